Background: an optimization exercise with open tools, aiming at small area. Do not read the settings as production practice. RTL that was checked went through simulation tests only; none was proved equivalent to the original. Order is by start time. A run may have started before the one above it ended, and the first run may already hold edits. Some runs may be left out. An edit can pass the tests and still lose a function that they never use. No functional check of the RTL was part of runs 19, 20 and 22 to 25.

--- design/flow/run.sh ---
#!/bin/bash
# synth_recipe.tcl (not shown) runs the flow's synth.tcl, then flattens the netlist and writes it again
# the make line also repeats each setting of config.mk as NAME=value (left out here)
make -C /OpenROAD-flow-scripts/flow DESIGN_CONFIG=/design/flow/config.mk WORK_HOME=/design/flow/orfs CLKGATE_MAP_FILE= SYNTH_SCRIPT=/design/flow/synth_recipe.tcl finish
--- design/flow/config.mk ---
export PLATFORM = sky130hd
export DESIGN_NAME = uart_copro_top
export DESIGN_NICKNAME = uart_copro_top
export VERILOG_FILES = /design/flow/design.v
export SDC_FILE = /design/flow/constraint.sdc
export NUM_CORES = 4
export LEC_CHECK = 0
export CAP_MARGIN = 20
export CORE_MARGIN = 2
export CORE_UTILIZATION = 40
export SLEW_MARGIN = 20
--- design/flow/constraint.sdc ---
create_clock -name core_clock -period 10.0 [get_ports {clk}]
set_input_delay 2.0000 -clock core_clock [delete_from_list [all_inputs] [get_ports {clk}]]
set_output_delay 2.0000 -clock core_clock [all_outputs]
set_load 0.01 [all_outputs]
--- design/flow/design.v ---
`timescale 1ns / 1ps
module baud_rate_generator
    #(               
        parameter   N = 10,      
                    M = 651      
    )
    (
        input clk_100MHz,        
        input reset,             
        output tick              
    );
    reg [N-1:0] counter;         
    wire [N-1:0] next;           
    always @(posedge clk_100MHz)
        if(reset)
            counter <= 0;
        else
            counter <= next;
    assign next = (counter >= (M-1)) ? 0 : counter + 1;
    assign tick = (counter >= (M-1)) ? 1'b1 : 1'b0;
endmodule
`timescale 1ns / 1ps
module uart_receiver
    #(
        parameter   DBITS = 8,           
                    SB_TICK = 16         
    )
    (
        input clk_100MHz,                
        input reset,                     
        input rx,                        
        input sample_tick,               
        output reg data_ready,           
        output [DBITS-1:0] data_out      
    );
    localparam [1:0] idle  = 2'b00,
                     start = 2'b01,
                     data  = 2'b10,
                     stop  = 2'b11;
    reg [1:0] state, next_state;         
    reg [3:0] tick_reg, tick_next;       
    reg [2:0] nbits_reg, nbits_next;     
    reg [7:0] data_reg, data_next;       
    always @(posedge clk_100MHz)
        if(reset) begin
            state <= idle;
            tick_reg <= 0;
            nbits_reg <= 0;
            data_reg <= 0;
        end
        else begin
            state <= next_state;
            tick_reg <= tick_next;
            nbits_reg <= nbits_next;
            data_reg <= data_next;
        end        
    always @* begin
        next_state = state;
        data_ready = 1'b0;
        tick_next = tick_reg;
        nbits_next = nbits_reg;
        data_next = data_reg;
        case(state)
            idle:
                if(~rx) begin                
                    next_state = start;
                    tick_next = 0;
                end
            start:
                if(sample_tick)
                    if(tick_reg == 7) begin
                        next_state = data;
                        tick_next = 0;
                        nbits_next = 0;
                    end
                    else
                        tick_next = tick_reg + 1;
            data:
                if(sample_tick)
                    if(tick_reg == 15) begin
                        tick_next = 0;
                        data_next = {rx, data_reg[7:1]};
                        if(nbits_reg == (DBITS-1))
                            next_state = stop;
                        else
                            nbits_next = nbits_reg + 1;
                    end
                    else
                        tick_next = tick_reg + 1;
            stop:
                if(sample_tick)
                    if(tick_reg == (SB_TICK-1)) begin
                        next_state = idle;
                        data_ready = 1'b1;
                    end
                    else
                        tick_next = tick_reg + 1;
        endcase                    
    end
    assign data_out = data_reg;
endmodule
`timescale 1ns / 1ps
module uart_transmitter
    #(
        parameter   DBITS = 8,           
                    SB_TICK = 16         
    )
    (
        input clk_100MHz,                
        input reset,                     
        input tx_start,                  
        input sample_tick,               
        input [DBITS-1:0] data_in,       
        output reg tx_done,              
        output tx,                        
        output [1:0] state_out
    );
    localparam [1:0]    idle  = 2'b00,
                        start = 2'b01,
                        data  = 2'b10,
                        stop  = 2'b11;
    reg [1:0] state, next_state;             
    reg [3:0] tick_reg, tick_next;           
    reg [2:0] nbits_reg, nbits_next;         
    reg [DBITS-1:0] data_reg, data_next;     
    reg tx_reg, tx_next;                     
    always @(posedge clk_100MHz)
        if(reset) begin
            state <= idle;
            tick_reg <= 0;
            nbits_reg <= 0;
            data_reg <= 0;
            tx_reg <= 1'b0;
        end
        else begin
            state <= next_state;
            tick_reg <= tick_next;
            nbits_reg <= nbits_next;
            data_reg <= data_next;
            tx_reg <= tx_next;
        end
    always @* begin
        next_state = state;
        tx_done = 1'b0;
        tick_next = tick_reg;
        nbits_next = nbits_reg;
        data_next = data_reg;
        tx_next = tx_reg;
        case(state)
            idle: begin                      
                tx_next = 1'b1;              
                if(tx_start) begin           
                    next_state = start;
                    tick_next = 0;
                    data_next = data_in;
                end
            end
            start: begin
                tx_next = 1'b0;              
                if(sample_tick)
                    if(tick_reg == 15) begin
                        next_state = data;
                        tick_next = 0;
                        nbits_next = 0;
                    end
                    else
                        tick_next = tick_reg + 1;
            end
            data: begin
                tx_next = data_reg[0];
                if(sample_tick)
                    if(tick_reg == 15) begin
                        tick_next = 0;
                        data_next = data_reg >> 1;
                        if(nbits_reg == (DBITS-1))
                            next_state = stop;
                        else
                            nbits_next = nbits_reg + 1;
                    end
                    else
                        tick_next = tick_reg + 1;
            end
            stop: begin
                tx_next = 1'b1;          
                if(sample_tick)
                    if(tick_reg == (SB_TICK-1)) begin
                        next_state = idle;
                        tx_done = 1'b1;
                    end
                    else
                        tick_next = tick_reg + 1;
            end
        endcase    
    end
    assign tx = tx_next;  
    assign state_out = state;
endmodule
`timescale 1ns /1ps
 module fifo_shift
	#(
	   parameter	DATA_SIZE  = 8,	        
				    ADDR_SPACE = 4	            
	)
	(
	   input clk,                               
	   input reset,                             
       input write_to_fifo,                     
	   input [DATA_SIZE-1:0] write_data_in,     
       input write_batch_to_fifo,               
       input [(DATA_SIZE * ADDR_SPACE)-1:0] write_batch_data_in,        
       input shift,
	   output [DATA_SIZE-1:0] read_data_out,    
       output [DATA_SIZE-1:0] read_data_out_last,    
	   output [(DATA_SIZE * ADDR_SPACE)-1:0] read_all_data_out,
	   output reg tick
);
	reg [(DATA_SIZE * ADDR_SPACE)-1:0] memory;		 
	reg fifo_full, fifo_empty, full_buff, empty_buff;
    wire [(DATA_SIZE * ADDR_SPACE)-1:0]shifted_memory = memory << DATA_SIZE;  
    reg past_shift;
	always @(posedge clk) begin
	    tick <= 1'b0;
        if(write_batch_to_fifo) begin
            memory <= write_batch_data_in;
			tick <= 1'b1;
		end
		if(write_to_fifo || (shift != past_shift && shift == 1)) begin  
		    memory <= shifted_memory | write_data_in ;   
			tick <= 1'b1;
		end 
        past_shift <= shift;
        if (reset) past_shift <= 1'b0;
    end
	assign read_data_out = memory[DATA_SIZE-1:0];
	assign read_data_out_last = memory[(DATA_SIZE * ADDR_SPACE)-1:(DATA_SIZE * (ADDR_SPACE-1))];
	assign read_all_data_out = memory;
endmodule
`timescale 1ns / 1ps
module uart_top
    #(
        parameter   
            DBITS = 8,           
            SB_TICK = 16,        
            BR_LIMIT = 14,      
            BR_BITS = 4,        
            FIFO_IN_SIZE = 4,        
            FIFO_OUT_SIZE = 4, 
            FIFO_OUT_SIZE_EXP = 32
    )
    (
        input clk_100MHz,                
        input reset,                     
        input [DBITS-1:0] write_data,    
        input rx,                
        output tx,               
        output rx_char_received, 
        output rx_full,                  
        output rx_empty,                 
        output [DBITS*FIFO_IN_SIZE - 1:0] rx_out,
        output [DBITS*FIFO_OUT_SIZE - 1:0] tx_fifo_out,
        input tx_trigger,
        input [DBITS*FIFO_OUT_SIZE -1 :0] tx_in  
    );
    wire tick;                           
    baud_rate_generator 
        #(
            .M(BR_LIMIT), 
            .N(BR_BITS)
         ) 
        BAUD_RATE_GEN   
        (
            .clk_100MHz(clk_100MHz), 
            .reset(reset),
            .tick(tick)
         );
    wire rx_done_tick;                   
    wire [DBITS-1:0] rx_data_out;        
    uart_receiver
        #(
            .DBITS(DBITS),
            .SB_TICK(SB_TICK)
         )
         UART_RX_UNIT
         (
            .clk_100MHz(clk_100MHz),
            .reset(reset),
            .rx(rx),
            .sample_tick(tick),
            .data_ready(rx_done_tick),
            .data_out(rx_data_out)
         );
    assign rx_char_received = rx_done_tick;
    reg  [(DBITS * FIFO_IN_SIZE)-1:0] memory;
    wire [(DBITS * FIFO_IN_SIZE)-1:0] shifted_memory = memory << DBITS; 
    always @ (posedge clk_100MHz) begin
        if (reset) begin
            memory <= 0;
        end else if (rx_done_tick) begin
            memory <= shifted_memory | rx_data_out;
        end
    end
    assign rx_out = memory;
    wire tx_done_tick;                   
    wire read_tick;
    wire tx_empty;                       
    wire tx_fifo_not_empty;              
    fifo_shift
        #(
            .DATA_SIZE(DBITS),
            .ADDR_SPACE(FIFO_OUT_SIZE)
         )
         FIFO_TX_UNIT
         (
             .clk(clk_100MHz),
             .reset(reset),
             .write_to_fifo(1'b0),
             .write_data_in({DBITS{1'b0}}),
             .write_batch_to_fifo(tx_trigger),
             .write_batch_data_in(tx_in),
             .shift(tx_done_tick),
             .read_data_out_last(tx_fifo_out),
             .tick(read_tick)  
           );
    reg [FIFO_OUT_SIZE_EXP-1:0] count;
    reg tx_done_tick_latch;
    wire tx_send = count != 0 & ~tx_trigger;
    uart_transmitter
        #(
            .DBITS(DBITS),
            .SB_TICK(SB_TICK)
         )
         UART_TX_UNIT
         (
            .clk_100MHz(clk_100MHz),
            .reset(reset),
            .tx(tx),
            .sample_tick(tick),
            .tx_start(tx_send),
            .data_in(tx_fifo_out),
            .tx_done(tx_done_tick)
         );
    always @(posedge clk_100MHz) begin
        if (reset) begin
            count <= 0;
        end else if (tx_trigger) begin
            count <= FIFO_OUT_SIZE;  
        end else if (tx_done_tick != tx_done_tick_latch && tx_done_tick && count != 0) begin
            count <= count - 1;
        end
        tx_done_tick_latch <= reset ? 1'b0 : tx_done_tick;
    end
endmodule
module coprocessor #(
    parameter WIDTH_DIN  = 18*8,
    parameter WIDTH_DOUT = 18*8
)(
    input clk, 
    input rst, 
    input [WIDTH_DIN-1:0] din,
    input din_valid,
    output [WIDTH_DOUT-1:0] dout,
    output dout_valid, 
    input [1:0] control
);  
    reg send;
    always @ (posedge clk) begin
        if (rst) send <= 1'b0;
        else     send <= din_valid;
    end
    reg [WIDTH_DIN-1:0] prev_din_2;
    reg [WIDTH_DIN-1:0] prev_din;
    always @ (posedge clk) begin
        if (rst) begin
            prev_din_2 <= 0;
            prev_din   <= 0;
        end else if (din_valid) begin
            prev_din_2[WIDTH_DIN-1:0] <= prev_din[WIDTH_DIN-1:0];
            prev_din  [WIDTH_DIN-1:0] <= din[WIDTH_DIN-1:0];
        end
    end
    wire [WIDTH_DIN-1:0] out = (
        control[0] ? din :
        control[1] ? prev_din_2 :
                     (prev_din + din)
    );
    assign dout = out;  
    assign dout_valid = send;
endmodule
module uart_copro_top(
    input  clk,
    input  reset,
    input  rx,
    output tx,
    input  [1:0] mode
);
    parameter DBITS = 8;
    parameter UART_FRAME_SIZE = 16;
    wire [UART_FRAME_SIZE*DBITS-1:0] uart_rx_out;
    wire [UART_FRAME_SIZE*DBITS-1:0] uart_tx_out;
    wire                             uart_tx_controller_send;
    wire                             uart_rx_received;
    wire rx_full, rx_empty;
    uart_top 
        #(
            .FIFO_IN_SIZE(UART_FRAME_SIZE),
            .FIFO_OUT_SIZE(UART_FRAME_SIZE),
            .FIFO_OUT_SIZE_EXP(32)
        ) 
        UART_UNIT
        (
            .clk_100MHz  (clk),
            .reset       (reset),
            .write_data  ({DBITS{1'b0}}),
            .rx          (rx),
            .tx          (tx),
            .rx_char_received (uart_rx_received),
            .rx_full     (rx_full),
            .rx_empty    (rx_empty),
            .rx_out      (uart_rx_out),
            .tx_trigger  (uart_tx_controller_send),
            .tx_in       (uart_tx_out) 
        );
    reg [7:0] rx_char_count;
    reg din_valid;
    reg [UART_FRAME_SIZE*DBITS-1:0] din_dly;
    always @ (posedge clk) begin
        if (reset) begin
            rx_char_count <= 0; 
            din_valid     <= 0;
            din_dly       <= 0;
        end else if (uart_rx_received) begin
            if (rx_char_count >= 15) begin
                rx_char_count <= 0;
                din_valid     <= 1;  
            end else begin
                rx_char_count <= rx_char_count + 1;
                din_valid     <= 0;
            end
        end else if (rx_char_count == 0) begin
            din_valid     <= 0;
            din_dly       <= uart_rx_out;
        end
    end
    coprocessor #(
        .WIDTH_DIN    (UART_FRAME_SIZE*DBITS),
        .WIDTH_DOUT   (UART_FRAME_SIZE*DBITS)
    ) u_coprocessor (
        .clk (clk),
        .rst (reset),
        .din         (din_dly),
        .din_valid   (din_valid),
        .dout        (uart_tx_out),
        .dout_valid  (uart_tx_controller_send), 
        .control     (mode)
    );
endmodule
==> flow_summary.yaml, run 1 <==
clock_tree:
  cts-resized-gates: 0
  clk-insertion-delay-late_ns: 0.66
  post-cts-setup-buffers: 0
  cts.path.max_buffers: 3
  cts_num_sinks: 721
  holdBufCountCts: 0
  cts_tree: "done"
  root_buffer: "clkbuf_16"
  ctsHtreeMaxLevel: 3
  numCtsBuffers: 82
  cts.clk_slew.worst_paths_ns: 0.06
logic_synthesis:
  synth_top_family_by_area: "compound AO/OA/AOI/OAI gates"
  synth_seq_cells: 721
  synth.cell_area_sq_mm: 0.03749
  synth-compound-area-share_pct: 20.00
  avgSynthCellArea_sq_um: 8.155
  ys_types: 92
  ys_seq_area_share_pct: 41.70
  synth-main-ff-cell: "dfxtp_1"
  synth_edf_count: 120
  synthAdderAreaFrac_pct: 5.026
  synth_warnings: 9
  yosys.area_share.simple_pct: 18.00
  synth_cells: 4597
  syn_nets: 4752
  synthArstFlopShare_pct: 0
  synthXorXnorAreaFrac_pct: 3.528
  synthMuxAreaShare_pct: 7.860
detailed_routing:
  postRouteWirelength_mm: 108.5
  firstDrtPassIters: 6
  post_drt_via_cell_ratio: 5.527
  drc: 0
  antenna_left: 0
  vias: 31738
  drtIter0Drc: 2352
  wire_per_inst_um: 18.89
die:
  die_width_um: 310.1
  die_height_um: 310.1
  rows: 112
  dieArea_sq_mm: 0.09619
  core_sq_mm: 0.09305
  initial_core_util_pct: 40.29
  ios: 6
global_routing:
  antenna_found_initial: 1
  grt_pass1_vias: 30163
  grt_max_degree: 198
  overflow: 0
  track_usage_pct: 22.30
  grt_pass1_wl_mm: 172.0
placement:
  place_hpwl_mm: 72.78
  gp_congestion: 0.9508
  io_buffers: 5
  place_inst: 5588
worst_hold_path:
  holdCritStartpoint: "UART_UNIT.memory[121]"
  worstHoldPathType: "reg -> reg"
timing:
  period_minus_slack_ns: 4.764
  fmax_ghz: 0.2099
  finalHoldViolCount: 0
  finClkSkew_ns: 0.02183
  maxSlewHeadroom_pct: 25.43
  worstMarginPinSlew_ns: 1.118
  finalSetupTns_ns: 0
  setup_viol: 0
  slew_violations: 0
  finalCritPeriodShare_pct: 47.64
  rsz0062_at_grt: "false"
final_layout:
  drive_gt1_share_pct: 4.924
  antenna_cells: 0
  syn2layout_area_growth_pct: 9.365
  fill_cells: 9449
  final_cell_mix: "nand2_1 (898), dfxtp_1 (599), a21oi_1 (542), nor2_1 (515), o21ai_0 (295)"
  final_cells: 5742
  num-nets-final: 4573
  final_common_cell: "nand2_1"
critical_path:
  crit_arrival_ns: 5.16
  worstSetupPathType: "reg -> reg"
  critPathMostFrequentCell: "a31oi_1"
  critical_path_required_ns: 10.39
  critPathTopFamily: "compound AO/OA/AOI/OAI gates"
  crit_slowest_cell: "o21ai_0"
  endpoint_kind: "register"
  crit_start: "din_dly[0]"
  r2r-start: "din_dly[0]"
  slowest_delay_ns: 0.54
  cp-start-kind: "register"
  cp_num_buf_inv: 1
  critPathMaxFanout: 4
  crit_chain: "ha_1 -> fa_1 -> a211oi_1 -> o21ai_1 -> a31oi_1 -> nand2_1 -> a31oi_1 -> o31ai_1 -> buf_4 -> o31a_1 -> o21ai_0 -> a22oi_1 -> a31oi_1 -> xor2_1 -> o22ai_1"
run:
  drv_cap: 0
status:
  status: "no timing/DRC/antenna violations"
-- cells by family after synthesis --
| group | count (synthesis) |
|---|---|
| and+or+nand+nor | 1651 |
| AOI/OAI and AO/OA | 1264 |
| DFF | 721 |
| buffers and inverters | 366 |
| muxes | 294 |
| xor gates and xnor gates | 151 |
| adders and majority gates | 150 |
-- final cells by class --
| cell class | count | area (sq um) | area share, % |
|---|---|---|---|
| Timing Repair Buffer | 39 | 325.3 | 0.7934 |
| Inverter | 64 | 242.7 | 0.5920 |
| Sequential cell | 721 | 15640 | 38.15 |
| Clock buffer | 108 | 2283 | 5.569 |
| Tap cell | 1254 | 1569 | 3.827 |
| Clock inverter | 46 | 490.5 | 1.196 |
| Multi-Input combinational cell | 3510 | 20450 | 49.88 |
-- worst reg2reg max path: stages (launching register included) --
cell      delay (ns)
dfxtp_1         0.33
ha_1            0.24
fa_1            0.45
a211oi_1        0.37
o21ai_1         0.15
a31oi_1         0.34
nand2_1         0.20
a31oi_1         0.38
o31ai_1         0.13
buf_4           0.17
o31a_1          0.37
o21ai_0         0.54
a22oi_1         0.30
a31oi_1         0.26
xor2_1          0.17
o22ai_1         0.10
-- metal layers --
| metal | vias to the layer above | part of all wire [%] | track usage, % |
|---|---|---|---|
| met1 | 15163 | 48 | 31.71 |
| li1 | 15709 | - | - |
| met2 | 711 | 45 | 35.98 |
| met4 | 2 | 2.1 | 5.089 |
| met3 | 153 | 4.6 | 2.779 |
| met5 | - | 0.012 | 0 |
-- path summary, 6_finish.rpt --
check	cells after the start	slack, ns	endpoint
max	15	5.24	UART_UNIT.FIFO_TX_UNIT.memory[124]
min	2	0.45	din_dly[121]
max reg2reg	15	5.24	UART_UNIT.FIFO_TX_UNIT.memory[124]
min reg2reg	2	0.45	din_dly[121]
-- through the flow --
step	worst slack, ns	util [%]	instance area, sq um	hold WS (ns)
after global routing	4.960	44.06	41000	0.4746
after floorplan	5.411	-	37490	0.4315
after detailed placement	5.373	41.08	38220	0.4452
final	5.236	44.06	41000	0.4547
after CTS	5.328	44.06	41000	0.4540
after global placement	5.537	41.08	38220	0.4411
-- cells in the mapped netlist, types with 4 or more instances --
cell type | count | area, sq um
a21o_1 | 86 | 645.6
buf_1 | 38 | 142.6
o21a_1 | 23 | 172.7
inv_1 | 64 | 240.2
and2_1 | 5 | 31.28
a21oi_2 | 4 | 35.03
clkbuf_1 | 241 | 904.6
o21ai_1 | 14 | 70.07
o21bai_1 | 56 | 420.4
edfxtp_1 | 120 | 3603
o2111ai_1 | 4 | 35.03
a221oi_1 | 7 | 61.31
and3_1 | 21 | 131.4
nand4_1 | 57 | 356.6
dfxtp_1 | 601 | 12030
a21boi_0 | 7 | 52.55
o22ai_1 | 47 | 294.0
xnor2_1 | 98 | 858.3
ha_1 | 149 | 1864
nor4_1 | 20 | 125.1
nor2b_1 | 9 | 56.30
a221o_1 | 10 | 100.1
a21oi_1 | 542 | 2713
a211oi_1 | 22 | 165.2
buf_2 | 12 | 60.06
or4_1 | 7 | 52.55
o211ai_1 | 48 | 360.4
nand3_1 | 33 | 165.2
xor2_1 | 53 | 464.2
or2_2 | 6 | 37.54
or3_1 | 9 | 56.30
o31ai_1 | 6 | 45.04
nand2b_1 | 10 | 62.56
a22o_1 | 5 | 43.79
a31oi_1 | 29 | 181.4
o221ai_1 | 7 | 61.31
nand3b_1 | 5 | 37.54
o21ai_0 | 295 | 1476
nor2_1 | 518 | 1944
nand2_1 | 899 | 3374
mux2i_1 | 291 | 2913
buf_6 | 6 | 67.56
nor3_1 | 36 | 180.2
Power of run 1 is not shown: the default activity estimate is doubtful for this run.
==> run 2: changes to the inputs <==
==> design/flow/design.v (replaced) <==
module baud_rate_generator(
    input  clk,
    input  reset,
    output tick,
    output bc1
);
    reg [3:0] counter;
    assign bc1  = (counter == 4'd1);
    assign tick = counter[3] & counter[2] & counter[0];    
    always @(posedge clk)
        if (reset | tick) counter <= 4'd0;
        else              counter <= counter + 4'd1;
endmodule
module uart_copro_top(
    input  clk,
    input  reset,
    input  rx,
    output tx,
    input  [1:0] mode
);
    localparam [1:0] IDLE = 2'd0, START = 2'd1, DATA = 2'd2, STOP = 2'd3;
    wire tick, bc1;
    baud_rate_generator BAUD (.clk(clk), .reset(reset), .tick(tick), .bc1(bc1));
    reg [5:0] ph;
    always @(posedge clk) ph <= ph + 6'd1;
    wire ph63 = &ph;
    reg [1:0] rs;
    reg [3:0] rt;
    reg [6:0] w;         
    reg       rxb;       
    reg       rpend;
    wire rt15 = &rt;
    wire rsample    = (rs == DATA) & tick & rt15;
    wire data_ready = (rs == STOP) & tick & rt15;
    wire [5:0] welem = w[6:1] ^ 6'h3C;    
    wire rwr = rpend & (ph == welem);
    always @(posedge clk) begin
        case (rs)
            IDLE:  if (~rx) begin rs <= START; rt <= 4'd0; end
            START: if (tick) begin
                       if (rt == 4'd7) begin rs <= DATA; rt <= 4'd0; end
                       else rt <= rt + 4'd1;
                   end
            DATA:  if (tick) begin
                       if (rt15) begin
                           rt <= 4'd0;
                           if (&w[2:0]) rs <= STOP;
                       end else rt <= rt + 4'd1;
                   end
            STOP:  if (tick) begin
                       if (rt15) rs <= IDLE;
                       else rt <= rt + 4'd1;
                   end
        endcase
        if (rsample) rxb <= rx;
        if (reset) begin
            rs    <= IDLE;
            w     <= 7'd0;
            rpend <= 1'b0;
        end else if (rsample) begin
            rpend <= 1'b1;
        end else if (rwr) begin
            rpend <= 1'b0;
            w     <= w + 7'd1;
        end
    end
    reg cflag;
    wire trig = cflag & bc1;
    always @(posedge clk)
        cflag <= ~reset & ((data_ready & (w == 7'd0)) | (cflag & ~bc1));
    reg [63:0] A0, A1, B0, B1, C0, C1, R0, R1;
    reg cpend, act, cy, fv1, fv2;
    reg [1:0] mL;
    wire a0 = A0[0], a1 = A1[0];
    wire b0 = B0[0] & fv1, b1 = B1[0] & fv1;
    wire c0 = C0[0] & fv2, c1 = C1[0] & fv2;
    wire s0 = a0 ^ b0 ^ cy;
    wire k0 = (a0 & b0) | (cy & (a0 ^ b0));
    wire s1 = a1 ^ b1 ^ k0;
    wire k1 = (a1 & b1) | (k0 & (a1 ^ b1));
    wire r0 = mL[0] ? a0 : mL[1] ? c0 : s0;
    wire r1 = mL[0] ? a1 : mL[1] ? c1 : s1;
    always @(posedge clk) begin
        A0 <= {(rwr & ~w[0]) ? rxb : A0[0], A0[63:1]};
        A1 <= {(rwr &  w[0]) ? rxb : A1[0], A1[63:1]};
        B0 <= {act ? A0[0] : B0[0], B0[63:1]};
        B1 <= {act ? A1[0] : B1[0], B1[63:1]};
        C0 <= {act ? B0[0] : C0[0], C0[63:1]};
        C1 <= {act ? B1[0] : C1[0], C1[63:1]};
        R0 <= {act ? r0 : R0[0], R0[63:1]};
        R1 <= {act ? r1 : R1[0], R1[63:1]};
        cy <= act & k1;
        if (trig) mL <= mode;
        cpend <= ~reset & (trig | (cpend & ~ph63));
        act   <= ~reset & ((act & ~ph63) | (cpend & ph63));
        if (reset) begin
            fv1 <= 1'b0;
            fv2 <= 1'b0;
        end else if (act & ph63) begin
            fv1 <= 1'b1;
            fv2 <= fv1;
        end
    end
    reg [4:0] p;
    reg [1:0] ts;
    reg [3:0] tt;
    reg [2:0] nb;
    reg [7:0] dr;
    wire tt15 = &tt;
    wire tx_done  = (ts == STOP) & tick & tt15;
    wire tx_start = (ts == IDLE) & ~p[4] & ~trig;
    wire fetch = (ts == START) & ~cpend & ~act & (ph[5:2] == ~p[3:0]);
    always @(posedge clk) begin
        if (reset) p[4] <= 1'b1;
        else if (trig) p <= 5'd0;
        else if (tx_done) p <= p + 5'd1;
        if (fetch) begin
            dr[{ph[1:0], 1'b0}] <= R0[0];
            dr[{ph[1:0], 1'b1}] <= R1[0];
        end
        case (ts)
            IDLE:  if (tx_start) begin ts <= START; tt <= 4'd0; end
            START: if (tick) begin
                       if (tt15) begin ts <= DATA; tt <= 4'd0; nb <= 3'd0; end
                       else tt <= tt + 4'd1;
                   end
            DATA:  if (tick) begin
                       if (tt15) begin
                           tt <= 4'd0;
                           if (&nb) ts <= STOP; else nb <= nb + 3'd1;
                       end else tt <= tt + 4'd1;
                   end
            STOP:  if (tick) begin
                       if (tt15) ts <= IDLE;
                       else tt <= tt + 4'd1;
                   end
        endcase
        if (reset) ts <= IDLE;
    end
    assign tx = (ts == DATA) ? dr[nb] : (ts != START);
endmodule
==> flow_summary.yaml, run 2 <==
global_routing:
  grt_pass1_wl_mm: 26.11
  grt_pass1_vias: 5230
  track_usage_pct: 9.045
  grt_max_degree: 27
  overflow: 0
  antenna_found_initial: 0
timing:
  finalSetupTns_ns: 0
  rsz0062_at_grt: "false"
  worstMarginPinSlew_ns: 0.9764
  finClkSkew_ns: 0.01159
  maxSlewHeadroom_pct: 34.70
  period_minus_slack_ns: 4.195
  finalCritPeriodShare_pct: 41.95
  setup_viol: 0
  finalHoldViolCount: 0
  fmax_ghz: 0.2384
  slew_violations: 0
final_layout:
  num-nets-final: 881
  antenna_cells: 0
  fin_area_sq_mm: 0.01551
  multiInputGateArea_sq_mm: 0.001582
  final_cell_mix: "dfxtp_1 (541), clkbuf_16 (53), nor2_1 (30), edfxtp_1 (26), ha_1 (22)"
  drive_gt1_share_pct: 11.04
  syn2layout_area_growth_pct: 16.62
  fill_cells: 2755
  final_cells: 1330
  regArea_sq_mm: 0.01161
  final_common_cell: "dfxtp_1"
logic_synthesis:
  syn_nets: 832
  yosysTopAreaCellShare_pct: 81.41
  synth_cells: 803
  synth_warnings: 2
  ys_seq_area_share_pct: 87.28
  synth_edf_count: 26
  synth_most_common_cell: "dfxtp_1"
  synth-main-ff-cell: "dfxtp_1"
  synth_seq_cells: 567
  netlist_top_cells_count: "dfxtp_1 (541), nor2_1 (30), edfxtp_1 (26), ha_1 (22)"
  avgSynthCellArea_sq_um: 16.57
  ys_types: 51
  synth.cell_area_sq_mm: 0.01330
  ys_top_cells_by_area: "dfxtp_1 (81%), edfxtp_1 (5.9%), ha_1 (2.1%)"
  synthArstFlopShare_pct: 0
  synth_top_cell_by_area: "dfxtp_1"
die:
  core_sq_mm: 0.03262
  initial_core_util_pct: 40.78
  dieArea_sq_mm: 0.03473
  die_height_um: 186.4
  ios: 6
  die_width_um: 186.4
  rows: 66
critical_path:
  crit_arrival_ns: 2.20
  critPathTopFamily: "multiplexers"
  critPathMostFrequentCell: "mux2i_1"
  cp-start-kind: "register"
  worstSetupPathType: "reg -> out"
  cp_num_buf_inv: 1
  critPathMaxFanout: 3
  critical_path_required_ns: 8.00
  endpoint_kind: "primary output"
  crit_chain: "mux4_2 -> mux2i_1 -> mux2i_1 -> clkdlybuf4s50_1"
  crit_slowest_cell: "mux4_2"
  slowest_delay_ns: 0.52
clock_tree:
  numCtsBuffers: 50
  clk-insertion-delay-late_ns: 0.55
  cts_tree: "done"
  cts_num_sinks: 567
  cts.path.max_buffers: 3
  holdBufCountCts: 0
  cts.clk_slew.worst_paths_ns: 0.06
  root_buffer: "clkbuf_16"
  ctsHtreeMaxLevel: 2
  cts-resized-gates: 0
  post-cts-setup-buffers: 0
placement:
  place_hpwl_mm: 7.767
  place_inst: 1242
  place_area_sq_mm: 0.01386
  io_buffers: 5
  gp_congestion: 0.7239
detailed_routing:
  wire_per_inst_um: 11.36
  top_layer: "met4"
  route.met3.wl_um: 709
  drt-met1-wl_mm: 8.316
  drtIter0Drc: 293
  firstDrtPassIters: 4
  drc: 0
  postRouteWirelength_mm: 15.11
  vias: 5346
  post_drt_via_cell_ratio: 4.020
  wl_met2_mm: 5.715
  antenna_left: 0
status:
  status: "no timing/DRC/antenna violations"
worst_hold_path:
  worstHoldPathType: "reg -> reg"
run:
  drv_cap: 0
==> run 2: changes by cell type after synthesis, moves of 60 or more <==
cell / delta
a21oi_1: -532
nand2_1: -887
a21o_1: -85
xnor2_1: -85
edfxtp_1: -94
mux2i_1: -284
ha_1: -127
o21ai_0: -289
nor2_1: -488
dfxtp_1: -60
clkbuf_1: -236
==> run 2: per-stage QoR <==
step	hold slack, ns	setup slack (ns)	util, %
global route	0.3242	5.639	47.56
CTS	0.3101	5.747	47.56
floorplan	0.3096	6.864	-
global placement	0.3097	6.266	42.50
finish	0.3153	5.805	47.56
detailed placement	0.3121	6.181	42.50
==> run 2: per-layer routing <==
metal  global-route usage, %  vias to the layer above
met5                       0                        -
met4                   4.000                        0
met3                   2.784                       31
met2                   11.84                       76
met1                   13.56                     2521
li1                        -                     2718
==> run 2: cell type report <==
class	count	share of cell area [%]
clock inverter	10	0.5162
multi-input combinational	211	10.19
tap	442	3.565
clock buffer	78	10.12
sequential	567	74.84
timing repair buffer	6	0.3710
inverter	16	0.3871
==> run 2: cells by family (layout without fill, tap and decap cells) <==
group | count (synthesis) | after routing | synth area share, %
AND/OR/NAND/NOR | 107 | 107 | 4.289
buffers and inverters | 25 | 110 | 0.8276
multiplexers | 21 | 21 | 1.881
AO/OA/AOI/OAI | 36 | 36 | 1.834
flip-flops | 567 | 567 | 87.28
XOR/XNOR | 23 | 23 | 1.514
adder cells (fa/ha/maj) | 24 | 24 | 2.370
==> run 2: path summary, 6_finish.rpt <==
check                            start      to  slack, ns  cells after the start
worst min register to register  R1[61]  R1[60]       0.32                      0
worst max register to register   rs[0]   rs[1]       7.91                      6
worst min-delay path            R1[61]  R1[60]       0.32                      0
worst max-delay path             nb[1]      tx       5.80                      4
Power of run 2 is not shown: the default activity estimate is doubtful for this run.
==> run 3: changes to the inputs <==
--- a/design/flow/design.v
+++ b/design/flow/design.v
@@ -68,7 +68,8 @@
     wire trig = cflag & bc1;
     always @(posedge clk)
         cflag <= ~reset & ((data_ready & (w == 7'd0)) | (cflag & ~bc1));
-    reg [63:0] A0, A1, B0, B1, C0, C1, R0, R1;
+    reg [63:0] A0, A1, B0, B1, C0, C1;
+    reg [3:0]  X0, X1;
     reg cpend, act, cy, fv1, fv2;
     reg [1:0] mL;
     wire a0 = A0[0], a1 = A1[0];
@@ -80,15 +81,18 @@
     wire k1 = (a1 & b1) | (k0 & (a1 ^ b1));
     wire r0 = mL[0] ? a0 : mL[1] ? c0 : s0;
     wire r1 = mL[0] ? a1 : mL[1] ? c1 : s1;
+    wire slot0 = (ph[5:2] == 4'd0);
+    wire wra = act & ~slot0;     
+    wire wrx = act & slot0;      
     always @(posedge clk) begin
-        A0 <= {(rwr & ~w[0]) ? rxb : A0[0], A0[63:1]};
-        A1 <= {(rwr &  w[0]) ? rxb : A1[0], A1[63:1]};
+        A0 <= {(rwr & ~w[0]) ? rxb : A0[0], A0[63:61], wra ? r0 : A0[60], A0[59:1]};
+        A1 <= {(rwr &  w[0]) ? rxb : A1[0], A1[63:61], wra ? r1 : A1[60], A1[59:1]};
+        X0 <= {wrx ? r0 : X0[0], X0[3:1]};
+        X1 <= {wrx ? r1 : X1[0], X1[3:1]};
         B0 <= {act ? A0[0] : B0[0], B0[63:1]};
         B1 <= {act ? A1[0] : B1[0], B1[63:1]};
         C0 <= {act ? B0[0] : C0[0], C0[63:1]};
         C1 <= {act ? B1[0] : C1[0], C1[63:1]};
-        R0 <= {act ? r0 : R0[0], R0[63:1]};
-        R1 <= {act ? r1 : R1[0], R1[63:1]};
         cy <= act & k1;
         if (trig) mL <= mode;
         cpend <= ~reset & (trig | (cpend & ~ph63));
@@ -101,22 +105,22 @@
             fv2 <= fv1;
         end
     end
-    reg [4:0] p;
+    reg [4:0] pd;
     reg [1:0] ts;
     reg [3:0] tt;
     reg [2:0] nb;
     reg [7:0] dr;
     wire tt15 = &tt;
     wire tx_done  = (ts == STOP) & tick & tt15;
-    wire tx_start = (ts == IDLE) & ~p[4] & ~trig;
-    wire fetch = (ts == START) & ~cpend & ~act & (ph[5:2] == ~p[3:0]);
+    wire tx_start = (ts == IDLE) & ~(pd[4] & ~pd[0]) & ~trig;
+    wire fetch = (ts == START) & (pd[4] | (ph[5:2] == pd[3:0]));
     always @(posedge clk) begin
-        if (reset) p[4] <= 1'b1;
-        else if (trig) p <= 5'd0;
-        else if (tx_done) p <= p + 5'd1;
+        if (reset) begin pd[4] <= 1'b1; pd[0] <= 1'b0; end
+        else if (trig) pd <= 5'd14;
+        else if (tx_done) pd <= pd - 5'd1;
         if (fetch) begin
-            dr[{ph[1:0], 1'b0}] <= R0[0];
-            dr[{ph[1:0], 1'b1}] <= R1[0];
+            dr[{ph[1:0], 1'b0}] <= pd[4] ? X0[0] : A0[0];
+            dr[{ph[1:0], 1'b1}] <= pd[4] ? X1[0] : A1[0];
         end
         case (ts)
             IDLE:  if (tx_start) begin ts <= START; tt <= 4'd0; end
==> flow_summary.yaml, run 3 <==
logic_synthesis:
  ys_top_cells_by_area: "dfxtp_1 (77%), edfxtp_1 (6.8%), ha_1 (2.5%)"
  yosysTopAreaCellShare_pct: 76.61
  synth_most_common_cell: "dfxtp_1"
  avgSynthCellArea_sq_um: 15.78
  netlist_top_cells_count: "dfxtp_1 (422), edfxtp_1 (25), nor2_1 (25), ha_1 (22), nand2_1 (22)"
  synthArstFlopShare_pct: 0
  synth_seq_cells: 447
  synth_edf_count: 25
  synth_top_cell_by_area: "dfxtp_1"
  synth.cell_area_sq_mm: 0.01103
  syn_nets: 728
  ys_types: 61
  synth-main-ff-cell: "dfxtp_1"
  ys_seq_area_share_pct: 83.42
  synth_cells: 699
  synth_warnings: 2
clock_tree:
  ctsHtreeMaxLevel: 2
  post-cts-setup-buffers: 0
  holdBufCountCts: 0
  cts-resized-gates: 0
  cts_num_sinks: 447
  root_buffer: "clkbuf_16"
  numCtsBuffers: 39
  cts.path.max_buffers: 3
  cts_tree: "done"
  cts.clk_slew.worst_paths_ns: 0.06
  clk-insertion-delay-late_ns: 0.53
timing:
  worstMarginPinSlew_ns: 0.8340
  period_minus_slack_ns: 4.242
  finalCritPeriodShare_pct: 42.42
  fmax_ghz: 0.2357
  rsz0062_at_grt: "false"
  slew_violations: 0
  finalHoldViolCount: 0
  finalSetupTns_ns: 0
  finClkSkew_ns: 0.01851
  setup_viol: 0
  maxSlewHeadroom_pct: 44.23
global_routing:
  overflow: 0
  track_usage_pct: 9.539
  grt_pass1_vias: 4610
  antenna_found_initial: 0
  grt_pass1_wl_mm: 22.53
  grt_max_degree: 23
final_layout:
  num-nets-final: 765
  drive_gt1_share_pct: 11.11
  antenna_cells: 0
  syn2layout_area_growth_pct: 16.39
  final_cell_mix: "dfxtp_1 (422), clkbuf_16 (39), nor2_1 (25), edfxtp_1 (25)"
  final_common_cell: "dfxtp_1"
critical_path:
  cp-start-kind: "register"
  worstSetupPathType: "reg -> out"
  critPathMaxFanout: 3
  critical_path_required_ns: 8.00
  endpoint_kind: "primary output"
  reg2reg_depth: 7
  crit_arrival_ns: 2.24
detailed_routing:
  vias: 4571
  antenna_left: 0
  post_drt_via_cell_ratio: 4.133
  drc: 0
  postRouteWirelength_mm: 13.16
  firstDrtPassIters: 4
  drtIter0Drc: 208
  wire_per_inst_um: 11.90
run:
  drv_cap: 0
die:
  initial_core_util_pct: 40.80
  dieArea_sq_mm: 0.02891
  rows: 60
  die_width_um: 170.0
  core_sq_mm: 0.02703
  die_height_um: 170.0
  ios: 6
worst_hold_path:
  min_path_cells: 0
  worstHoldPathType: "reg -> reg"
placement:
  place_hpwl_mm: 7.257
  io_buffers: 5
  gp_congestion: 0.7545
status:
  status: "no timing/DRC/antenna violations"
run 3: cell count changes after synthesis, sizes merged, moves of 4 or more:
cell    previous run  this run
nor2              30        26
nor2b             10         5
nor3              10        16
inv               16        22
o32ai              0         4
nand2             12        23
nand2b             0         4
xnor2             13        19
dfxtp            541       422
run 3: per-layer routing:
layer,global-route usage [%],vias up,wire [um]
li1,-,2376,-
met1,14.01,2112,7262
met2,13.15,51,5031
met3,2.791,32,523
met4,3.753,0,346
met5,0,-,0
run 3: critical path, stage by stage, from the launching register on:
cell and delay (ns):
edfxtp_1 0.44, mux4_2 0.53, mux2i_1 0.16, mux2i_1 0.11, clkdlybuf4s50_1 0.49
run 3: final timing paths:
kind	start	end	slack, ns
min	C0[23]	C0[22]	0.31
max	nb[1]	tx	5.76
min reg2reg	C0[23]	C0[22]	0.31
max reg2reg	B0[0]	A1[59]	7.79
run 3: final cells by class:
class | count | area (sq um)
Fill cell | 2302 | 14190
Sequential cell | 447 | 9199
Multi-Input combinational cell | 221 | 1700
Clock buffer | 52 | 1115
Tap cell | 341 | 426.7
Clock inverter | 18 | 260.3
Inverter | 22 | 82.58
Timing Repair Buffer | 5 | 50.05
run 3: cells by family (layout without fill, tap and decap cells):
family,count (synthesis),after routing,share of synthesized area (%)
adder cells (fa/ha/maj),24,24,2.859
XOR/XNOR,26,26,2.133
buffers and inverters,31,97,1.157
AO/OA/AOI/OAI,37,37,2.360
flip-flops,447,447,83.42
AND/OR/NAND/NOR,112,112,5.685
multiplexers,22,22,2.383
run 3: metrics by stage:
stage	util, %	cell area [sq um]	std cells	hold WS [ns]	setup WS, ns
2_1_floorplan	-	11030	699	0.3096	6.864
3_3_place_gp	42.40	11460	1036	0.3109	6.156
3_5_place_dp	42.40	11460	1036	0.3121	6.093
4_1_cts	47.49	12830	1106	0.3139	5.732
5_1_grt	47.49	12830	1106	0.3157	5.688
6_report	47.49	12830	1106	0.3118	5.758
Power of run 3 is not shown: the default activity estimate is doubtful for this run.
==> run 4: changes to the inputs <==
--- a/design/flow/config.mk
+++ b/design/flow/config.mk
@@ -8,4 +8,5 @@
 export CAP_MARGIN = 20
 export CORE_MARGIN = 2
 export CORE_UTILIZATION = 40
+export CTS_BUF_LIST = sky130_fd_sc_hd__clkbuf_4
 export SLEW_MARGIN = 20
==> flow_summary.yaml, run 4 <==
detailed_routing:
  vias: 4944
  drc: 0
  post_drt_via_cell_ratio: 4.103
  drtIter0Drc: 191
  wire_per_inst_um: 11.28
  firstDrtPassIters: 4
  antenna_left: 0
  postRouteWirelength_mm: 13.59
final_layout:
  num-nets-final: 824
  final_cell_mix: "dfxtp_1 (422), clkbuf_4 (153), nor2_1 (25), edfxtp_1 (25)"
  fin_area_sq_mm: 0.01270
  fill_cells: 2410
  final_util_pct: 46.99
  syn2layout_area_growth_pct: 15.16
  drive_gt1_share_pct: 20.83
  final_common_cell: "dfxtp_1"
  antenna_cells: 0
critical_path:
  crit_chain: "mux4_2 -> mux2i_1 -> mux2i_1 -> clkdlybuf4s50_1"
  endpoint_kind: "primary output"
  cp_num_buf_inv: 1
  slowest_delay_ns: 0.53
  r2r-start: "fv1"
  critPathMaxFanout: 3
  critical_path_required_ns: 8.00
  critPathMostFrequentCell: "mux2i_1"
  cp-start-kind: "register"
  crit_slowest_cell: "mux4_2"
  crit_arrival_ns: 2.42
  worstSetupPathType: "reg -> out"
  critPathTopFamily: "multiplexers"
  crit_start: "nb[1]"
placement:
  gp_congestion: 0.7545
  io_buffers: 5
  pre_cts_slack_ns: 6.093
  place_area_sq_mm: 0.01146
  place_hpwl_mm: 7.257
clock_tree:
  cts.clk_slew.worst_paths_ns: 0.07
  cts_num_sinks: 447
  cts-resized-gates: 0
  post-cts-setup-buffers: 0
  numCtsBuffers: 98
  ctsHtreeMaxLevel: 3
  holdBufCountCts: 0
  root_buffer: "clkbuf_4"
  cts.path.max_buffers: 3
  cts_tree: "done"
  clk-insertion-delay-late_ns: 0.70
logic_synthesis:
  synth_most_common_cell: "dfxtp_1"
  yosysTopAreaCellShare_pct: 76.61
  synth_warnings: 2
  avgSynthCellArea_sq_um: 15.78
  syn_nets: 728
  ys_types: 61
  synth_edf_count: 25
  ys_top_cells_by_area: "dfxtp_1 (77%), edfxtp_1 (6.8%), ha_1 (2.5%)"
  synth_seq_cells: 447
  netlist_top_cells_count: "dfxtp_1 (422), edfxtp_1 (25), nor2_1 (25), ha_1 (22), nand2_1 (22)"
  synth_top_cell_by_area: "dfxtp_1"
  synthArstFlopShare_pct: 0
  synth-main-ff-cell: "dfxtp_1"
  synth.cell_area_sq_mm: 0.01103
  synth_cells: 699
  ys_seq_area_share_pct: 83.42
die:
  rows: 60
  die_height_um: 170.0
  die_width_um: 170.0
  dieArea_sq_mm: 0.02891
  initial_core_util_pct: 40.80
  core_sq_mm: 0.02703
  ios: 6
global_routing:
  overflow: 0
  grt_max_degree: 23
  grt_pass1_wl_mm: 23.76
  grt_pass1_vias: 5115
  track_usage_pct: 10.20
  antenna_found_initial: 0
timing:
  finalHoldViolCount: 0
  setup_viol: 0
  maxSlewHeadroom_pct: 44.01
  slew_violations: 0
  period_minus_slack_ns: 4.424
  rsz0062_at_grt: "false"
  finalSetupTns_ns: 0
  finalCritPeriodShare_pct: 44.24
  fmax_ghz: 0.2260
  worstMarginPinSlew_ns: 0.8372
  setup_ws_ns: 5.576
  finClkSkew_ns: 0.04768
worst_hold_path:
  worstHoldPathType: "reg -> reg"
  holdCritStartpoint: "C1[55]"
run:
  drv_cap: 0
status:
  status: "no timing/DRC/antenna violations"
run 4: cell counts after synthesis:
Identical to the previous run, type by type.
run 4: layout make-up:
cell class,count,area (sq um),share of cell area [%]
inverters,22,82.58,0.6503
repair buffers,5,50.05,0.3941
clock buffers,153,1149,9.045
well taps,341,426.7,3.360
multi-input cells,221,1700,13.39
flip-flops and latches,447,9199,72.44
clock inverters,16,91.34,0.7193
run 4: worst reg2reg max path, delay by kind of cell (launching register included):
family                     cells  cell delay [ns]
AOI/OAI and AO/OA              2             0.28
adders and majority gates      2             0.81
DFF                            1             0.34
muxes                          1             0.34
and+or+nand+nor                2             0.29
run 4: final timing paths:
| path | end | slack, ns | cells past startpoint |
|---|---|---|---|
| hold reg to reg | C1[54] | 0.29 | 0 |
| hold / removal | C1[54] | 0.29 | 0 |
| setup / recovery | tx | 5.58 | 4 |
| setup reg to reg | A1[59] | 7.78 | 7 |
run 4: per-layer routing:
layer	global-route usage, %	routed length [um]	vias to the layer above
met1	14.02	7289	2284
li1	-	-	2555
met2	13.36	5397	78
met4	5.946	236	0
met3	4.186	668	27
met5	0	0	-
run 4: kinds of logic (layout without fill, tap and decap cells):
kind of cell               count (synthesis)  after routing  synth area share [%]
adders and majority gates                 24             24                 2.859
xor gates and xnor gates                  26             26                 2.133
AOI/OAI and AO/OA                         37             37                 2.360
muxes                                     22             22                 2.383
DFF                                      447            447                 83.42
and+or+nand+nor                          112            112                 5.685
buffers and inverters                     31            196                 1.157
run 4: per-stage QoR:
step | hold slack (ns) | cells
after floorplan | 0.3096 | 699
after global placement | 0.3109 | 1036
after detailed placement | 0.3121 | 1036
after CTS | 0.2678 | 1205
after global routing | 0.2775 | 1205
final | 0.2932 | 1205
Power of run 4 is not shown: the default activity estimate is doubtful for this run.
==> run 5: changes to the inputs <==
--- a/design/flow/config.mk
+++ b/design/flow/config.mk
@@ -8,5 +8,7 @@
 export CAP_MARGIN = 20
 export CORE_MARGIN = 2
 export CORE_UTILIZATION = 40
-export CTS_BUF_LIST = sky130_fd_sc_hd__clkbuf_4
+export CTS_BUF_LIST = sky130_fd_sc_hd__clkbuf_8
+export CTS_CLUSTER_DIAMETER = 80
+export CTS_CLUSTER_SIZE = 20
 export SLEW_MARGIN = 20
==> flow_summary.yaml, run 5 <==
status:
  status: "no timing/DRC/antenna violations"
global_routing:
  track_usage_pct: 9.124
  grt_pass1_wl_mm: 21.70
  grt_max_degree: 23
  antenna_found_initial: 0
  overflow: 0
  grt_pass1_vias: 4360
clock_tree:
  cts.path.max_buffers: 3
  cts_num_sinks: 447
  clk-insertion-delay-late_ns: 0.57
  numCtsBuffers: 26
  root_buffer: "clkbuf_8"
  ctsHtreeMaxLevel: 1
  cts.clk_slew.worst_paths_ns: 0.13
  cts-resized-gates: 0
  cts_tree: "done"
  post-cts-setup-buffers: 0
  holdBufCountCts: 0
critical_path:
  reg2reg_to: "A1[59]"
  crit_arrival_ns: 2.34
  critPathMaxFanout: 3
  r2r-start: "fv1"
  r2r_setup_slack_ns: 7.79
  critical_path_required_ns: 8.00
  worstSetupPathType: "reg -> out"
  cp-start-kind: "register"
  reg2reg_depth: 7
  endpoint_kind: "primary output"
detailed_routing:
  drtIter0Drc: 231
  wire_per_inst_um: 11.88
  vias: 4409
  firstDrtPassIters: 4
  postRouteWirelength_mm: 12.71
  drc: 0
  post_drt_via_cell_ratio: 4.121
  antenna_left: 0
placement:
  place_hpwl_mm: 7.257
  gp_congestion: 0.7545
  io_buffers: 5
final_layout:
  num-nets-final: 752
  drive_gt1_share_pct: 6.584
  final_common_cell: "dfxtp_1"
  final_cell_mix: "dfxtp_1 (422), inv_1 (27), clkbuf_8 (26), nor2_1 (25), edfxtp_1 (25)"
  antenna_cells: 0
  syn2layout_area_growth_pct: 7.591
logic_synthesis:
  synth.cell_area_sq_mm: 0.01103
  synth_warnings: 2
  synth_top_cell_by_area: "dfxtp_1"
  yosys.area_share.simple_pct: 5.685
  syn_nets: 728
  synthMuxAreaShare_pct: 2.383
  synth_most_common_cell: "dfxtp_1"
  synth_cells: 699
  synthArstFlopShare_pct: 0
  synth_edf_count: 25
  synthXorXnorAreaFrac_pct: 2.133
  yosysTopAreaCellShare_pct: 76.61
  ys_seq_area_share_pct: 83.42
  ys_types: 61
  synthAdderAreaFrac_pct: 2.859
  synth-compound-area-share_pct: 2.360
  synth-main-ff-cell: "dfxtp_1"
  avgSynthCellArea_sq_um: 15.78
  synth_seq_cells: 447
  ys_top_cells_by_area: "dfxtp_1 (77%), edfxtp_1 (6.8%), ha_1 (2.5%)"
  synth_top_family_by_area: "simple AND/OR/NAND/NOR gates"
  netlist_top_cells_count: "dfxtp_1 (422), edfxtp_1 (25), nor2_1 (25), ha_1 (22), nand2_1 (22)"
timing:
  worstMarginPinSlew_ns: 0.8436
  finalSetupTns_ns: 0
  setup_viol: 0
  finClkSkew_ns: 0.02582
  period_minus_slack_ns: 4.335
  finalHoldViolCount: 0
  maxSlewHeadroom_pct: 43.58
  rsz0062_at_grt: "false"
  slew_violations: 0
  fmax_ghz: 0.2307
  finalCritPeriodShare_pct: 43.35
die:
  core_sq_mm: 0.02703
  initial_core_util_pct: 40.80
  dieArea_sq_mm: 0.02891
  die_width_um: 170.0
  rows: 60
  ios: 6
  die_height_um: 170.0
worst_hold_path:
  holdCritStartpoint: "A1[29]"
  hold_end: "A1[28]"
  min_path_cells: 0
  worstHoldPathType: "reg -> reg"
run:
  drv_cap: 0
run 5: kinds of logic after synthesis:
| group | after synthesis |
|---|---|
| fa+ha+maj | 24 |
| mux | 22 |
| compound gates | 37 |
| xor+xnor | 26 |
| flops | 447 |
| buf+inv | 31 |
| simple gates | 112 |
run 5: how the worst max path moves through the flow:
stage	from	endpoint	cells after the start
after floorplan	nb[1]	tx	3
after global placement	reset	w[6]	5
after detailed placement	reset	w[5]	5
after CTS	nb[1]	tx	4
after global routing	nb[1]	tx	4
final	nb[1]	tx	4
run 5: final cells by class:
type / count / area, sq um
Clock inverter: 8 / 47.55
Clock buffer: 26 / 357.8
Timing Repair Buffer: 5 / 50.05
Multi-Input combinational cell: 221 / 1700
Fill cell: 2393 / 15160
Inverter: 22 / 82.58
Tap cell: 341 / 426.7
Sequential cell: 447 / 9199
run 5: critical path, stage by stage, from the launching register on:
cell and delay [ns]:
edfxtp_1 0.46, mux4_2 0.53, mux2i_1 0.16, mux2i_1 0.11
clkdlybuf4s50_1 0.49
run 5: per-layer routing:
layer	global-route usage [%]	up-vias	wire, um
li1	-	2317	-
met1	14.07	2029	7189
met2	12.56	37	4778
met3	2.186	26	412
met4	2.750	0	333
met5	0	-	0
run 5: metrics by stage:
step	util [%]	instance area, sq um	std cells	hold slack, ns	worst slack (ns)
finish	43.90	11860	1070	0.3130	5.665
global route	43.90	11860	1070	0.3156	5.564
CTS	43.90	11860	1070	0.3140	5.604
detailed placement	42.40	11460	1036	0.3121	6.093
global placement	42.40	11460	1036	0.3109	6.156
floorplan	-	11030	699	0.3096	6.864
Power of run 5 is not shown: the default activity estimate is doubtful for this run.
==> run 6: changes to the inputs <==
--- a/design/flow/config.mk
+++ b/design/flow/config.mk
@@ -9,6 +9,6 @@
 export CORE_MARGIN = 2
 export CORE_UTILIZATION = 40
 export CTS_BUF_LIST = sky130_fd_sc_hd__clkbuf_8
-export CTS_CLUSTER_DIAMETER = 80
-export CTS_CLUSTER_SIZE = 20
+export CTS_CLUSTER_DIAMETER = 60
+export CTS_CLUSTER_SIZE = 16
 export SLEW_MARGIN = 20
==> flow_summary.yaml, run 6 <==
placement:
  pre_cts_slack_ns: 6.093
  gp_congestion: 0.7545
  place_area_sq_mm: 0.01146
  io_buffers: 5
  place_hpwl_mm: 7.257
die:
  die_width_um: 170.0
  die_height_um: 170.0
  dieArea_sq_mm: 0.02891
  core_sq_mm: 0.02703
  rows: 60
  ios: 6
  initial_core_util_pct: 40.80
logic_synthesis:
  synth_warnings: 2
  synth_top_cell_by_area: "dfxtp_1"
  synth-main-ff-cell: "dfxtp_1"
  syn_nets: 728
  synth_seq_cells: 447
  ys_seq_area_share_pct: 83.42
  netlist_top_cells_count: "dfxtp_1 (422), edfxtp_1 (25), nor2_1 (25), ha_1 (22), nand2_1 (22)"
  synth.cell_area_sq_mm: 0.01103
  synth_edf_count: 25
  synth_cells: 699
  synth_most_common_cell: "dfxtp_1"
  ys_top_cells_by_area: "dfxtp_1 (77%), edfxtp_1 (6.8%), ha_1 (2.5%)"
  synthArstFlopShare_pct: 0
  ys_types: 61
  yosysTopAreaCellShare_pct: 76.61
  avgSynthCellArea_sq_um: 15.78
detailed_routing:
  vias: 4476
  post_drt_via_cell_ratio: 4.144
  firstDrtPassIters: 4
  postRouteWirelength_mm: 12.89
  drtIter0Drc: 270
  antenna_left: 0
  wire_per_inst_um: 11.93
  drc: 0
critical_path:
  critical_path_required_ns: 8.00
  critPathMaxFanout: 3
  slowest_delay_ns: 0.53
  crit_chain: "mux4_2 -> mux2i_1 -> mux2i_1 -> clkdlybuf4s50_1"
  critPathMostFrequentCell: "mux2i_1"
  critPathTopFamily: "multiplexers"
  worstSetupPathType: "reg -> out"
  crit_arrival_ns: 2.27
  crit_slowest_cell: "mux4_2"
  endpoint_kind: "primary output"
  cp_num_buf_inv: 1
  cp-start-kind: "register"
  crit_start: "nb[1]"
  r2r-start: "B0[0]"
worst_hold_path:
  holdCritStartpoint: "A1[40]"
  worstHoldPathType: "reg -> reg"
timing:
  maxSlewHeadroom_pct: 44.17
  finClkSkew_ns: 0.02003
  setup_viol: 0
  worstMarginPinSlew_ns: 0.8348
  finalSetupTns_ns: 0
  finalCritPeriodShare_pct: 42.72
  finalHoldViolCount: 0
  slew_violations: 0
  period_minus_slack_ns: 4.272
  fmax_ghz: 0.2341
  rsz0062_at_grt: "false"
  setup_ws_ns: 5.728
global_routing:
  grt_max_degree: 23
  track_usage_pct: 9.366
  antenna_found_initial: 0
  grt_pass1_vias: 4509
  grt_pass1_wl_mm: 22.09
  overflow: 0
final_layout:
  num-nets-final: 760
  antenna_cells: 0
  fill_cells: 2372
  final_common_cell: "dfxtp_1"
  drive_gt1_share_pct: 7.984
  final_cell_mix: "dfxtp_1 (422), clkbuf_8 (36), inv_1 (26), nor2_1 (25), edfxtp_1 (25)"
  syn2layout_area_growth_pct: 8.896
  fin_area_sq_mm: 0.01201
clock_tree:
  holdBufCountCts: 0
  clk-insertion-delay-late_ns: 0.53
  cts_num_sinks: 447
  post-cts-setup-buffers: 0
  root_buffer: "clkbuf_8"
  cts.clk_slew.worst_paths_ns: 0.10
  cts_tree: "done"
  numCtsBuffers: 34
  cts.path.max_buffers: 3
  cts-resized-gates: 0
  ctsHtreeMaxLevel: 2
status:
  status: "no timing/DRC/antenna violations"
run:
  drv_cap: 0
==> run 6: cell counts after synthesis <==
Identical to the previous run, type by type.
==> run 6: routing by layer <==
layer,part of all wire (%),up-vias,GRT usage [%]
met5,0,-,0
met4,2.5,0,3.530
met3,4.0,30,2.628
met2,38,43,12.60
met1,56,2064,14.15
li1,-,2339,-
==> run 6: worst paths after layout <==
check / slack, ns / depth (start not counted) / endpoint
setup / recovery: 5.73 / 4 / tx
hold / removal: 0.31 / 0 / A1[39]
setup reg to reg: 7.80 / 7 / A1[59]
hold reg to reg: 0.31 / 0 / A1[39]
==> run 6: logic make-up after synthesis <==
kind of cell | share of synthesized area [%]
AND/OR/NAND/NOR | 5.685
flip-flops | 83.42
XOR/XNOR | 2.133
multiplexers | 2.383
buffers and inverters | 1.157
adder cells (fa/ha/maj) | 2.859
AO/OA/AOI/OAI | 2.360
==> run 6: stage by stage <==
stage                     util (%)  hold slack [ns]  std cells
after global routing         44.43           0.3128       1080
after detailed placement     42.40           0.3121       1036
after global placement       42.40           0.3109       1036
after CTS                    44.43           0.3131       1080
final                        44.43           0.3141       1080
after floorplan                  -           0.3096        699
==> run 6: area by class of cell <==
cell class                 count  area, sq um  area share (%)
tap                          341        426.7           3.553
multi-input combinational    221         1700           14.16
sequential                   447         9199           76.61
clock buffer                  36        495.5           4.126
timing repair buffer           5        50.05          0.4168
clock inverter                 8        53.80          0.4481
inverter                      22        82.58          0.6877
Power of run 6 is not shown: the default activity estimate is doubtful for this run.
==> run 7: changes to the inputs <==
--- a/design/flow/config.mk
+++ b/design/flow/config.mk
@@ -7,8 +7,8 @@
 export LEC_CHECK = 0
 export CAP_MARGIN = 20
 export CORE_MARGIN = 2
-export CORE_UTILIZATION = 40
+export CORE_UTILIZATION = 65
 export CTS_BUF_LIST = sky130_fd_sc_hd__clkbuf_8
 export CTS_CLUSTER_DIAMETER = 60
-export CTS_CLUSTER_SIZE = 16
+export CTS_CLUSTER_SIZE = 20
 export SLEW_MARGIN = 20
==> flow_summary.yaml, run 7 <==
status:
  status: "no timing/DRC/antenna violations"
global_routing:
  grt_max_degree: 23
  met2_usage_pct: 23.38
  grtUsageMet1_pct: 23.95
  grtUsageMet3_pct: 2.608
  track_usage_pct: 15.74
  overflow: 0
  grt_pass1_wl_mm: 22.83
  grt_pass1_vias: 4543
  busiest_layer: "met1"
  antenna_found_initial: 0
final_layout:
  final_cell_mix: "dfxtp_1 (422), inv_1 (29), clkbuf_8 (26), nor2_1 (25), edfxtp_1 (25)"
  drive_gt1_share_pct: 6.694
  final_common_cell: "dfxtp_1"
  syn2layout_area_growth_pct: 6.274
  multiInputGateArea_sq_mm: 0.001700
  fill_cells: 1109
  antenna_cells: 0
  regArea_sq_mm: 0.009199
  num-nets-final: 752
logic_synthesis:
  synth_top_cell_by_area: "dfxtp_1"
  yosysTopAreaCellShare_pct: 76.61
  synth-main-ff-cell: "dfxtp_1"
  ys_types: 61
  ys_top_cells_by_area: "dfxtp_1 (77%), edfxtp_1 (6.8%), ha_1 (2.5%)"
  syn_nets: 728
  synth_cells: 699
  synthArstFlopShare_pct: 0
  synth_most_common_cell: "dfxtp_1"
  netlist_top_cells_count: "dfxtp_1 (422), edfxtp_1 (25), nor2_1 (25), ha_1 (22), nand2_1 (22)"
  ys_seq_area_share_pct: 83.42
  synth_warnings: 2
  avgSynthCellArea_sq_um: 15.78
  synth_edf_count: 25
  synth_seq_cells: 447
  synth.cell_area_sq_mm: 0.01103
critical_path:
  crit_slowest_cell: "mux4_2"
  endpoint_kind: "primary output"
  cp-start-kind: "register"
  critPathMostFrequentCell: "mux2i_1"
  slowest_delay_ns: 0.53
  critical_path_required_ns: 8.00
  crit_chain: "mux4_2 -> mux2i_1 -> mux2i_1 -> clkdlybuf4s50_1"
  critPathMaxFanout: 3
  worstSetupPathType: "reg -> out"
  crit_arrival_ns: 2.30
detailed_routing:
  vias: 4584
  post_drt_via_cell_ratio: 4.815
  postRouteWirelength_mm: 13.46
  drc: 0
  wire_per_inst_um: 14.14
  antenna_left: 0
  drtIter0Drc: 231
  firstDrtPassIters: 4
clock_tree:
  cts-resized-gates: 0
  cts_tree: "done"
  cts_num_sinks: 447
  holdBufCountCts: 0
  root_buffer: "clkbuf_8"
  clk-insertion-delay-late_ns: 0.58
  cts.clk_slew.worst_paths_ns: 0.12
  cts.path.max_buffers: 3
  numCtsBuffers: 26
  ctsHtreeMaxLevel: 1
  post-cts-setup-buffers: 0
die:
  initial_core_util_pct: 66.49
  die_width_um: 134.2
  rows: 47
  die_height_um: 134.2
  ios: 6
  dieArea_sq_mm: 0.01802
  core_sq_mm: 0.01658
timing:
  fmax_ghz: 0.2327
  period_minus_slack_ns: 4.298
  finClkSkew_ns: 0.01743
  finalSetupTns_ns: 0
  worstMarginPinSlew_ns: 0.8681
  finalHoldViolCount: 0
  finalCritPeriodShare_pct: 42.98
  setup_viol: 0
  slew_violations: 0
  rsz0062_at_grt: "false"
  maxSlewHeadroom_pct: 41.95
placement:
  io_buffers: 5
  gp_congestion: 0.7384
  place_hpwl_mm: 8.421
worst_hold_path:
  worstHoldPathType: "reg -> reg"
run:
  drv_cap: 0
run 7: area by class of cell:
| class | instances | area share [%] |
|---|---|---|
| inverters | 22 | 0.7047 |
| repair buffers | 5 | 0.4271 |
| well taps | 220 | 2.349 |
| clock buffers | 26 | 3.054 |
| flip-flops and latches | 447 | 78.50 |
| clock inverters | 11 | 0.4591 |
| multi-input cells | 221 | 14.51 |
run 7: routing by layer:
metal | vias up | routed length (um)
met5 | - | 0
met4 | 0 | 331
met3 | 25 | 298
met2 | 47 | 5861
met1 | 2193 | 6971
li1 | 2319 | -
run 7: critical path, delay by kind of cell, from the launching register on:
family	cells	cell delay [ns]
mux	3	0.80
flops	1	0.45
buf+inv	1	0.48
run 7: path summary, 6_finish.rpt:
| path | start | end | slack, ns | cells after the start |
|---|---|---|---|---|
| worst max-delay path | nb[1] | tx | 5.70 | 4 |
| worst min-delay path | A0[30] | A0[29] | 0.32 | 0 |
| worst max register to register | B0[0] | A1[59] | 7.79 | 7 |
| worst min register to register | A0[30] | A0[29] | 0.32 | 0 |
run 7: cell families (layout without fill, tap and decap cells):
family	Yosys count	after routing	share of synthesized area (%)
buf+inv	31	64	1.157
xor+xnor	26	26	2.133
simple gates	112	112	5.685
fa+ha+maj	24	24	2.859
flops	447	447	83.42
mux	22	22	2.383
compound gates	37	37	2.360
run 7: stage by stage:
stage	hold slack [ns]	util, %	worst slack [ns]	instance area (sq um)	std cells
2_1_floorplan	0.3096	-	6.864	11030	699
3_3_place_gp	0.3095	68.18	6.191	11310	915
3_5_place_dp	0.3121	68.18	6.176	11310	915
4_1_cts	0.3276	70.67	5.643	11720	952
5_1_grt	0.3325	70.67	5.576	11720	952
6_report	0.3230	70.67	5.702	11720	952
Power of run 7 is not shown: the default activity estimate is doubtful for this run.
==> run 8: changes to the inputs <==
--- a/design/flow/config.mk
+++ b/design/flow/config.mk
@@ -5,10 +5,11 @@
 export SDC_FILE = /design/flow/constraint.sdc
 export NUM_CORES = 4
 export LEC_CHECK = 0
+export ABC_AREA = 1
 export CAP_MARGIN = 20
 export CORE_MARGIN = 2
-export CORE_UTILIZATION = 65
+export CORE_UTILIZATION = 50
 export CTS_BUF_LIST = sky130_fd_sc_hd__clkbuf_8
 export CTS_CLUSTER_DIAMETER = 60
-export CTS_CLUSTER_SIZE = 20
+export CTS_CLUSTER_SIZE = 18
 export SLEW_MARGIN = 20
==> flow_summary.yaml, run 8 <==
logic_synthesis:
  synth_most_common_cell: "dfxtp_1"
  ys_top_cells_by_area: "dfxtp_1 (76%), edfxtp_1 (6.7%), nand2_1 (3.0%)"
  syn_nets: 828
  ys_seq_area_share_pct: 82.66
  synth_seq_cells: 447
  avgSynthCellArea_sq_um: 13.93
  synth_warnings: 2
  synth_cells: 799
  netlist_top_cells_count: "dfxtp_1 (422), nand2_1 (90), inv_1 (60), nor2_1 (34), edfxtp_1 (25)"
  synth.cell_area_sq_mm: 0.01113
  ys_types: 38
  synth_edf_count: 25
  synth-main-ff-cell: "dfxtp_1"
  yosysTopAreaCellShare_pct: 75.92
  synth_top_cell_by_area: "dfxtp_1"
  synthArstFlopShare_pct: 0
detailed_routing:
  vias: 4986
  wire_per_inst_um: 12.38
  drc: 0
  post_drt_via_cell_ratio: 4.460
  antenna_left: 0
  drtIter0Drc: 213
  postRouteWirelength_mm: 13.84
  firstDrtPassIters: 6
clock_tree:
  cts-resized-gates: 0
  holdBufCountCts: 0
  numCtsBuffers: 31
  post-cts-setup-buffers: 0
  root_buffer: "clkbuf_8"
  cts.path.max_buffers: 3
  ctsHtreeMaxLevel: 1
  clk-insertion-delay-late_ns: 0.60
  cts_tree: "done"
  cts_num_sinks: 447
  cts.clk_slew.worst_paths_ns: 0.10
critical_path:
  critical_path_required_ns: 8.00
  crit_arrival_ns: 2.24
  critPathMaxFanout: 10
  worstSetupPathType: "reg -> out"
  endpoint_kind: "primary output"
  cp-start-kind: "register"
die:
  core_sq_mm: 0.02182
  dieArea_sq_mm: 0.02347
  die_width_um: 153.2
  rows: 54
  ios: 6
  die_height_um: 153.2
  initial_core_util_pct: 50.99
timing:
  maxSlewHeadroom_pct: 49.29
  finalCritPeriodShare_pct: 42.39
  period_minus_slack_ns: 4.239
  rsz0062_at_grt: "false"
  worstMarginPinSlew_ns: 0.7607
  fmax_ghz: 0.2359
  finalSetupTns_ns: 0
  slew_violations: 0
  setup_ws_ns: 5.761
  setup_viol: 0
  finalHoldViolCount: 0
  finClkSkew_ns: 0.02142
final_layout:
  syn2layout_area_growth_pct: 7.860
  final_cell_mix: "dfxtp_1 (422), nand2_1 (90), inv_1 (61), nor2_1 (34), clkbuf_8 (31)"
  antenna_cells: 0
  num-nets-final: 861
  final_common_cell: "dfxtp_1"
  drive_gt1_share_pct: 7.637
global_routing:
  grt_max_degree: 20
  antenna_found_initial: 0
  track_usage_pct: 12.42
  grt_pass1_vias: 5031
  overflow: 0
  grt_pass1_wl_mm: 24.44
placement:
  pre_cts_slack_ns: 6.403
  io_buffers: 5
  place_hpwl_mm: 8.319
  gp_congestion: 0.7737
worst_hold_path:
  worstHoldPathType: "reg -> reg"
run:
  drv_cap: 0
status:
  status: "no timing/DRC/antenna violations"
## run 8: changes by cell type after synthesis, moves of 11 or more
cell / delta
nand2_1: +68
inv_1: +39
o21ai_0: +21
xnor2_1: -14
nand4_1: +11
## run 8: metrics by stage
step	cells	utilization [%]	cell area, sq um	hold WS [ns]
after floorplan	799	-	11130	0.3096
after global placement	1079	52.64	11490	0.3107
after detailed placement	1079	52.64	11490	0.3121
after CTS	1118	55.00	12000	0.3211
after global routing	1118	55.00	12000	0.3208
final	1118	55.00	12000	0.3229
## run 8: logic make-up (layout without fill, tap and decap cells)
logic type,after synthesis,in the layout,synth area share [%]
xor+xnor,13,13,1.023
compound gates,64,64,3.204
fa+ha+maj,24,24,2.833
buf+inv,73,112,2.665
simple gates,178,178,7.612
flops,447,447,82.66
## run 8: cell type report
class	count	area (sq um)
clock buffers	31	426.7
clock inverters	8	87.58
fillers	1744	9821
inverters	68	256.5
multi-input cells	279	1633
flip-flops and latches	447	9199
well taps	280	350.3
repair buffers	5	50.05
## run 8: final timing paths
kind              cells past startpoint    from  slack, ns      to
hold reg to reg                       0  A0[62]       0.32  A0[61]
setup / recovery                      6   nb[0]       5.76      tx
setup reg to reg                      6   rs[0]       7.92   rt[0]
hold / removal                        0  A0[62]       0.32  A0[61]
## run 8: layer usage
metal	track usage (%)	up-vias	part of all wire, %
met5	0	-	0
met4	4.145	0	2.8
met3	2.920	30	3.8
met2	18.26	61	42
met1	18.19	2305	52
li1	-	2590	-
## run 8: worst max-delay path, cell delays in order, from the launching register on
cell,delay (ns)
edfxtp_1,0.53
a21oi_1,0.18
o21ai_0,0.10
nand2_1,0.08
o211ai_1,0.09
o21ai_0,0.11
clkdlybuf4s50_1,0.56
Power of run 8 is not shown: the default activity estimate is doubtful for this run.
==> run 9: changes to the inputs <==
--- a/design/flow/config.mk
+++ b/design/flow/config.mk
@@ -11,5 +11,5 @@
 export CORE_UTILIZATION = 50
 export CTS_BUF_LIST = sky130_fd_sc_hd__clkbuf_8
 export CTS_CLUSTER_DIAMETER = 60
-export CTS_CLUSTER_SIZE = 18
+export CTS_CLUSTER_SIZE = 16
 export SLEW_MARGIN = 20
==> flow_summary.yaml, run 9 <==
clock_tree:
  holdBufCountCts: 0
  cts-resized-gates: 0
  numCtsBuffers: 35
  clk-insertion-delay-late_ns: 0.55
  cts.clk_slew.worst_paths_ns: 0.09
  post-cts-setup-buffers: 0
  cts_num_sinks: 447
  ctsHtreeMaxLevel: 2
  cts_tree: "done"
  root_buffer: "clkbuf_8"
  cts.path.max_buffers: 3
critical_path:
  r2r-start: "rs[0]"
  critPathMaxFanout: 10
  worstSetupEndpoint: "tx"
  cp-start-kind: "register"
  crit_arrival_ns: 2.17
  critical_path_required_ns: 8.00
  reg2reg_to: "rt[0]"
  worstSetupPathType: "reg -> out"
  endpoint_kind: "primary output"
  crit_start: "nb[0]"
  reg2reg_depth: 6
  r2r_setup_slack_ns: 7.91
timing:
  finClkSkew_ns: 0.01957
  finalCritPeriodShare_pct: 41.71
  slew_violations: 0
  period_minus_slack_ns: 4.171
  setup_viol: 0
  maxSlewHeadroom_pct: 48.17
  fmax_ghz: 0.2398
  finalHoldViolCount: 0
  rsz0062_at_grt: "false"
  finalSetupTns_ns: 0
  worstMarginPinSlew_ns: 0.7775
die:
  die_height_um: 153.2
  die_width_um: 153.2
  rows: 54
  core_sq_mm: 0.02182
  ios: 6
  dieArea_sq_mm: 0.02347
  initial_core_util_pct: 50.99
run:
  drv_cap: 0
logic_synthesis:
  ys_seq_area_share_pct: 82.66
  synth_cells: 799
  syn_nets: 828
  synth-main-ff-cell: "dfxtp_1"
  synth_edf_count: 25
  netlist_top_cells_count: "dfxtp_1 (422), nand2_1 (90), inv_1 (60), nor2_1 (34), edfxtp_1 (25)"
  synth_seq_cells: 447
  ys_top_cells_by_area: "dfxtp_1 (76%), edfxtp_1 (6.7%), nand2_1 (3.0%)"
  synth_most_common_cell: "dfxtp_1"
  synth_warnings: 2
  synthArstFlopShare_pct: 0
  synth_top_cell_by_area: "dfxtp_1"
  ys_types: 38
  avgSynthCellArea_sq_um: 13.93
  synth.cell_area_sq_mm: 0.01113
  yosysTopAreaCellShare_pct: 75.92
detailed_routing:
  antenna_left: 0
  postRouteWirelength_mm: 13.79
  post_drt_via_cell_ratio: 4.481
  vias: 5032
  drtIter0Drc: 212
  firstDrtPassIters: 4
  wire_per_inst_um: 12.28
  drc: 0
worst_hold_path:
  min_path_cells: 0
  worstHoldPathType: "reg -> reg"
final_layout:
  fill_cells: 1756
  drive_gt1_share_pct: 8.185
  syn2layout_area_growth_pct: 8.286
  final_common_cell: "dfxtp_1"
  antenna_cells: 0
  final_cell_mix: "dfxtp_1 (422), nand2_1 (90), inv_1 (61), clkbuf_8 (36), nor2_1 (34)"
  num-nets-final: 865
global_routing:
  grt_pass1_wl_mm: 24.43
  grt_max_degree: 18
  track_usage_pct: 12.54
  overflow: 0
  grt_pass1_vias: 5070
  antenna_found_initial: 0
status:
  status: "no timing/DRC/antenna violations"
placement:
  gp_congestion: 0.7737
  io_buffers: 5
  place_hpwl_mm: 8.319
## run 9: how the worst min path moves through the flow
stage | from | slack [ns] | endpoint
finish | B1[12] | 0.32 | B1[11]
global route | A0[58] | 0.32 | A0[57]
CTS | B1[12] | 0.32 | B1[11]
detailed placement | B1[60] | 0.31 | B1[59]
global placement | A1[59] | 0.31 | A1[58]
floorplan | A0[1] | 0.31 | A0[0]
## run 9: worst max-delay path, stage by stage (launching register included)
cell             delay [ns]
edfxtp_1               0.53
a21oi_1                0.18
o21ai_0                0.09
nand3_1                0.08
o211ai_1               0.09
o21ai_0                0.10
clkdlybuf4s50_1        0.56
## run 9: layout make-up
cell class	count	area, sq um	share of cell area (%)
Sequential cell	447	9199	76.34
Multi-Input combinational cell	279	1633	13.55
Clock buffer	36	495.5	4.112
Tap cell	280	350.3	2.907
Inverter	68	256.5	2.129
Clock inverter	8	66.31	0.5503
Timing Repair Buffer	5	50.05	0.4153
## run 9: per-layer routing
metal	part of all wire, %	GRT usage (%)
met5	0	0
met4	2.6	5.159
met3	4.1	3.204
met2	42	18.28
met1	51	17.94
## run 9: cell families after synthesis
group	after synthesis	share of synthesized area, %
xor+xnor	13	1.023
buf+inv	73	2.665
flops	447	82.66
compound gates	64	3.204
simple gates	178	7.612
fa+ha+maj	24	2.833
## run 9: through the flow
| stage | instance area (sq um) | hold slack [ns] | cells | util, % | setup WS [ns] |
|---|---|---|---|---|---|
| after floorplan | 11130 | 0.3096 | 799 | - | 6.928 |
| after detailed placement | 11490 | 0.3121 | 1079 | 52.64 | 6.403 |
| after global placement | 11490 | 0.3107 | 1079 | 52.64 | 6.412 |
| after CTS | 12050 | 0.3170 | 1123 | 55.22 | 5.789 |
| after global routing | 12050 | 0.3236 | 1123 | 55.22 | 5.711 |
| final | 12050 | 0.3222 | 1123 | 55.22 | 5.829 |
Power of run 9 is not shown: the default activity estimate is doubtful for this run.
==> run 10: changes to the inputs <==
--- a/design/flow/design.v
+++ b/design/flow/design.v
@@ -28,12 +28,11 @@
     reg [3:0] rt;
     reg [6:0] w;         
     reg       rxb;       
-    reg       rpend;
     wire rt15 = &rt;
     wire rsample    = (rs == DATA) & tick & rt15;
     wire data_ready = (rs == STOP) & tick & rt15;
     wire [5:0] welem = w[6:1] ^ 6'h3C;    
-    wire rwr = rpend & (ph == welem);
+    wire rwr = ((rs == STOP) | ((rs == DATA) & ~&w[2:0])) & (ph == welem);
     always @(posedge clk) begin
         case (rs)
             IDLE:  if (~rx) begin rs <= START; rt <= 4'd0; end
@@ -44,7 +43,7 @@
             DATA:  if (tick) begin
                        if (rt15) begin
                            rt <= 4'd0;
-                           if (&w[2:0]) rs <= STOP;
+                           if (w[2:0] == 3'd6) rs <= STOP;
                        end else rt <= rt + 4'd1;
                    end
             STOP:  if (tick) begin
@@ -54,20 +53,16 @@
         endcase
         if (rsample) rxb <= rx;
         if (reset) begin
-            rs    <= IDLE;
-            w     <= 7'd0;
-            rpend <= 1'b0;
+            rs <= IDLE;
+            w  <= 7'h7F;
         end else if (rsample) begin
-            rpend <= 1'b1;
-        end else if (rwr) begin
-            rpend <= 1'b0;
-            w     <= w + 7'd1;
+            w  <= w + 7'd1;
         end
     end
     reg cflag;
     wire trig = cflag & bc1;
     always @(posedge clk)
-        cflag <= ~reset & ((data_ready & (w == 7'd0)) | (cflag & ~bc1));
+        cflag <= ~reset & ((data_ready & (&w)) | (cflag & ~bc1));
     reg [63:0] A0, A1, B0, B1, C0, C1;
     reg [3:0]  X0, X1;
     reg cpend, act, cy, fv1, fv2;
@@ -109,7 +104,7 @@
     reg [1:0] ts;
     reg [3:0] tt;
     reg [2:0] nb;
-    reg [7:0] dr;
+    reg [3:0] D0, D1;    
     wire tt15 = &tt;
     wire tx_done  = (ts == STOP) & tick & tt15;
     wire tx_start = (ts == IDLE) & ~(pd[4] & ~pd[0]) & ~trig;
@@ -118,10 +113,8 @@
         if (reset) begin pd[4] <= 1'b1; pd[0] <= 1'b0; end
         else if (trig) pd <= 5'd14;
         else if (tx_done) pd <= pd - 5'd1;
-        if (fetch) begin
-            dr[{ph[1:0], 1'b0}] <= pd[4] ? X0[0] : A0[0];
-            dr[{ph[1:0], 1'b1}] <= pd[4] ? X1[0] : A1[0];
-        end
+        D0 <= {fetch ? (pd[4] ? X0[0] : A0[0]) : D0[0], D0[3:1]};
+        D1 <= {fetch ? (pd[4] ? X1[0] : A1[0]) : D1[0], D1[3:1]};
         case (ts)
             IDLE:  if (tx_start) begin ts <= START; tt <= 4'd0; end
             START: if (tick) begin
@@ -141,5 +134,7 @@
         endcase
         if (reset) ts <= IDLE;
     end
-    assign tx = (ts == DATA) ? dr[nb] : (ts != START);
+    wire [1:0] dst = nb[2:1] - ph[1:0];
+    wire [3:0] dsel = nb[0] ? D1 : D0;
+    assign tx = (ts == DATA) ? dsel[dst] : (ts != START);
 endmodule
==> design/flow/config.mk (replaced) <==
export PLATFORM = sky130hd
export DESIGN_NAME = uart_copro_top
export DESIGN_NICKNAME = uart_copro_top
export VERILOG_FILES = /design/flow/design.v
export SDC_FILE = /design/flow/constraint.sdc
export NUM_CORES = 4
export LEC_CHECK = 0
export CAP_MARGIN = 20
export CORE_MARGIN = 2
export CORE_UTILIZATION = 65
export CTS_BUF_LIST = sky130_fd_sc_hd__clkbuf_16
export CTS_CLUSTER_DIAMETER = 50
export CTS_CLUSTER_SIZE = 30
export SLEW_MARGIN = 20
==> flow_summary.yaml, run 10 <==
status:
  status: "no timing/DRC/antenna violations"
timing:
  rsz0062_at_grt: "false"
  worstMarginPinSlew_ns: 0.6767
  period_minus_slack_ns: 4.315
  whs_ns: 0.3215
  fmax_ghz: 0.2317
  maxSlewHeadroom_pct: 54.89
  slew_violations: 0
  setup_viol: 0
  finalSetupTns_ns: 0
  finalHoldViolCount: 0
  finalCritPeriodShare_pct: 43.15
  finClkSkew_ns: 0.01752
detailed_routing:
  vias: 4448
  drc: 0
  drtIter0Drc: 184
  antenna_left: 0
  postRouteWirelength_mm: 13.77
  wire_per_inst_um: 14.67
  firstDrtPassIters: 4
  post_drt_via_cell_ratio: 4.742
placement:
  gp_congestion: 0.7787
  io_buffers: 5
  place_hpwl_mm: 7.495
  place_inst: 890
final_layout:
  antenna_cells: 0
  multiInputGateArea_sq_mm: 0.001499
  fill_cells: 973
  final_cell_mix: "dfxtp_1 (429), clkbuf_16 (27), nand2_1 (25), xnor2_1 (20), ha_1 (20)"
  syn2layout_area_growth_pct: 12.18
  num-nets-final: 729
  drive_gt1_share_pct: 8.310
  regArea_sq_mm: 0.009099
  final_common_cell: "dfxtp_1"
  final_cells: 938
critical_path:
  worstSetupPathType: "reg -> out"
  crit_arrival_ns: 2.32
  worstSetupEndpoint: "tx"
  critPathMaxFanout: 6
  slowest_delay_ns: 0.55
  cp_num_buf_inv: 1
  cp-start-kind: "register"
  critical_path_required_ns: 8.00
  crit_chain: "ha_1 -> xor2_1 -> xnor2_1 -> mux2i_1 -> mux2i_1 -> clkdlybuf4s50_1"
  reg2reg_to: "rt[3]"
  critPathMostFrequentCell: "mux2i_1"
  endpoint_kind: "primary output"
  r2r-start: "rs[0]"
  cp.depth: 6
  reg2reg_depth: 6
  r2r_setup_slack_ns: 7.80
  crit_start: "ph[0]"
  critPathTopFamily: "buffers and inverters"
  crit_slowest_cell: "clkdlybuf4s50_1"
die:
  initial_core_util_pct: 66.77
  ios: 6
  die_width_um: 132.2
  rows: 46
  dieArea_sq_mm: 0.01748
  core_sq_mm: 0.01600
  die_height_um: 132.2
logic_synthesis:
  synthAdderAreaFrac_pct: 2.717
  synthMuxAreaShare_pct: 2.167
  synthArstFlopShare_pct: 0
  synthXorXnorAreaFrac_pct: 2.213
  ys_top_cells_by_area: "dfxtp_1 (80%), edfxtp_1 (4.8%), ha_1 (2.3%)"
  netlist_top_cells_count: "dfxtp_1 (429), nand2_1 (25), ha_1 (20), xnor2_1 (20)"
  synth_top_family_by_area: "simple AND/OR/NAND/NOR gates"
  ys_seq_area_share_pct: 85.16
  synth_edf_count: 17
  synth_seq_cells: 446
  synth_most_common_cell: "dfxtp_1"
  synth-compound-area-share_pct: 1.956
  synth_top_cell_by_area: "dfxtp_1"
  yosysTopAreaCellShare_pct: 80.38
  synth_warnings: 2
  syn_nets: 702
  yosys.area_share.simple_pct: 4.977
  synth_cells: 675
  avgSynthCellArea_sq_um: 15.83
  synth-main-ff-cell: "dfxtp_1"
  ys_types: 44
  synth.cell_area_sq_mm: 0.01068
global_routing:
  overflow: 0
  grt_max_degree: 31
  antenna_found_initial: 0
  track_usage_pct: 16.76
  grt_pass1_vias: 4709
  grt_pass1_wl_mm: 23.61
clock_tree:
  cts_num_sinks: 446
  cts.clk_slew.worst_paths_ns: 0.10
  clk-insertion-delay-late_ns: 0.55
  cts-resized-gates: 0
  ctsHtreeMaxLevel: 1
  cts.path.max_buffers: 3
  root_buffer: "clkbuf_16"
  holdBufCountCts: 0
  numCtsBuffers: 26
  cts_tree: "done"
  post-cts-setup-buffers: 0
run:
  drv_cap: 0
worst_hold_path:
  worstHoldPathType: "reg -> reg"
## run 10: area by class of cell
type	count	area share, %
tap	216	2.255
clock inverter	21	2.798
multi-input combinational	208	12.51
inverter	15	0.4698
sequential	446	75.92
clock buffer	27	5.637
timing repair buffer	5	0.4176
## run 10: cell families (layout without fill, tap and decap cells)
logic type	Yosys count	count (layout)
muxes	19	19
AOI/OAI and AO/OA	35	35
DFF	446	446
buffers and inverters	21	68
adders and majority gates	22	22
and+or+nand+nor	105	105
xor gates and xnor gates	27	27
## run 10: how the worst min path moves through the flow
stage | slack, ns | startpoint | cells past startpoint | end
2_1_floorplan | 0.31 | A0[1] | 0 | A0[0]
3_5_place_dp | 0.31 | B0[18] | 0 | B0[17]
5_1_grt | 0.34 | B0[8] | 0 | B0[7]
4_1_cts | 0.33 | B1[45] | 0 | B1[44]
3_3_place_gp | 0.31 | X0[3] | 0 | X0[2]
6_report | 0.32 | B1[45] | 0 | B1[44]
## run 10: through the flow
stage,instance area [sq um],utilization [%],setup WS (ns)
2_1_floorplan,10680,-,6.795
6_report,11990,74.91,5.685
3_3_place_gp,10970,68.59,6.268
4_1_cts,11990,74.91,5.638
3_5_place_dp,10970,68.59,6.250
5_1_grt,11990,74.91,5.515
## run 10: per-layer routing
layer,vias to the layer above,global-route usage (%),routed length (um)
met3,36,3.383,497
met1,2101,23.14,6635
met4,0,5.496,354
met2,59,26.97,6276
met5,-,0,0
li1,2252,-,-
Power of run 10 is not shown: the default activity estimate is doubtful for this run.
==> run 11: changes to the inputs <==
--- a/design/flow/config.mk
+++ b/design/flow/config.mk
@@ -8,7 +8,7 @@
 export CAP_MARGIN = 20
 export CORE_MARGIN = 2
 export CORE_UTILIZATION = 65
-export CTS_BUF_LIST = sky130_fd_sc_hd__clkbuf_16
-export CTS_CLUSTER_DIAMETER = 50
-export CTS_CLUSTER_SIZE = 30
+export CTS_BUF_LIST = sky130_fd_sc_hd__clkbuf_8
+export CTS_CLUSTER_DIAMETER = 60
+export CTS_CLUSTER_SIZE = 16
 export SLEW_MARGIN = 20
==> flow_summary.yaml, run 11 <==
status:
  status: "no timing/DRC/antenna violations"
logic_synthesis:
  syn_nets: 702
  netlist_top_cells_count: "dfxtp_1 (429), nand2_1 (25), ha_1 (20), xnor2_1 (20)"
  synth_seq_cells: 446
  ys_types: 44
  synth_edf_count: 17
  synthArstFlopShare_pct: 0
  ys_seq_area_share_pct: 85.16
  synth_most_common_cell: "dfxtp_1"
  yosysTopAreaCellShare_pct: 80.38
  avgSynthCellArea_sq_um: 15.83
  synth_warnings: 2
  synth-main-ff-cell: "dfxtp_1"
  synth.cell_area_sq_mm: 0.01068
  ys_top_cells_by_area: "dfxtp_1 (80%), edfxtp_1 (4.8%), ha_1 (2.3%)"
  synth_cells: 675
  synth_top_cell_by_area: "dfxtp_1"
detailed_routing:
  postRouteWirelength_mm: 12.44
  vias: 4360
  post_drt_via_cell_ratio: 4.693
  drc: 0
  firstDrtPassIters: 4
  wire_per_inst_um: 13.39
  antenna_left: 0
  drtIter0Drc: 147
worst_hold_path:
  holdCritStartpoint: "B0[55]"
  hold_end: "B0[54]"
  min_path_cells: 0
  worstHoldPathType: "reg -> reg"
critical_path:
  reg2reg_to: "tt[0]"
  reg2reg_depth: 5
  crit_chain: "ha_1 -> xor2_1 -> xnor2_1 -> mux2i_1 -> mux2i_1 -> clkdlybuf4s50_1"
  crit_start: "ph[0]"
  r2r-start: "BAUD.counter[0]"
  r2r_setup_slack_ns: 7.82
  critPathMostFrequentCell: "mux2i_1"
  critPathMaxFanout: 6
  cp-start-kind: "register"
  endpoint_kind: "primary output"
  crit_arrival_ns: 2.36
  crit_slowest_cell: "clkdlybuf4s50_1"
  slowest_delay_ns: 0.55
  worstSetupPathType: "reg -> out"
  critical_path_required_ns: 8.00
placement:
  io_buffers: 5
  gp_congestion: 0.7787
  place_hpwl_mm: 7.495
  place_inst: 890
run:
  drv_cap: 0
global_routing:
  antenna_found_initial: 0
  grt_max_degree: 18
  grt_pass1_wl_mm: 21.43
  overflow: 0
  grt_pass1_vias: 4502
  track_usage_pct: 15.00
timing:
  finalCritPeriodShare_pct: 43.61
  finalSetupTns_ns: 0
  worstMarginPinSlew_ns: 0.6513
  setup_viol: 0
  period_minus_slack_ns: 4.361
  finClkSkew_ns: 0.01708
  rsz0062_at_grt: "false"
  fmax_ghz: 0.2293
  slew_violations: 0
  maxSlewHeadroom_pct: 56.58
  finalHoldViolCount: 0
clock_tree:
  root_buffer: "clkbuf_8"
  cts-resized-gates: 0
  numCtsBuffers: 31
  holdBufCountCts: 0
  cts.clk_slew.worst_paths_ns: 0.11
  cts.path.max_buffers: 3
  cts_tree: "done"
  ctsHtreeMaxLevel: 1
  cts_num_sinks: 446
  clk-insertion-delay-late_ns: 0.59
  post-cts-setup-buffers: 0
final_layout:
  fill_cells: 1083
  regArea_sq_mm: 0.009099
  drive_gt1_share_pct: 6.311
  multiInputGateArea_sq_mm: 0.001499
  syn2layout_area_growth_pct: 7.062
  antenna_cells: 0
  final_cell_mix: "dfxtp_1 (429), clkbuf_8 (31), nand2_1 (25), inv_1 (21)"
  num-nets-final: 734
  final_cells: 929
  final_common_cell: "dfxtp_1"
die:
  die_height_um: 132.2
  core_sq_mm: 0.01600
  initial_core_util_pct: 66.77
  dieArea_sq_mm: 0.01748
  die_width_um: 132.2
  ios: 6
  rows: 46
==> run 11: changes by cell type in the layout (fill, tap and decap cells not counted), sizes merged <==
cell and delta:
bufinv -1, clkbuf +4, clkinvlp -3, clkinv -7, inv -2
==> run 11: cells by family (layout without fill, tap and decap cells) <==
family          count (synthesis)  count (layout)  synth area share, %
fa+ha+maj                      22              22                2.717
buf+inv                        21              59               0.8079
xor+xnor                       27              27                2.213
flops                         446             446                85.16
mux                            19              19                2.167
compound gates                 35              35                1.956
simple gates                  105             105                4.977
==> run 11: how the worst max path moves through the flow <==
stage	endpoint	cells past startpoint
3_3_place_gp	tx	6
5_1_grt	tx	6
2_1_floorplan	tx	5
4_1_cts	tx	6
3_5_place_dp	tx	6
6_report	tx	6
==> run 11: critical path, delay by kind of cell (launching register included) <==
family	cells	cell delay, ns
xor gates and xnor gates	2	0.34
muxes	2	0.23
adders and majority gates	1	0.20
buffers and inverters	1	0.55
DFF	1	0.47
==> run 11: routing by layer <==
layer	wire, um	global-route usage, %	up-vias
met1	6515	21.89	2045
met4	342	4.898	0
met3	413	3.230	24
li1	-	-	2239
met5	0	0	-
met2	5172	22.69	52
==> run 11: layout make-up <==
type,instances,share of cell area (%)
Timing Repair Buffer,5,0.4375
Clock buffer,31,3.730
Sequential cell,446,79.54
Clock inverter,8,0.3282
Inverter,15,0.4922
Tap cell,216,2.363
Multi-Input combinational cell,208,13.10
==> run 11: metrics by stage <==
stage	utilization (%)	hold WS, ns	setup slack (ns)	instance area, sq um
6_report	71.49	0.3139	5.639	11440
5_1_grt	71.49	0.3241	5.500	11440
4_1_cts	71.49	0.3193	5.585	11440
3_5_place_dp	68.59	0.3121	6.250	10970
3_3_place_gp	68.59	0.3100	6.268	10970
2_1_floorplan	-	0.3096	6.795	10680
Power of run 11 is not shown: the default activity estimate is doubtful for this run.
==> run 12: changes to the inputs <==
--- a/design/flow/config.mk
+++ b/design/flow/config.mk
@@ -7,8 +7,8 @@
 export LEC_CHECK = 0
 export CAP_MARGIN = 20
 export CORE_MARGIN = 2
-export CORE_UTILIZATION = 65
+export CORE_UTILIZATION = 80
 export CTS_BUF_LIST = sky130_fd_sc_hd__clkbuf_8
-export CTS_CLUSTER_DIAMETER = 60
-export CTS_CLUSTER_SIZE = 16
+export CTS_CLUSTER_DIAMETER = 50
+export CTS_CLUSTER_SIZE = 18
 export SLEW_MARGIN = 20
==> flow_summary.yaml, run 12 <==
logic_synthesis:
  synth_warnings: 2
  synthArstFlopShare_pct: 0
  synth.cell_area_sq_mm: 0.01068
  synth_top_cell_by_area: "dfxtp_1"
  synth_edf_count: 17
  synth_cells: 675
  synth_most_common_cell: "dfxtp_1"
  synth-main-ff-cell: "dfxtp_1"
  ys_seq_area_share_pct: 85.16
  yosysTopAreaCellShare_pct: 80.38
  ys_types: 44
  syn_nets: 702
  synth_seq_cells: 446
  ys_top_cells_by_area: "dfxtp_1 (80%), edfxtp_1 (4.8%), ha_1 (2.3%)"
  netlist_top_cells_count: "dfxtp_1 (429), nand2_1 (25), ha_1 (20), xnor2_1 (20)"
  avgSynthCellArea_sq_um: 15.83
detailed_routing:
  postRouteWirelength_mm: 18.86
  post_drt_via_cell_ratio: 5.506
  antenna_left: 0
  firstDrtPassIters: 5
  drtIter0Drc: 510
  wire_per_inst_um: 21.24
  drc: 0
  vias: 4889
global_routing:
  antenna_found_initial: 0
  overflow: 0
  grt_pass1_vias: 5249
  grt_pass1_wl_mm: 29.78
  grt_max_degree: 20
  track_usage_pct: 27.85
timing:
  fmax_ghz: 0.2169
  slew_violations: 0
  finClkSkew_ns: 0.02476
  finalSetupTns_ns: 0
  rsz0062_at_grt: "false"
  finalHoldViolCount: 0
  finalCritPeriodShare_pct: 46.10
  setup_viol: 0
  maxSlewHeadroom_pct: 52.22
  worstMarginPinSlew_ns: 0.7167
  period_minus_slack_ns: 4.610
critical_path:
  r2r-start: "B0[0]"
  crit_slowest_cell: "clkdlybuf4s50_1"
  critPathMaxFanout: 2
  cp-start-kind: "register"
  critical_path_required_ns: 8.00
  r2r_setup_slack_ns: 7.68
  slowest_delay_ns: 0.59
  worstSetupPathType: "reg -> out"
  reg2reg_depth: 7
  critPathMostFrequentCell: "mux2i_1"
  crit_arrival_ns: 2.61
  crit_chain: "inv_1 -> ha_1 -> xor2_1 -> xnor2_1 -> mux2i_1 -> mux2i_1 -> clkdlybuf4s50_1"
  reg2reg_to: "X1[3]"
  endpoint_kind: "primary output"
clock_tree:
  root_buffer: "clkbuf_8"
  holdBufCountCts: 0
  cts_tree: "done"
  cts.clk_slew.worst_paths_ns: 0.11
  ctsHtreeMaxLevel: 1
  post-cts-setup-buffers: 0
  clk-insertion-delay-late_ns: 0.59
  cts.path.max_buffers: 3
  cts_num_sinks: 446
  cts-resized-gates: 0
  numCtsBuffers: 29
final_layout:
  num-nets-final: 732
  final_common_cell: "dfxtp_1"
  antenna_cells: 0
  final_cell_mix: "dfxtp_1 (429), clkbuf_8 (30), nand2_1 (25), xnor2_1 (20), ha_1 (20)"
  final_util_pct: 86.66
  drive_gt1_share_pct: 6.601
  syn2layout_area_growth_pct: 6.558
status:
  status: "no timing/DRC/antenna violations"
worst_hold_path:
  holdCritStartpoint: "C0[61]"
  hold_end: "C0[60]"
  min_path_cells: 0
  worstHoldPathType: "reg -> reg"
die:
  die_height_um: 119.6
  initial_core_util_pct: 81.32
  die_width_um: 119.6
  core_sq_mm: 0.01314
  dieArea_sq_mm: 0.01430
  rows: 42
  ios: 6
run:
  drv_cap: 0
placement:
  place_hpwl_mm: 10.68
  gp_congestion: 0.8363
  io_buffers: 5
run 12: worst max-delay path by stage:
stage	start	slack (ns)	endpoint
floorplan	ph[0]	6.80	tx
global placement	ph[0]	6.28	tx
detailed placement	ph[0]	6.07	tx
CTS	nb[1]	5.35	tx
global route	nb[1]	5.33	tx
finish	nb[1]	5.39	tx
run 12: worst max-delay path, delay by kind of cell (launching register included):
family                     cells  cell delay (ns)
xor gates and xnor gates       2             0.44
adders and majority gates      1             0.15
buffers and inverters          2             0.69
DFF                            1             0.46
muxes                          2             0.28
run 12: cell families after synthesis:
group	count (synthesis)	share of synthesized area, %
compound gates	35	1.956
xor+xnor	27	2.213
fa+ha+maj	22	2.717
buf+inv	21	0.8079
flops	446	85.16
mux	19	2.167
simple gates	105	4.977
run 12: routing by layer:
metal / part of all wire [%] / vias up / GRT usage (%)
li1: - / 2240 / -
met1: 38 / 2369 / 33.33
met2: 52 / 209 / 49.57
met3: 5.3 / 71 / 4.468
met4: 4.9 / 0 / 12.87
met5: 0 / - / 0
run 12: final cells by class:
cell class,instances,area (sq um)
clock buffers,30,412.9
clock inverters,8,47.55
fillers,505,1753
inverters,15,56.30
multi-input cells,208,1499
flip-flops and latches,446,9099
well taps,176,220.2
repair buffers,5,50.05
run 12: stage by stage:
| stage | instances | worst slack, ns | hold WS [ns] | cell area, sq um |
|---|---|---|---|---|
| CTS | 888 | 5.355 | 0.3288 | 11380 |
| detailed placement | 850 | 6.073 | 0.3121 | 10920 |
| global placement | 850 | 6.276 | 0.3105 | 10920 |
| global route | 888 | 5.331 | 0.3275 | 11380 |
| floorplan | 675 | 6.795 | 0.3096 | 10680 |
| finish | 888 | 5.390 | 0.3192 | 11380 |
Power of run 12 is not shown: the default activity estimate is doubtful for this run.
==> run 13: changes to the inputs <==
==> design/flow/config.mk (replaced) <==
export PLATFORM = sky130hd
export DESIGN_NAME = uart_copro_top
export DESIGN_NICKNAME = uart_copro_top
export VERILOG_FILES = /design/flow/design.v
export SDC_FILE = /design/flow/constraint.sdc
export NUM_CORES = 4
export LEC_CHECK = 0
export CAP_MARGIN = 20
export CORE_MARGIN = 2
export CORE_UTILIZATION = 65
export CTS_BUF_LIST = sky130_fd_sc_hd__clkbuf_4 sky130_fd_sc_hd__clkbuf_8
export CTS_CLUSTER_DIAMETER = 60
export CTS_CLUSTER_SIZE = 16
export SLEW_MARGIN = 20
==> flow_summary.yaml, run 13 <==
global_routing:
  track_usage_pct: 14.98
  grt_pass1_wl_mm: 21.41
  grt_pass1_vias: 4498
  grt_max_degree: 18
  overflow: 0
  antenna_found_initial: 0
final_layout:
  drive_gt1_share_pct: 7.293
  final_cell_mix: "dfxtp_1 (429), clkbuf_8 (31), nand2_1 (25), xnor2_1 (20), ha_1 (20)"
  num-nets-final: 734
  final_common_cell: "dfxtp_1"
  antenna_cells: 0
  final_util_pct: 71.65
  final_cells: 929
  fill_cells: 1080
  syn2layout_area_growth_pct: 7.307
clock_tree:
  post-cts-setup-buffers: 0
  numCtsBuffers: 31
  cts.clk_slew.worst_paths_ns: 0.11
  clk-insertion-delay-late_ns: 0.59
  cts.path.max_buffers: 3
  cts_num_sinks: 446
  cts_tree: "done"
  cts-resized-gates: 0
  ctsHtreeMaxLevel: 1
  root_buffer: "clkbuf_8"
  holdBufCountCts: 0
detailed_routing:
  post_drt_via_cell_ratio: 4.700
  drtIter0Drc: 144
  drc: 0
  wire_per_inst_um: 13.37
  antenna_left: 0
  postRouteWirelength_mm: 12.42
  firstDrtPassIters: 4
  vias: 4366
critical_path:
  r2r_setup_slack_ns: 7.82
  endpoint_kind: "primary output"
  crit_chain: "ha_1 -> xor2_1 -> xnor2_1 -> mux2i_1 -> mux2i_1 -> clkdlybuf4s50_1"
  crit_slowest_cell: "clkdlybuf4s50_1"
  cp-start-kind: "register"
  worstSetupPathType: "reg -> out"
  slowest_delay_ns: 0.55
  crit_arrival_ns: 2.36
  critPathMostFrequentCell: "mux2i_1"
  critical_path_required_ns: 8.00
  critPathMaxFanout: 6
timing:
  finalCritPeriodShare_pct: 43.62
  worstMarginPinSlew_ns: 0.6514
  maxSlewHeadroom_pct: 56.58
  finalHoldViolCount: 0
  period_minus_slack_ns: 4.362
  slew_violations: 0
  finClkSkew_ns: 0.01687
  rsz0062_at_grt: "false"
  setup_viol: 0
  finalSetupTns_ns: 0
  fmax_ghz: 0.2293
logic_synthesis:
  syn_nets: 702
  synth_top_cell_by_area: "dfxtp_1"
  synth_most_common_cell: "dfxtp_1"
  ys_top_cells_by_area: "dfxtp_1 (80%), edfxtp_1 (4.8%), ha_1 (2.3%)"
  yosysTopAreaCellShare_pct: 80.38
  synth.cell_area_sq_mm: 0.01068
  synth-main-ff-cell: "dfxtp_1"
  synth_warnings: 2
  synthArstFlopShare_pct: 0
  synth_seq_cells: 446
  netlist_top_cells_count: "dfxtp_1 (429), nand2_1 (25), ha_1 (20), xnor2_1 (20)"
  synth_cells: 675
  ys_types: 44
  avgSynthCellArea_sq_um: 15.83
  ys_seq_area_share_pct: 85.16
  synth_edf_count: 17
placement:
  gp_congestion: 0.7787
  place_inst: 890
  place_hpwl_mm: 7.495
  io_buffers: 5
die:
  initial_core_util_pct: 66.77
  rows: 46
  die_height_um: 132.2
  core_sq_mm: 0.01600
  dieArea_sq_mm: 0.01748
  ios: 6
  die_width_um: 132.2
status:
  status: "no timing/DRC/antenna violations"
run:
  drv_cap: 0
worst_hold_path:
  worstHoldPathType: "reg -> reg"
==> run 13: cell count changes in the layout (fill, tap and decap cells not counted), sizes merged <==
| cell | delta |
|---|---|
| clkbuf | +8 |
| clkinv | -1 |
| clkinvlp | -1 |
| inv | -5 |
==> run 13: metrics by stage <==
step	instance area (sq um)	worst slack [ns]	hold WS (ns)
2_1_floorplan	10680	6.795	0.3096
3_3_place_gp	10970	6.268	0.3100
3_5_place_dp	10970	6.250	0.3121
4_1_cts	11460	5.585	0.3195
5_1_grt	11460	5.500	0.3243
6_report	11460	5.638	0.3144
==> run 13: worst paths after layout <==
kind              startpoint      to  cells after the start
setup / recovery       ph[0]      tx                      6
hold / removal        B0[55]  B0[54]                      0
setup reg to reg       rs[0]   rt[3]                      6
hold reg to reg       B0[55]  B0[54]                      0
==> run 13: worst max-delay path: cells and delay by family (launching register included) <==
| family | cells | cell delay, ns |
|---|---|---|
| buffers and inverters | 1 | 0.55 |
| DFF | 1 | 0.47 |
| xor gates and xnor gates | 2 | 0.34 |
| muxes | 2 | 0.23 |
| adders and majority gates | 1 | 0.20 |
==> run 13: area by class of cell <==
class	count	area, sq um	area share, %
Clock inverter	1	11.26	0.09822
Multi-Input combinational cell	208	1499	13.07
Inverter	15	56.30	0.4911
Tap cell	216	270.3	2.357
Timing Repair Buffer	5	50.05	0.4365
Sequential cell	446	9099	79.36
Clock buffer	38	479.2	4.180
==> run 13: cells by family (layout without fill, tap and decap cells) <==
group                      Yosys count  in the layout  synth area share, %
buffers and inverters               21             59               0.8079
xor gates and xnor gates            27             27                2.213
AOI/OAI and AO/OA                   35             35                1.956
adders and majority gates           22             22                2.717
and+or+nand+nor                    105            105                4.977
DFF                                446            446                85.16
muxes                               19             19                2.167
==> run 13: routing by layer <==
layer	track usage [%]	wire, um
met2	22.69	5184
met5	0	0
met1	21.84	6494
met4	4.898	340
met3	3.230	399
Power of run 13 is not shown: the default activity estimate is doubtful for this run.
==> run 14: changes to the inputs <==
==> design/flow/flow/run.sh (new file) <==
#!/bin/bash
# Probe: run the standard flow unchanged, logging its output.
bash standard.sh > standard.log 2>&1
==> design/flow/standard.sh (new file) <==
#!/bin/bash
# synth_recipe.tcl (not shown) runs the flow's synth.tcl, then flattens the netlist and writes it again
# the make line also repeats each setting of config.mk as NAME=value (left out here)
make -C /OpenROAD-flow-scripts/flow DESIGN_CONFIG=/design/flow/config.mk WORK_HOME=/design/flow/orfs CLKGATE_MAP_FILE= SYNTH_SCRIPT=/design/flow/synth_recipe.tcl "${@:-finish}"
--- a/design/flow/config.mk
+++ b/design/flow/config.mk
@@ -8,7 +8,7 @@
 export CAP_MARGIN = 20
 export CORE_MARGIN = 2
 export CORE_UTILIZATION = 65
-export CTS_BUF_LIST = sky130_fd_sc_hd__clkbuf_4 sky130_fd_sc_hd__clkbuf_8
+export CTS_BUF_LIST = sky130_fd_sc_hd__clkbuf_8
 export CTS_CLUSTER_DIAMETER = 60
 export CTS_CLUSTER_SIZE = 16
 export SLEW_MARGIN = 20
removed: design/flow/run.sh
==> flow_summary.yaml, run 14 <==
timing:
  period_minus_slack_ns: 4.361
  finalCritPeriodShare_pct: 43.61
  setup_viol: 0
  finClkSkew_ns: 0.01708
  finalHoldViolCount: 0
  maxSlewHeadroom_pct: 56.58
  slew_violations: 0
  finalSetupTns_ns: 0
  whs_ns: 0.3139
  worstMarginPinSlew_ns: 0.6513
  rsz0062_at_grt: "false"
  fmax_ghz: 0.2293
detailed_routing:
  vias: 4360
  firstDrtPassIters: 4
  wire_per_inst_um: 13.39
  postRouteWirelength_mm: 12.44
  drtIter0Drc: 147
  drc: 0
  post_drt_via_cell_ratio: 4.693
  antenna_left: 0
clock_tree:
  holdBufCountCts: 0
  cts_num_sinks: 446
  cts_tree: "done"
  clk-insertion-delay-late_ns: 0.59
  numCtsBuffers: 31
  cts-resized-gates: 0
  ctsHtreeMaxLevel: 1
  cts.path.max_buffers: 3
  cts.clk_slew.worst_paths_ns: 0.11
  root_buffer: "clkbuf_8"
  post-cts-setup-buffers: 0
die:
  rows: 46
  die_height_um: 132.2
  ios: 6
  core_sq_mm: 0.01600
  dieArea_sq_mm: 0.01748
  initial_core_util_pct: 66.77
  die_width_um: 132.2
logic_synthesis:
  synth_warnings: 2
  synth-main-ff-cell: "dfxtp_1"
  yosys.area_share.simple_pct: 4.977
  yosysTopAreaCellShare_pct: 80.38
  synth_top_cell_by_area: "dfxtp_1"
  synth_seq_cells: 446
  synth-compound-area-share_pct: 1.956
  synth_edf_count: 17
  synth_most_common_cell: "dfxtp_1"
  ys_top_cells_by_area: "dfxtp_1 (80%), edfxtp_1 (4.8%), ha_1 (2.3%)"
  syn_nets: 702
  avgSynthCellArea_sq_um: 15.83
  synthArstFlopShare_pct: 0
  ys_types: 44
  synthMuxAreaShare_pct: 2.167
  netlist_top_cells_count: "dfxtp_1 (429), nand2_1 (25), ha_1 (20), xnor2_1 (20)"
  synth.cell_area_sq_mm: 0.01068
  synthXorXnorAreaFrac_pct: 2.213
  synthAdderAreaFrac_pct: 2.717
  ys_seq_area_share_pct: 85.16
  synth_cells: 675
  synth_top_family_by_area: "simple AND/OR/NAND/NOR gates"
critical_path:
  crit_arrival_ns: 2.36
  critical_path_required_ns: 8.00
  reg2reg_depth: 5
  cp-start-kind: "register"
  reg2reg_to: "tt[0]"
  r2r_setup_slack_ns: 7.82
  critPathMaxFanout: 6
  endpoint_kind: "primary output"
  r2r-start: "BAUD.counter[0]"
  worstSetupPathType: "reg -> out"
worst_hold_path:
  worstHoldPathType: "reg -> reg"
  holdCritStartpoint: "B0[55]"
  hold_end: "B0[54]"
  min_path_cells: 0
placement:
  place_inst: 890
  gp_congestion: 0.7787
  place_hpwl_mm: 7.495
  io_buffers: 5
global_routing:
  track_usage_pct: 15.00
  grt_pass1_wl_mm: 21.43
  antenna_found_initial: 0
  grt_max_degree: 18
  grt_pass1_vias: 4502
  overflow: 0
final_layout:
  final_cells: 929
  syn2layout_area_growth_pct: 7.062
  final_common_cell: "dfxtp_1"
  drive_gt1_share_pct: 6.311
  final_cell_mix: "dfxtp_1 (429), clkbuf_8 (31), nand2_1 (25), inv_1 (21)"
  num-nets-final: 734
  antenna_cells: 0
status:
  status: "no timing/DRC/antenna violations"
run:
  drv_cap: 0
[run 14: cell count changes in the layout (fill, tap and decap cells not counted)]
cell / before / now
clkbuf_4: 7 / 0
inv_1: 14 / 21
[run 14: cell families (layout without fill, tap and decap cells)]
kind of cell	after synthesis	after routing
compound gates	35	35
flops	446	446
mux	19	19
buf+inv	21	59
xor+xnor	27	27
simple gates	105	105
fa+ha+maj	22	22
[run 14: cell type report]
cell class	instances	area (sq um)
flip-flops and latches	446	9099
fillers	1083	4562
multi-input cells	208	1499
clock buffers	31	426.7
well taps	216	270.3
inverters	15	56.30
repair buffers	5	50.05
clock inverters	8	37.54
[run 14: how the worst max path moves through the flow]
stage	startpoint	endpoint	cells after the start
6_report	ph[0]	tx	6
5_1_grt	ph[0]	tx	6
4_1_cts	ph[0]	tx	6
3_5_place_dp	ph[0]	tx	6
3_3_place_gp	ph[0]	tx	6
2_1_floorplan	ph[0]	tx	5
[run 14: layer usage]
layer	GRT usage [%]	routed length, um
met1	21.89	6515
met2	22.69	5172
met3	3.230	413
met4	4.898	342
met5	0	0
[run 14: per-stage QoR]
step	cell area, sq um	worst slack, ns	util (%)
global placement	10970	6.268	68.59
floorplan	10680	6.795	-
detailed placement	10970	6.250	68.59
finish	11440	5.639	71.49
global route	11440	5.500	71.49
CTS	11440	5.585	71.49
[run 14: critical path, stage by stage, from the launching register on]
cell	delay, ns
dfxtp_1	0.47
ha_1	0.20
xor2_1	0.18
xnor2_1	0.16
mux2i_1	0.09
mux2i_1	0.14
clkdlybuf4s50_1	0.55
Power of run 14 is not shown: the default activity estimate is doubtful for this run.
==> run 15: changes to the inputs <==
==> design/flow/run.sh (new file) <==
#!/bin/bash
# synth_recipe.tcl (not shown) runs the flow's synth.tcl, then flattens the netlist and writes it again
# the make line also repeats each setting of config.mk as NAME=value (left out here)
make -C /OpenROAD-flow-scripts/flow DESIGN_CONFIG=/design/flow/config.mk WORK_HOME=/design/flow/orfs CLKGATE_MAP_FILE= SYNTH_SCRIPT=/design/flow/synth_recipe.tcl finish
--- a/design/flow/config.mk
+++ b/design/flow/config.mk
@@ -7,8 +7,8 @@
 export LEC_CHECK = 0
 export CAP_MARGIN = 20
 export CORE_MARGIN = 2
-export CORE_UTILIZATION = 65
+export CORE_UTILIZATION = 70
 export CTS_BUF_LIST = sky130_fd_sc_hd__clkbuf_8
-export CTS_CLUSTER_DIAMETER = 60
-export CTS_CLUSTER_SIZE = 16
+export CTS_CLUSTER_DIAMETER = 30
+export CTS_CLUSTER_SIZE = 20
 export SLEW_MARGIN = 20
removed: design/flow/flow/run.sh
removed: design/flow/standard.sh
==> flow_summary.yaml, run 15 <==
placement:
  gp_congestion: 0.7549
  place_hpwl_mm: 7.873
  io_buffers: 5
clock_tree:
  holdBufCountCts: 0
  numCtsBuffers: 48
  post-cts-setup-buffers: 0
  cts_tree: "done"
  cts.path.max_buffers: 3
  clk-insertion-delay-late_ns: 0.56
  cts_num_sinks: 446
  ctsHtreeMaxLevel: 2
  cts-resized-gates: 0
  cts.clk_slew.worst_paths_ns: 0.09
  root_buffer: "clkbuf_8"
logic_synthesis:
  ys_types: 44
  synthArstFlopShare_pct: 0
  synth.cell_area_sq_mm: 0.01068
  synth_seq_cells: 446
  netlist_top_cells_count: "dfxtp_1 (429), nand2_1 (25), ha_1 (20), xnor2_1 (20)"
  syn_nets: 702
  synth_cells: 675
  synth_top_cell_by_area: "dfxtp_1"
  ys_seq_area_share_pct: 85.16
  synth_most_common_cell: "dfxtp_1"
  yosysTopAreaCellShare_pct: 80.38
  synth-main-ff-cell: "dfxtp_1"
  avgSynthCellArea_sq_um: 15.83
  synth_edf_count: 17
  synth_warnings: 2
  ys_top_cells_by_area: "dfxtp_1 (80%), edfxtp_1 (4.8%), ha_1 (2.3%)"
die:
  initial_core_util_pct: 71.07
  die_width_um: 127.5
  core_sq_mm: 0.01503
  dieArea_sq_mm: 0.01627
  rows: 45
  die_height_um: 127.5
  ios: 6
worst_hold_path:
  worstHoldPathType: "reg -> reg"
timing:
  finClkSkew_ns: 0.01433
  finalCritPeriodShare_pct: 44.14
  finalHoldViolCount: 0
  setup_viol: 0
  maxSlewHeadroom_pct: 55.77
  worstMarginPinSlew_ns: 0.6613
  finalSetupTns_ns: 0
  rsz0062_at_grt: "false"
  slew_violations: 0
  fmax_ghz: 0.2265
  period_minus_slack_ns: 4.414
final_layout:
  syn2layout_area_growth_pct: 13.49
  num-nets-final: 751
  regArea_sq_mm: 0.009099
  antenna_cells: 0
  multiInputGateArea_sq_mm: 0.001499
  drive_gt1_share_pct: 13.22
  final_common_cell: "dfxtp_1"
  fill_cells: 743
  final_cell_mix: "dfxtp_1 (429), clkbuf_8 (50), nand2_1 (25), xnor2_1 (20), ha_1 (20)"
critical_path:
  crit_chain: "ha_1 -> xor2_1 -> xnor2_1 -> mux2i_1 -> mux2i_1 -> clkdlybuf4s50_1"
  r2r_setup_slack_ns: 7.83
  reg2reg_depth: 6
  critical_path_required_ns: 8.00
  crit_arrival_ns: 2.41
  crit_start: "ph[0]"
  crit_slowest_cell: "clkdlybuf4s50_1"
  r2r-start: "rs[0]"
  slowest_delay_ns: 0.49
  critPathMostFrequentCell: "mux2i_1"
  endpoint_kind: "primary output"
  cp-start-kind: "register"
  reg2reg_to: "rt[0]"
  worstSetupEndpoint: "tx"
  worstSetupPathType: "reg -> out"
  critPathMaxFanout: 6
detailed_routing:
  wire_per_inst_um: 14.89
  post_drt_via_cell_ratio: 4.798
  drtIter0Drc: 187
  drc: 0
  antenna_left: 0
  postRouteWirelength_mm: 14.18
  firstDrtPassIters: 4
  vias: 4568
global_routing:
  track_usage_pct: 18.94
  grt_max_degree: 18
  antenna_found_initial: 0
  grt_pass1_vias: 4881
  overflow: 0
  grt_pass1_wl_mm: 24.25
status:
  status: "no timing/DRC/antenna violations"
run:
  drv_cap: 0
run 15: cell counts after synthesis:
No cell type changed its count.
run 15: cell families after synthesis:
family	Yosys count	share of synthesized area [%]
and+or+nand+nor	105	4.977
buffers and inverters	21	0.8079
adders and majority gates	22	2.717
DFF	446	85.16
AOI/OAI and AO/OA	35	1.956
muxes	19	2.167
xor gates and xnor gates	27	2.213
run 15: how the worst min path moves through the flow:
stage | startpoint | end | cells past startpoint
3_5_place_dp | A1[18] | A1[17] | 0
6_report | X0[1] | X0[0] | 0
4_1_cts | X0[1] | X0[0] | 0
3_3_place_gp | X0[3] | X0[2] | 0
5_1_grt | C1[37] | C1[36] | 0
2_1_floorplan | A0[1] | A0[0] | 0
run 15: worst max-delay path, delay by kind of cell, from the launching register on:
kind,cells,cell delay [ns]
flip-flops,1,0.45
multiplexers,2,0.37
XOR/XNOR,2,0.35
buffers and inverters,1,0.49
adder cells (fa/ha/maj),1,0.20
run 15: cell type report:
type / instances / share of cell area, %
sequential: 446 / 75.04
multi-input combinational: 208 / 12.36
clock buffer: 50 / 5.675
clock inverter: 40 / 4.107
tap: 188 / 1.940
inverter: 15 / 0.4643
timing repair buffer: 5 / 0.4128
run 15: per-layer routing:
metal  global-route usage, %  vias up  part of all wire [%]
met1                   25.50     2169                    48
met5                       0        -                     0
met2                   29.95       58                    47
li1                        -     2313                     -
met4                   7.692        0                   2.2
met3                   4.606       28                   3.3
run 15: through the flow:
step / hold slack, ns / instance area (sq um) / worst slack [ns] / instances / utilization, %
4_1_cts: 0.3205 / 12130 / 5.546 / 952 / 80.66
3_5_place_dp: 0.3121 / 10940 / 6.240 / 862 / 72.77
5_1_grt: 0.3279 / 12130 / 5.423 / 952 / 80.66
2_1_floorplan: 0.3096 / 10680 / 6.795 / 675 / -
6_report: 0.3180 / 12130 / 5.586 / 952 / 80.66
3_3_place_gp: 0.3108 / 10940 / 6.269 / 862 / 72.77
Power of run 15 is not shown: the default activity estimate is doubtful for this run.
==> run 16: changes to the inputs <==
--- a/design/flow/config.mk
+++ b/design/flow/config.mk
@@ -9,6 +9,6 @@
 export CORE_MARGIN = 2
 export CORE_UTILIZATION = 70
 export CTS_BUF_LIST = sky130_fd_sc_hd__clkbuf_8
-export CTS_CLUSTER_DIAMETER = 30
-export CTS_CLUSTER_SIZE = 20
+export CTS_CLUSTER_DIAMETER = 35
+export CTS_CLUSTER_SIZE = 18
 export SLEW_MARGIN = 20
==> flow_summary.yaml, run 16 <==
logic_synthesis:
  ys_types: 44
  synth_warnings: 2
  ys_seq_area_share_pct: 85.16
  synth_top_cell_by_area: "dfxtp_1"
  ys_top_cells_by_area: "dfxtp_1 (80%), edfxtp_1 (4.8%), ha_1 (2.3%)"
  synthArstFlopShare_pct: 0
  synth_edf_count: 17
  yosysTopAreaCellShare_pct: 80.38
  synth_seq_cells: 446
  syn_nets: 702
  synth_most_common_cell: "dfxtp_1"
  avgSynthCellArea_sq_um: 15.83
  synth.cell_area_sq_mm: 0.01068
  synth-main-ff-cell: "dfxtp_1"
  synth_cells: 675
  netlist_top_cells_count: "dfxtp_1 (429), nand2_1 (25), ha_1 (20), xnor2_1 (20)"
critical_path:
  cp-start-kind: "register"
  worstSetupPathType: "reg -> out"
  reg2reg_depth: 6
  endpoint_kind: "primary output"
  critical_path_required_ns: 8.00
  critPathMaxFanout: 6
  reg2reg_to: "rt[0]"
  crit_arrival_ns: 2.31
  r2r_setup_slack_ns: 7.82
  crit_start: "ph[0]"
  worstSetupEndpoint: "tx"
  r2r-start: "rs[0]"
worst_hold_path:
  worstHoldPathType: "reg -> reg"
final_layout:
  drive_gt1_share_pct: 10.51
  final_common_cell: "dfxtp_1"
  fill_cells: 804
  final_cell_mix: "dfxtp_1 (429), clkbuf_8 (44), nand2_1 (25), xnor2_1 (20), ha_1 (20)"
  final_cells: 930
  num-nets-final: 743
  antenna_cells: 0
  syn2layout_area_growth_pct: 10.19
detailed_routing:
  postRouteWirelength_mm: 14.11
  drc: 0
  firstDrtPassIters: 4
  antenna_left: 0
  drtIter0Drc: 183
  wire_per_inst_um: 15.18
  post_drt_via_cell_ratio: 4.843
  vias: 4504
clock_tree:
  cts.clk_slew.worst_paths_ns: 0.10
  root_buffer: "clkbuf_8"
  cts_num_sinks: 446
  clk-insertion-delay-late_ns: 0.55
  holdBufCountCts: 0
  cts.path.max_buffers: 3
  ctsHtreeMaxLevel: 2
  numCtsBuffers: 40
  post-cts-setup-buffers: 0
  cts-resized-gates: 0
  cts_tree: "done"
timing:
  setup_viol: 0
  finalSetupTns_ns: 0
  finalHoldViolCount: 0
  whs_ns: 0.3165
  finClkSkew_ns: 0.03207
  rsz0062_at_grt: "false"
  slew_violations: 0
  finalCritPeriodShare_pct: 43.10
  period_minus_slack_ns: 4.310
  fmax_ghz: 0.2320
  maxSlewHeadroom_pct: 56.23
  worstMarginPinSlew_ns: 0.6545
global_routing:
  grt_max_degree: 20
  grt_pass1_wl_mm: 23.57
  grt_pass1_vias: 4678
  track_usage_pct: 18.59
  overflow: 0
  antenna_found_initial: 0
die:
  dieArea_sq_mm: 0.01627
  die_height_um: 127.5
  die_width_um: 127.5
  ios: 6
  core_sq_mm: 0.01503
  initial_core_util_pct: 71.07
  rows: 45
run:
  drv_cap: 0
status:
  status: "no timing/DRC/antenna violations"
placement:
  gp_congestion: 0.7549
  place_inst: 862
  io_buffers: 5
  place_hpwl_mm: 7.873
==> run 16: cell counts after synthesis <==
Identical to the previous run, type by type.
==> run 16: layout make-up <==
class,count,area (sq um),area share [%]
clock buffers,44,605.6,5.144
clock inverters,24,227.7,1.934
inverters,15,56.30,0.4783
multi-input cells,208,1499,12.73
flip-flops and latches,446,9099,77.29
well taps,188,235.2,1.998
repair buffers,5,50.05,0.4251
==> run 16: logic make-up after synthesis <==
logic type               count (synthesis)  synth area share (%)
AO/OA/AOI/OAI                           35                 1.956
XOR/XNOR                                27                 2.213
adder cells (fa/ha/maj)                 22                 2.717
buffers and inverters                   21                0.8079
flip-flops                             446                 85.16
multiplexers                            19                 2.167
AND/OR/NAND/NOR                        105                 4.977
==> run 16: through the flow <==
step                      util (%)  instance area (sq um)  setup slack (ns)
after floorplan                  -                  10680             6.795
after global placement       72.77                  10940             6.269
after detailed placement     72.77                  10940             6.240
after CTS                    78.31                  11770             5.657
after global routing         78.31                  11770             5.574
final                        78.31                  11770             5.690
==> run 16: metal layers <==
layer	vias up	GRT usage, %	part of all wire (%)
met5	-	0	0
met4	0	8.080	2.8
met3	30	4.188	3.6
met2	80	29.13	45
met1	2115	25.24	48
li1	2279	-	-
==> run 16: worst max-delay path, cell delays in order, from the launching register on <==
cell and delay, ns:
dfxtp_1 0.45, ha_1 0.20, xor2_1 0.17, xnor2_1 0.16
mux2i_1 0.23, mux2i_1 0.10, clkdlybuf4s50_1 0.48
==> run 16: worst min-delay path by stage <==
stage	start	slack, ns	to	cells past startpoint
floorplan	A0[1]	0.31	A0[0]	0
global placement	X0[3]	0.31	X0[2]	0
detailed placement	A1[18]	0.31	A1[17]	0
CTS	A1[51]	0.32	A1[50]	0
global route	B0[37]	0.32	B0[36]	0
finish	A1[51]	0.32	A1[50]	0
Power of run 16 is not shown: the default activity estimate is doubtful for this run.
==> run 17: changes to the inputs <==
--- a/design/flow/config.mk
+++ b/design/flow/config.mk
@@ -7,8 +7,8 @@
 export LEC_CHECK = 0
 export CAP_MARGIN = 20
 export CORE_MARGIN = 2
-export CORE_UTILIZATION = 70
+export CORE_UTILIZATION = 65
 export CTS_BUF_LIST = sky130_fd_sc_hd__clkbuf_8
-export CTS_CLUSTER_DIAMETER = 35
-export CTS_CLUSTER_SIZE = 18
+export CTS_CLUSTER_DIAMETER = 80
+export CTS_CLUSTER_SIZE = 17
 export SLEW_MARGIN = 20
==> flow_summary.yaml, run 17 <==
timing:
  finClkSkew_ns: 0.01988
  setup_viol: 0
  worstMarginPinSlew_ns: 0.6671
  maxSlewHeadroom_pct: 55.53
  period_minus_slack_ns: 4.358
  slew_violations: 0
  rsz0062_at_grt: "false"
  fmax_ghz: 0.2295
  finalHoldViolCount: 0
  finalCritPeriodShare_pct: 43.58
  finalSetupTns_ns: 0
worst_hold_path:
  holdCritStartpoint: "C0[25]"
  worstHoldPathType: "reg -> reg"
  min_path_cells: 0
clock_tree:
  cts_num_sinks: 446
  clk-insertion-delay-late_ns: 0.58
  cts-resized-gates: 0
  holdBufCountCts: 0
  cts.path.max_buffers: 3
  numCtsBuffers: 30
  root_buffer: "clkbuf_8"
  post-cts-setup-buffers: 0
  cts.clk_slew.worst_paths_ns: 0.11
  ctsHtreeMaxLevel: 1
  cts_tree: "done"
placement:
  io_buffers: 5
  place_hpwl_mm: 7.495
  gp_congestion: 0.7787
critical_path:
  endpoint_kind: "primary output"
  critPathMaxFanout: 6
  crit_start: "ph[0]"
  r2r-start: "rs[0]"
  worstSetupPathType: "reg -> out"
  reg2reg_depth: 6
  critical_path_required_ns: 8.00
  crit_arrival_ns: 2.36
  cp-start-kind: "register"
detailed_routing:
  antenna_left: 0
  firstDrtPassIters: 4
  drc: 0
  vias: 4371
  wire_per_inst_um: 13.44
  postRouteWirelength_mm: 12.48
  drtIter0Drc: 143
  post_drt_via_cell_ratio: 4.710
logic_synthesis:
  synth_cells: 675
  synth_top_cell_by_area: "dfxtp_1"
  ys_seq_area_share_pct: 85.16
  netlist_top_cells_count: "dfxtp_1 (429), nand2_1 (25), ha_1 (20), xnor2_1 (20)"
  ys_top_cells_by_area: "dfxtp_1 (80%), edfxtp_1 (4.8%), ha_1 (2.3%)"
  synth_edf_count: 17
  synth-main-ff-cell: "dfxtp_1"
  synth_most_common_cell: "dfxtp_1"
  ys_types: 44
  avgSynthCellArea_sq_um: 15.83
  synth.cell_area_sq_mm: 0.01068
  synthArstFlopShare_pct: 0
  yosysTopAreaCellShare_pct: 80.38
  synth_warnings: 2
  syn_nets: 702
  synth_seq_cells: 446
die:
  core_sq_mm: 0.01600
  die_width_um: 132.2
  die_height_um: 132.2
  rows: 46
  ios: 6
  initial_core_util_pct: 66.77
  dieArea_sq_mm: 0.01748
global_routing:
  antenna_found_initial: 0
  overflow: 0
  track_usage_pct: 15.04
  grt_pass1_wl_mm: 21.51
  grt_max_degree: 19
  grt_pass1_vias: 4531
run:
  drv_cap: 0
status:
  status: "no timing/DRC/antenna violations"
final_layout:
  drive_gt1_share_pct: 6.320
  fill_cells: 1075
  multiInputGateArea_sq_mm: 0.001499
  syn2layout_area_growth_pct: 7.026
  antenna_cells: 0
  final_common_cell: "dfxtp_1"
  num-nets-final: 733
  final_cell_mix: "dfxtp_1 (429), clkbuf_8 (30), nand2_1 (25)"
  regArea_sq_mm: 0.009099
-- run 17: cell count changes in the layout (fill, tap and decap cells not counted), sizes merged --
cell and change:
clkinv -11, bufinv -2, inv -3, clkbuf -14
-- run 17: final cells by class --
class	instances	area share, %
well taps	216	2.363
repair buffers	5	0.4377
flip-flops and latches	446	79.57
clock buffers	30	3.611
clock inverters	8	0.4158
multi-input cells	208	13.11
inverters	15	0.4924
-- run 17: routing by layer --
metal / vias up / routed length (um) / track usage, %
li1: 2245 / - / -
met1: 2044 / 6542 / 21.92
met2: 52 / 5207 / 22.54
met3: 30 / 377 / 3.076
met4: 0 / 347 / 5.615
met5: - / 0 / 0
-- run 17: metrics by stage --
step / hold WS (ns) / setup slack (ns) / instances / instance area [sq um] / utilization (%)
5_1_grt: 0.3324 / 5.506 / 928 / 11430 / 71.47
6_report: 0.3250 / 5.642 / 928 / 11430 / 71.47
4_1_cts: 0.3213 / 5.592 / 928 / 11430 / 71.47
3_5_place_dp: 0.3121 / 6.250 / 890 / 10970 / 68.59
2_1_floorplan: 0.3096 / 6.795 / 675 / 10680 / -
3_3_place_gp: 0.3100 / 6.268 / 890 / 10970 / 68.59
-- run 17: cell families after synthesis --
| family | after synthesis | synth area share (%) |
|---|---|---|
| flops | 446 | 85.16 |
| compound gates | 35 | 1.956 |
| simple gates | 105 | 4.977 |
| mux | 19 | 2.167 |
| fa+ha+maj | 22 | 2.717 |
| xor+xnor | 27 | 2.213 |
| buf+inv | 21 | 0.8079 |
-- run 17: worst paths after layout --
path         endpoint  slack, ns
min            C0[24]       0.32
min reg2reg    C0[24]       0.32
max reg2reg     rt[2]       7.81
max                tx       5.64
-- run 17: worst max-delay path: stages, from the launching register on --
cell and delay (ns):
dfxtp_1 0.47, ha_1 0.20, xor2_1 0.18, xnor2_1 0.16
mux2i_1 0.09, mux2i_1 0.14, clkdlybuf4s50_1 0.55
Power of run 17 is not shown: the default activity estimate is doubtful for this run.
==> run 18: changes to the inputs <==
--- a/design/flow/config.mk
+++ b/design/flow/config.mk
@@ -9,6 +9,6 @@
 export CORE_MARGIN = 2
 export CORE_UTILIZATION = 65
 export CTS_BUF_LIST = sky130_fd_sc_hd__clkbuf_8
-export CTS_CLUSTER_DIAMETER = 80
-export CTS_CLUSTER_SIZE = 17
+export CTS_CLUSTER_DIAMETER = 100
+export CTS_CLUSTER_SIZE = 16
 export SLEW_MARGIN = 20
==> flow_summary.yaml, run 18 <==
logic_synthesis:
  ys_types: 44
  yosysTopAreaCellShare_pct: 80.38
  synth_top_family_by_area: "simple AND/OR/NAND/NOR gates"
  synth.cell_area_sq_mm: 0.01068
  synth_edf_count: 17
  synth_cells: 675
  syn_nets: 702
  synth-compound-area-share_pct: 1.956
  synthArstFlopShare_pct: 0
  synthAdderAreaFrac_pct: 2.717
  synth_top_cell_by_area: "dfxtp_1"
  netlist_top_cells_count: "dfxtp_1 (429), nand2_1 (25), ha_1 (20), xnor2_1 (20)"
  synthXorXnorAreaFrac_pct: 2.213
  synth_most_common_cell: "dfxtp_1"
  yosys.area_share.simple_pct: 4.977
  ys_seq_area_share_pct: 85.16
  synth_warnings: 2
  synth_seq_cells: 446
  synthMuxAreaShare_pct: 2.167
  ys_top_cells_by_area: "dfxtp_1 (80%), edfxtp_1 (4.8%), ha_1 (2.3%)"
  avgSynthCellArea_sq_um: 15.83
  synth-main-ff-cell: "dfxtp_1"
die:
  rows: 46
  die_width_um: 132.2
  dieArea_sq_mm: 0.01748
  ios: 6
  initial_core_util_pct: 66.77
  die_height_um: 132.2
  core_sq_mm: 0.01600
critical_path:
  crit_arrival_ns: 2.37
  critPathMostFrequentCell: "mux2i_1"
  critPathTopFamily: "buffers and inverters"
  critPathMaxFanout: 6
  crit_slowest_cell: "clkdlybuf4s50_1"
  slowest_delay_ns: 0.55
  worstSetupPathType: "reg -> out"
  endpoint_kind: "primary output"
  critical_path_required_ns: 8.00
  cp-start-kind: "register"
  cp_num_buf_inv: 1
  crit_chain: "ha_1 -> xor2_1 -> xnor2_1 -> mux2i_1 -> mux2i_1 -> clkdlybuf4s50_1"
timing:
  fmax_ghz: 0.2289
  whs_ns: 0.3052
  maxSlewHeadroom_pct: 56.37
  finalHoldViolCount: 0
  slew_violations: 0
  rsz0062_at_grt: "false"
  finClkSkew_ns: 0.03516
  finalSetupTns_ns: 0
  period_minus_slack_ns: 4.369
  finalCritPeriodShare_pct: 43.69
  worstMarginPinSlew_ns: 0.6544
  setup_viol: 0
final_layout:
  antenna_cells: 0
  syn2layout_area_growth_pct: 7.190
  fill_cells: 1080
  num-nets-final: 734
  drive_gt1_share_pct: 6.443
  final_util_pct: 71.57
  final_cell_mix: "dfxtp_1 (429), clkbuf_8 (32), nand2_1 (25), inv_1 (21)"
  final_common_cell: "dfxtp_1"
  fin_area_sq_mm: 0.01145
clock_tree:
  cts-resized-gates: 0
  cts.clk_slew.worst_paths_ns: 0.10
  root_buffer: "clkbuf_8"
  cts_tree: "done"
  ctsHtreeMaxLevel: 1
  numCtsBuffers: 31
  post-cts-setup-buffers: 0
  cts.path.max_buffers: 3
  holdBufCountCts: 0
  clk-insertion-delay-late_ns: 0.60
  cts_num_sinks: 446
global_routing:
  overflow: 0
  grt_pass1_vias: 4520
  grt_max_degree: 18
  track_usage_pct: 15.23
  antenna_found_initial: 0
  grt_pass1_wl_mm: 21.68
detailed_routing:
  drc: 0
  firstDrtPassIters: 4
  wire_per_inst_um: 13.54
  route.met3.wl_um: 407
  antenna_left: 0
  drtIter0Drc: 163
  post_drt_via_cell_ratio: 4.745
  drt-met1-wl_mm: 6.428
  vias: 4413
  postRouteWirelength_mm: 12.59
  top_layer: "met4"
  wl_met2_mm: 5.303
placement:
  place_area_sq_mm: 0.01097
  io_buffers: 5
  gp_congestion: 0.7787
  place_hpwl_mm: 7.495
worst_hold_path:
  worstHoldPathType: "reg -> reg"
run:
  drv_cap: 0
status:
  status: "no timing/DRC/antenna violations"
run 18: cell counts after synthesis:
Identical to the previous run, type by type.
run 18: per-layer routing:
layer / track usage (%) / vias up
met5: 0 / -
met4: 6.332 / 0
met3: 3.153 / 34
met2: 22.74 / 61
met1: 21.99 / 2076
li1: - / 2242
run 18: final timing paths:
path	startpoint	to	slack, ns	cells after the start
max	ph[0]	tx	5.63	6
min	C1[5]	C1[4]	0.31	0
max reg2reg	rs[0]	rt[3]	7.82	6
min reg2reg	C1[5]	C1[4]	0.31	0
run 18: worst reg2reg max path, delay by kind of cell (launching register included):
kind / cells / cell delay (ns)
DFF: 1 / 0.38
and+or+nand+nor: 2 / 0.52
buffers and inverters: 1 / 0.09
AOI/OAI and AO/OA: 2 / 0.58
adders and majority gates: 1 / 0.28
run 18: cell families (layout without fill, tap and decap cells):
group / after synthesis / count (layout)
simple gates: 105 / 105
mux: 19 / 19
compound gates: 35 / 35
xor+xnor: 27 / 27
fa+ha+maj: 22 / 22
buf+inv: 21 / 60
flops: 446 / 446
run 18: layout make-up:
class | instances | area, sq um | share of cell area [%]
clock buffers | 32 | 440.4 | 3.846
multi-input cells | 208 | 1499 | 13.09
well taps | 216 | 270.3 | 2.360
flip-flops and latches | 446 | 9099 | 79.45
repair buffers | 5 | 50.05 | 0.4370
inverters | 15 | 56.30 | 0.4916
clock inverters | 8 | 37.54 | 0.3278
run 18: through the flow:
step                      std cells  setup slack [ns]
after global placement          890             6.268
final                           930             5.631
after global routing            930             5.494
after CTS                       930             5.574
after floorplan                 675             6.795
after detailed placement        890             6.250
Power of run 18 is not shown: the default activity estimate is doubtful for this run.
==> run 19: changes to the inputs <==
--- a/design/flow/design.v
+++ b/design/flow/design.v
@@ -59,13 +59,18 @@
             w  <= w + 7'd1;
         end
     end
-    reg cflag;
-    wire trig = cflag & bc1;
-    always @(posedge clk)
-        cflag <= ~reset & ((data_ready & (&w)) | (cflag & ~bc1));
+    reg [1:0] sq;
+    wire trig  = (sq == 2'd1) & bc1;
+    wire cpend = (sq == 2'd3);
+    wire act   = (sq == 2'd2);
+    wire compl = data_ready & (&w);
+    always @(posedge clk) begin
+        sq[0] <= ~reset & ((~sq[1] & (sq[0] | compl)) | (sq[1] & sq[0] & ~ph63));
+        sq[1] <= ~reset & ((sq[0] & (sq[1] | bc1)) | (sq[1] & ~sq[0] & ~ph63));
+    end
     reg [63:0] A0, A1, B0, B1, C0, C1;
     reg [3:0]  X0, X1;
-    reg cpend, act, cy, fv1, fv2;
+    reg cy, fv1, fv2;
     reg [1:0] mL;
     wire a0 = A0[0], a1 = A1[0];
     wire b0 = B0[0] & fv1, b1 = B1[0] & fv1;
@@ -90,8 +95,6 @@
         C1 <= {act ? B1[0] : C1[0], C1[63:1]};
         cy <= act & k1;
         if (trig) mL <= mode;
-        cpend <= ~reset & (trig | (cpend & ~ph63));
-        act   <= ~reset & ((act & ~ph63) | (cpend & ph63));
         if (reset) begin
             fv1 <= 1'b0;
             fv2 <= 1'b0;
--- a/design/flow/config.mk
+++ b/design/flow/config.mk
@@ -9,6 +9,6 @@
 export CORE_MARGIN = 2
 export CORE_UTILIZATION = 65
 export CTS_BUF_LIST = sky130_fd_sc_hd__clkbuf_8
-export CTS_CLUSTER_DIAMETER = 100
+export CTS_CLUSTER_DIAMETER = 60
 export CTS_CLUSTER_SIZE = 16
 export SLEW_MARGIN = 20
==> flow_summary.yaml, run 19 <==
logic_synthesis:
  avgSynthCellArea_sq_um: 15.97
  netlist_top_cells_count: "dfxtp_1 (428), ha_1 (21), xnor2_1 (19), edfxtp_1 (17), inv_1 (17)"
  synth_edf_count: 17
  syn_nets: 702
  ys_seq_area_share_pct: 84.33
  ys_types: 49
  synth.cell_area_sq_mm: 0.01077
  synth_most_common_cell: "dfxtp_1"
  synth_cells: 674
  synth_top_cell_by_area: "dfxtp_1"
  yosysTopAreaCellShare_pct: 79.59
  synth-main-ff-cell: "dfxtp_1"
  synthArstFlopShare_pct: 0
  synth_warnings: 2
  ys_top_cells_by_area: "dfxtp_1 (80%), edfxtp_1 (4.7%), ha_1 (2.4%)"
  synth_seq_cells: 445
timing:
  rsz0062_at_grt: "false"
  whs_ns: 0.3231
  slew_violations: 0
  maxSlewHeadroom_pct: 39.57
  period_minus_slack_ns: 4.393
  finalSetupTns_ns: 0
  finalCritPeriodShare_pct: 43.93
  setup_ws_ns: 5.607
  finClkSkew_ns: 0.01477
  fmax_ghz: 0.2276
  worstMarginPinSlew_ns: 0.9035
  setup_viol: 0
  finalHoldViolCount: 0
global_routing:
  grt_max_degree: 29
  grtUsageMet1_pct: 22.70
  grt_pass1_vias: 4439
  track_usage_pct: 15.31
  grt_pass1_wl_mm: 21.82
  busiest_layer: "met2"
  met2_usage_pct: 22.86
  overflow: 0
  antenna_found_initial: 0
  grtUsageMet3_pct: 3.410
worst_hold_path:
  holdCritStartpoint: "A0[63]"
  min_path_cells: 0
  hold_end: "A0[62]"
  worstHoldPathType: "reg -> reg"
final_layout:
  final_cell_mix: "dfxtp_1 (428), clkbuf_8 (31), ha_1 (21), inv_1 (20), xnor2_1 (19)"
  final_common_cell: "dfxtp_1"
  fill_cells: 1092
  syn2layout_area_growth_pct: 6.660
  regArea_sq_mm: 0.009079
  antenna_cells: 0
  drive_gt1_share_pct: 7.255
  multiInputGateArea_sq_mm: 0.001564
  num-nets-final: 728
clock_tree:
  cts_num_sinks: 445
  root_buffer: "clkbuf_8"
  cts.path.max_buffers: 3
  cts.clk_slew.worst_paths_ns: 0.10
  post-cts-setup-buffers: 0
  ctsHtreeMaxLevel: 1
  cts_tree: "done"
  numCtsBuffers: 31
  cts-resized-gates: 0
  clk-insertion-delay-late_ns: 0.58
  holdBufCountCts: 0
placement:
  gp_congestion: 0.8457
  place_hpwl_mm: 7.842
  io_buffers: 5
  pre_cts_slack_ns: 6.189
critical_path:
  reg2reg_to: "rs[0]"
  cp-start-kind: "register"
  r2r_setup_slack_ns: 7.88
  crit_arrival_ns: 2.39
  endpoint_kind: "primary output"
  reg2reg_depth: 6
  r2r-start: "rs[0]"
  critPathMaxFanout: 6
  worstSetupPathType: "reg -> out"
  critical_path_required_ns: 8.00
  crit_start: "ph[0]"
die:
  dieArea_sq_mm: 0.01761
  ios: 6
  core_sq_mm: 0.01641
  die_width_um: 132.7
  initial_core_util_pct: 65.61
  rows: 47
  die_height_um: 132.7
detailed_routing:
  postRouteWirelength_mm: 12.80
  drtIter0Drc: 154
  post_drt_via_cell_ratio: 4.793
  firstDrtPassIters: 4
  wire_per_inst_um: 13.87
  vias: 4424
  drc: 0
  antenna_left: 0
status:
  status: "no timing/DRC/antenna violations"
run:
  drv_cap: 0
run 19: worst max path at each step:
stage / to / slack [ns] / cells after the start
6_report: tx / 5.61 / 6
5_1_grt: tx / 5.39 / 6
4_1_cts: tx / 5.53 / 6
3_5_place_dp: tx / 6.19 / 6
3_3_place_gp: tx / 6.26 / 6
2_1_floorplan: tx / 6.80 / 5
run 19: metrics by stage:
stage	std cells	cell area, sq um	util (%)
global placement	887	11030	67.24
detailed placement	887	11030	67.24
global route	923	11480	69.98
finish	923	11480	69.98
floorplan	674	10770	-
CTS	923	11480	69.98
run 19: layout make-up:
class | count | area share, %
clock inverters | 5 | 0.2070
inverters | 17 | 0.5557
flip-flops and latches | 445 | 79.07
multi-input cells | 200 | 13.62
well taps | 220 | 2.397
repair buffers | 5 | 0.4359
clock buffers | 31 | 3.716
run 19: critical path, stage by stage (launching register included):
cell and delay, ns:
dfxtp_1 0.45, ha_1 0.20, xor2_1 0.19, xnor2_1 0.17
mux2i_1 0.11, mux2i_1 0.14, clkdlybuf4s50_1 0.55
run 19: kinds of logic (layout without fill, tap and decap cells):
group           Yosys count  count (layout)  share of synthesized area [%]
mux                      23              23                          2.534
flops                   445             445                          84.33
xor+xnor                 28              28                          2.278
simple gates             93              93                          4.800
fa+ha+maj                23              23                          2.813
compound gates           33              33                          2.104
buf+inv                  29              58                          1.139
run 19: per-layer routing:
metal	wire length (um)	part of all wire, %
met3	421	3.3
met2	5409	42
met4	334	2.6
met1	6632	52
met5	0	0
Power of run 19 is not shown: the default activity estimate is doubtful for this run.
==> run 20: changes to the inputs <==
--- a/design/flow/design.v
+++ b/design/flow/design.v
@@ -35,9 +35,9 @@
     wire rwr = ((rs == STOP) | ((rs == DATA) & ~&w[2:0])) & (ph == welem);
     always @(posedge clk) begin
         case (rs)
-            IDLE:  if (~rx) begin rs <= START; rt <= 4'd0; end
+            IDLE:  if (~rx) begin rs <= START; rt <= 4'd8; end
             START: if (tick) begin
-                       if (rt == 4'd7) begin rs <= DATA; rt <= 4'd0; end
+                       if (rt15) begin rs <= DATA; rt <= 4'd0; end
                        else rt <= rt + 4'd1;
                    end
             DATA:  if (tick) begin
==> flow_summary.yaml, run 20 <==
logic_synthesis:
  ys_top_cells_by_area: "dfxtp_1 (80%), edfxtp_1 (4.8%), ha_1 (2.4%)"
  netlist_top_cells_count: "dfxtp_1 (428), nand2_1 (34), ha_1 (21), edfxtp_1 (17), xnor2_1 (17)"
  ys_types: 46
  synth_warnings: 2
  synth.cell_area_sq_mm: 0.01074
  ys_seq_area_share_pct: 84.53
  yosysTopAreaCellShare_pct: 79.78
  synth-main-ff-cell: "dfxtp_1"
  syn_nets: 710
  synth_cells: 682
  synth_seq_cells: 445
  synthArstFlopShare_pct: 0
  synth_most_common_cell: "dfxtp_1"
  synth_top_cell_by_area: "dfxtp_1"
  synth_edf_count: 17
  avgSynthCellArea_sq_um: 15.75
timing:
  period_minus_slack_ns: 4.339
  rsz0062_at_grt: "false"
  setup_viol: 0
  finalHoldViolCount: 0
  fmax_ghz: 0.2305
  slew_violations: 0
  finalCritPeriodShare_pct: 43.39
  finClkSkew_ns: 0.02600
  finalSetupTns_ns: 0
  maxSlewHeadroom_pct: 66.47
  worstMarginPinSlew_ns: 0.5013
clock_tree:
  post-cts-setup-buffers: 0
  ctsHtreeMaxLevel: 2
  cts_tree: "done"
  cts.clk_slew.worst_paths_ns: 0.10
  cts-resized-gates: 0
  numCtsBuffers: 34
  root_buffer: "clkbuf_8"
  cts.path.max_buffers: 3
  cts_num_sinks: 445
  clk-insertion-delay-late_ns: 0.55
  holdBufCountCts: 0
detailed_routing:
  route.met3.wl_um: 515
  drt-met1-wl_mm: 6.823
  drtIter0Drc: 316
  antenna_left: 0
  post_drt_via_cell_ratio: 4.760
  drc: 0
  wl_met2_mm: 5.432
  firstDrtPassIters: 5
  postRouteWirelength_mm: 13.07
  vias: 4455
  wire_per_inst_um: 13.96
  top_layer: "met4"
global_routing:
  antenna_found_initial: 0
  grt_max_degree: 18
  grt_pass1_wl_mm: 22.32
  track_usage_pct: 15.83
  overflow: 0
  grt_pass1_vias: 4529
die:
  rows: 46
  dieArea_sq_mm: 0.01757
  die_width_um: 132.5
  core_sq_mm: 0.01600
  die_height_um: 132.5
  initial_core_util_pct: 67.13
  ios: 6
final_layout:
  antenna_cells: 0
  num-nets-final: 741
  fin_area_sq_mm: 0.01153
  syn2layout_area_growth_pct: 7.340
  final_common_cell: "dfxtp_1"
  drive_gt1_share_pct: 7.639
  fill_cells: 1061
  final_cell_mix: "dfxtp_1 (428), nand2_1 (34), clkbuf_8 (34), ha_1 (21), inv_1 (20)"
critical_path:
  reg2reg_to: "A1[59]"
  crit_arrival_ns: 2.34
  critPathMostFrequentCell: "mux2i_1"
  endpoint_kind: "primary output"
  worstSetupPathType: "reg -> out"
  critPathTopFamily: "buffers and inverters"
  reg2reg_depth: 7
  cp_num_buf_inv: 1
  critPathMaxFanout: 6
  slowest_delay_ns: 0.56
  critical_path_required_ns: 8.00
  cp-start-kind: "register"
  crit_slowest_cell: "clkdlybuf4s50_1"
  crit_chain: "ha_1 -> xor2_1 -> xnor2_1 -> mux2i_1 -> mux2i_1 -> clkdlybuf4s50_1"
  r2r_setup_slack_ns: 7.92
  r2r-start: "fv1"
run:
  drv_cap: 0
worst_hold_path:
  holdCritStartpoint: "B1[58]"
  worstHoldPathType: "reg -> reg"
  min_path_cells: 0
  hold_end: "B1[57]"
placement:
  place_area_sq_mm: 0.01100
  gp_congestion: 0.8169
  io_buffers: 5
  place_hpwl_mm: 7.822
status:
  status: "no timing/DRC/antenna violations"
==> run 20: per-layer routing <==
layer / global-route usage, % / vias to the layer above
li1: - / 2272
met1: 23.31 / 2089
met2: 22.54 / 66
met3: 3.870 / 28
met4: 6.750 / 0
met5: 0 / -
==> run 20: cells by family after synthesis <==
logic type                 count (synthesis)  synth area share [%]
AOI/OAI and AO/OA                         37                 2.225
xor gates and xnor gates                  27                 2.202
adders and majority gates                 23                 2.819
buffers and inverters                     26                 1.153
DFF                                      445                 84.53
muxes                                     17                 1.934
and+or+nand+nor                          107                 5.138
==> run 20: worst max-delay path by stage <==
stage	from	to	slack (ns)	cells after the start
6_report	ph[0]	tx	5.66	6
5_1_grt	ph[0]	tx	5.49	5
4_1_cts	ph[0]	tx	5.62	5
3_5_place_dp	ph[0]	tx	6.22	6
3_3_place_gp	ph[0]	tx	6.22	6
2_1_floorplan	ph[0]	tx	6.80	5
==> run 20: final cells by class <==
type                            instances  area, sq um  share of cell area (%)
Clock buffer                           34        467.9                   4.059
Clock inverter                          9        63.81                  0.5535
Inverter                               16        60.06                  0.5209
Multi-Input combinational cell        211         1538                   13.34
Sequential cell                       445         9079                   78.75
Tap cell                              216        270.3                   2.344
Timing Repair Buffer                    5        50.05                  0.4341
==> run 20: per-stage QoR <==
stage	utilization, %	hold WS [ns]	setup slack [ns]	instances
2_1_floorplan	-	0.3096	6.797	682
3_3_place_gp	68.73	0.3097	6.225	893
3_5_place_dp	68.73	0.3121	6.219	893
4_1_cts	72.05	0.3257	5.616	936
5_1_grt	72.05	0.3316	5.495	936
6_report	72.05	0.3203	5.661	936
Power of run 20 is not shown: the default activity estimate is doubtful for this run.
==> run 21: changes to the inputs <==
--- a/design/flow/design.v
+++ b/design/flow/design.v
@@ -35,9 +35,9 @@
     wire rwr = ((rs == STOP) | ((rs == DATA) & ~&w[2:0])) & (ph == welem);
     always @(posedge clk) begin
         case (rs)
-            IDLE:  if (~rx) begin rs <= START; rt <= 4'd8; end
+            IDLE:  if (~rx) begin rs <= START; rt <= 4'd0; end
             START: if (tick) begin
-                       if (rt15) begin rs <= DATA; rt <= 4'd0; end
+                       if (rt == 4'd7) begin rs <= DATA; rt <= 4'd0; end
                        else rt <= rt + 4'd1;
                    end
             DATA:  if (tick) begin
@@ -59,18 +59,13 @@
             w  <= w + 7'd1;
         end
     end
-    reg [1:0] sq;
-    wire trig  = (sq == 2'd1) & bc1;
-    wire cpend = (sq == 2'd3);
-    wire act   = (sq == 2'd2);
-    wire compl = data_ready & (&w);
-    always @(posedge clk) begin
-        sq[0] <= ~reset & ((~sq[1] & (sq[0] | compl)) | (sq[1] & sq[0] & ~ph63));
-        sq[1] <= ~reset & ((sq[0] & (sq[1] | bc1)) | (sq[1] & ~sq[0] & ~ph63));
-    end
+    reg cflag;
+    wire trig = cflag & bc1;
+    always @(posedge clk)
+        cflag <= ~reset & ((data_ready & (&w)) | (cflag & ~bc1));
     reg [63:0] A0, A1, B0, B1, C0, C1;
     reg [3:0]  X0, X1;
-    reg cy, fv1, fv2;
+    reg cpend, act, cy, fv1, fv2;
     reg [1:0] mL;
     wire a0 = A0[0], a1 = A1[0];
     wire b0 = B0[0] & fv1, b1 = B1[0] & fv1;
@@ -95,6 +90,8 @@
         C1 <= {act ? B1[0] : C1[0], C1[63:1]};
         cy <= act & k1;
         if (trig) mL <= mode;
+        cpend <= ~reset & (trig | (cpend & ~ph63));
+        act   <= ~reset & ((act & ~ph63) | (cpend & ph63));
         if (reset) begin
             fv1 <= 1'b0;
             fv2 <= 1'b0;
==> design/flow/flow/run.sh (new file) <==
#!/bin/bash
# Standard layout, except that synthesis maps the logic with an area-oriented
# ABC script (flow/area.abc) instead of ORFS's speed script.  Everything else
# in synthesis is the standard flow's own script (synth_recipe.tcl), so the registers are
# the standard synthesis's.
set -euo pipefail
HERE=$(pwd)
{
  cat <<TCL
proc abc {args} {
  set i [lsearch -exact \$args -script]
  if {\$i >= 0} { lset args [expr {\$i + 1}] $HERE/flow/area.abc }
  yosys abc {*}\$args
}
TCL
  cat synth_recipe.tcl
} > area_synth.tcl
bash standard.sh SYNTH_SCRIPT=$HERE/area_synth.tcl finish > standard.log 2>&1
==> design/flow/flow/area.abc (new file) <==
strash
ifraig
scorr
dc2
strash
dch -f
amap -m
==> design/flow/standard.sh (new file) <==
#!/bin/bash
# synth_recipe.tcl (not shown) runs the flow's synth.tcl, then flattens the netlist and writes it again
# the make line also repeats each setting of config.mk as NAME=value (left out here)
make -C /OpenROAD-flow-scripts/flow DESIGN_CONFIG=/design/flow/config.mk WORK_HOME=/design/flow/orfs CLKGATE_MAP_FILE= SYNTH_SCRIPT=/design/flow/synth_recipe.tcl "${@:-finish}"
removed: design/flow/run.sh
==> flow_summary.yaml, run 21 <==
status:
  status: "no timing/DRC/antenna violations"
clock_tree:
  holdBufCountCts: 0
  clk-insertion-delay-late_ns: 0.53
  cts.clk_slew.worst_paths_ns: 0.09
  numCtsBuffers: 34
  post-cts-setup-buffers: 0
  cts-resized-gates: 0
  root_buffer: "clkbuf_8"
  cts.path.max_buffers: 3
  ctsHtreeMaxLevel: 2
  cts_num_sinks: 446
  cts_tree: "done"
timing:
  rsz0062_at_grt: "false"
  setup_viol: 0
  finalHoldViolCount: 0
  slew_violations: 0
  setup_ws_ns: 5.540
  fmax_ghz: 0.2242
  period_minus_slack_ns: 4.460
  maxSlewHeadroom_pct: 24.43
  finalCritPeriodShare_pct: 44.60
  worstMarginPinSlew_ns: 1.105
  finClkSkew_ns: 0.01911
  finalSetupTns_ns: 0
detailed_routing:
  drtIter0Drc: 222
  vias: 4639
  drc: 0
  antenna_left: 0
  firstDrtPassIters: 5
  wire_per_inst_um: 13.33
  postRouteWirelength_mm: 12.88
  post_drt_via_cell_ratio: 4.802
die:
  ios: 6
  core_sq_mm: 0.01589
  dieArea_sq_mm: 0.01729
  initial_core_util_pct: 66.52
  die_height_um: 131.5
  rows: 46
  die_width_um: 131.5
placement:
  place_hpwl_mm: 7.744
  gp_congestion: 0.8097
  place_inst: 925
  pre_cts_slack_ns: 6.089
  io_buffers: 5
logic_synthesis:
  synth.cell_area_sq_mm: 0.01057
  avgSynthCellArea_sq_um: 15.01
  synth_warnings: 2
  synth_most_common_cell: "dfxtp_1"
  synth-main-ff-cell: "dfxtp_1"
  synth_seq_cells: 446
  ys_seq_area_share_pct: 86.10
  netlist_top_cells_count: "dfxtp_1 (429), clkinv_1 (50), nor2_1 (45), a21oi_1 (24), o21ai_0 (21)"
  ys_types: 31
  synth_top_cell_by_area: "dfxtp_1"
  synth_edf_count: 17
  syn_nets: 731
  synthArstFlopShare_pct: 0
  yosysTopAreaCellShare_pct: 81.27
  synth_cells: 704
  ys_top_cells_by_area: "dfxtp_1 (81%), edfxtp_1 (4.8%), ha_1 (2.4%)"
final_layout:
  syn2layout_area_growth_pct: 7.945
  num-nets-final: 772
  drive_gt1_share_pct: 5.200
  antenna_cells: 0
  final_cell_mix: "dfxtp_1 (429), clkinv_1 (50), nor2_1 (45), clkbuf_8 (35), a21oi_1 (24)"
  final_cells: 966
  final_util_pct: 71.81
  final_common_cell: "dfxtp_1"
worst_hold_path:
  worstHoldPathType: "reg -> reg"
global_routing:
  antenna_found_initial: 0
  grt_max_degree: 18
  overflow: 0
  grt_pass1_wl_mm: 21.79
  grt_pass1_vias: 4536
  track_usage_pct: 15.61
critical_path:
  critPathTopFamily: "buffers and inverters"
  cp_num_buf_inv: 2
  crit_arrival_ns: 2.46
  critPathMaxFanout: 4
  crit_chain: "clkinv_1 -> ha_1 -> a221oi_1 -> a21oi_1 -> or2_0 -> a31o_1 -> clkdlybuf4s50_1"
  slowest_delay_ns: 0.47
  critical_path_required_ns: 8.00
  cp-start-kind: "register"
  crit_slowest_cell: "clkdlybuf4s50_1"
  endpoint_kind: "primary output"
  worstSetupPathType: "reg -> out"
run:
  drv_cap: 0
==> run 21: changes by cell type in the layout (fill, tap and decap cells not counted), moves of 9 or more <==
cell      change
mux2_2       -10
nand2_1      -19
o21ai_0      +15
a21oi_1      +13
xnor2_1      -17
nand3_1       -9
xor2_1       -10
nor2_1       +35
clkinv_1     +50
o22ai_1      +12
inv_1        -18
==> run 21: per-stage QoR <==
| stage | cell area, sq um | hold slack, ns |
|---|---|---|
| after floorplan | 10570 | 0.3096 |
| after global placement | 10890 | 0.3099 |
| after detailed placement | 10890 | 0.3121 |
| after CTS | 11410 | 0.3282 |
| after global routing | 11410 | 0.3291 |
| final | 11410 | 0.3242 |
==> run 21: kinds of logic (layout without fill, tap and decap cells) <==
logic type / after synthesis / after routing / synth area share, %
flops: 446 / 446 / 86.10
compound gates: 93 / 93 / 5.506
simple gates: 93 / 93 / 3.872
buf+inv: 50 / 96 / 1.776
fa+ha+maj: 22 / 22 / 2.747
==> run 21: final timing paths <==
path | end | start | slack [ns] | cells after the start
worst max register to register | w[5] | rt[0] | 7.27 | 11
worst min register to register | C1[40] | C1[41] | 0.32 | 0
worst max-delay path | tx | nb[1] | 5.54 | 7
worst min-delay path | C1[40] | C1[41] | 0.32 | 0
==> run 21: cell type report <==
| class | instances | area (sq um) |
|---|---|---|
| Clock buffer | 35 | 481.7 |
| Clock inverter | 6 | 37.54 |
| Fill cell | 1051 | 4478 |
| Inverter | 50 | 187.7 |
| Multi-Input combinational cell | 208 | 1281 |
| Sequential cell | 446 | 9099 |
| Tap cell | 216 | 270.3 |
| Timing Repair Buffer | 5 | 50.05 |
==> run 21: layer usage <==
metal	vias up	part of all wire (%)	track usage [%]
met5	-	0	0
li1	2391	-	-
met2	77	41	21.61
met4	0	2.8	7.065
met3	34	3.8	3.704
met1	2137	53	23.43
Power of run 21 is not shown: the default activity estimate is doubtful for this run.
==> run 22: changes to the inputs <==
--- a/design/flow/design.v
+++ b/design/flow/design.v
@@ -59,13 +59,18 @@
             w  <= w + 7'd1;
         end
     end
-    reg cflag;
-    wire trig = cflag & bc1;
-    always @(posedge clk)
-        cflag <= ~reset & ((data_ready & (&w)) | (cflag & ~bc1));
+    reg [1:0] sq;
+    wire trig  = (sq == 2'd1) & bc1;
+    wire cpend = (sq == 2'd3);
+    wire act   = (sq == 2'd2);
+    wire compl = data_ready & (&w);
+    always @(posedge clk) begin
+        sq[0] <= ~reset & ((~sq[1] & (sq[0] | compl)) | (sq[1] & sq[0] & ~ph63));
+        sq[1] <= ~reset & ((sq[0] & (sq[1] | bc1)) | (sq[1] & ~sq[0] & ~ph63));
+    end
     reg [63:0] A0, A1, B0, B1, C0, C1;
     reg [3:0]  X0, X1;
-    reg cpend, act, cy, fv1, fv2;
+    reg cy, fv1, fv2;
     reg [1:0] mL;
     wire a0 = A0[0], a1 = A1[0];
     wire b0 = B0[0] & fv1, b1 = B1[0] & fv1;
@@ -90,8 +95,6 @@
         C1 <= {act ? B1[0] : C1[0], C1[63:1]};
         cy <= act & k1;
         if (trig) mL <= mode;
-        cpend <= ~reset & (trig | (cpend & ~ph63));
-        act   <= ~reset & ((act & ~ph63) | (cpend & ph63));
         if (reset) begin
             fv1 <= 1'b0;
             fv2 <= 1'b0;
==> flow_summary.yaml, run 22 <==
status:
  status: "no timing/DRC/antenna violations"
critical_path:
  reg2reg_depth: 11
  cp-start-kind: "register"
  worstSetupPathType: "reg -> out"
  crit_arrival_ns: 2.46
  critPathMaxFanout: 4
  endpoint_kind: "primary output"
  critical_path_required_ns: 8.00
timing:
  rsz0062_at_grt: "false"
  slew_violations: 0
  finalSetupTns_ns: 0
  finalHoldViolCount: 0
  setup_ws_ns: 5.536
  finalCritPeriodShare_pct: 44.64
  maxSlewHeadroom_pct: 35.96
  period_minus_slack_ns: 4.464
  worstMarginPinSlew_ns: 0.9582
  fmax_ghz: 0.2240
  finClkSkew_ns: 0.03321
  setup_viol: 0
logic_synthesis:
  synth-main-ff-cell: "dfxtp_1"
  synthArstFlopShare_pct: 0
  ys_top_cells_by_area: "dfxtp_1 (81%), edfxtp_1 (4.8%), ha_1 (2.5%)"
  synth_warnings: 2
  ys_types: 29
  synth_cells: 712
  synth_top_cell_by_area: "dfxtp_1"
  ys_seq_area_share_pct: 85.83
  avgSynthCellArea_sq_um: 14.86
  yosysTopAreaCellShare_pct: 81.00
  synth_most_common_cell: "dfxtp_1"
  netlist_top_cells_count: "dfxtp_1 (428), clkinv_1 (51), nor2_1 (51), a21oi_1 (26), o21ai_0 (24)"
  synth_seq_cells: 445
  synth.cell_area_sq_mm: 0.01058
  synth_edf_count: 17
  syn_nets: 740
final_layout:
  final_common_cell: "dfxtp_1"
  syn2layout_area_growth_pct: 8.126
  antenna_cells: 0
  num-nets-final: 781
  drive_gt1_share_pct: 5.263
  fill_cells: 1044
  final_cell_mix: "dfxtp_1 (428), clkinv_1 (51), nor2_1 (51), clkbuf_8 (35), a21oi_1 (26)"
worst_hold_path:
  worstHoldPathType: "reg -> reg"
  min_path_cells: 0
die:
  core_sq_mm: 0.01589
  initial_core_util_pct: 66.59
  rows: 46
  die_height_um: 131.6
  die_width_um: 131.6
  ios: 6
  dieArea_sq_mm: 0.01731
placement:
  gp_congestion: 0.8403
  pre_cts_slack_ns: 6.093
  io_buffers: 5
  place_hpwl_mm: 7.797
clock_tree:
  cts_num_sinks: 445
  cts.clk_slew.worst_paths_ns: 0.09
  holdBufCountCts: 0
  clk-insertion-delay-late_ns: 0.53
  ctsHtreeMaxLevel: 2
  post-cts-setup-buffers: 0
  cts.path.max_buffers: 3
  cts_tree: "done"
  numCtsBuffers: 34
  root_buffer: "clkbuf_8"
  cts-resized-gates: 0
global_routing:
  antenna_found_initial: 0
  grt_max_degree: 18
  track_usage_pct: 15.90
  grt_pass1_vias: 4654
  overflow: 0
  grt_pass1_wl_mm: 22.32
detailed_routing:
  vias: 4675
  drc: 0
  antenna_left: 0
  wire_per_inst_um: 13.44
  post_drt_via_cell_ratio: 4.790
  drtIter0Drc: 235
  postRouteWirelength_mm: 13.11
  firstDrtPassIters: 4
run:
  drv_cap: 0
-- run 22: routing by layer --
metal	track usage, %	vias to the layer above	part of all wire [%]	wire length [um]
met4	6.461	0	2.3	297
met2	22.45	70	41	5319
met3	3.511	29	3.3	429
met5	0	-	0	0
li1	-	2412	-	-
met1	23.94	2164	54	7068
-- run 22: worst paths after layout --
check / from / endpoint / slack [ns]
setup / recovery: nb[1] / tx / 5.54
hold / removal: B0[4] / B0[3] / 0.32
setup reg to reg: rt[0] / w[5] / 7.29
hold reg to reg: B0[4] / B0[3] / 0.32
-- run 22: per-stage QoR --
stage / hold slack (ns) / area [sq um] / cells / util, %
global placement: 0.3101 / 10900 / 933 / 68.60
global route: 0.3271 / 11440 / 976 / 72.00
finish: 0.3192 / 11440 / 976 / 72.00
floorplan: 0.3096 / 10580 / 712 / -
detailed placement: 0.3121 / 10900 / 933 / 68.61
CTS: 0.3198 / 11440 / 976 / 72.00
-- run 22: cell type report --
type / count / area (sq um) / share of cell area, %
sequential: 445 / 9079 / 79.38
multi-input combinational: 216 / 1309 / 11.44
clock buffer: 35 / 481.7 / 4.212
tap: 216 / 270.3 / 2.363
inverter: 51 / 191.4 / 1.674
clock inverter: 8 / 56.30 / 0.4923
timing repair buffer: 5 / 50.05 / 0.4376
-- run 22: worst max-delay path: stages, from the launching register on --
cell and delay (ns):
edfxtp_1 0.37, clkinv_1 0.07, ha_1 0.32, a221oi_1 0.22, a21oi_1 0.07, or2_0 0.20
a31o_1 0.21, clkdlybuf4s50_1 0.47
-- run 22: cells by family after synthesis --
logic type	synth area share, %
flip-flops	85.83
adder cells (fa/ha/maj)	2.863
AND/OR/NAND/NOR	4.069
AO/OA/AOI/OAI	5.429
buffers and inverters	1.810
Power of run 22 is not shown: the default activity estimate is doubtful for this run.
==> run 23: changes to the inputs <==
--- a/design/flow/design.v
+++ b/design/flow/design.v
@@ -35,9 +35,9 @@
     wire rwr = ((rs == STOP) | ((rs == DATA) & ~&w[2:0])) & (ph == welem);
     always @(posedge clk) begin
         case (rs)
-            IDLE:  if (~rx) begin rs <= START; rt <= 4'd0; end
+            IDLE:  if (~rx) begin rs <= START; rt <= 4'd8; end
             START: if (tick) begin
-                       if (rt == 4'd7) begin rs <= DATA; rt <= 4'd0; end
+                       if (rt15) begin rs <= DATA; rt <= 4'd0; end
                        else rt <= rt + 4'd1;
                    end
             DATA:  if (tick) begin
--- a/design/flow/config.mk
+++ b/design/flow/config.mk
@@ -10,5 +10,5 @@
 export CORE_UTILIZATION = 65
 export CTS_BUF_LIST = sky130_fd_sc_hd__clkbuf_8
 export CTS_CLUSTER_DIAMETER = 60
-export CTS_CLUSTER_SIZE = 16
+export CTS_CLUSTER_SIZE = 20
 export SLEW_MARGIN = 20
==> flow_summary.yaml, run 23 <==
die:
  ios: 6
  dieArea_sq_mm: 0.01727
  initial_core_util_pct: 66.41
  core_sq_mm: 0.01589
  rows: 46
  die_width_um: 131.4
  die_height_um: 131.4
worst_hold_path:
  worstHoldPathType: "reg -> reg"
  hold_end: "B0[42]"
  holdCritStartpoint: "B0[43]"
  min_path_cells: 0
logic_synthesis:
  synth_edf_count: 17
  synth-main-ff-cell: "dfxtp_1"
  synthArstFlopShare_pct: 0
  syn_nets: 731
  ys_top_cells_by_area: "dfxtp_1 (81%), edfxtp_1 (4.8%), ha_1 (2.5%)"
  synth_seq_cells: 445
  yosysTopAreaCellShare_pct: 81.21
  synth_top_cell_by_area: "dfxtp_1"
  ys_seq_area_share_pct: 86.05
  synth_cells: 703
  avgSynthCellArea_sq_um: 15.01
  netlist_top_cells_count: "dfxtp_1 (428), nor2_1 (53), clkinv_1 (45), a21oi_1 (27), ha_1 (21)"
  synth_warnings: 2
  ys_types: 32
  synth.cell_area_sq_mm: 0.01055
  synth_most_common_cell: "dfxtp_1"
clock_tree:
  cts.path.max_buffers: 3
  cts-resized-gates: 0
  post-cts-setup-buffers: 0
  cts.clk_slew.worst_paths_ns: 0.11
  ctsHtreeMaxLevel: 1
  root_buffer: "clkbuf_8"
  cts_tree: "done"
  clk-insertion-delay-late_ns: 0.58
  holdBufCountCts: 0
  cts_num_sinks: 445
  numCtsBuffers: 26
critical_path:
  endpoint_kind: "primary output"
  critPathMaxFanout: 5
  r2r_setup_slack_ns: 7.66
  r2r-start: "BAUD.counter[0]"
  crit_arrival_ns: 2.42
  reg2reg_depth: 9
  cp-start-kind: "register"
  reg2reg_to: "w[5]"
  worstSetupPathType: "reg -> out"
  critical_path_required_ns: 8.00
global_routing:
  track_usage_pct: 15.33
  grt_pass1_wl_mm: 21.85
  antenna_found_initial: 0
  overflow: 0
  grt_max_degree: 22
  grt_pass1_vias: 4545
detailed_routing:
  antenna_left: 0
  wire_per_inst_um: 13.30
  post_drt_via_cell_ratio: 4.816
  vias: 4614
  drc: 0
  firstDrtPassIters: 4
  postRouteWirelength_mm: 12.74
  drtIter0Drc: 269
final_layout:
  final_util_pct: 71.01
  final_cell_mix: "dfxtp_1 (428), nor2_1 (53), clkinv_1 (45), a21oi_1 (27), clkbuf_8 (26)"
  drive_gt1_share_pct: 4.043
  final_common_cell: "dfxtp_1"
  num-nets-final: 765
  antenna_cells: 0
  syn2layout_area_growth_pct: 6.914
timing:
  worstMarginPinSlew_ns: 0.5746
  finalHoldViolCount: 0
  whs_ns: 0.3295
  finalCritPeriodShare_pct: 44.16
  setup_viol: 0
  maxSlewHeadroom_pct: 61.57
  rsz0062_at_grt: "false"
  slew_violations: 0
  finClkSkew_ns: 0.01545
  fmax_ghz: 0.2265
  period_minus_slack_ns: 4.416
  finalSetupTns_ns: 0
placement:
  gp_congestion: 0.7732
  io_buffers: 5
  place_hpwl_mm: 7.620
run:
  drv_cap: 0
status:
  status: "no timing/DRC/antenna violations"
run 23: cell count changes after synthesis, sizes merged, moves of 3 or more:
| cell | previous run | this run |
|---|---|---|
| nor3 | 12 | 9 |
| o21ai | 24 | 20 |
| clkinv | 51 | 45 |
| o22ai | 14 | 9 |
run 23: critical path: stages, from the launching register on:
cell,delay (ns)
dfxtp_1,0.44
ha_1,0.20
nor2_1,0.04
a21oi_1,0.15
nand2_1,0.07
o21ai_0,0.10
o311ai_0,0.16
o211ai_1,0.10
o21ai_0,0.10
clkdlybuf4s50_1,0.48
run 23: metrics by stage:
step | setup slack, ns | instances | cell area, sq um
final | 5.584 | 958 | 11280
after global placement | 6.209 | 925 | 10880
after global routing | 5.347 | 958 | 11280
after floorplan | 6.728 | 703 | 10550
after detailed placement | 6.193 | 925 | 10880
after CTS | 5.536 | 958 | 11280
run 23: area by class of cell:
| type | instances | area [sq um] |
|---|---|---|
| fillers | 1072 | 4606 |
| repair buffers | 6 | 57.56 |
| clock buffers | 26 | 357.8 |
| clock inverters | 7 | 43.79 |
| well taps | 216 | 270.3 |
| multi-input cells | 213 | 1303 |
| inverters | 45 | 168.9 |
| flip-flops and latches | 445 | 9079 |
run 23: worst max path at each step:
stage | from | to | slack, ns | depth (start not counted)
floorplan | nb[1] | tx | 6.73 | 9
global route | ph[0] | tx | 5.35 | 9
global placement | nb[1] | tx | 6.21 | 9
finish | ph[0] | tx | 5.58 | 9
CTS | ph[0] | tx | 5.54 | 9
detailed placement | nb[1] | tx | 6.19 | 6
run 23: routing by layer:
metal	global-route usage, %	up-vias	share of wire (%)	wire length (um)
met1	23.17	2150	53	6761
li1	-	2362	-	-
met2	22.37	68	40	5130
met4	4.952	0	2.8	363
met5	0	-	0	0
met3	3.164	34	3.8	483
run 23: logic make-up after synthesis:
group / synth area share [%]
AO/OA/AOI/OAI: 5.242
adder cells (fa/ha/maj): 2.870
buffers and inverters: 1.601
flip-flops: 86.05
AND/OR/NAND/NOR: 4.234
Power of run 23 is not shown: the default activity estimate is doubtful for this run.
==> run 24: changes to the inputs <==
--- a/design/flow/config.mk
+++ b/design/flow/config.mk
@@ -10,5 +10,5 @@
 export CORE_UTILIZATION = 65
 export CTS_BUF_LIST = sky130_fd_sc_hd__clkbuf_8
 export CTS_CLUSTER_DIAMETER = 60
-export CTS_CLUSTER_SIZE = 20
+export CTS_CLUSTER_SIZE = 18
 export SLEW_MARGIN = 20
==> flow_summary.yaml, run 24 <==
clock_tree:
  holdBufCountCts: 0
  post-cts-setup-buffers: 0
  numCtsBuffers: 29
  ctsHtreeMaxLevel: 1
  cts_tree: "done"
  cts_num_sinks: 445
  clk-insertion-delay-late_ns: 0.59
  cts-resized-gates: 0
  cts.path.max_buffers: 3
  cts.clk_slew.worst_paths_ns: 0.11
  root_buffer: "clkbuf_8"
global_routing:
  grt_pass1_wl_mm: 21.80
  grt_max_degree: 20
  grt_pass1_vias: 4547
  track_usage_pct: 15.25
  antenna_found_initial: 0
  overflow: 0
logic_synthesis:
  ys_top_cells_by_area: "dfxtp_1 (81%), edfxtp_1 (4.8%), ha_1 (2.5%)"
  avgSynthCellArea_sq_um: 15.01
  netlist_top_cells_count: "dfxtp_1 (428), nor2_1 (53), clkinv_1 (45), a21oi_1 (27), ha_1 (21)"
  ys_types: 32
  synth_warnings: 2
  syn_nets: 731
  synthArstFlopShare_pct: 0
  synth_seq_cells: 445
  synth.cell_area_sq_mm: 0.01055
  synth-main-ff-cell: "dfxtp_1"
  yosysTopAreaCellShare_pct: 81.21
  synth_most_common_cell: "dfxtp_1"
  synth_top_cell_by_area: "dfxtp_1"
  synth_cells: 703
  synth_edf_count: 17
  ys_seq_area_share_pct: 86.05
timing:
  period_minus_slack_ns: 4.421
  maxSlewHeadroom_pct: 60.85
  fmax_ghz: 0.2262
  finalCritPeriodShare_pct: 44.21
  finalSetupTns_ns: 0
  slew_violations: 0
  rsz0062_at_grt: "false"
  finClkSkew_ns: 0.02798
  worstMarginPinSlew_ns: 0.5854
  setup_viol: 0
  finalHoldViolCount: 0
die:
  initial_core_util_pct: 66.41
  die_height_um: 131.4
  dieArea_sq_mm: 0.01727
  ios: 6
  rows: 46
  core_sq_mm: 0.01589
  die_width_um: 131.4
final_layout:
  num-nets-final: 768
  syn2layout_area_growth_pct: 7.365
  antenna_cells: 0
  final_common_cell: "dfxtp_1"
  final_cell_mix: "dfxtp_1 (428), nor2_1 (53), clkinv_1 (45), clkbuf_8 (29), a21oi_1 (27)"
  drive_gt1_share_pct: 4.564
detailed_routing:
  postRouteWirelength_mm: 12.78
  drc: 0
  drtIter0Drc: 259
  antenna_left: 0
  firstDrtPassIters: 4
  post_drt_via_cell_ratio: 4.846
  vias: 4657
  wire_per_inst_um: 13.30
critical_path:
  worstSetupPathType: "reg -> out"
  r2r_setup_slack_ns: 7.63
  cp-start-kind: "register"
  crit_arrival_ns: 2.42
  critical_path_required_ns: 8.00
  endpoint_kind: "primary output"
  critPathMaxFanout: 5
run:
  drv_cap: 0
status:
  status: "no timing/DRC/antenna violations"
placement:
  io_buffers: 5
  place_hpwl_mm: 7.620
  gp_congestion: 0.7732
worst_hold_path:
  worstHoldPathType: "reg -> reg"
==> run 24: cell count changes in the layout (fill, tap and decap cells not counted) <==
| cell | before | now |
|---|---|---|
| clkbuf_8 | 26 | 29 |
| clkinv_4 | 1 | 0 |
| inv_1 | 4 | 3 |
| inv_6 | 1 | 0 |
| clkinv_2 | 0 | 1 |
| inv_12 | 0 | 1 |
| inv_4 | 0 | 1 |
==> run 24: metrics by stage <==
stage	cell area [sq um]	instances	util [%]	worst slack, ns	hold WS [ns]
2_1_floorplan	10550	703	-	6.728	0.3096
3_3_place_gp	10880	925	68.48	6.209	0.3102
3_5_place_dp	10880	925	68.48	6.193	0.3121
4_1_cts	11330	961	71.31	5.530	0.3132
5_1_grt	11330	961	71.31	5.353	0.3259
6_report	11330	961	71.31	5.579	0.3276
==> run 24: path summary, 6_finish.rpt <==
kind,from,endpoint,cells past startpoint
worst min-delay path,A0[4],A0[3],0
worst max-delay path,ph[0],tx,9
worst max register to register,BAUD.counter[0],w[5],9
worst min register to register,A0[4],A0[3],0
==> run 24: critical path, cell delays in order (launching register included) <==
cell and delay (ns):
dfxtp_1 0.44, ha_1 0.20, nor2_1 0.04, a21oi_1 0.15, nand2_1 0.07, o21ai_0 0.10, o311ai_0 0.16, o211ai_1 0.10
o21ai_0 0.10, clkdlybuf4s50_1 0.48
==> run 24: area by class of cell <==
type / instances / area, sq um
timing repair buffer: 6 / 57.56
inverter: 45 / 168.9
multi-input combinational: 213 / 1303
sequential: 445 / 9079
fill: 1052 / 4558
tap: 216 / 270.3
clock buffer: 29 / 399.1
clock inverter: 7 / 50.05
==> run 24: cell families (layout without fill, tap and decap cells) <==
family          after synthesis  after routing  synth area share (%)
flops                       445            445                 86.05
compound gates               89             89                 5.242
buf+inv                      45             87                 1.601
simple gates                101            101                 4.234
fa+ha+maj                    23             23                 2.870
==> run 24: routing by layer <==
layer | GRT usage [%] | vias up | routed length (um)
li1 | - | 2367 | -
met5 | 0 | - | 0
met1 | 23.22 | 2194 | 6742
met3 | 3.279 | 26 | 481
met2 | 21.93 | 70 | 5261
met4 | 5.012 | 0 | 296
Power of run 24 is not shown: the default activity estimate is doubtful for this run.
==> run 25: changes to the inputs <==
==> design/flow/design.v (replaced) <==
module baud_rate_generator(
    input  clk,
    input  reset,
    output tick,
    output bc1
);
    reg [3:0] counter;
    assign bc1  = (counter == 4'd1);
    assign tick = counter[3] & counter[2] & counter[0];    
    always @(posedge clk)
        if (reset | tick) counter <= 4'd0;
        else              counter <= counter + 4'd1;
endmodule
module uart_copro_top(
    input  clk,
    input  reset,
    input  rx,
    output tx,
    input  [1:0] mode
);
    localparam [1:0] IDLE = 2'd0, START = 2'd1, DATA = 2'd2, STOP = 2'd3;
    wire tick, bc1;
    baud_rate_generator BAUD (.clk(clk), .reset(reset), .tick(tick), .bc1(bc1));
    reg [5:0] ph;
    always @(posedge clk) ph <= ph + 6'd1;
    wire ph63 = &ph;
    reg [7:0] q;
    reg [3:0] cc;        
    reg       rxb;       
    wire rsample    = tick & (&q[3:0]) & (q[7] ? ~&q[6:4] : &q[6:4]);
    wire data_ready = tick & (&q);
    wire [5:0] welem = {~cc, q[6:5]};    
    wire rwr = q[7] & (ph == welem);
    always @(posedge clk) begin
        if (reset) q <= 8'd0;
        else if (q == 8'd0) begin if (~rx) q <= 8'd104; end
        else if (tick) q <= q + 8'd1;
        if (rsample) rxb <= rx;
        if (reset) cc <= 4'd0;
        else if (data_ready) cc <= cc + 4'd1;
    end
    reg [1:0] sq;
    wire trig  = (sq == 2'd1) & bc1;
    wire cpend = (sq == 2'd3);
    wire act   = (sq == 2'd2);
    wire compl = data_ready & (&cc);
    always @(posedge clk) begin
        sq[0] <= ~reset & ((~sq[1] & (sq[0] | compl)) | (sq[1] & sq[0] & ~ph63));
        sq[1] <= ~reset & ((sq[0] & (sq[1] | bc1)) | (sq[1] & ~sq[0] & ~ph63));
    end
    reg [63:0] A0, A1, B0, B1, C0, C1;
    reg [3:0]  X0, X1;
    reg cy, fv1, fv2;
    reg [1:0] mL;
    wire a0 = A0[0], a1 = A1[0];
    wire b0 = B0[0] & fv1, b1 = B1[0] & fv1;
    wire c0 = C0[0] & fv2, c1 = C1[0] & fv2;
    wire s0 = a0 ^ b0 ^ cy;
    wire k0 = (a0 & b0) | (cy & (a0 ^ b0));
    wire s1 = a1 ^ b1 ^ k0;
    wire k1 = (a1 & b1) | (k0 & (a1 ^ b1));
    wire r0 = mL[0] ? a0 : mL[1] ? c0 : s0;
    wire r1 = mL[0] ? a1 : mL[1] ? c1 : s1;
    wire slot0 = (ph[5:2] == 4'd0);
    wire wra = act & ~slot0;     
    wire wrx = act & slot0;      
    always @(posedge clk) begin
        A0 <= {(rwr & ~q[4]) ? rxb : A0[0], A0[63:61], wra ? r0 : A0[60], A0[59:1]};
        A1 <= {(rwr &  q[4]) ? rxb : A1[0], A1[63:61], wra ? r1 : A1[60], A1[59:1]};
        X0 <= {wrx ? r0 : X0[0], X0[3:1]};
        X1 <= {wrx ? r1 : X1[0], X1[3:1]};
        B0 <= {act ? A0[0] : B0[0], B0[63:1]};
        B1 <= {act ? A1[0] : B1[0], B1[63:1]};
        C0 <= {act ? B0[0] : C0[0], C0[63:1]};
        C1 <= {act ? B1[0] : C1[0], C1[63:1]};
        cy <= act & k1;
        if (trig) mL <= mode;
        if (reset) begin
            fv1 <= 1'b0;
            fv2 <= 1'b0;
        end else if (act & ph63) begin
            fv1 <= 1'b1;
            fv2 <= fv1;
        end
    end
    reg [4:0] pd;
    reg [8:0] u;
    reg [3:0] D0, D1;    
    wire tidle    = (u[8:4] == 5'd0);
    wire tstart   = ~u[8] & (u[7:4] == 4'd7);
    wire tdata    = ~u[8] & u[7];
    wire tx_done  = tick & u[8] & (&u[3:0]);
    wire tx_start = tidle & ~(pd[4] & ~pd[0]) & ~trig;
    wire fetch = tstart & (pd[4] | (ph[5:2] == pd[3:0]));
    always @(posedge clk) begin
        if (reset) begin pd[4] <= 1'b1; pd[0] <= 1'b0; end
        else if (trig) pd <= 5'd14;
        else if (tx_done) pd <= pd - 5'd1;
        D0 <= {fetch ? (pd[4] ? X0[0] : A0[0]) : D0[0], D0[3:1]};
        D1 <= {fetch ? (pd[4] ? X1[0] : A1[0]) : D1[0], D1[3:1]};
        if (reset | tx_done) u <= 9'd0;
        else if (tidle) begin if (tx_start) u <= 9'h070; end
        else if (tick) u <= u + 9'd1;
    end
    wire [1:0] dst = u[6:5] - ph[1:0];
    wire [3:0] dsel = u[4] ? D1 : D0;
    assign tx = tdata ? dsel[dst] : ~tstart;
endmodule
==> flow_summary.yaml, run 25 <==
placement:
  gp_congestion: 0.7665
  io_buffers: 5
  pre_cts_slack_ns: 5.510
  place_hpwl_mm: 7.750
  place_area_sq_mm: 0.01060
  place_inst: 908
critical_path:
  worstSetupPathType: "reg -> out"
  critPathMostFrequentCell: "nor2_1"
  critPathMaxFanout: 4
  r2r_setup_slack_ns: 6.85
  crit_chain: "clkinv_1 -> ha_1 -> a21oi_1 -> nor2_1 -> a21oi_1 -> nor2_1 -> a31oi_1 -> nor3b_1 -> nor2_1 -> clkdlybuf4s50_1"
  crit_arrival_ns: 2.56
  critical_path_required_ns: 8.00
  cp_num_buf_inv: 2
  critPathTopFamily: "buffers and inverters"
  reg2reg_to: "cc[3]"
  crit_slowest_cell: "clkdlybuf4s50_1"
  endpoint_kind: "primary output"
  cp-start-kind: "register"
  reg2reg_depth: 15
  r2r-start: "q[0]"
  slowest_delay_ns: 0.54
final_layout:
  final_cell_mix: "dfxtp_1 (438), nor2_1 (53), clkinv_1 (46), clkbuf_8 (29), nand2_1 (27)"
  final_common_cell: "dfxtp_1"
  multiInputGateArea_sq_mm: 0.001160
  fill_cells: 1008
  regArea_sq_mm: 0.008949
  final_cells: 941
  num-nets-final: 743
  fin_area_sq_mm: 0.01101
  antenna_cells: 0
  syn2layout_area_growth_pct: 7.107
  drive_gt1_share_pct: 4.247
detailed_routing:
  wire_per_inst_um: 13.32
  antenna_left: 0
  vias: 4488
  firstDrtPassIters: 4
  drc: 0
  postRouteWirelength_mm: 12.53
  post_drt_via_cell_ratio: 4.769
  drtIter0Drc: 240
global_routing:
  grt_pass1_vias: 4627
  track_usage_pct: 16.21
  overflow: 0
  grt_max_degree: 20
  antenna_found_initial: 0
  grt_pass1_wl_mm: 21.67
timing:
  slew_violations: 0
  rsz0062_at_grt: "false"
  setup_ws_ns: 5.441
  period_minus_slack_ns: 4.559
  finalCritPeriodShare_pct: 45.59
  fmax_ghz: 0.2194
  finalSetupTns_ns: 0
  finalHoldViolCount: 0
  worstMarginPinSlew_ns: 0.6594
  maxSlewHeadroom_pct: 55.91
  setup_viol: 0
  finClkSkew_ns: 0.02194
worst_hold_path:
  worstHoldPathType: "reg -> reg"
  min_path_cells: 0
  hold_end: "X1[0]"
  holdCritStartpoint: "X1[1]"
die:
  ios: 6
  rows: 45
  die_height_um: 129.8
  dieArea_sq_mm: 0.01684
  core_sq_mm: 0.01531
  initial_core_util_pct: 67.13
  die_width_um: 129.8
logic_synthesis:
  ys_top_cells_by_area: "dfxtp_1 (85%), nor2_1 (1.9%), edfxtp_1 (1.8%)"
  ys_seq_area_share_pct: 87.04
  synth_seq_cells: 444
  synth_top_cell_by_area: "dfxtp_1"
  yosysTopAreaCellShare_pct: 85.29
  synthArstFlopShare_pct: 0
  synth.cell_area_sq_mm: 0.01028
  synth-main-ff-cell: "dfxtp_1"
  synth_cells: 692
  synth_most_common_cell: "dfxtp_1"
  syn_nets: 708
  synth_edf_count: 6
  netlist_top_cells_count: "dfxtp_1 (438), nor2_1 (53), clkinv_1 (46), nand2_1 (27), o21ai_0 (17)"
  avgSynthCellArea_sq_um: 14.86
  ys_types: 35
  synth_warnings: 2
clock_tree:
  cts.clk_slew.worst_paths_ns: 0.11
  clk-insertion-delay-late_ns: 0.56
  cts_num_sinks: 444
  root_buffer: "clkbuf_8"
  cts_tree: "done"
  post-cts-setup-buffers: 0
  numCtsBuffers: 28
  holdBufCountCts: 0
  cts-resized-gates: 0
  ctsHtreeMaxLevel: 1
  cts.path.max_buffers: 3
status:
  status: "no timing/DRC/antenna violations"
run:
  drv_cap: 0
==> run 25: cell count changes in the layout (fill, tap and decap cells not counted), moves of 3 or more <==
cell      change
o22ai_1       +3
ha_1         -12
nand3_1       -3
edfxtp_1     -11
a21oi_1      -13
a31oi_1       +4
o21ai_0       -3
nor2b_1       -5
nand2_1      +14
dfxtp_1      +10
==> run 25: area by class of cell <==
| type | count | share of cell area (%) |
|---|---|---|
| Inverter | 46 | 1.568 |
| Timing Repair Buffer | 5 | 0.4545 |
| Sequential cell | 444 | 81.26 |
| Tap cell | 211 | 2.397 |
| Clock buffer | 29 | 3.625 |
| Clock inverter | 4 | 0.1591 |
| Multi-Input combinational cell | 202 | 10.53 |
==> run 25: worst max-delay path by stage <==
stage	startpoint	slack (ns)	end	cells past startpoint
6_report	u[5]	5.44	tx	10
5_1_grt	u[5]	5.25	tx	10
4_1_cts	u[5]	5.40	tx	9
3_5_place_dp	rx	5.51	cc[3]	12
3_3_place_gp	rx	5.73	cc[3]	12
2_1_floorplan	rx	6.39	cc[3]	11
==> run 25: per-stage QoR <==
stage | util (%) | hold slack [ns]
after floorplan | - | 0.3096
after global placement | 69.18 | 0.3101
after detailed placement | 69.18 | 0.3121
after CTS | 71.90 | 0.3226
after global routing | 71.90 | 0.3257
final | 71.90 | 0.3186
==> run 25: cell families after synthesis <==
family | share of synthesized area (%)
AOI/OAI and AO/OA | 5.172
adders and majority gates | 1.485
buffers and inverters | 1.679
DFF | 87.04
and+or+nand+nor | 4.625
==> run 25: per-layer routing <==
metal  track usage, %  up-vias  share of wire (%)
li1                 -     2325                  -
met1            23.27     2073                 51
met2            24.82       57                 42
met3            3.239       33                3.6
met4            6.009        0                3.0
met5                0        -                  0
Power of run 25 is not shown: the default activity estimate is doubtful for this run.
==> run 26: changes to the inputs <==
--- a/design/flow/design.v
+++ b/design/flow/design.v
@@ -27,13 +27,14 @@
     reg [7:0] q;
     reg [3:0] cc;        
     reg       rxb;       
-    wire rsample    = tick & (&q[3:0]) & (q[7] ? ~&q[6:4] : &q[6:4]);
+    wire qidle      = ~q[7] & ~q[6];
+    wire rsample    = tick & (&q[3:0]) & (q[7] ? ~&q[6:4] : q[4]);
     wire data_ready = tick & (&q);
     wire [5:0] welem = {~cc, q[6:5]};    
     wire rwr = q[7] & (ph == welem);
     always @(posedge clk) begin
         if (reset) q <= 8'd0;
-        else if (q == 8'd0) begin if (~rx) q <= 8'd104; end
+        else if (qidle) begin if (~rx) q <= 8'd104; end
         else if (tick) q <= q + 8'd1;
         if (rsample) rxb <= rx;
         if (reset) cc <= 4'd0;
@@ -84,12 +85,12 @@
         end
     end
     reg [4:0] pd;
-    reg [8:0] u;
+    reg [7:0] u;
     reg [3:0] D0, D1;    
-    wire tidle    = (u[8:4] == 5'd0);
-    wire tstart   = ~u[8] & (u[7:4] == 4'd7);
-    wire tdata    = ~u[8] & u[7];
-    wire tx_done  = tick & u[8] & (&u[3:0]);
+    wire tidle    = ~u[7] & ~u[6] & u[4];
+    wire tstart   = ~u[7] & u[6];
+    wire tdata    = u[7];
+    wire tx_done  = tick & ~u[7] & ~u[6] & ~u[4] & (&u[3:0]);
     wire tx_start = tidle & ~(pd[4] & ~pd[0]) & ~trig;
     wire fetch = tstart & (pd[4] | (ph[5:2] == pd[3:0]));
     always @(posedge clk) begin
@@ -98,9 +99,9 @@
         else if (tx_done) pd <= pd - 5'd1;
         D0 <= {fetch ? (pd[4] ? X0[0] : A0[0]) : D0[0], D0[3:1]};
         D1 <= {fetch ? (pd[4] ? X1[0] : A1[0]) : D1[0], D1[3:1]};
-        if (reset | tx_done) u <= 9'd0;
-        else if (tidle) begin if (tx_start) u <= 9'h070; end
-        else if (tick) u <= u + 9'd1;
+        if (reset) u <= 8'h10;
+        else if (tidle) begin if (tx_start) u <= 8'h70; end
+        else if (tick) u <= u + 8'd1;
     end
     wire [1:0] dst = u[6:5] - ph[1:0];
     wire [3:0] dsel = u[4] ? D1 : D0;
==> flow_summary.yaml, run 26 <==
status:
  status: "no timing/DRC/antenna violations"
logic_synthesis:
  synthArstFlopShare_pct: 0
  synth-compound-area-share_pct: 5.171
  avgSynthCellArea_sq_um: 14.78
  synth_edf_count: 6
  synth_cells: 694
  synth_top_cell_by_area: "dfxtp_1"
  synth_most_common_cell: "dfxtp_1"
  synthAdderAreaFrac_pct: 1.366
  ys_types: 32
  netlist_top_cells_count: "dfxtp_1 (437), nor2_1 (57), clkinv_1 (45), a21oi_1 (22), nand2_1 (19)"
  syn_nets: 709
  synth_seq_cells: 443
  synth.cell_area_sq_mm: 0.01026
  synth_top_family_by_area: "compound AO/OA/AOI/OAI gates"
  yosys.area_share.simple_pct: 4.707
  yosysTopAreaCellShare_pct: 85.27
  synthXorXnorAreaFrac_pct: 0.08537
  ys_top_cells_by_area: "dfxtp_1 (85%), nor2_1 (2.1%), edfxtp_1 (1.8%)"
  synth_warnings: 2
  ys_seq_area_share_pct: 87.02
  synthMuxAreaShare_pct: 0
  synth-main-ff-cell: "dfxtp_1"
critical_path:
  worstSetupPathType: "reg -> out"
  critical_path_required_ns: 8.00
  r2r-start: "BAUD.counter[0]"
  crit_start: "u[5]"
  worstSetupEndpoint: "tx"
  r2r_setup_slack_ns: 7.12
  critPathMaxFanout: 4
  crit_arrival_ns: 2.52
  cp-start-kind: "register"
  endpoint_kind: "primary output"
  reg2reg_depth: 9
  reg2reg_to: "u[3]"
clock_tree:
  cts_tree: "done"
  cts.clk_slew.worst_paths_ns: 0.11
  ctsHtreeMaxLevel: 1
  post-cts-setup-buffers: 0
  root_buffer: "clkbuf_8"
  cts-resized-gates: 0
  clk-insertion-delay-late_ns: 0.56
  cts.path.max_buffers: 3
  holdBufCountCts: 0
  cts_num_sinks: 443
  numCtsBuffers: 28
final_layout:
  drive_gt1_share_pct: 4.235
  antenna_cells: 0
  syn2layout_area_growth_pct: 7.317
  final_cells: 943
  num-nets-final: 744
  final_cell_mix: "dfxtp_1 (437), nor2_1 (57), clkinv_1 (45), clkbuf_8 (28), a21oi_1 (22)"
  fin_area_sq_mm: 0.01101
  final_common_cell: "dfxtp_1"
placement:
  place_hpwl_mm: 7.351
  place_area_sq_mm: 0.01057
  gp_congestion: 0.7766
  io_buffers: 5
  place_inst: 910
global_routing:
  grt_pass1_vias: 4420
  grt_pass1_wl_mm: 20.77
  antenna_found_initial: 0
  track_usage_pct: 15.46
  grt_max_degree: 26
  overflow: 0
worst_hold_path:
  worstHoldPathType: "reg -> reg"
timing:
  period_minus_slack_ns: 4.517
  finalCritPeriodShare_pct: 45.17
  maxSlewHeadroom_pct: 34.84
  setup_viol: 0
  finalSetupTns_ns: 0
  rsz0062_at_grt: "false"
  worstMarginPinSlew_ns: 0.9744
  slew_violations: 0
  fmax_ghz: 0.2214
  finClkSkew_ns: 0.01507
  finalHoldViolCount: 0
  whs_ns: 0.3237
detailed_routing:
  post_drt_via_cell_ratio: 4.775
  postRouteWirelength_mm: 12.37
  antenna_left: 0
  vias: 4503
  drtIter0Drc: 169
  firstDrtPassIters: 5
  drc: 0
  wire_per_inst_um: 13.12
die:
  core_sq_mm: 0.01531
  dieArea_sq_mm: 0.01681
  die_width_um: 129.6
  rows: 45
  die_height_um: 129.6
  ios: 6
  initial_core_util_pct: 66.99
run:
  drv_cap: 0
run 26: cell count changes after synthesis, sizes merged, moves of 2 or more:
cell   previous run  this run
a22oi             5        10
a21oi            14        22
nor3              8        14
nand3             6         8
nand2            27        19
a31oi             7         4
nor2             53        57
o22ai            12         7
run 26: stage by stage:
stage | worst slack [ns] | util (%)
3_5_place_dp | 6.070 | 69.04
2_1_floorplan | 6.740 | -
3_3_place_gp | 6.213 | 69.04
4_1_cts | 5.437 | 71.90
6_report | 5.483 | 71.90
5_1_grt | 5.255 | 71.90
run 26: layer usage:
metal	part of all wire (%)	track usage [%]	vias up
met5	0	0	-
met3	3.5	3.262	22
met1	52	22.92	2081
met4	2.2	5.123	0
met2	42	22.98	71
li1	-	-	2329
run 26: layout make-up:
type                            count  area [sq um]
Clock buffer                       28         385.4
Inverter                           45         168.9
Multi-Input combinational cell    206          1162
Timing Repair Buffer                5         50.05
Fill cell                        1010          4304
Tap cell                          211         264.0
Sequential cell                   443          8929
Clock inverter                      5         51.30
run 26: kinds of logic (layout without fill, tap and decap cells):
logic type / Yosys count / in the layout
AO/OA/AOI/OAI: 83 / 83
XOR/XNOR: 1 / 1
adder cells (fa/ha/maj): 10 / 10
buffers and inverters: 45 / 83
flip-flops: 443 / 443
AND/OR/NAND/NOR: 112 / 112
run 26: worst max-delay path, stage by stage, from the launching register on:
cell	delay (ns)
dfxtp_1	0.35
clkinv_1	0.13
ha_1	0.22
nor2_1	0.11
a21oi_1	0.06
o21ai_0	0.21
o311ai_0	0.19
o211ai_1	0.13
nand2_1	0.08
clkdlybuf4s50_1	0.48
run 26: how the worst min path moves through the flow:
| stage | depth (start not counted) | endpoint | from |
|---|---|---|---|
| floorplan | 0 | A0[0] | A0[1] |
| global placement | 0 | A0[61] | A0[62] |
| detailed placement | 0 | A0[15] | A0[16] |
| CTS | 0 | C1[2] | C1[3] |
| global route | 0 | A0[57] | A0[58] |
| finish | 0 | X1[2] | X1[3] |
Power of run 26 is not shown: the default activity estimate is doubtful for this run.
==> run 27: changes to the inputs <==
==> design/flow/run.sh (new file) <==
#!/bin/bash
# synth_recipe.tcl (not shown) runs the flow's synth.tcl, then flattens the netlist and writes it again
# the make line also repeats each setting of config.mk as NAME=value (left out here)
make -C /OpenROAD-flow-scripts/flow DESIGN_CONFIG=/design/flow/config.mk WORK_HOME=/design/flow/orfs CLKGATE_MAP_FILE= SYNTH_SCRIPT=/design/flow/synth_recipe.tcl finish
--- a/design/flow/config.mk
+++ b/design/flow/config.mk
@@ -10,5 +10,5 @@
 export CORE_UTILIZATION = 65
 export CTS_BUF_LIST = sky130_fd_sc_hd__clkbuf_8
 export CTS_CLUSTER_DIAMETER = 60
-export CTS_CLUSTER_SIZE = 18
+export CTS_CLUSTER_SIZE = 16
 export SLEW_MARGIN = 20
removed: design/flow/flow/run.sh
removed: design/flow/flow/area.abc
removed: design/flow/standard.sh
==> flow_summary.yaml, run 27 <==
logic_synthesis:
  synthArstFlopShare_pct: 0
  synth.cell_area_sq_mm: 0.01046
  synth_cells: 673
  ys_top_cells_by_area: "dfxtp_1 (84%), edfxtp_1 (1.7%), xnor2_1 (1.7%)"
  ys_types: 43
  synth_top_cell_by_area: "dfxtp_1"
  synth-main-ff-cell: "dfxtp_1"
  ys_seq_area_share_pct: 85.33
  syn_nets: 688
  avgSynthCellArea_sq_um: 15.55
  synth_most_common_cell: "dfxtp_1"
  netlist_top_cells_count: "dfxtp_1 (437), nand2_1 (29), xnor2_1 (20), nor2_1 (17), a21oi_1 (16)"
  yosysTopAreaCellShare_pct: 83.61
  synth_seq_cells: 443
  synth_warnings: 2
  synth_edf_count: 6
final_layout:
  fill_cells: 1061
  num-nets-final: 712
  syn2layout_area_growth_pct: 6.875
  drive_gt1_share_pct: 7.000
  antenna_cells: 0
  final_cell_mix: "dfxtp_1 (437), clkbuf_8 (32), nand2_1 (29), xnor2_1 (20), nor2_1 (17)"
  final_common_cell: "dfxtp_1"
worst_hold_path:
  worstHoldPathType: "reg -> reg"
  min_path_cells: 0
clock_tree:
  clk-insertion-delay-late_ns: 0.58
  numCtsBuffers: 31
  cts_num_sinks: 443
  cts_tree: "done"
  post-cts-setup-buffers: 0
  root_buffer: "clkbuf_8"
  cts.clk_slew.worst_paths_ns: 0.10
  ctsHtreeMaxLevel: 1
  cts-resized-gates: 0
  holdBufCountCts: 0
  cts.path.max_buffers: 3
timing:
  worstMarginPinSlew_ns: 0.5319
  period_minus_slack_ns: 4.669
  finalCritPeriodShare_pct: 46.69
  finClkSkew_ns: 0.02195
  slew_violations: 0
  fmax_ghz: 0.2142
  setup_viol: 0
  rsz0062_at_grt: "false"
  finalHoldViolCount: 0
  maxSlewHeadroom_pct: 64.21
  finalSetupTns_ns: 0
detailed_routing:
  wire_per_inst_um: 13.22
  drc: 0
  post_drt_via_cell_ratio: 4.762
  antenna_left: 0
  vias: 4362
  drtIter0Drc: 167
  firstDrtPassIters: 4
  postRouteWirelength_mm: 12.11
die:
  initial_core_util_pct: 66.11
  dieArea_sq_mm: 0.01713
  die_height_um: 130.9
  die_width_um: 130.9
  ios: 6
  rows: 46
  core_sq_mm: 0.01583
critical_path:
  crit_slowest_cell: "mux4_1"
  worstSetupPathType: "reg -> out"
  slowest_delay_ns: 0.62
  crit_arrival_ns: 2.67
  reg2reg_depth: 5
  critical_path_required_ns: 8.00
  crit_chain: "mux4_1 -> mux2_2 -> a31o_2 -> clkdlybuf4s50_1"
  critPathMaxFanout: 9
  endpoint_kind: "primary output"
  cp-start-kind: "register"
global_routing:
  grt_pass1_vias: 4256
  overflow: 0
  grt_pass1_wl_mm: 20.18
  track_usage_pct: 14.75
  grt_max_degree: 34
  antenna_found_initial: 0
placement:
  place_hpwl_mm: 7.150
  io_buffers: 5
  gp_congestion: 0.7732
status:
  status: "no timing/DRC/antenna violations"
run:
  drv_cap: 0
-- run 27: cell types whose count changed after synthesis, sizes merged, moves of 10 or more --
| cell | before | now |
|---|---|---|
| xor2 | 0 | 10 |
| nor2 | 57 | 17 |
| clkbuf | 0 | 13 |
| xnor2 | 1 | 20 |
| a22oi | 10 | 0 |
| mux2 | 0 | 11 |
| nand2 | 19 | 29 |
| clkinv | 45 | 0 |
-- run 27: path summary, 6_finish.rpt --
kind | start | to | slack [ns]
hold reg to reg | B1[48] | B1[47] | 0.32
hold / removal | B1[48] | B1[47] | 0.32
setup / recovery | u[4] | tx | 5.33
setup reg to reg | BAUD.counter[0] | u[7] | 7.88
-- run 27: cell families (layout without fill, tap and decap cells) --
kind of cell | after synthesis | in the layout | share of synthesized area [%]
flip-flops | 443 | 443 | 85.33
AND/OR/NAND/NOR | 112 | 112 | 5.560
AO/OA/AOI/OAI | 37 | 37 | 2.117
XOR/XNOR | 30 | 30 | 2.511
buffers and inverters | 23 | 50 | 0.9804
multiplexers | 18 | 18 | 2.164
adder cells (fa/ha/maj) | 10 | 10 | 1.339
-- run 27: final cells by class --
type	instances	area, sq um	share of cell area, %
Inverter	8	30.03	0.2685
Clock inverter	4	23.77	0.2126
Clock buffer	32	440.4	3.938
Multi-Input combinational cell	207	1433	12.81
Timing Repair Buffer	6	57.56	0.5147
Tap cell	216	270.3	2.417
Sequential cell	443	8929	79.84
-- run 27: stage by stage --
| stage | hold WS (ns) | setup slack, ns | utilization (%) | cells | instance area, sq um |
|---|---|---|---|---|---|
| 2_1_floorplan | 0.3096 | 6.503 | - | 673 | 10460 |
| 3_3_place_gp | 0.3107 | 5.955 | 67.72 | 880 | 10720 |
| 3_5_place_dp | 0.3121 | 5.922 | 67.72 | 880 | 10720 |
| 4_1_cts | 0.3158 | 5.277 | 70.66 | 916 | 11180 |
| 5_1_grt | 0.3134 | 5.181 | 70.66 | 916 | 11180 |
| 6_report | 0.3225 | 5.331 | 70.66 | 916 | 11180 |
-- run 27: layer usage --
| metal | routed length, um | global-route usage [%] | share of wire [%] |
|---|---|---|---|
| met5 | 0 | 0 | 0 |
| met4 | 357 | 5.507 | 2.9 |
| met3 | 397 | 3.339 | 3.3 |
| met2 | 5103 | 22.18 | 42 |
| met1 | 6247 | 21.18 | 52 |
-- run 27: critical path: cells and delay by family, from the launching register on --
kind	cells	cell delay [ns]
AOI/OAI and AO/OA	1	0.24
buffers and inverters	1	0.47
DFF	1	0.50
muxes	2	0.90
Power of run 27 is not shown: the default activity estimate is doubtful for this run.
==> run 28: changes to the inputs <==
==> design/flow/flow/run.sh (new file) <==
#!/bin/bash
# Standard layout, except that synthesis maps the logic with an area-oriented
# ABC script (flow/area.abc) instead of ORFS's speed script.  Everything else
# in synthesis is the standard flow's own script (synth_recipe.tcl), so the registers are
# the standard synthesis's.  The ports are buffered as in the standard flow,
# with the smallest buffer cell.
set -euo pipefail
HERE=$(pwd)
{
  cat <<TCL
proc abc {args} {
  set i [lsearch -exact \$args -script]
  if {\$i >= 0} { lset args [expr {\$i + 1}] $HERE/flow/area.abc }
  yosys abc {*}\$args
}
TCL
  cat synth_recipe.tcl
} > area_synth.tcl
bash standard.sh SYNTH_SCRIPT=$HERE/area_synth.tcl "BUFFER_PORTS_ARGS=-buffer_cell sky130_fd_sc_hd__buf_1" finish > standard.log 2>&1
==> design/flow/flow/area.abc (new file) <==
strash
ifraig
scorr
dc2
strash
dch -f
amap -m
==> design/flow/standard.sh (new file) <==
#!/bin/bash
# synth_recipe.tcl (not shown) runs the flow's synth.tcl, then flattens the netlist and writes it again
# the make line also repeats each setting of config.mk as NAME=value (left out here)
make -C /OpenROAD-flow-scripts/flow DESIGN_CONFIG=/design/flow/config.mk WORK_HOME=/design/flow/orfs CLKGATE_MAP_FILE= SYNTH_SCRIPT=/design/flow/synth_recipe.tcl "${@:-finish}"
--- a/design/flow/config.mk
+++ b/design/flow/config.mk
@@ -10,5 +10,5 @@
 export CORE_UTILIZATION = 65
 export CTS_BUF_LIST = sky130_fd_sc_hd__clkbuf_8
 export CTS_CLUSTER_DIAMETER = 60
-export CTS_CLUSTER_SIZE = 16
+export CTS_CLUSTER_SIZE = 18
 export SLEW_MARGIN = 20
removed: design/flow/run.sh
==> flow_summary.yaml, run 28 <==
clock_tree:
  cts_tree: "done"
  cts.path.max_buffers: 3
  numCtsBuffers: 28
  holdBufCountCts: 0
  cts.clk_slew.worst_paths_ns: 0.11
  cts-resized-gates: 0
  root_buffer: "clkbuf_8"
  ctsHtreeMaxLevel: 1
  cts_num_sinks: 443
  clk-insertion-delay-late_ns: 0.58
  post-cts-setup-buffers: 0
detailed_routing:
  wire_per_inst_um: 13.08
  drtIter0Drc: 262
  vias: 4535
  firstDrtPassIters: 4
  drc: 0
  antenna_left: 0
  postRouteWirelength_mm: 12.35
  post_drt_via_cell_ratio: 4.804
global_routing:
  met2_usage_pct: 22.88
  antenna_found_initial: 0
  grt_pass1_wl_mm: 21.16
  track_usage_pct: 15.71
  grtUsageMet3_pct: 3.179
  grt_pass1_vias: 4466
  overflow: 0
  busiest_layer: "met1"
  grtUsageMet1_pct: 23.80
  grt_max_degree: 26
critical_path:
  critPathMaxFanout: 4
  worstSetupPathType: "reg -> out"
  crit_slowest_cell: "dfxtp_1"
  r2r-start: "BAUD.counter[0]"
  crit_start: "u[5]"
  slowest_delay_ns: 0.35
  critPathTopFamily: "compound AO/OA/AOI/OAI gates"
  r2r_setup_slack_ns: 7.23
  cp-start-kind: "register"
  endpoint_kind: "primary output"
  crit_chain: "clkinv_1 -> ha_1 -> nor2_1 -> a21oi_1 -> o21ai_0 -> o311ai_0 -> o211ai_1 -> nand2_1 -> buf_1"
  reg2reg_to: "u[3]"
  cp.depth: 9
  reg2reg_depth: 9
  crit_arrival_ns: 2.10
  critical_path_required_ns: 8.00
  cp_num_buf_inv: 2
  worstSetupEndpoint: "tx"
die:
  die_width_um: 129.6
  die_height_um: 129.6
  rows: 45
  ios: 6
  dieArea_sq_mm: 0.01681
  initial_core_util_pct: 66.99
  core_sq_mm: 0.01531
final_layout:
  antenna_cells: 0
  fin_area_sq_mm: 0.01099
  syn2layout_area_growth_pct: 7.085
  drive_gt1_share_pct: 4.366
  final_common_cell: "dfxtp_1"
  final_cell_mix: "dfxtp_1 (437), nor2_1 (57), clkinv_1 (45), clkbuf_8 (28), a21oi_1 (22)"
  fill_cells: 1016
  num-nets-final: 745
timing:
  finalHoldViolCount: 0
  slew_violations: 0
  finalSetupTns_ns: 0
  finClkSkew_ns: 0.02681
  period_minus_slack_ns: 4.096
  finalCritPeriodShare_pct: 40.96
  setup_viol: 0
  fmax_ghz: 0.2442
  worstMarginPinSlew_ns: 0.4237
  setup_ws_ns: 5.904
  maxSlewHeadroom_pct: 71.53
  rsz0062_at_grt: "false"
logic_synthesis:
  synthArstFlopShare_pct: 0
  synth_most_common_cell: "dfxtp_1"
  synth_cells: 694
  synth_seq_cells: 443
  ys_types: 32
  avgSynthCellArea_sq_um: 14.78
  synth_edf_count: 6
  yosysTopAreaCellShare_pct: 85.27
  ys_seq_area_share_pct: 87.02
  synth_warnings: 2
  synth_top_cell_by_area: "dfxtp_1"
  synth.cell_area_sq_mm: 0.01026
  synth-main-ff-cell: "dfxtp_1"
  ys_top_cells_by_area: "dfxtp_1 (85%), nor2_1 (2.1%), edfxtp_1 (1.8%)"
  syn_nets: 709
  netlist_top_cells_count: "dfxtp_1 (437), nor2_1 (57), clkinv_1 (45), a21oi_1 (22), nand2_1 (19)"
placement:
  gp_congestion: 0.7721
  io_buffers: 5
  place_area_sq_mm: 0.01055
  pre_cts_slack_ns: 6.487
  place_hpwl_mm: 7.425
status:
  status: "no timing/DRC/antenna violations"
run:
  drv_cap: 0
worst_hold_path:
  worstHoldPathType: "reg -> reg"
==> run 28: cell count changes after synthesis, moves of 8 or more <==
cell,previous run,this run
a22oi_1,0,10
clkbuf_1,12,0
clkinv_1,0,45
inv_1,8,0
mux2_2,11,0
nand2_1,29,19
nor2_1,17,57
xnor2_1,20,1
xor2_1,10,0
==> run 28: layout make-up <==
cell class	count	area, sq um	area share (%)
inverter	45	168.9	1.537
sequential	443	8929	81.27
timing repair buffer	6	26.28	0.2392
multi-input combinational	206	1162	10.58
clock inverter	5	51.30	0.4669
clock buffer	28	385.4	3.508
tap	211	264.0	2.403
==> run 28: routing by layer <==
metal / part of all wire [%] / up-vias / wire (um)
met5: 0 / - / 0
met4: 2.3 / 0 / 289
met3: 4.3 / 26 / 532
met2: 41 / 67 / 5029
met1: 53 / 2119 / 6501
li1: - / 2323 / -
==> run 28: cell families (layout without fill, tap and decap cells) <==
logic type | Yosys count | in the layout | share of synthesized area [%]
DFF | 443 | 443 | 87.02
xor gates and xnor gates | 1 | 1 | 0.08538
buffers and inverters | 45 | 84 | 1.646
AOI/OAI and AO/OA | 83 | 83 | 5.171
adders and majority gates | 10 | 10 | 1.366
and+or+nand+nor | 112 | 112 | 4.708
==> run 28: how the worst min path moves through the flow <==
stage	start	end	slack (ns)	cells past startpoint
6_report	A0[58]	A0[57]	0.32	0
5_1_grt	A0[58]	A0[57]	0.33	0
4_1_cts	B1[17]	B1[16]	0.32	0
3_5_place_dp	B0[35]	B0[34]	0.31	0
3_3_place_gp	A0[59]	A0[58]	0.31	0
2_1_floorplan	A0[1]	A0[0]	0.31	0
==> run 28: stage by stage <==
| step | std cells | hold WS (ns) | utilization, % |
|---|---|---|---|
| finish | 944 | 0.3179 | 71.74 |
| global route | 944 | 0.3264 | 71.74 |
| CTS | 944 | 0.3164 | 71.74 |
| detailed placement | 911 | 0.3121 | 68.89 |
| global placement | 911 | 0.3099 | 68.89 |
| floorplan | 694 | 0.3096 | - |
Power of run 28 is not shown: the default activity estimate is doubtful for this run.
==> run 29: changes to the inputs <==
--- a/design/flow/config.mk
+++ b/design/flow/config.mk
@@ -10,5 +10,5 @@
 export CORE_UTILIZATION = 65
 export CTS_BUF_LIST = sky130_fd_sc_hd__clkbuf_8
 export CTS_CLUSTER_DIAMETER = 60
-export CTS_CLUSTER_SIZE = 18
+export CTS_CLUSTER_SIZE = 19
 export SLEW_MARGIN = 20
==> flow_summary.yaml, run 29 <==
critical_path:
  endpoint_kind: "primary output"
  cp-start-kind: "register"
  worstSetupPathType: "reg -> out"
  crit_arrival_ns: 2.10
  critical_path_required_ns: 8.00
  critPathMaxFanout: 4
die:
  core_sq_mm: 0.01531
  initial_core_util_pct: 66.99
  die_width_um: 129.6
  dieArea_sq_mm: 0.01681
  ios: 6
  rows: 45
  die_height_um: 129.6
logic_synthesis:
  yosysTopAreaCellShare_pct: 85.27
  synthArstFlopShare_pct: 0
  ys_seq_area_share_pct: 87.02
  synth_top_cell_by_area: "dfxtp_1"
  ys_top_cells_by_area: "dfxtp_1 (85%), nor2_1 (2.1%), edfxtp_1 (1.8%)"
  ys_types: 32
  synth_seq_cells: 443
  synth.cell_area_sq_mm: 0.01026
  synth_most_common_cell: "dfxtp_1"
  synth_edf_count: 6
  synth_cells: 694
  synth_warnings: 2
  synth-main-ff-cell: "dfxtp_1"
  avgSynthCellArea_sq_um: 14.78
  netlist_top_cells_count: "dfxtp_1 (437), nor2_1 (57), clkinv_1 (45), a21oi_1 (22), nand2_1 (19)"
  syn_nets: 709
final_layout:
  drive_gt1_share_pct: 4.235
  syn2layout_area_growth_pct: 6.769
  final_cells: 943
  antenna_cells: 0
  final_common_cell: "dfxtp_1"
  final_cell_mix: "dfxtp_1 (437), nor2_1 (57), clkinv_1 (45), clkbuf_8 (27), a21oi_1 (22)"
  num-nets-final: 744
placement:
  place_inst: 911
  io_buffers: 5
  gp_congestion: 0.7721
  pre_cts_slack_ns: 6.487
  place_hpwl_mm: 7.425
clock_tree:
  numCtsBuffers: 27
  cts-resized-gates: 0
  ctsHtreeMaxLevel: 1
  cts.path.max_buffers: 3
  cts_num_sinks: 443
  cts.clk_slew.worst_paths_ns: 0.11
  holdBufCountCts: 0
  post-cts-setup-buffers: 0
  clk-insertion-delay-late_ns: 0.57
  root_buffer: "clkbuf_8"
  cts_tree: "done"
global_routing:
  met2_usage_pct: 23.10
  grt_max_degree: 26
  grt_pass1_vias: 4466
  overflow: 0
  grt_pass1_wl_mm: 21.11
  busiest_layer: "met1"
  grtUsageMet1_pct: 23.44
  grtUsageMet3_pct: 3.262
  antenna_found_initial: 0
  track_usage_pct: 15.78
run:
  drv_cap: 0
timing:
  setup_viol: 0
  finalCritPeriodShare_pct: 41.05
  setup_ws_ns: 5.895
  maxSlewHeadroom_pct: 72.04
  rsz0062_at_grt: "false"
  finalHoldViolCount: 0
  slew_violations: 0
  period_minus_slack_ns: 4.105
  finalSetupTns_ns: 0
  worstMarginPinSlew_ns: 0.4163
  finClkSkew_ns: 0.01194
  fmax_ghz: 0.2436
status:
  status: "no timing/DRC/antenna violations"
detailed_routing:
  wire_per_inst_um: 13.16
  post_drt_via_cell_ratio: 4.822
  postRouteWirelength_mm: 12.41
  drtIter0Drc: 236
  firstDrtPassIters: 5
  vias: 4547
  antenna_left: 0
  drc: 0
worst_hold_path:
  worstHoldPathType: "reg -> reg"
-- run 29: changes by cell type in the layout (fill, tap and decap cells not counted), sizes merged --
cell,change
inv,-1
clkinv,+1
clkbuf,-1
clkinvlp,+1
bufinv,-1
-- run 29: cell families (layout without fill, tap and decap cells) --
group | Yosys count | after routing | synth area share [%]
compound gates | 83 | 83 | 5.171
xor+xnor | 1 | 1 | 0.08538
buf+inv | 45 | 83 | 1.646
flops | 443 | 443 | 87.02
fa+ha+maj | 10 | 10 | 1.366
simple gates | 112 | 112 | 4.708
-- run 29: critical path, stage by stage, from the launching register on --
cell and delay, ns:
dfxtp_1 0.35, clkinv_1 0.12, ha_1 0.22, nor2_1 0.10
a21oi_1 0.06, o21ai_0 0.21, o311ai_0 0.16, o211ai_1 0.11
nand2_1 0.07, buf_1 0.13
-- run 29: metrics by stage --
| step | hold WS [ns] | utilization [%] | cell area, sq um |
|---|---|---|---|
| after floorplan | 0.3096 | - | 10260 |
| after global placement | 0.3099 | 68.89 | 10550 |
| after detailed placement | 0.3121 | 68.89 | 10550 |
| after CTS | 0.3240 | 71.53 | 10950 |
| after global routing | 0.3336 | 71.53 | 10950 |
| final | 0.3294 | 71.53 | 10950 |
-- run 29: path summary, 6_finish.rpt --
path / start / slack, ns / endpoint / cells after the start
worst min-delay path: A1[1] / 0.33 / A1[0] / 0
worst max-delay path: u[5] / 5.90 / tx / 9
worst max register to register: BAUD.counter[0] / 7.15 / u[3] / 9
worst min register to register: A1[1] / 0.33 / A1[0] / 0
-- run 29: cell type report --
type | count | area, sq um
inverters | 45 | 168.9
fillers | 1019 | 4360
flip-flops and latches | 443 | 8929
well taps | 211 | 264.0
clock buffers | 27 | 371.6
repair buffers | 6 | 26.28
multi-input cells | 206 | 1162
clock inverters | 5 | 32.53
-- run 29: per-layer routing --
metal | wire length, um | part of all wire [%] | vias to the layer above
met2 | 5069 | 41 | 73
met4 | 354 | 2.9 | 0
li1 | - | - | 2327
met5 | 0 | 0 | -
met1 | 6489 | 52 | 2118
met3 | 500 | 4.0 | 29
Power of run 29 is not shown: the default activity estimate is doubtful for this run.
==> run 30: changes to the inputs <==
--- a/design/flow/config.mk
+++ b/design/flow/config.mk
@@ -10,5 +10,5 @@
 export CORE_UTILIZATION = 65
 export CTS_BUF_LIST = sky130_fd_sc_hd__clkbuf_8
 export CTS_CLUSTER_DIAMETER = 60
-export CTS_CLUSTER_SIZE = 19
+export CTS_CLUSTER_SIZE = 20
 export SLEW_MARGIN = 20
==> flow_summary.yaml, run 30 <==
global_routing:
  antenna_found_initial: 0
  grt_pass1_wl_mm: 20.76
  overflow: 0
  grt_pass1_vias: 4420
  track_usage_pct: 15.44
  grt_max_degree: 26
critical_path:
  crit_chain: "clkinv_1 -> ha_1 -> nor2_1 -> a21oi_1 -> o21ai_0 -> o311ai_0 -> o211ai_1 -> nand2_1 -> buf_1"
  endpoint_kind: "primary output"
  cp-start-kind: "register"
  worstSetupPathType: "reg -> out"
  crit_arrival_ns: 2.10
  critical_path_required_ns: 8.00
  crit_slowest_cell: "dfxtp_1"
  slowest_delay_ns: 0.35
  critPathMaxFanout: 4
timing:
  maxSlewHeadroom_pct: 71.84
  finalCritPeriodShare_pct: 41.01
  period_minus_slack_ns: 4.101
  setup_viol: 0
  finalHoldViolCount: 0
  fmax_ghz: 0.2438
  finClkSkew_ns: 0.01944
  slew_violations: 0
  rsz0062_at_grt: "false"
  finalSetupTns_ns: 0
  worstMarginPinSlew_ns: 0.4192
logic_synthesis:
  synth_seq_cells: 443
  yosysTopAreaCellShare_pct: 85.27
  ys_seq_area_share_pct: 87.02
  synth_most_common_cell: "dfxtp_1"
  synth-main-ff-cell: "dfxtp_1"
  ys_top_cells_by_area: "dfxtp_1 (85%), nor2_1 (2.1%), edfxtp_1 (1.8%)"
  netlist_top_cells_count: "dfxtp_1 (437), nor2_1 (57), clkinv_1 (45), a21oi_1 (22), nand2_1 (19)"
  avgSynthCellArea_sq_um: 14.78
  ys_types: 32
  synthXorXnorAreaFrac_pct: 0.08537
  synth_warnings: 2
  synthAdderAreaFrac_pct: 1.366
  synth-compound-area-share_pct: 5.171
  synthArstFlopShare_pct: 0
  synthMuxAreaShare_pct: 0
  synth_top_family_by_area: "compound AO/OA/AOI/OAI gates"
  yosys.area_share.simple_pct: 4.707
  synth_cells: 694
  synth.cell_area_sq_mm: 0.01026
  synth_top_cell_by_area: "dfxtp_1"
  synth_edf_count: 6
  syn_nets: 709
placement:
  place_hpwl_mm: 7.425
  io_buffers: 5
  gp_congestion: 0.7721
clock_tree:
  cts_tree: "done"
  cts.path.max_buffers: 3
  cts.clk_slew.worst_paths_ns: 0.11
  numCtsBuffers: 26
  holdBufCountCts: 0
  ctsHtreeMaxLevel: 1
  post-cts-setup-buffers: 0
  clk-insertion-delay-late_ns: 0.57
  root_buffer: "clkbuf_8"
  cts_num_sinks: 443
  cts-resized-gates: 0
detailed_routing:
  post_drt_via_cell_ratio: 4.806
  antenna_left: 0
  vias: 4527
  drtIter0Drc: 268
  drc: 0
  postRouteWirelength_mm: 12.29
  wire_per_inst_um: 13.05
  firstDrtPassIters: 5
die:
  initial_core_util_pct: 66.99
  ios: 6
  core_sq_mm: 0.01531
  dieArea_sq_mm: 0.01681
  die_height_um: 129.6
  die_width_um: 129.6
  rows: 45
final_layout:
  syn2layout_area_growth_pct: 6.670
  drive_gt1_share_pct: 4.104
  antenna_cells: 0
  num-nets-final: 743
  final_cell_mix: "dfxtp_1 (437), nor2_1 (57), clkinv_1 (45), clkbuf_8 (26), a21oi_1 (22)"
  final_common_cell: "dfxtp_1"
run:
  drv_cap: 0
status:
  status: "no timing/DRC/antenna violations"
worst_hold_path:
  worstHoldPathType: "reg -> reg"
## run 30: cell type report
type	instances	area, sq um
inverter	45	168.9
fill	1027	4370
timing repair buffer	6	26.28
clock inverter	5	36.28
clock buffer	26	357.8
multi-input combinational	206	1162
tap	211	264.0
sequential	443	8929
## run 30: kinds of logic after synthesis
kind of cell	Yosys count
AOI/OAI and AO/OA	83
and+or+nand+nor	112
buffers and inverters	45
adders and majority gates	10
xor gates and xnor gates	1
DFF	443
## run 30: final timing paths
check	slack (ns)	end	cells after the start	from
max	5.90	tx	9	u[5]
min	0.33	B1[12]	0	B1[13]
max reg2reg	7.22	u[7]	11	BAUD.counter[0]
min reg2reg	0.33	B1[12]	0	B1[13]
## run 30: through the flow
stage | instances | instance area (sq um) | hold slack, ns | utilization, % | setup slack [ns]
global route | 942 | 10940 | 0.3307 | 71.46 | 5.674
detailed placement | 911 | 10550 | 0.3121 | 68.89 | 6.487
global placement | 911 | 10550 | 0.3099 | 68.89 | 6.536
CTS | 942 | 10940 | 0.3247 | 71.46 | 5.856
finish | 942 | 10940 | 0.3277 | 71.46 | 5.899
floorplan | 694 | 10260 | 0.3096 | - | 6.740
## run 30: layer usage
layer  track usage [%]  share of wire (%)
met5                 0                  0
met3             3.097                4.5
met4             5.123                2.5
met2             22.91                 41
met1             23.02                 52
## run 30: worst max-delay path, delay by kind of cell, from the launching register on
kind	cells	cell delay [ns]
buffers and inverters	2	0.25
flip-flops	1	0.35
AO/OA/AOI/OAI	4	0.54
adder cells (fa/ha/maj)	1	0.22
AND/OR/NAND/NOR	2	0.17
Power of run 30 is not shown: the default activity estimate is doubtful for this run.
==> run 31: changes to the inputs <==
--- a/design/flow/design.v
+++ b/design/flow/design.v
@@ -51,11 +51,11 @@
     end
     reg [63:0] A0, A1, B0, B1, C0, C1;
     reg [3:0]  X0, X1;
-    reg cy, fv1, fv2;
+    reg cy, fv1;
     reg [1:0] mL;
     wire a0 = A0[0], a1 = A1[0];
     wire b0 = B0[0] & fv1, b1 = B1[0] & fv1;
-    wire c0 = C0[0] & fv2, c1 = C1[0] & fv2;
+    wire c0 = C0[0] & fv1, c1 = C1[0] & fv1;
     wire s0 = a0 ^ b0 ^ cy;
     wire k0 = (a0 & b0) | (cy & (a0 ^ b0));
     wire s1 = a1 ^ b1 ^ k0;
@@ -72,17 +72,12 @@
         X1 <= {wrx ? r1 : X1[0], X1[3:1]};
         B0 <= {act ? A0[0] : B0[0], B0[63:1]};
         B1 <= {act ? A1[0] : B1[0], B1[63:1]};
-        C0 <= {act ? B0[0] : C0[0], C0[63:1]};
-        C1 <= {act ? B1[0] : C1[0], C1[63:1]};
+        C0 <= {act ? b0 : C0[0], C0[63:1]};
+        C1 <= {act ? b1 : C1[0], C1[63:1]};
         cy <= act & k1;
         if (trig) mL <= mode;
-        if (reset) begin
-            fv1 <= 1'b0;
-            fv2 <= 1'b0;
-        end else if (act & ph63) begin
-            fv1 <= 1'b1;
-            fv2 <= fv1;
-        end
+        if (reset) fv1 <= 1'b0;
+        else if (act & ph63) fv1 <= 1'b1;
     end
     reg [4:0] pd;
     reg [7:0] u;
==> flow_summary.yaml, run 31 <==
status:
  status: "no timing/DRC/antenna violations"
logic_synthesis:
  synth_edf_count: 6
  ys_types: 34
  ys_top_cells_by_area: "dfxtp_1 (85%), nor2_1 (2.2%), edfxtp_1 (1.8%)"
  synth_most_common_cell: "dfxtp_1"
  synth.cell_area_sq_mm: 0.01023
  synth_warnings: 2
  synth_cells: 691
  syn_nets: 706
  ys_seq_area_share_pct: 87.04
  synthArstFlopShare_pct: 0
  netlist_top_cells_count: "dfxtp_1 (436), nor2_1 (60), clkinv_1 (45), a21oi_1 (21), nand2_1 (20)"
  synth_top_cell_by_area: "dfxtp_1"
  yosysTopAreaCellShare_pct: 85.28
  synth-main-ff-cell: "dfxtp_1"
  synth_seq_cells: 442
  avgSynthCellArea_sq_um: 14.81
clock_tree:
  holdBufCountCts: 0
  ctsHtreeMaxLevel: 1
  cts.path.max_buffers: 3
  root_buffer: "clkbuf_8"
  post-cts-setup-buffers: 0
  cts_num_sinks: 442
  numCtsBuffers: 26
  cts-resized-gates: 0
  cts.clk_slew.worst_paths_ns: 0.12
  clk-insertion-delay-late_ns: 0.57
  cts_tree: "done"
worst_hold_path:
  holdCritStartpoint: "B0[62]"
  worstHoldPathType: "reg -> reg"
  min_path_cells: 0
  hold_end: "B0[61]"
global_routing:
  track_usage_pct: 15.50
  grt_pass1_vias: 4399
  antenna_found_initial: 0
  grt_pass1_wl_mm: 20.71
  grt_max_degree: 22
  overflow: 0
detailed_routing:
  drtIter0Drc: 236
  vias: 4544
  post_drt_via_cell_ratio: 4.839
  postRouteWirelength_mm: 12.45
  drc: 0
  antenna_left: 0
  wire_per_inst_um: 13.26
  firstDrtPassIters: 5
critical_path:
  worstSetupPathType: "reg -> out"
  crit_arrival_ns: 2.29
  cp_num_buf_inv: 2
  reg2reg_depth: 13
  reg2reg_to: "u[4]"
  cp-start-kind: "register"
  r2r-start: "BAUD.counter[0]"
  critPathMaxFanout: 4
  critical_path_required_ns: 8.00
  crit_chain: "clkinv_1 -> ha_1 -> nor2_1 -> a21oi_1 -> o21ai_0 -> o311ai_0 -> o211ai_1 -> nand2_1 -> buf_1"
  r2r_setup_slack_ns: 7.01
  slowest_delay_ns: 0.39
  crit_slowest_cell: "dfxtp_1"
  critPathTopFamily: "compound AO/OA/AOI/OAI gates"
  endpoint_kind: "primary output"
final_layout:
  final_cell_mix: "dfxtp_1 (436), nor2_1 (60), clkinv_1 (45), clkbuf_8 (27), a21oi_1 (21)"
  num-nets-final: 739
  final_util_pct: 71.47
  syn2layout_area_growth_pct: 6.944
  drive_gt1_share_pct: 4.121
  fill_cells: 1022
  antenna_cells: 0
  final_common_cell: "dfxtp_1"
timing:
  worstMarginPinSlew_ns: 1.004
  maxSlewHeadroom_pct: 33.04
  rsz0062_at_grt: "false"
  period_minus_slack_ns: 4.289
  finalCritPeriodShare_pct: 42.89
  finClkSkew_ns: 0.01913
  fmax_ghz: 0.2332
  finalHoldViolCount: 0
  setup_viol: 0
  slew_violations: 0
  finalSetupTns_ns: 0
die:
  ios: 6
  die_width_um: 129.5
  initial_core_util_pct: 66.83
  core_sq_mm: 0.01531
  dieArea_sq_mm: 0.01677
  die_height_um: 129.5
  rows: 45
placement:
  place_hpwl_mm: 7.428
  gp_congestion: 0.7746
  io_buffers: 5
run:
  drv_cap: 0
-- run 31: kinds of logic (layout without fill, tap and decap cells) --
group | count (synthesis) | count (layout) | share of synthesized area [%]
flops | 442 | 442 | 87.04
xor+xnor | 1 | 1 | 0.08559
fa+ha+maj | 10 | 10 | 1.369
compound gates | 76 | 76 | 4.890
simple gates | 117 | 117 | 4.963
buf+inv | 45 | 82 | 1.650
-- run 31: worst max path at each step --
stage | startpoint | slack [ns] | end | cells after the start
detailed placement | reset | 6.37 | BAUD.counter[2] | 4
finish | u[5] | 5.71 | tx | 9
floorplan | u[5] | 6.71 | tx | 8
CTS | u[5] | 5.72 | tx | 9
global placement | reset | 6.47 | BAUD.counter[2] | 4
global route | u[5] | 5.47 | tx | 9
-- run 31: metal layers --
| layer | vias up | routed length [um] | GRT usage (%) |
|---|---|---|---|
| li1 | 2305 | - | - |
| met1 | 2113 | 6411 | 22.46 |
| met2 | 101 | 5148 | 23.37 |
| met3 | 25 | 610 | 3.509 |
| met4 | 0 | 279 | 5.313 |
| met5 | - | 0 | 0 |
-- run 31: layout make-up --
cell class | count | area (sq um) | share of cell area [%]
clock buffer | 27 | 371.6 | 3.395
clock inverter | 5 | 56.30 | 0.5144
inverter | 45 | 168.9 | 1.543
multi-input combinational | 204 | 1157 | 10.57
sequential | 442 | 8909 | 81.39
tap | 211 | 264.0 | 2.412
timing repair buffer | 5 | 18.77 | 0.1715
-- run 31: metrics by stage --
step	setup WS (ns)	instance area [sq um]	hold slack, ns	std cells
after floorplan	6.714	10230	0.3096	691
after global placement	6.469	10520	0.3100	907
after detailed placement	6.367	10520	0.3121	907
after CTS	5.719	10950	0.3148	939
after global routing	5.469	10950	0.3156	939
final	5.711	10950	0.3152	939
Power of run 31 is not shown: the default activity estimate is doubtful for this run.
==> run 32: changes to the inputs <==
--- a/design/flow/config.mk
+++ b/design/flow/config.mk
@@ -10,5 +10,5 @@
 export CORE_UTILIZATION = 65
 export CTS_BUF_LIST = sky130_fd_sc_hd__clkbuf_8
 export CTS_CLUSTER_DIAMETER = 60
-export CTS_CLUSTER_SIZE = 20
+export CTS_CLUSTER_SIZE = 19
 export SLEW_MARGIN = 20
==> flow_summary.yaml, run 32 <==
status:
  status: "no timing/DRC/antenna violations"
critical_path:
  endpoint_kind: "primary output"
  worstSetupPathType: "reg -> out"
  slowest_delay_ns: 0.39
  crit_arrival_ns: 2.29
  critPathTopFamily: "compound AO/OA/AOI/OAI gates"
  crit_slowest_cell: "dfxtp_1"
  critPathMaxFanout: 4
  crit_chain: "clkinv_1 -> ha_1 -> nor2_1 -> a21oi_1 -> o21ai_0 -> o311ai_0 -> o211ai_1 -> nand2_1 -> buf_1"
  cp_num_buf_inv: 2
  cp-start-kind: "register"
  r2r_setup_slack_ns: 7.00
  critical_path_required_ns: 8.00
timing:
  finalCritPeriodShare_pct: 42.87
  finalHoldViolCount: 0
  worstMarginPinSlew_ns: 1.028
  maxSlewHeadroom_pct: 31.49
  rsz0062_at_grt: "false"
  slew_violations: 0
  fmax_ghz: 0.2333
  setup_viol: 0
  finalSetupTns_ns: 0
  finClkSkew_ns: 0.01870
  period_minus_slack_ns: 4.287
final_layout:
  syn2layout_area_growth_pct: 6.833
  num-nets-final: 740
  multiInputGateArea_sq_mm: 0.001157
  final_cell_mix: "dfxtp_1 (436), nor2_1 (60), clkinv_1 (45), clkbuf_8 (28), a21oi_1 (21)"
  antenna_cells: 0
  drive_gt1_share_pct: 4.121
  fill_cells: 1017
  final_common_cell: "dfxtp_1"
  regArea_sq_mm: 0.008909
logic_synthesis:
  synth_most_common_cell: "dfxtp_1"
  synth-main-ff-cell: "dfxtp_1"
  synth_seq_cells: 442
  synth_edf_count: 6
  avgSynthCellArea_sq_um: 14.81
  netlist_top_cells_count: "dfxtp_1 (436), nor2_1 (60), clkinv_1 (45), a21oi_1 (21), nand2_1 (20)"
  yosysTopAreaCellShare_pct: 85.28
  synth_warnings: 2
  synth.cell_area_sq_mm: 0.01023
  synth_top_cell_by_area: "dfxtp_1"
  ys_types: 34
  syn_nets: 706
  ys_seq_area_share_pct: 87.04
  synth_cells: 691
  ys_top_cells_by_area: "dfxtp_1 (85%), nor2_1 (2.2%), edfxtp_1 (1.8%)"
  synthArstFlopShare_pct: 0
run:
  drv_cap: 0
die:
  ios: 6
  initial_core_util_pct: 66.83
  die_width_um: 129.5
  core_sq_mm: 0.01531
  rows: 45
  die_height_um: 129.5
  dieArea_sq_mm: 0.01677
clock_tree:
  holdBufCountCts: 0
  cts_tree: "done"
  cts.clk_slew.worst_paths_ns: 0.11
  ctsHtreeMaxLevel: 1
  cts_num_sinks: 442
  root_buffer: "clkbuf_8"
  clk-insertion-delay-late_ns: 0.57
  cts.path.max_buffers: 3
  numCtsBuffers: 27
  post-cts-setup-buffers: 0
  cts-resized-gates: 0
placement:
  gp_congestion: 0.7746
  place_hpwl_mm: 7.428
  io_buffers: 5
global_routing:
  track_usage_pct: 15.36
  overflow: 0
  grt_max_degree: 22
  antenna_found_initial: 0
  grt_pass1_wl_mm: 20.49
  grt_pass1_vias: 4407
detailed_routing:
  drc: 0
  wire_per_inst_um: 13.04
  post_drt_via_cell_ratio: 4.831
  vias: 4536
  antenna_left: 0
  drtIter0Drc: 246
  postRouteWirelength_mm: 12.24
  firstDrtPassIters: 5
worst_hold_path:
  worstHoldPathType: "reg -> reg"
==> run 32: cell counts after synthesis <==
No cell type changed its count.
==> run 32: cell families (layout without fill, tap and decap cells) <==
logic type | after synthesis | count (layout) | synth area share, %
and+or+nand+nor | 117 | 117 | 4.963
xor gates and xnor gates | 1 | 1 | 0.08559
DFF | 442 | 442 | 87.04
buffers and inverters | 45 | 82 | 1.650
AOI/OAI and AO/OA | 76 | 76 | 4.890
adders and majority gates | 10 | 10 | 1.369
==> run 32: stage by stage <==
stage,std cells,utilization (%),setup slack [ns],hold WS (ns),area [sq um]
6_report,939,71.40,5.713,0.3281,10930
5_1_grt,939,71.40,5.472,0.3366,10930
4_1_cts,939,71.40,5.703,0.3182,10930
3_5_place_dp,907,68.68,6.367,0.3121,10520
3_3_place_gp,907,68.68,6.469,0.3100,10520
2_1_floorplan,691,-,6.714,0.3096,10230
==> run 32: area by class of cell <==
cell class,instances,share of cell area [%]
Multi-Input combinational cell,204,10.58
Clock buffer,28,3.524
Inverter,45,1.545
Tap cell,211,2.414
Clock inverter,4,0.2861
Sequential cell,442,81.47
Timing Repair Buffer,5,0.1716
==> run 32: metal layers <==
metal	wire (um)	global-route usage [%]	vias up
met2	5016	23.16	86
met3	502	3.509	28
met1	6383	22.09	2110
li1	-	-	2312
met5	0	0	-
met4	342	5.566	0
==> run 32: worst paths after layout <==
| check | cells past startpoint | from | end |
|---|---|---|---|
| setup / recovery | 9 | u[5] | tx |
| hold / removal | 0 | A1[16] | A1[15] |
| setup reg to reg | 13 | BAUD.counter[0] | u[4] |
| hold reg to reg | 0 | A1[16] | A1[15] |
Power of run 32 is not shown: the default activity estimate is doubtful for this run.
==> run 33: changes to the inputs <==
==> design/flow/run.sh (new file) <==
#!/bin/bash
# synth_recipe.tcl (not shown) runs the flow's synth.tcl, then flattens the netlist and writes it again
# the make line also repeats each setting of config.mk as NAME=value (left out here)
make -C /OpenROAD-flow-scripts/flow DESIGN_CONFIG=/design/flow/config.mk WORK_HOME=/design/flow/orfs CLKGATE_MAP_FILE= SYNTH_SCRIPT=/design/flow/synth_recipe.tcl finish
--- a/design/flow/config.mk
+++ b/design/flow/config.mk
@@ -10,5 +10,5 @@
 export CORE_UTILIZATION = 65
 export CTS_BUF_LIST = sky130_fd_sc_hd__clkbuf_8
 export CTS_CLUSTER_DIAMETER = 60
-export CTS_CLUSTER_SIZE = 19
+export CTS_CLUSTER_SIZE = 16
 export SLEW_MARGIN = 20
removed: design/flow/flow/run.sh
removed: design/flow/flow/area.abc
removed: design/flow/standard.sh
==> flow_summary.yaml, run 33 <==
status:
  status: "no timing/DRC/antenna violations"
critical_path:
  reg2reg_to: "A1[59]"
  cp-start-kind: "register"
  r2r-start: "fv1"
  critical_path_required_ns: 8.00
  critPathMaxFanout: 9
  crit_arrival_ns: 2.65
  worstSetupPathType: "reg -> out"
  r2r_setup_slack_ns: 7.76
  endpoint_kind: "primary output"
  reg2reg_depth: 8
detailed_routing:
  drc: 0
  antenna_left: 0
  drtIter0Drc: 325
  firstDrtPassIters: 4
  vias: 4331
  wire_per_inst_um: 13.16
  postRouteWirelength_mm: 12.02
  post_drt_via_cell_ratio: 4.744
die:
  initial_core_util_pct: 66.24
  rows: 46
  core_sq_mm: 0.01577
  die_height_um: 130.8
  ios: 6
  dieArea_sq_mm: 0.01710
  die_width_um: 130.8
timing:
  finalHoldViolCount: 0
  setup_viol: 0
  whs_ns: 0.3061
  slew_violations: 0
  maxSlewHeadroom_pct: 62.90
  finalSetupTns_ns: 0
  finalCritPeriodShare_pct: 46.51
  rsz0062_at_grt: "false"
  finClkSkew_ns: 0.03215
  period_minus_slack_ns: 4.651
  worstMarginPinSlew_ns: 0.5565
  fmax_ghz: 0.2150
worst_hold_path:
  min_path_cells: 0
  worstHoldPathType: "reg -> reg"
  hold_end: "B0[33]"
  holdCritStartpoint: "B0[34]"
logic_synthesis:
  synth_seq_cells: 442
  synth_most_common_cell: "dfxtp_1"
  yosysTopAreaCellShare_pct: 83.55
  netlist_top_cells_count: "dfxtp_1 (436), nand2_1 (26), xnor2_1 (19), nor2_1 (18), a21oi_1 (15)"
  ys_types: 47
  syn_nets: 683
  ys_top_cells_by_area: "dfxtp_1 (84%), edfxtp_1 (1.7%), xnor2_1 (1.6%)"
  synthArstFlopShare_pct: 0
  ys_seq_area_share_pct: 85.28
  avgSynthCellArea_sq_um: 15.64
  synth.cell_area_sq_mm: 0.01045
  synth-main-ff-cell: "dfxtp_1"
  synth_top_cell_by_area: "dfxtp_1"
  synth_cells: 668
  synth_warnings: 2
  synth_edf_count: 6
run:
  drv_cap: 0
clock_tree:
  ctsHtreeMaxLevel: 1
  clk-insertion-delay-late_ns: 0.59
  cts-resized-gates: 0
  numCtsBuffers: 31
  post-cts-setup-buffers: 0
  cts_num_sinks: 442
  root_buffer: "clkbuf_8"
  cts.path.max_buffers: 3
  cts.clk_slew.worst_paths_ns: 0.10
  cts_tree: "done"
  holdBufCountCts: 0
final_layout:
  final_util_pct: 70.72
  final_common_cell: "dfxtp_1"
  antenna_cells: 0
  syn2layout_area_growth_pct: 6.755
  final_cell_mix: "dfxtp_1 (436), clkbuf_8 (31), nand2_1 (26), xnor2_1 (19), nor2_1 (18)"
  fill_cells: 1071
  drive_gt1_share_pct: 6.313
  num-nets-final: 707
global_routing:
  grt_pass1_vias: 4302
  track_usage_pct: 15.14
  antenna_found_initial: 0
  grt_max_degree: 32
  grt_pass1_wl_mm: 20.45
  overflow: 0
placement:
  io_buffers: 5
  gp_congestion: 0.7713
  place_hpwl_mm: 6.867
-- run 33: changes by cell type after synthesis, sizes merged, moves of 9 or more --
cell    change
xor2       +10
o22ai       -9
inv        +12
clkinv     -45
xnor2      +18
nor2       -42
mux2       +12
-- run 33: worst max path at each step --
| stage | start | to | slack (ns) | depth (start not counted) |
|---|---|---|---|---|
| 2_1_floorplan | u[5] | tx | 6.54 | 5 |
| 3_3_place_gp | u[4] | tx | 6.02 | 4 |
| 3_5_place_dp | u[4] | tx | 5.98 | 4 |
| 4_1_cts | u[4] | tx | 5.31 | 4 |
| 5_1_grt | u[4] | tx | 5.19 | 4 |
| 6_report | u[4] | tx | 5.35 | 4 |
-- run 33: worst max-delay path: stages (launching register included) --
cell             delay (ns)
dfxtp_1                0.53
mux4_2                 0.57
mux2_2                 0.28
a31o_1                 0.21
clkdlybuf4s50_1        0.47
-- run 33: kinds of logic after synthesis --
kind of cell | share of synthesized area [%]
muxes | 2.012
adders and majority gates | 1.342
buffers and inverters | 1.102
xor gates and xnor gates | 2.431
DFF | 85.28
and+or+nand+nor | 5.318
AOI/OAI and AO/OA | 2.515
-- run 33: area by class of cell --
cell class / instances / area, sq um / area share [%]
Clock buffer: 31 / 426.7 / 3.826
Clock inverter: 7 / 33.78 / 0.3029
Inverter: 12 / 45.04 / 0.4039
Multi-Input combinational cell: 200 / 1423 / 12.76
Sequential cell: 442 / 8909 / 79.88
Tap cell: 216 / 270.3 / 2.423
Timing Repair Buffer: 5 / 45.04 / 0.4039
-- run 33: per-layer routing --
layer | part of all wire [%] | up-vias | global-route usage, %
met4 | 2.6 | 0 | 5.757
li1 | - | 2205 | -
met2 | 41 | 72 | 21.54
met5 | 0 | - | 0
met3 | 4.5 | 23 | 3.746
met1 | 52 | 2031 | 22.63
-- run 33: stage by stage --
stage / setup WS [ns] / cells / area (sq um)
after CTS: 5.312 / 913 / 11160
after floorplan: 6.535 / 668 / 10450
after detailed placement: 5.983 / 875 / 10700
final: 5.349 / 913 / 11150
after global placement: 6.023 / 875 / 10700
after global routing: 5.193 / 913 / 11150
Power of run 33 is not shown: the default activity estimate is doubtful for this run.
==> run 34: changes to the inputs <==
==> design/flow/flow/run.sh (new file) <==
#!/bin/bash
# Standard layout, except that synthesis maps the logic with an area-oriented
# ABC script (flow/area.abc) instead of ORFS's speed script.  Everything else
# in synthesis is the standard flow's own script (synth_recipe.tcl), so the registers are
# the standard synthesis's.  The ports are buffered as in the standard flow,
# with the smallest buffer cell.
set -euo pipefail
HERE=$(pwd)
{
  cat <<TCL
proc abc {args} {
  set i [lsearch -exact \$args -script]
  if {\$i >= 0} { lset args [expr {\$i + 1}] $HERE/flow/area.abc }
  yosys abc {*}\$args
}
TCL
  cat synth_recipe.tcl
} > area_synth.tcl
bash standard.sh SYNTH_SCRIPT=$HERE/area_synth.tcl "BUFFER_PORTS_ARGS=-buffer_cell sky130_fd_sc_hd__buf_1" finish > standard.log 2>&1
==> design/flow/flow/area.abc (new file) <==
strash
ifraig
scorr
dc2
strash
dch -f
amap -m
==> design/flow/standard.sh (new file) <==
#!/bin/bash
# synth_recipe.tcl (not shown) runs the flow's synth.tcl, then flattens the netlist and writes it again
# the make line also repeats each setting of config.mk as NAME=value (left out here)
make -C /OpenROAD-flow-scripts/flow DESIGN_CONFIG=/design/flow/config.mk WORK_HOME=/design/flow/orfs CLKGATE_MAP_FILE= SYNTH_SCRIPT=/design/flow/synth_recipe.tcl "${@:-finish}"
--- a/design/flow/config.mk
+++ b/design/flow/config.mk
@@ -7,8 +7,8 @@
 export LEC_CHECK = 0
 export CAP_MARGIN = 20
 export CORE_MARGIN = 2
-export CORE_UTILIZATION = 65
+export CORE_UTILIZATION = 75
 export CTS_BUF_LIST = sky130_fd_sc_hd__clkbuf_8
 export CTS_CLUSTER_DIAMETER = 60
-export CTS_CLUSTER_SIZE = 16
+export CTS_CLUSTER_SIZE = 19
 export SLEW_MARGIN = 20
removed: design/flow/run.sh
==> flow_summary.yaml, run 34 <==
detailed_routing:
  route.met3.wl_um: 810
  wire_per_inst_um: 17.37
  drt-met1-wl_mm: 6.776
  wl_met2_mm: 7.484
  top_layer: "met4"
  firstDrtPassIters: 5
  antenna_left: 0
  postRouteWirelength_mm: 15.72
  drtIter0Drc: 393
  post_drt_via_cell_ratio: 5.382
  vias: 4871
  drc: 0
clock_tree:
  cts_tree: "done"
  numCtsBuffers: 27
  cts.clk_slew.worst_paths_ns: 0.11
  post-cts-setup-buffers: 0
  holdBufCountCts: 0
  cts-resized-gates: 0
  clk-insertion-delay-late_ns: 0.59
  cts.path.max_buffers: 3
  ctsHtreeMaxLevel: 1
  cts_num_sinks: 442
  root_buffer: "clkbuf_8"
logic_synthesis:
  synth_edf_count: 6
  synth_top_family_by_area: "simple AND/OR/NAND/NOR gates"
  avgSynthCellArea_sq_um: 14.81
  synth_warnings: 2
  synth-compound-area-share_pct: 4.890
  syn_nets: 706
  synth_top_cell_by_area: "dfxtp_1"
  synthArstFlopShare_pct: 0
  synthMuxAreaShare_pct: 0
  synthAdderAreaFrac_pct: 1.369
  yosys.area_share.simple_pct: 4.963
  synth_seq_cells: 442
  ys_seq_area_share_pct: 87.04
  synth.cell_area_sq_mm: 0.01023
  synth_cells: 691
  synthXorXnorAreaFrac_pct: 0.08557
  ys_top_cells_by_area: "dfxtp_1 (85%), nor2_1 (2.2%), edfxtp_1 (1.8%)"
  netlist_top_cells_count: "dfxtp_1 (436), nor2_1 (60), clkinv_1 (45), a21oi_1 (21), nand2_1 (20)"
  synth-main-ff-cell: "dfxtp_1"
  ys_types: 34
  yosysTopAreaCellShare_pct: 85.28
  synth_most_common_cell: "dfxtp_1"
critical_path:
  cp-start-kind: "register"
  critical_path_required_ns: 8.00
  slowest_delay_ns: 0.42
  reg2reg_depth: 13
  critPathMaxFanout: 4
  critPathMostFrequentCell: "nand2_1"
  r2r-start: "BAUD.counter[0]"
  crit_arrival_ns: 2.33
  endpoint_kind: "primary output"
  cp_num_buf_inv: 2
  crit_chain: "clkinv_1 -> ha_1 -> a21oi_1 -> nand2_1 -> o21ai_0 -> o311ai_0 -> o211ai_1 -> nand2_1 -> buf_1"
  crit_slowest_cell: "dfxtp_1"
  worstSetupPathType: "reg -> out"
  reg2reg_to: "u[4]"
  r2r_setup_slack_ns: 6.84
  critPathTopFamily: "compound AO/OA/AOI/OAI gates"
global_routing:
  antenna_found_initial: 0
  grt_pass1_vias: 4934
  track_usage_pct: 22.53
  grt_pass1_wl_mm: 25.30
  overflow: 0
  grt_max_degree: 22
placement:
  gp_congestion: 0.8106
  io_buffers: 5
  place_inst: 872
  place_hpwl_mm: 9.471
die:
  core_sq_mm: 0.01330
  die_width_um: 120.8
  initial_core_util_pct: 76.98
  dieArea_sq_mm: 0.01460
  rows: 42
  die_height_um: 120.8
  ios: 6
timing:
  finalCritPeriodShare_pct: 43.26
  worstMarginPinSlew_ns: 1.058
  maxSlewHeadroom_pct: 29.44
  slew_violations: 0
  finalSetupTns_ns: 0
  period_minus_slack_ns: 4.326
  finClkSkew_ns: 0.02732
  setup_viol: 0
  finalHoldViolCount: 0
  rsz0062_at_grt: "false"
  whs_ns: 0.3214
  fmax_ghz: 0.2311
final_layout:
  final_cells: 905
  antenna_cells: 0
  final_util_pct: 81.87
  num-nets-final: 740
  drive_gt1_share_pct: 3.978
  final_cell_mix: "dfxtp_1 (436), nor2_1 (60), clkinv_1 (45), clkbuf_8 (27), a21oi_1 (21)"
  syn2layout_area_growth_pct: 6.345
  final_common_cell: "dfxtp_1"
run:
  drv_cap: 0
worst_hold_path:
  worstHoldPathType: "reg -> reg"
  min_path_cells: 0
  holdCritStartpoint: "C0[51]"
  hold_end: "C0[50]"
status:
  status: "no timing/DRC/antenna violations"
==> run 34: logic make-up (layout without fill, tap and decap cells) <==
kind of cell | Yosys count | after routing
buffers and inverters | 45 | 83
XOR/XNOR | 1 | 1
AO/OA/AOI/OAI | 76 | 76
flip-flops | 442 | 442
AND/OR/NAND/NOR | 117 | 117
adder cells (fa/ha/maj) | 10 | 10
==> run 34: routing by layer <==
layer | vias to the layer above | global-route usage, %
li1 | 2306 | -
met1 | 2309 | 29.99
met2 | 194 | 37.43
met3 | 62 | 3.868
met4 | 0 | 8.503
met5 | - | 0
==> run 34: metrics by stage <==
stage	setup slack (ns)	instance area (sq um)
global route	5.520	10880
CTS	5.702	10880
global placement	6.541	10470
floorplan	6.714	10230
finish	5.674	10880
detailed placement	6.383	10470
==> run 34: worst max-delay path by stage <==
stage                from         endpoint  cells after the start
floorplan            u[5]               tx                      8
global placement    reset  BAUD.counter[2]                      4
detailed placement  reset  BAUD.counter[2]                      4
CTS                  u[5]               tx                      9
global route         u[5]               tx                      9
finish               u[5]               tx                      9
==> run 34: final cells by class <==
| cell class | instances | area, sq um |
|---|---|---|
| Fill cell | 589 | 2411 |
| Inverter | 45 | 168.9 |
| Sequential cell | 442 | 8909 |
| Multi-Input combinational cell | 204 | 1157 |
| Timing Repair Buffer | 5 | 18.77 |
| Tap cell | 176 | 220.2 |
| Clock buffer | 27 | 371.6 |
| Clock inverter | 6 | 38.79 |
==> run 34: worst reg2reg max path, cell delays in order (launching register included) <==
cell,delay (ns)
dfxtp_1,0.42
ha_1,0.17
nand3_1,0.11
nor2_1,0.43
clkinv_1,0.33
o211ai_1,0.30
clkinv_1,0.17
nor2_1,0.29
clkinv_1,0.18
nand2_1,0.12
nor2_1,0.06
nand2_1,0.10
a21oi_1,0.07
or3_1,0.32
Power of run 34 is not shown: the default activity estimate is doubtful for this run.
==> run 35: changes to the inputs <==
--- a/design/flow/config.mk
+++ b/design/flow/config.mk
@@ -7,8 +7,8 @@
 export LEC_CHECK = 0
 export CAP_MARGIN = 20
 export CORE_MARGIN = 2
-export CORE_UTILIZATION = 75
+export CORE_UTILIZATION = 65
 export CTS_BUF_LIST = sky130_fd_sc_hd__clkbuf_8
-export CTS_CLUSTER_DIAMETER = 60
+export CTS_CLUSTER_DIAMETER = 90
 export CTS_CLUSTER_SIZE = 19
 export SLEW_MARGIN = 20
==> flow_summary.yaml, run 35 <==
logic_synthesis:
  ys_seq_area_share_pct: 87.04
  synthMuxAreaShare_pct: 0
  synth-main-ff-cell: "dfxtp_1"
  synth-compound-area-share_pct: 4.890
  yosys.area_share.simple_pct: 4.963
  ys_top_cells_by_area: "dfxtp_1 (85%), nor2_1 (2.2%), edfxtp_1 (1.8%)"
  avgSynthCellArea_sq_um: 14.81
  synthArstFlopShare_pct: 0
  synth_cells: 691
  synth_edf_count: 6
  yosysTopAreaCellShare_pct: 85.28
  synth_warnings: 2
  synth_top_family_by_area: "simple AND/OR/NAND/NOR gates"
  synth_most_common_cell: "dfxtp_1"
  synthAdderAreaFrac_pct: 1.369
  netlist_top_cells_count: "dfxtp_1 (436), nor2_1 (60), clkinv_1 (45), a21oi_1 (21), nand2_1 (20)"
  ys_types: 34
  synthXorXnorAreaFrac_pct: 0.08557
  synth_top_cell_by_area: "dfxtp_1"
  synth_seq_cells: 442
  syn_nets: 706
  synth.cell_area_sq_mm: 0.01023
clock_tree:
  holdBufCountCts: 0
  cts.path.max_buffers: 3
  post-cts-setup-buffers: 0
  clk-insertion-delay-late_ns: 0.57
  ctsHtreeMaxLevel: 1
  cts_num_sinks: 442
  root_buffer: "clkbuf_8"
  cts-resized-gates: 0
  numCtsBuffers: 27
  cts.clk_slew.worst_paths_ns: 0.11
  cts_tree: "done"
placement:
  io_buffers: 5
  place_hpwl_mm: 7.428
  gp_congestion: 0.7746
critical_path:
  crit_slowest_cell: "dfxtp_1"
  r2r_setup_slack_ns: 6.97
  cp-start-kind: "register"
  worstSetupEndpoint: "tx"
  endpoint_kind: "primary output"
  critPathTopFamily: "compound AO/OA/AOI/OAI gates"
  cp_num_buf_inv: 2
  slowest_delay_ns: 0.40
  cp.depth: 9
  crit_chain: "clkinv_1 -> ha_1 -> nor2_1 -> a21oi_1 -> o21ai_0 -> o311ai_0 -> o211ai_1 -> nand2_1 -> buf_1"
  crit_start: "u[5]"
  reg2reg_depth: 13
  worstSetupPathType: "reg -> out"
  critical_path_required_ns: 8.00
  r2r-start: "BAUD.counter[0]"
  critPathMaxFanout: 4
  crit_arrival_ns: 2.29
  reg2reg_to: "u[4]"
detailed_routing:
  wire_per_inst_um: 13.22
  vias: 4581
  post_drt_via_cell_ratio: 4.884
  postRouteWirelength_mm: 12.40
  drtIter0Drc: 251
  antenna_left: 0
  firstDrtPassIters: 5
  drc: 0
global_routing:
  overflow: 0
  track_usage_pct: 15.47
  grt_pass1_vias: 4463
  antenna_found_initial: 0
  grt_max_degree: 22
  grt_pass1_wl_mm: 20.66
die:
  initial_core_util_pct: 66.83
  rows: 45
  core_sq_mm: 0.01531
  dieArea_sq_mm: 0.01677
  ios: 6
  die_width_um: 129.5
  die_height_um: 129.5
timing:
  worstMarginPinSlew_ns: 0.9965
  finalSetupTns_ns: 0
  finalCritPeriodShare_pct: 42.94
  fmax_ghz: 0.2329
  period_minus_slack_ns: 4.294
  setup_viol: 0
  finalHoldViolCount: 0
  finClkSkew_ns: 0.02104
  slew_violations: 0
  maxSlewHeadroom_pct: 33.57
  rsz0062_at_grt: "false"
run:
  drv_cap: 0
worst_hold_path:
  worstHoldPathType: "reg -> reg"
final_layout:
  num-nets-final: 740
  final_cell_mix: "dfxtp_1 (436), nor2_1 (60), clkinv_1 (45), clkbuf_8 (27), a21oi_1 (21)"
  syn2layout_area_growth_pct: 6.700
  fill_cells: 1027
  final_common_cell: "dfxtp_1"
  antenna_cells: 0
  drive_gt1_share_pct: 3.989
status:
  status: "no timing/DRC/antenna violations"
## run 35: cell type report
type / count / area [sq um] / share of cell area (%)
Sequential cell: 442 / 8909 / 81.58
Multi-Input combinational cell: 204 / 1157 / 10.60
Clock buffer: 27 / 371.6 / 3.403
Tap cell: 211 / 264.0 / 2.417
Inverter: 45 / 168.9 / 1.547
Clock inverter: 4 / 31.28 / 0.2864
Timing Repair Buffer: 5 / 18.77 / 0.1719
## run 35: worst min path at each step
stage                      start  endpoint  cells past startpoint
after floorplan            A0[1]     A0[0]                      0
after global placement    A1[56]    A1[55]                      0
after detailed placement  A0[28]    A0[27]                      0
after CTS                 C1[52]    C1[51]                      0
after global routing      B0[11]    B0[10]                      0
final                     C1[63]    C1[62]                      0
## run 35: worst register-to-register path: stages (launching register included)
cell,delay (ns)
dfxtp_1,0.43
ha_1,0.18
nand3_1,0.09
nor2_1,0.38
clkinv_1,0.26
o211ai_1,0.26
clkinv_1,0.15
nor2_1,0.32
clkinv_1,0.20
nand2_1,0.13
nor2_1,0.06
nand2_1,0.10
a21oi_1,0.08
or3_1,0.30
## run 35: per-layer routing
layer / track usage, % / vias up / share of wire (%)
li1: - / 2312 / -
met1: 21.99 / 2135 / 52
met2: 23.37 / 103 / 41
met3: 3.551 / 31 / 4.5
met4: 6.072 / 0 / 3.1
met5: 0 / - / 0
## run 35: through the flow
stage | std cells | utilization, % | hold slack (ns) | area [sq um] | setup slack [ns]
after floorplan | 691 | - | 0.3096 | 10230 | 6.714
after global placement | 907 | 68.68 | 0.3100 | 10520 | 6.469
after detailed placement | 907 | 68.68 | 0.3121 | 10520 | 6.367
after CTS | 938 | 71.31 | 0.3298 | 10920 | 5.696
after global routing | 938 | 71.31 | 0.3379 | 10920 | 5.466
final | 938 | 71.31 | 0.3292 | 10920 | 5.706
## run 35: cells by family after synthesis
family	count (synthesis)
AND/OR/NAND/NOR	117
AO/OA/AOI/OAI	76
adder cells (fa/ha/maj)	10
buffers and inverters	45
flip-flops	442
XOR/XNOR	1
Power of run 35 is not shown: the default activity estimate is doubtful for this run.

separate check: timing with driven ports:
The results above use ideal ports. As a check the final layouts listed here were re-extracted and re-timed, cells and wires unchanged.
Step 1 sets driving cells, clkbuf_16 on the clock port and buf_2 on the other inputs (assumed; they add their load-dependent delay and slew).
Step 2 moves the port delays by t, midway between the first and last clock arrival at a register: inputs arrive t later, outputs are due t later. That takes back most of the time a late clock gives input paths.
a / b / c = ideal ports / drivers / drivers and shift; a / b = the first two.
run	t, ns	setup WS [ns]	hold WS [ns]	worst register clock-pin slew, ns
run 1	0.711	5.236 / 5.236 / 5.236	0.455 / 0.455 / 0.455	0.07 / 0.07
run 2	0.583	5.805 / 5.759 / 6.213	0.315 / 0.315 / 0.315	0.06 / 0.06
run 3	0.565	5.758 / 5.712 / 6.158	0.312 / 0.312 / 0.312	0.07 / 0.07
run 4	0.713	5.576 / 5.536 / 6.178	0.293 / 0.293 / 0.293	0.07 / 0.07
run 5	0.605	5.665 / 5.625 / 6.187	0.313 / 0.313 / 0.313	0.13 / 0.13
run 6	0.564	5.728 / 5.688 / 6.178	0.314 / 0.314 / 0.314	0.11 / 0.11
run 7	0.601	5.702 / 5.666 / 6.177	0.323 / 0.323 / 0.323	0.12 / 0.12
run 8	0.623	5.761 / 5.723 / 6.346	0.323 / 0.323 / 0.323	0.11 / 0.11
run 9	0.573	5.829 / 5.791 / 6.363	0.322 / 0.322 / 0.322	0.10 / 0.10
run 10	0.583	5.685 / 5.641 / 6.223	0.322 / 0.322 / 0.322	0.10 / 0.10
run 11	0.610	5.639 / 5.605 / 6.215	0.314 / 0.314 / 0.314	0.11 / 0.11
run 12	0.617	5.390 / 5.354 / 5.970	0.319 / 0.319 / 0.319	0.11 / 0.11
run 13	0.610	5.638 / 5.604 / 6.214	0.314 / 0.314 / 0.314	0.11 / 0.11
run 14	0.610	5.639 / 5.605 / 6.215	0.314 / 0.314 / 0.314	0.11 / 0.11
run 15	0.589	5.586 / 5.549 / 6.138	0.318 / 0.318 / 0.318	0.09 / 0.09
run 16	0.571	5.690 / 5.653 / 6.224	0.316 / 0.316 / 0.316	0.11 / 0.11
run 17	0.603	5.642 / 5.607 / 6.210	0.325 / 0.325 / 0.325	0.11 / 0.11
run 18	0.623	5.631 / 5.592 / 6.215	0.305 / 0.305 / 0.305	0.11 / 0.11
run 19	0.607	5.607 / 5.569 / 6.175	0.323 / 0.323 / 0.323	0.10 / 0.10
run 20	0.571	5.661 / 5.623 / 6.194	0.320 / 0.320 / 0.320	0.10 / 0.10
run 21	0.555	5.540 / 5.504 / 6.060	0.324 / 0.324 / 0.324	0.10 / 0.10
run 22	0.553	5.536 / 5.497 / 6.050	0.319 / 0.319 / 0.319	0.11 / 0.11
run 23	0.605	5.584 / 5.546 / 6.151	0.330 / 0.330 / 0.330	0.12 / 0.12
run 24	0.611	5.579 / 5.541 / 6.152	0.328 / 0.328 / 0.328	0.11 / 0.11
run 25	0.589	5.441 / 5.405 / 5.445	0.319 / 0.319 / 0.319	0.11 / 0.11
run 26	0.591	5.483 / 5.446 / 6.037	0.324 / 0.324 / 0.324	0.11 / 0.11
run 27	0.605	5.331 / 5.294 / 5.898	0.323 / 0.323 / 0.323	0.10 / 0.10
run 28	0.601	5.904 / 5.866 / 6.466	0.318 / 0.318 / 0.318	0.12 / 0.12
run 29	0.601	5.895 / 5.857 / 6.458	0.329 / 0.329 / 0.329	0.11 / 0.11
run 30	0.595	5.899 / 5.860 / 6.456	0.328 / 0.328 / 0.328	0.12 / 0.12
run 31	0.592	5.711 / 5.677 / 6.269	0.315 / 0.315 / 0.315	0.12 / 0.12
run 32	0.597	5.713 / 5.677 / 6.274	0.328 / 0.328 / 0.328	0.11 / 0.11
run 33	0.613	5.349 / 5.310 / 5.923	0.306 / 0.306 / 0.306	0.10 / 0.10
run 34	0.608	5.674 / 5.643 / 6.251	0.321 / 0.321 / 0.321	0.11 / 0.11
run 35	0.599	5.706 / 5.670 / 6.269	0.329 / 0.329 / 0.329	0.11 / 0.11
After both steps setup and hold are still met in every run listed.
